Background: an optimization exercise with open tools, aiming at small area. Do not read the settings as production practice. At most, simulation tests tie the RTL to the original design; equivalence was not proved. The runs stand in the order in which they began. Some may have run side by side, so a run need not build on the results above it, and the first need not be the original design. The series may have gaps, and a smaller design here may also do less where the tests do not look. For run 7, only the layout was checked, not whether the RTL still works. Power is estimated from default activity; no workload was simulated.

==> design/flow/design.v <==
module alu#(
  parameter WIDTH = 16
) (
  input [WIDTH-1:0] a,
  input [WIDTH-1:0] b,
  input cond,
  input [5:0] sel,
  output [WIDTH-1:0] out
);
assign out = alu(a, b, cond, sel);
function [WIDTH-1:0] alu(
  input [WIDTH-1:0] a,
  input [WIDTH-1:0] b,
  input cond,
  input [5:0] sel);
begin
  logic [WIDTH-1:0] add;
  logic [WIDTH:0] sub;
  logic of;
  logic zf;
  logic sf;  
  logic lt;  
  logic cf;  
  logic signed [WIDTH-1:0] sb;
  add = b + a;
  sub = b - a;
  of = is_overflow(a[15], b[15], sub[15]);
  zf = sub == {WIDTH{1'b0}};
  sf = sub[15];
  lt = sf ^ of;
  cf = sub[16];
  sb = b;
  casex (sel)
    6'b0000xx: alu = a + sel[1:0];
    6'b000100: alu = ~a;
    6'b0001x1: alu = a ^ 16'h8000;
    6'b000110: alu = a | (a[7] ? 16'hff00 : 16'd0);
    6'b001xxx: alu = b;
    6'b010000: alu = b & a;
    6'b010001: alu = b | a;
    6'b01001x: alu = b ^ a;
    6'b010100: alu = b >> a;
    6'b010101: alu = sb >>> a;
    6'b010110: alu = b << a;
    6'b100000: alu = add;
    6'b100001: alu = sub;
    6'b100010: alu = b * a;
    6'b101000: alu = {{WIDTH-1{1'b0}}, zf};
    6'b101001: alu = {{WIDTH-1{1'b0}}, ~zf};
    6'b101010: alu = lt;
    6'b101011: alu = lt | zf;
    6'b101100: alu = cf;
    6'b101101: alu = cf | zf;
    6'b11xxx0: alu = cond ? a : add;
    6'b11xxx1: alu = cond ? add : a;
    default:   alu = {WIDTH{1'b0}};
  endcase
end
endfunction
function is_overflow(input a, input b, input b_sub_a);
begin
  is_overflow = (b & ~a & ~b_sub_a) | (~b & a & b_sub_a);
end
endfunction
endmodule
module stack#(
  parameter WIDTH = 16,
  parameter DEPTH = 16
) (
  input rst,
  input clk,
  input pop,
  input push,
  input load,
  input [WIDTH-1:0] data_in,
  output [WIDTH-1:0] data0,
  output [WIDTH-1:0] data1
);
logic [WIDTH-1:0] data[0:DEPTH-1];
assign data0 = data[0];
assign data1 = data[1];
integer i;
always @(posedge clk, posedge rst) begin
  if (rst)
    for (i = 0; i < DEPTH; i = i+1) data[i] <= {WIDTH{1'b0}};
  else begin
    if (load)
      data[0] <= data_in;
    else if (pop)
      data[0] <= data[1];
    else if (push)
      data[0] <= {WIDTH{1'b0}};
    if (pop) begin
      for (i = 1; i < DEPTH-1; i = i+1) data[i] <= data[i + 1];
      data[DEPTH-1] <= {WIDTH{1'b0}};
    end
    else if (push) begin
      for (i = 1; i < DEPTH; i = i+1) data[i] <= data[i - 1];
    end
  end
end
endmodule
module signalizer(
  input rst,
  input clk,
  output phase_decode,
  output phase_exec,
  output phase_rdmem,
  output phase_fetch
);
logic reg1, reg2;
assign phase_decode = ~reg1 & ~reg2;
assign phase_exec   =  reg1 & ~reg2;
assign phase_rdmem  =  reg1 &  reg2;
assign phase_fetch  = ~reg1 &  reg2;
always @(posedge clk, posedge rst) begin
  if (rst) begin
    reg1 <= 1'b1;
    reg2 <= 1'b1;
  end else begin
    reg1 <= ~reg2;
    reg2 <= reg1;
  end
end
endmodule
module decoder(
  input [17:0] insn,
  output sign,
  output [15:0] imm_mask,
  output [2:0] src_a,
  output [1:0] src_b,
  output [5:0] alu_sel,
  output wr_stk1,
  output pop,
  output push,
  output load_stk,
  output load_fp,
  output load_gp,
  output load_ip,
  output load_isr,
  output cpop,
  output cpush,
  output byt,
  output dmem_ren,
  output dmem_wen,
  output set_ien, clear_ien,
  output call,
  output pmem_wenh, pmem_wenl
);
assign imm_mask = calc_imm_mask(insn[17:14]);
assign {sign, src_a, src_b, alu_sel,
  load_stk, load_fp, load_gp, load_ip, load_isr,
  push, pop, cpush, cpop,
  wr_stk1, byt, dmem_ren, dmem_wen,
  set_ien, clear_ien, call, pmem_wenh, pmem_wenl} = decode(insn);
function [29:0] decode(input [17:0] insn);
  logic sign;
  logic [2:0] src_a;
  logic [1:0] pp;
  logic [4:0] load;
  sign = insn[11];
  src_a = {1'b0, insn[13:12]};
  pp = insn[7:6];
  load = src_a === 3'h3;
  decode = 30'd0;
  casex (insn)
    18'b11_xxxx_xxxx_xxxx_xxxx:  
      decode = {1'b0, 3'h0, 2'h1,  6'h0f,     18'b10000_1000_0000_00_000};
    18'b00_00xx_xxxx_xxxx_xxxx:  
      decode = {sign, 3'h3,   2'h1,  6'h20,   18'b00010_0010_0000_00_100};
    18'b00_0100_xxxx_xxxx_xxxx:  
      decode = {sign, 3'h3,   2'h1,  6'h20,   18'b00010_0000_0000_00_000};
    18'b00_0101_xxxx_xxxx_xxxx:  
      decode = {sign, src_a, 2'h1,  6'h20,   18'b01000_0000_0000_00_000};
    18'b00_0110_xxxx_xxxx_xxxx:  
      decode = {sign, 3'h3,   2'h1,  6'h30,  18'b00010_0100_0000_00_000};
    18'b00_1000_xxxx_xxxx_xxxx:  
      decode = {1'b0, src_a, 2'h1,  6'h0f,     18'b10000_1000_0110_00_000};
    18'b00_10xx_xxxx_xxxx_xxxx:  
      decode = {1'b0, src_a, 2'h1,  6'h20,   18'b10000_1000_0110_00_000};
    18'b00_1100_xxxx_xxxx_xxxx:  
      decode = {1'b0, src_a, 2'h1,  6'h0f,     18'b00000_0100_0101_00_000};
    18'b00_11xx_xxxx_xxxx_xxxx:  
      decode = {1'b0, src_a, 2'h1,  6'h20,   18'b00000_0100_0101_00_000};
    18'b01_0000_xxxx_xxxx_xxx0:  
      decode = {1'b0, src_a, 2'h1,  6'h0f,     18'b10000_1000_0010_00_000};
    18'b01_00xx_xxxx_xxxx_xxx0:  
      decode = {1'b0, src_a, 2'h1,  6'h20,   18'b10000_1000_0010_00_000};
    18'b01_0000_xxxx_xxxx_xxx1:  
      decode = {1'b0, src_a, 2'h1,  6'h0f,     18'b00000_0100_0001_00_000};
    18'b01_00xx_xxxx_xxxx_xxx1:  
      decode = {1'b0, src_a, 2'h1,  6'h20,   18'b00000_0100_0001_00_000};
    18'b01_01xx_xxxx_xxxx_xxxx:  
      decode = {1'b0, src_a, 2'h1,  6'h20,   18'b10000_1000_0000_00_000};
    18'b01_11xx_0xxx_xxxx_xxxx:  
      decode = {1'b0, 3'h0, 2'h0, insn[5:0],  18'b10000_0000_0000_00_000 | (pp << 11)};
    18'b01_11xx_1xxx_xx00_0x00:  
      decode = {1'b0, 3'h4, 2'h1,  6'h00,     18'b00010_0001_0000_00_000};
    18'b01_11xx_1xxx_xx00_0x01:  
      decode = {1'b0, 3'h0, 2'h1,  6'h00,     18'b00010_0110_0000_00_100};
    18'b01_11xx_1xxx_xx00_0x10:  
      decode = {1'b0, 3'h4, 2'h1,  6'h00,     18'b01000_0001_0000_00_000};
    18'b01_11xx_1xxx_xx00_0x11:  
      decode = {1'b0, 3'h1,   2'h1,  6'h00,     18'b00000_0010_0000_00_000};
    18'b01_11xx_1xxx_xx00_10x0:  
      decode = {1'b0, 3'h0, 2'h1,  6'h00,     18'b10000_0000_0010_00_000};
    18'b01_11xx_1xxx_xx00_1100:  
      decode = {1'b0, 3'h0, 2'h1,  6'h00,     18'b10000_0100_1001_00_000};
    18'b01_11xx_1xxx_xx00_1110:  
      decode = {1'b0, 3'h0, 2'h1,  6'h00,     18'b00000_0100_1001_00_000};
    18'b01_11xx_1xxx_xx00_10x1:  
      decode = {1'b0, 3'h0, 2'h1,  6'h00,     18'b10000_0000_0110_00_000};
    18'b01_11xx_1xxx_xx00_1101:  
      decode = {1'b0, 3'h0, 2'h1,  6'h00,     18'b10000_0100_1101_00_000};
    18'b01_11xx_1xxx_xx00_1111:  
      decode = {1'b0, 3'h0, 2'h1,  6'h00,     18'b00000_0100_1101_00_000};
    18'b01_11xx_1xxx_xxx1_xx0x:  
      decode = {1'b0, 3'h3,   2'h2,  6'h0f,     18'b00010_0010_0000_00_000};
    18'b01_11xx_1xxx_xxx1_xx1x:  
      decode = {1'b0, 3'h4, 2'h1,  6'h00,     18'b00010_0001_0000_10_000};
    18'b01_11xx_1xxx_xx1x_x000:  
      decode = {1'b0, 3'h0, 2'h1,  6'h00,     18'b01000_0100_0000_00_000};
    18'b01_11xx_1xxx_xx1x_x001:  
      decode = {1'b0, 3'h0, 2'h1,  6'h00,     18'b00100_0100_0000_00_000};
    18'b01_11xx_1xxx_xx1x_x010:  
      decode = {1'b0, 3'h0, 2'h1,  6'h00,     18'b00001_0100_0000_00_000};
    18'b01_11xx_1xxx_xx1x_x100:  
      decode = {1'b0, 3'h0, 2'h1,  6'h00,     18'b10000_0100_1000_00_010};
    18'b01_11xx_1xxx_xx1x_x101:  
      decode = {1'b0, 3'h0, 2'h1,  6'h00,     18'b10000_0100_1000_00_001};
  endcase
endfunction
function [15:0] calc_imm_mask(input [3:0] op);
begin
  casex (op)
    4'b11xx: calc_imm_mask = 16'hffff;  
    4'b0000: calc_imm_mask = 16'h3fff;  
    4'b0100: calc_imm_mask = 16'h0ffe;  
    default: calc_imm_mask = 16'h0fff;  
  endcase
end
endfunction
endmodule
module signals(
  input rst,
  input clk,
  input irq,
  input [17:0] insn,
  output sign,
  output [15:0] imm_mask,
  output [2:0] src_a_sel,
  output [1:0] src_b_sel,
  output [5:0] alu_sel,
  output wr_stk1,
  output pop,
  output push,
  output load_stk,
  output load_fp,
  output load_gp,
  output load_ip,
  output load_insn,
  output load_isr,
  output cpop,
  output cpush,
  output byt,
  output dmem_ren,
  output dmem_wen,
  output set_ien, clear_ien,
  output [1:0] phase,
  output pmem_wenh, pmem_wenl
);
logic src_a_fp, src_a_gp, src_a_ip, src_a_cstk;
assign src_a_sel = src_a_fp ? 3'h1
                   : src_a_gp ? 3'h2
                   : src_a_ip ? 3'h3
                   : src_a_cstk ? 3'h4
                   : 3'h0;
assign src_a_fp = phase_half & (insn_src_a === 3'h1) & ~irq_pend;
assign src_a_gp = phase_half & (insn_src_a === 3'h2) & ~irq_pend;
assign src_a_ip = ~phase_half | (insn_src_a === 3'h3) | irq_pend | (insn_call & phase_decode);
assign src_a_cstk = phase_half & (insn_src_a === 3'h4) & ~irq_pend;
assign src_b_sel = irq_pend ? 2'h2 : insn_src_b;
assign alu_sel = phase_exec ? (irq_pend ? 6'h0f : insn_alu_sel) : phase_fetch ? 6'h01 : 6'h00;
assign pop = (insn_pop & ~irq_pend) & phase_exec;
assign push = (insn_push & ~irq_pend) & (insn_dmem_ren ? phase_rdmem : phase_exec);
assign load_stk = (insn_stk & ~irq_pend) & (insn_dmem_ren ? phase_rdmem : phase_exec);
assign load_fp = (insn_fp & ~irq_pend) & phase_exec;
assign load_gp = (insn_gp & ~irq_pend) & phase_exec;
assign load_ip = reload_ip | (phase_fetch & ~irq  );
assign load_insn = phase_fetch;
assign load_isr = (insn_isr & ~irq_pend) & phase_exec;
assign cpop = (insn_cpop & ~irq_pend) & phase_exec;
assign cpush = (insn_cpush | irq_pend) & phase_decode;
assign byt = (insn_byt & ~irq_pend);
assign dmem_ren = phase_rdmem & insn_dmem_ren;
assign dmem_wen = (insn_dmem_wen & ~irq_pend) & phase_exec;
assign set_ien = (insn_set_ien & ~irq_pend) & phase_exec;
assign clear_ien = (insn_clear_ien | irq_pend) & phase_exec;
assign phase = phase_decode ? 2'd0
             : phase_exec ? 2'd1
             : phase_rdmem ? 2'd2 : 2'd3;
assign pmem_wenh = (insn_pmem_wenh & ~irq_pend) & phase_exec;
assign pmem_wenl = (insn_pmem_wenl & ~irq_pend) & phase_exec;
logic phase_decode, phase_exec, phase_rdmem, phase_fetch, irq_pend;
signalizer signalizer(.*);
logic [2:0] insn_src_a;
logic [1:0] insn_src_b;
logic [5:0] insn_alu_sel;
logic insn_pop, insn_push, insn_stk, insn_fp, insn_gp, insn_ip, insn_isr,
  insn_cpop, insn_cpush, insn_byt, insn_dmem_ren, insn_dmem_wen,
  insn_set_ien, insn_clear_ien, insn_call, insn_pmem_wenh, insn_pmem_wenl;
decoder decoder(
  .insn(insn),
  .sign(sign),
  .imm_mask(imm_mask),
  .src_a(insn_src_a),
  .src_b(insn_src_b),
  .alu_sel(insn_alu_sel),
  .wr_stk1(wr_stk1),
  .pop(insn_pop),
  .push(insn_push),
  .load_stk(insn_stk),
  .load_fp(insn_fp),
  .load_gp(insn_gp),
  .load_ip(insn_ip),
  .load_isr(insn_isr),
  .cpop(insn_cpop),
  .cpush(insn_cpush),
  .byt(insn_byt),
  .dmem_ren(insn_dmem_ren),
  .dmem_wen(insn_dmem_wen),
  .set_ien(insn_set_ien),
  .clear_ien(insn_clear_ien),
  .call(insn_call),
  .pmem_wenh(insn_pmem_wenh),
  .pmem_wenl(insn_pmem_wenl)
);
logic reload_ip;
assign reload_ip = (insn_ip | irq_pend) & phase_exec;
logic phase_half;
assign phase_half = phase_decode | phase_exec;
always @(posedge rst, posedge clk) begin
  if (rst)
    irq_pend <= 1'b0;
  else if (phase_fetch)
    irq_pend <= irq;
end
endmodule
module cpu#(
  parameter CLOCK_HZ = 27_000_000
) (
  input  rst,
  input  clk,
  input  irq,
  output dmem_ren,  
  output dmem_wen,  
  output dmem_byt,  
  output [14-1:0] dmem_addr,
  input  [15:0] dmem_rdata,  
  output [15:0] dmem_wdata,  
  output pmem_wenh, pmem_wenl,
  output [14-1:0] pmem_addr,
  input  [17:0] pmem_rdata,  
  output [17:0] pmem_wdata   
);
logic sign, wr_stk1, pop, push,
  load_stk, load_fp, load_gp, load_ip, load_isr, cpop, cpush,
  irq_masked, ien, set_ien, clear_ien, load_insn;
logic [2:0] src_a_sel;
logic [1:0] src_b_sel;
logic [1:0] phase;
logic [5:0] alu_sel;
logic [15:0] stack0, stack1, stack_in, cstack0,
             alu_out, src_a, src_b, imm_mask, dmem_wdata_raw;
logic [15:0] fp, gp, ip, isr;
logic [14-1:0] dmem_addr_d;
logic [17:0] insn;
assign src_a = src_a_sel === 3'h1   ? fp
             : src_a_sel === 3'h2   ? gp
             : src_a_sel === 3'h3   ? ip
             : src_a_sel === 3'h4 ? cstack0
             : stack0;
assign src_b = src_b_sel === 2'd0 ? stack1
               : src_b_sel === 2'd1 ? mask_imm(insn[15:0], imm_mask, sign)
               : isr;
assign stack_in = dmem_ren ? byte_format(dmem_rdata, dmem_byt, dmem_addr_d[0]) : alu_out;
assign dmem_addr = alu_out[14-1:0];
assign dmem_wdata_raw = wr_stk1 ? stack1 : stack0;
assign dmem_wdata = dmem_addr[0] ? {dmem_wdata_raw[7:0], 8'd0} : dmem_wdata_raw;
assign pmem_addr = alu_out[14-1:0];
assign pmem_wdata = {dmem_wdata_raw[1:0], dmem_wdata_raw};
assign irq_masked = ien & irq;
alu alu(
  .a(src_a),
  .b(src_b),
  .cond(stack0[0]),
  .sel(alu_sel),
  .out(alu_out)
);
stack stack(
  .rst(rst),
  .clk(clk),
  .pop(pop),
  .push(push),
  .load(load_stk),
  .data_in(stack_in),
  .data0(stack0),
  .data1(stack1)
);
stack cstack(
  .rst(rst),
  .clk(clk),
  .pop(cpop),
  .push(cpush),
  .load(cpush),
  .data_in(alu_out),
  .data0(cstack0)
);
signals signals(
  .rst(rst),
  .clk(clk),
  .irq(irq_masked),
  .insn(insn),
  .sign(sign),
  .imm_mask(imm_mask),
  .src_a_sel(src_a_sel),
  .src_b_sel(src_b_sel),
  .alu_sel(alu_sel),
  .wr_stk1(wr_stk1),
  .pop(pop),
  .push(push),
  .load_stk(load_stk),
  .load_fp(load_fp),
  .load_gp(load_gp),
  .load_ip(load_ip),
  .load_insn(load_insn),
  .load_isr(load_isr),
  .cpop(cpop),
  .cpush(cpush),
  .byt(dmem_byt),
  .dmem_ren(dmem_ren),
  .dmem_wen(dmem_wen),
  .set_ien(set_ien),
  .clear_ien(clear_ien),
  .phase(phase),
  .pmem_wenh(pmem_wenh),
  .pmem_wenl(pmem_wenl)
);
always @(posedge clk, posedge rst) begin
  if (rst)
    fp <= 16'h4000;
  else if (load_fp)
    fp <= alu_out;
end
always @(posedge clk, posedge rst) begin
  if (rst)
    gp <= 16'h0100;
  else if (load_gp)
    gp <= alu_out;
end
always @(posedge clk, posedge rst) begin
  if (rst)
    ip <= 16'h0;
  else if (load_ip)
    ip <= alu_out;
end
always @(posedge clk, posedge rst) begin
  if (rst)
    isr <= 16'd0;
  else if (load_isr)
    isr <= alu_out;
end
always @(posedge clk, posedge rst) begin
  if (rst)
    insn <= 18'd0;
  else if (load_insn)
    insn <= pmem_rdata;
end
always @(posedge clk, posedge rst) begin
  if (rst)
    dmem_addr_d <= 14'd0;
  else
    dmem_addr_d <= dmem_addr;
end
always @(posedge clk, posedge rst) begin
  if (rst)
    ien <= 1'b1;
  else if (set_ien)
    ien <= 1'b1;
  else if (clear_ien)
    ien <= 1'b0;
end
function [15:0] byte_format(input [15:0] val16, input dmem_byt, input addr1);
begin
  if (~dmem_byt)
    byte_format = val16;
  else begin
    if (addr1)
      byte_format = val16 >> 8;
    else
      byte_format = val16 & 16'h00ff;
  end
end
endfunction
function [15:0] mask_imm(input [15:0] imm16, input [15:0] imm_mask, input sign);
begin
  logic [5:0] sign_bits;
  logic [15:0] masked;
  sign_bits = 6'b111111 ^ imm_mask[15:10];
  masked = imm16 & imm_mask;
  mask_imm = sign ? (masked | (sign_bits << 10)) : masked;
end
endfunction
endmodule
==> design/flow/run.sh <==
#!/bin/bash
# synth_recipe.tcl (not shown) runs the flow's synth.tcl, then flattens the netlist and writes it again
# the make line also repeats each setting of config.mk as NAME=value (left out here)
make -C /OpenROAD-flow-scripts/flow DESIGN_CONFIG=/design/flow/config.mk WORK_HOME=/design/flow/orfs CLKGATE_MAP_FILE= SYNTH_SCRIPT=/design/flow/synth_recipe.tcl finish
==> design/flow/config.mk <==
export PLATFORM = sky130hd
export DESIGN_NAME = cpu
export DESIGN_NICKNAME = cpu
export VERILOG_FILES = /design/flow/design.v
export SDC_FILE = /design/flow/constraint.sdc
export NUM_CORES = 4
export LEC_CHECK = 0
export CAP_MARGIN = 20
export CORE_MARGIN = 2
export CORE_UTILIZATION = 40
export SLEW_MARGIN = 20
==> design/flow/constraint.sdc <==
create_clock -name core_clock -period 11.5 [get_ports {clk}]
set_input_delay 2.3000 -clock core_clock [delete_from_list [all_inputs] [get_ports {clk}]]
set_output_delay 2.3000 -clock core_clock [all_outputs]
set_load 0.01 [all_outputs]
==> flow_metrics.py, run 1 <==
metrics = {
    "global_routing": {
        "grt_pass1_vias": 32300,
        "antenna_found_initial": 0,
        "grt_util_all_layers_pct": 25.1,
        "grt_first_pass_wirelength_um": 194000,
        "overflow": 0,
        "grt_max_degree": 274,
    },
    "cells_and_area": {
        "final_common_cell": "nand2_1",
        "stdcell_count": 5897,
        "area_delta_synth_final_pct": 14.8,
        "layout_common_cells": "nand2_1, dfrtp_1, nor2_1",
        "fillers": 9243,
        "drive_gt1_share_pct": 11.3,
        "fin_nets": 4780,
    },
    "sta": {
        "fin_crit_sh_pct": 96.9,
        "worstMarginPinSlew_ns": 1.12,
        "max_slew_margin_pct": 25.2,
        "hold_viol_final": 0,
        "clock_skew_ns": 0.0463,
        "finalCriticalPeriod_ns": 11.14,
        "drv_slew": 0,
        "fmax_mhz": 89.8,
        "final-setup-viol-count": 0,
    },
    "placed_design": {
        "dp_hpwl_um": 89700,
        "place_inst": 5738,
        "io_buffers": 103,
        "gp_congestion": 1.00,
    },
    "cts": {
        "clk_pin_slew_worst_paths_ns": 0.06,
        "clockBufferDepth": 3,
        "holdBufCountCts": 0,
        "root_buffer": "clkbuf_16",
        "clk_latency_ns": 0.63,
        "tritoncts": "yes",
        "cts-buffers-inserted": 71,
        "cts_htree_levels": 3,
        "cts.sinks": 599,
    },
    "setup_path": {
        "regToRegSetupSlack_ns": 2.55,
        "critPathKind": "reg -> out",
        "required_ns": 9.20,
        "arrival_ns": 8.84,
        "worst_path_dominant_cell_family": "adder cells",
        "slowest_stage": "dfrtp_4",
        "cp_common_cell": "inv_1",
        "cp_num_buf_inv": 14,
        "path_max_fanout": 8,
        "critPathMaxStageDelay_ns": 0.54,
        "cp-start-kind": "flop",
        "crit_path_end_kind": "output pin",
    },
    "die": {
        "core_um2": 95000,
        "die_area_um2": 98200,
        "die_y_um": 313,
        "ioPinCount": 104,
        "die_x_um": 313,
        "start_util_pct": 40.3,
        "rows": 113,
    },
    "synthesis": {
        "synth_area_per_cell_um2": 8.45,
        "synthCells": 4531,
        "synthXorXnorAreaFrac_pct": 1.51,
        "yosysSeqAreaShare_pct": 39.2,
        "synth_top_flop_cell": "dfrtp_1",
        "ys_ff_latch": 599,
        "yosysWarnings": 7,
        "synthArstFlopShare_pct": 100,
        "syn_area_um2": 38300,
        "synth_top_family_by_area": "simple AND/OR/NAND/NOR gates",
        "synth-simple-area-share_pct": 19.1,
        "synthMuxAreaShare_pct": 9.30,
        "yosysUniqueCellTypes": 115,
        "synth_compound_area_share_pct": 17.9,
        "synth-edff-count": 0,
        "synth-adder-area-share_pct": 7.08,
    },
    "drt": {
        "route.detailed.drc": 0,
        "routedWlPerCell_um": 21.2,
        "firstDrtPassIters": 6,
        "drt.antenna.violating_nets": 0,
        "num_vias": 33700,
        "drt_wl_total_um": 125000,
        "drt_iter0_markers": 3405,
        "via_per_inst": 5.72,
    },
    "outcome": {
        "outcome": "complete, no violations",
    },
    "min_path": {
        "hold_class": "reg -> reg",
    },
    "run": {
        "maxCapViolCount": 0,
    },
}
==> cell type report <==
type	count	area, µm²	area share (%)
inverters	191	721	1.64
flip-flops and latches	599	15000	34.1
well taps	1265	1580	3.60
clock inverters	23	344	0.783
diodes	3	7.51	0.0171
multi-input cells	3383	21300	48.4
clock buffers	103	2100	4.77
repair buffers	330	2910	6.62
==> synth_stat cells (12+ instances only) <==
cell type	count	area share, %
dfrtp_1	594	39
inv_1	175	1.7
or3_1	16	0.26
mux2i_1	282	7.4
nand4_1	21	0.34
o211ai_1	21	0.41
buf_1	36	0.35
buf_2	29	0.38
nand2_1	1001	9.8
a211oi_1	32	0.63
a21oi_1	151	2.0
nand2b_1	15	0.25
o22ai_1	18	0.29
a21o_1	26	0.51
nand3_1	60	0.78
mux2_2	51	1.5
nor4_1	16	0.26
nor2b_1	14	0.23
nor2_1	444	4.4
a221oi_1	12	0.27
nor3_1	60	0.78
a31oi_1	255	4.2
o21ai_0	356	4.7
o21ai_1	14	0.18
xnor2_1	45	1.0
and2_1	12	0.20
fa_1	83	4.3
and3_1	17	0.28
clkbuf_1	247	2.4
ha_1	84	2.7
buf_4	40	0.78
o2111ai_1	15	0.34
==> kinds of logic after synthesis <==
group	count (synthesis)
compound gates	1073
buf+inv	549
mux	342
xor+xnor	58
flops	599
fa+ha+maj	167
simple gates	1743
==> repair_timing <==
| item | CTS | global route |
|---|---|---|
| pin swaps | 3 | 11 |
| endpoints found under the setup margin | 8 | 12 |
| resized for setup | 8 | 60 |
| buffers inserted | 3 | 26 |
==> final timing paths <==
kind	start	endpoint	cells after the start
worst min register to register	signals.signalizer.reg1$_DFF_PP1_	signals.signalizer.reg2$_DFF_PP1_	0
worst min-delay path	signals.signalizer.reg1$_DFF_PP1_	signals.signalizer.reg2$_DFF_PP1_	0
max in group asynchronous	rst	cstack.data[11][0]$_DFFE_PP0P_	4
min in group asynchronous	rst	stack.data[3][9]$_DFFE_PP0P_	2
worst max register to register	insn[15]$_DFFE_PP0P_	stack.data[0][15]$_DFFE_PP0P_	30
worst max-delay path	insn[15]$_DFFE_PP0P_	pmem_addr[9]	36
==> layer usage <==
layer | GRT usage [%] | wire, µm | up-vias | part of all wire, %
met3 | 3.88 | 8230 | 263 | 6.6
met4 | 10.4 | 5140 | 0 | 4.1
li1 | - | - | 15800 | -
met1 | 35.4 | 56000 | 16600 | 45
met2 | 38.5 | 55700 | 1073 | 45
met5 | 0 | 0 | - | 0
==> registers in the layout (all words and copies together), names as in the netlist, 16 cells and up <==
name	count
cstack.data	256
stack.data	256
insn	18
fp	16
gp	16
ip	16
isr	16
==> metrics by stage <==
step / hold slack (ns) / TNS (ns) / setup WS, ns / util [%] / area (µm²)
after global routing: 0.433 / -0.0709 / -0.0355 / 46.3 / 44000
after detailed placement: 0.412 / 0 / 0.528 / 43.2 / 41000
after CTS: 0.419 / 0 / 0.0242 / 45.8 / 43500
final: 0.420 / 0 / 0.362 / 46.3 / 44000
after global placement: 0.411 / 0 / 0.566 / 43.1 / 41000
after floorplan: 0.353 / 0 / 1.03 / - / 38300
==> worst register-to-register path, delay by kind of cell, from the launching register on <==
| family | cells | cell delay, ns |
|---|---|---|
| AO/OA/AOI/OAI | 7 | 2.02 |
| XOR/XNOR | 7 | 1.55 |
| adder cells (fa/ha/maj) | 6 | 3.03 |
| buffers and inverters | 7 | 1.06 |
| flip-flops | 1 | 0.54 |
| AND/OR/NAND/NOR | 3 | 0.72 |
Power of run 1 is not shown: the default activity estimate is doubtful for this run.
==> run 2, diff against run 1 <==
==> design/flow/design.v (replaced) <==
module alu(
  input [15:0] a,
  input [15:0] b,
  input [15:0] s0,
  input [15:0] s1,
  input [5:0] sel,
  output [15:0] out
);
assign out = alu_f(a, b, s0, s1, sel);
function [15:0] alu_f(input [15:0] a, input [15:0] b, input [15:0] s0, input [15:0] s1, input [5:0] sel);
  logic is_inc, is_sub, co, of, zf, lt, cf, left, fill;
  logic [15:0] p, q, sum, sh_in, sh;
  begin
    is_inc = sel[5:2] == 4'b0000;
    is_sub = sel[5] & ~sel[4] & (sel[3] | sel[0]);
    p = is_inc ? {14'd0, sel[1:0]} : b;
    q = a ^ {16{is_sub}};
    {co, sum} = {1'b0, p} + {1'b0, q} + {16'd0, is_sub};
    cf = ~co;
    zf = sum == 16'd0;
    of = (b[15] & ~a[15] & ~sum[15]) | (~b[15] & a[15] & sum[15]);
    lt = sum[15] ^ of;
    left = sel[1];
    fill = sel[0] & s1[15];
    sh_in = left ? rev16(s1) : s1;
    sh = (s0[15:4] != 12'd0) ? {16{fill}} : shr_fill(sh_in, s0[3:0], fill);
    casex (sel)
      6'b0000xx: alu_f = sum;
      6'b000100: alu_f = ~a;
      6'b0001x1: alu_f = a ^ 16'h8000;
      6'b000110: alu_f = a | (a[7] ? 16'hff00 : 16'd0);
      6'b001xxx: alu_f = b;
      6'b010000: alu_f = b & a;
      6'b010001: alu_f = b | a;
      6'b01001x: alu_f = b ^ a;
      6'b010100: alu_f = sh;
      6'b010101: alu_f = sh;
      6'b010110: alu_f = rev16(sh);
      6'b100000: alu_f = sum;
      6'b100001: alu_f = sum;
      6'b100010: alu_f = s1 * s0;
      6'b101000: alu_f = {15'd0, zf};
      6'b101001: alu_f = {15'd0, ~zf};
      6'b101010: alu_f = {15'd0, lt};
      6'b101011: alu_f = {15'd0, lt | zf};
      6'b101100: alu_f = {15'd0, cf};
      6'b101101: alu_f = {15'd0, cf | zf};
      6'b11xxx0: alu_f = s0[0] ? a : sum;
      6'b11xxx1: alu_f = s0[0] ? sum : a;
      default:   alu_f = 16'd0;
    endcase
  end
endfunction
function [15:0] rev16(input [15:0] x);
  integer k;
  begin
    for (k = 0; k < 16; k = k + 1)
      rev16[k] = x[15-k];
  end
endfunction
function [15:0] shr_fill(input [15:0] x, input [3:0] n, input fill);
  logic [15:0] t;
  begin
    t = x;
    if (n[0]) t = {fill, t[15:1]};
    if (n[1]) t = {{2{fill}}, t[15:2]};
    if (n[2]) t = {{4{fill}}, t[15:4]};
    if (n[3]) t = {{8{fill}}, t[15:8]};
    shr_fill = t;
  end
endfunction
endmodule
module sel3#(
  parameter W = 16
) (
  input u, d, h,
  input [W-1:0] a, b, c,
  output [W-1:0] y
);
assign y = ({W{u}} & a) | ({W{d}} & b) | ({W{h}} & c);
endmodule
module decoder(
  input [17:0] insn,
  output sign,
  output [15:0] imm_mask,
  output [2:0] src_a,
  output [1:0] src_b,
  output [5:0] alu_sel,
  output wr_stk1,
  output pop,
  output push,
  output load_stk,
  output load_fp,
  output load_gp,
  output load_ip,
  output load_isr,
  output cpop,
  output cpush,
  output byt,
  output dmem_ren,
  output dmem_wen,
  output set_ien, clear_ien,
  output call,
  output pmem_wenh, pmem_wenl
);
assign imm_mask = calc_imm_mask(insn[17:14]);
assign {sign, src_a, src_b, alu_sel,
  load_stk, load_fp, load_gp, load_ip, load_isr,
  push, pop, cpush, cpop,
  wr_stk1, byt, dmem_ren, dmem_wen,
  set_ien, clear_ien, call, pmem_wenh, pmem_wenl} = decode(insn);
function [29:0] decode(input [17:0] insn);
  logic sign;
  logic [2:0] src_a;
  logic [1:0] pp;
  logic [4:0] load;
  sign = insn[11];
  src_a = {1'b0, insn[13:12]};
  pp = insn[7:6];
  load = src_a === 3'h3;
  decode = 30'd0;
  casex (insn)
    18'b11_xxxx_xxxx_xxxx_xxxx:  
      decode = {1'b0, 3'h0, 2'h1,  6'h0f,     18'b10000_1000_0000_00_000};
    18'b00_00xx_xxxx_xxxx_xxxx:  
      decode = {sign, 3'h3,   2'h1,  6'h20,   18'b00010_0010_0000_00_100};
    18'b00_0100_xxxx_xxxx_xxxx:  
      decode = {sign, 3'h3,   2'h1,  6'h20,   18'b00010_0000_0000_00_000};
    18'b00_0101_xxxx_xxxx_xxxx:  
      decode = {sign, src_a, 2'h1,  6'h20,   18'b01000_0000_0000_00_000};
    18'b00_0110_xxxx_xxxx_xxxx:  
      decode = {sign, 3'h3,   2'h1,  6'h30,  18'b00010_0100_0000_00_000};
    18'b00_1000_xxxx_xxxx_xxxx:  
      decode = {1'b0, src_a, 2'h1,  6'h0f,     18'b10000_1000_0110_00_000};
    18'b00_10xx_xxxx_xxxx_xxxx:  
      decode = {1'b0, src_a, 2'h1,  6'h20,   18'b10000_1000_0110_00_000};
    18'b00_1100_xxxx_xxxx_xxxx:  
      decode = {1'b0, src_a, 2'h1,  6'h0f,     18'b00000_0100_0101_00_000};
    18'b00_11xx_xxxx_xxxx_xxxx:  
      decode = {1'b0, src_a, 2'h1,  6'h20,   18'b00000_0100_0101_00_000};
    18'b01_0000_xxxx_xxxx_xxx0:  
      decode = {1'b0, src_a, 2'h1,  6'h0f,     18'b10000_1000_0010_00_000};
    18'b01_00xx_xxxx_xxxx_xxx0:  
      decode = {1'b0, src_a, 2'h1,  6'h20,   18'b10000_1000_0010_00_000};
    18'b01_0000_xxxx_xxxx_xxx1:  
      decode = {1'b0, src_a, 2'h1,  6'h0f,     18'b00000_0100_0001_00_000};
    18'b01_00xx_xxxx_xxxx_xxx1:  
      decode = {1'b0, src_a, 2'h1,  6'h20,   18'b00000_0100_0001_00_000};
    18'b01_01xx_xxxx_xxxx_xxxx:  
      decode = {1'b0, src_a, 2'h1,  6'h20,   18'b10000_1000_0000_00_000};
    18'b01_11xx_0xxx_xxxx_xxxx:  
      decode = {1'b0, 3'h0, 2'h0, insn[5:0],  18'b10000_0000_0000_00_000 | (pp << 11)};
    18'b01_11xx_1xxx_xx00_0x00:  
      decode = {1'b0, 3'h4, 2'h1,  6'h00,     18'b00010_0001_0000_00_000};
    18'b01_11xx_1xxx_xx00_0x01:  
      decode = {1'b0, 3'h0, 2'h1,  6'h00,     18'b00010_0110_0000_00_100};
    18'b01_11xx_1xxx_xx00_0x10:  
      decode = {1'b0, 3'h4, 2'h1,  6'h00,     18'b01000_0001_0000_00_000};
    18'b01_11xx_1xxx_xx00_0x11:  
      decode = {1'b0, 3'h1,   2'h1,  6'h00,     18'b00000_0010_0000_00_000};
    18'b01_11xx_1xxx_xx00_10x0:  
      decode = {1'b0, 3'h0, 2'h1,  6'h00,     18'b10000_0000_0010_00_000};
    18'b01_11xx_1xxx_xx00_1100:  
      decode = {1'b0, 3'h0, 2'h1,  6'h00,     18'b10000_0100_1001_00_000};
    18'b01_11xx_1xxx_xx00_1110:  
      decode = {1'b0, 3'h0, 2'h1,  6'h00,     18'b00000_0100_1001_00_000};
    18'b01_11xx_1xxx_xx00_10x1:  
      decode = {1'b0, 3'h0, 2'h1,  6'h00,     18'b10000_0000_0110_00_000};
    18'b01_11xx_1xxx_xx00_1101:  
      decode = {1'b0, 3'h0, 2'h1,  6'h00,     18'b10000_0100_1101_00_000};
    18'b01_11xx_1xxx_xx00_1111:  
      decode = {1'b0, 3'h0, 2'h1,  6'h00,     18'b00000_0100_1101_00_000};
    18'b01_11xx_1xxx_xxx1_xx0x:  
      decode = {1'b0, 3'h3,   2'h2,  6'h0f,     18'b00010_0010_0000_00_000};
    18'b01_11xx_1xxx_xxx1_xx1x:  
      decode = {1'b0, 3'h4, 2'h1,  6'h00,     18'b00010_0001_0000_10_000};
    18'b01_11xx_1xxx_xx1x_x000:  
      decode = {1'b0, 3'h0, 2'h1,  6'h00,     18'b01000_0100_0000_00_000};
    18'b01_11xx_1xxx_xx1x_x001:  
      decode = {1'b0, 3'h0, 2'h1,  6'h00,     18'b00100_0100_0000_00_000};
    18'b01_11xx_1xxx_xx1x_x010:  
      decode = {1'b0, 3'h0, 2'h1,  6'h00,     18'b00001_0100_0000_00_000};
    18'b01_11xx_1xxx_xx1x_x100:  
      decode = {1'b0, 3'h0, 2'h1,  6'h00,     18'b10000_0100_1000_00_010};
    18'b01_11xx_1xxx_xx1x_x101:  
      decode = {1'b0, 3'h0, 2'h1,  6'h00,     18'b10000_0100_1000_00_001};
  endcase
endfunction
function [15:0] calc_imm_mask(input [3:0] op);
begin
  casex (op)
    4'b11xx: calc_imm_mask = 16'hffff;  
    4'b0000: calc_imm_mask = 16'h3fff;  
    4'b0100: calc_imm_mask = 16'h0ffe;  
    default: calc_imm_mask = 16'h0fff;  
  endcase
end
endfunction
endmodule
module cpu#(
  parameter CLOCK_HZ = 27_000_000
) (
  input  rst,
  input  clk,
  input  irq,
  output dmem_ren,
  output dmem_wen,
  output dmem_byt,
  output [14-1:0] dmem_addr,
  input  [15:0] dmem_rdata,
  output [15:0] dmem_wdata,
  output pmem_wenh, pmem_wenl,
  output [14-1:0] pmem_addr,
  input  [17:0] pmem_rdata,
  output [17:0] pmem_wdata
);
logic reg1, reg2;            
logic irq_pend, ien;
logic [17:0] insn;
logic [15:0] fp, gp, ip, isr;
logic addr_d0;               
wire ph_dec   = ~reg1 & ~reg2;
wire ph_exec  =  reg1 & ~reg2;
wire ph_rdmem =  reg1 &  reg2;
wire ph_fetch = ~reg1 &  reg2;
wire ph_half  = ~reg2;       
always @(posedge clk, posedge rst) begin
  if (rst) begin
    reg1 <= 1'b1;
    reg2 <= 1'b1;
  end else begin
    reg1 <= ~reg2;
    reg2 <= reg1;
  end
end
logic sign, wr_stk1;
logic [15:0] imm_mask;
logic [2:0] d_src_a;
logic [1:0] d_src_b;
logic [5:0] d_alu;
logic d_pop, d_push, d_stk, d_fp, d_gp, d_ip, d_isr, d_cpop, d_cpush, d_byt,
  d_ren, d_wen, d_set_ien, d_clear_ien, d_call, d_wenh, d_wenl;
decoder decoder(
  .insn(insn),
  .sign(sign),
  .imm_mask(imm_mask),
  .src_a(d_src_a),
  .src_b(d_src_b),
  .alu_sel(d_alu),
  .wr_stk1(wr_stk1),
  .pop(d_pop),
  .push(d_push),
  .load_stk(d_stk),
  .load_fp(d_fp),
  .load_gp(d_gp),
  .load_ip(d_ip),
  .load_isr(d_isr),
  .cpop(d_cpop),
  .cpush(d_cpush),
  .byt(d_byt),
  .dmem_ren(d_ren),
  .dmem_wen(d_wen),
  .set_ien(d_set_ien),
  .clear_ien(d_clear_ien),
  .call(d_call),
  .pmem_wenh(d_wenh),
  .pmem_wenl(d_wenl)
);
wire irq_masked = ien & irq;
wire np = ~irq_pend;
wire xp = np & ph_exec;      
wire stk_phase = d_ren ? ph_rdmem : ph_exec;
wire pop      = d_pop & xp;
wire push     = d_push & np & stk_phase;
wire load_stk = d_stk & np & stk_phase;
wire load_fp  = d_fp & xp;
wire load_gp  = d_gp & xp;
wire load_isr = d_isr & xp;
wire load_ip  = ((d_ip | irq_pend) & ph_exec) | (ph_fetch & ~irq_masked);
wire cpop     = d_cpop & xp;
wire cpush    = (d_cpush | irq_pend) & ph_dec;
wire set_ien  = d_set_ien & xp;
wire clear_ien = (d_clear_ien | irq_pend) & ph_exec;
assign dmem_ren  = ph_rdmem & d_ren;
assign dmem_wen  = d_wen & xp;
assign dmem_byt  = d_byt & np;
assign pmem_wenh = d_wenh & xp;
assign pmem_wenl = d_wenl & xp;
logic [15:0] stack0, stack1, cstack0, alu_out, stack_in;
logic [15:0] sr [1:15];
logic [3:0] sd;              
assign stack1 = (sd != 4'd0) ? sr[1] : 16'd0;
always @(posedge clk, posedge rst) begin
  if (rst)
    stack0 <= 16'd0;
  else if (load_stk)
    stack0 <= stack_in;
  else if (pop)
    stack0 <= stack1;
  else if (push)
    stack0 <= 16'd0;
end
always @(posedge clk, posedge rst) begin
  if (rst)
    sd <= 4'd0;
  else if (pop)
    sd <= (sd == 4'd0) ? 4'd0 : sd - 4'd1;
  else if (push)
    sd <= (sd == 4'd15) ? 4'd15 : sd + 4'd1;
end
wire s_up   = pop;
wire s_down = push & ~pop;
wire s_hold = ~pop & ~push;
logic [15:0] sr_next [1:14];
sel3 #(16) sr_sel1 (.u(s_up), .d(s_down), .h(s_hold), .a(sr[2]), .b(stack0), .c(sr[1]), .y(sr_next[1]));
genvar g;
generate
  for (g = 2; g < 15; g = g + 1) begin : sr_row
    sel3 #(16) sel (.u(s_up), .d(s_down), .h(s_hold), .a(sr[g+1]), .b(sr[g-1]), .c(sr[g]), .y(sr_next[g]));
  end
endgenerate
integer i;
always @(posedge clk) begin
  for (i = 1; i < 15; i = i + 1)
    sr[i] <= sr_next[i];
  sr[15] <= s_down ? sr[14] : sr[15];
end
logic [15:0] cr [1:15];
logic [3:0] cd;
wire [15:0] cstack1 = (cd != 4'd0) ? cr[1] : 16'd0;
always @(posedge clk, posedge rst) begin
  if (rst)
    cstack0 <= 16'd0;
  else if (cpush)
    cstack0 <= alu_out;
  else if (cpop)
    cstack0 <= cstack1;
end
always @(posedge clk, posedge rst) begin
  if (rst)
    cd <= 4'd0;
  else if (cpop)
    cd <= (cd == 4'd0) ? 4'd0 : cd - 4'd1;
  else if (cpush)
    cd <= (cd == 4'd15) ? 4'd15 : cd + 4'd1;
end
wire c_up   = cpop;
wire c_down = cpush & ~cpop;
wire c_hold = ~cpop & ~cpush;
logic [15:0] cr_next [1:14];
sel3 #(16) cr_sel1 (.u(c_up), .d(c_down), .h(c_hold), .a(cr[2]), .b(cstack0), .c(cr[1]), .y(cr_next[1]));
generate
  for (g = 2; g < 15; g = g + 1) begin : cr_row
    sel3 #(16) sel (.u(c_up), .d(c_down), .h(c_hold), .a(cr[g+1]), .b(cr[g-1]), .c(cr[g]), .y(cr_next[g]));
  end
endgenerate
always @(posedge clk) begin
  for (i = 1; i < 15; i = i + 1)
    cr[i] <= cr_next[i];
  cr[15] <= c_down ? cr[14] : cr[15];
end
logic [15:0] src_a, src_b, imm;
wire a_fp   = ph_half & np & (d_src_a == 3'h1);
wire a_gp   = ph_half & np & (d_src_a == 3'h2);
wire a_ip   = ~ph_half | (d_src_a == 3'h3) | irq_pend | (d_call & ph_dec);
wire a_cstk = ph_half & np & (d_src_a == 3'h4);
assign src_a = a_fp ? fp
             : a_gp ? gp
             : a_ip ? ip
             : a_cstk ? cstack0
             : stack0;
assign imm = (insn[15:0] & imm_mask) | (sign ? {~imm_mask[15:10], 10'd0} : 16'd0);
assign src_b = irq_pend ? isr
             : d_src_b == 2'h0 ? stack1
             : d_src_b == 2'h1 ? imm
             : isr;
wire [5:0] alu_sel = ph_exec ? (irq_pend ? 6'h0f : d_alu)
                   : ph_fetch ? 6'h01 : 6'h00;
alu alu(
  .a(src_a),
  .b(src_b),
  .s0(stack0),
  .s1(stack1),
  .sel(alu_sel),
  .out(alu_out)
);
assign stack_in = dmem_ren ? (dmem_byt ? (addr_d0 ? {8'd0, dmem_rdata[15:8]}
                                                  : {8'd0, dmem_rdata[7:0]})
                                       : dmem_rdata)
                           : alu_out;
assign dmem_addr = alu_out[14-1:0];
assign pmem_addr = alu_out[14-1:0];
wire [15:0] wdata_raw = wr_stk1 ? stack1 : stack0;
assign dmem_wdata = alu_out[0] ? {wdata_raw[7:0], 8'd0} : wdata_raw;
assign pmem_wdata = {wdata_raw[1:0], wdata_raw};
always @(posedge clk, posedge rst) begin
  if (rst)
    fp <= 16'h4000;
  else if (load_fp)
    fp <= alu_out;
end
always @(posedge clk, posedge rst) begin
  if (rst)
    gp <= 16'h0100;
  else if (load_gp)
    gp <= alu_out;
end
always @(posedge clk, posedge rst) begin
  if (rst)
    ip <= 16'h0;
  else if (load_ip)
    ip <= alu_out;
end
always @(posedge clk, posedge rst) begin
  if (rst)
    isr <= 16'd0;
  else if (load_isr)
    isr <= alu_out;
end
always @(posedge clk, posedge rst) begin
  if (rst)
    insn <= 18'd0;
  else if (ph_fetch)
    insn <= pmem_rdata;
end
always @(posedge clk, posedge rst) begin
  if (rst)
    addr_d0 <= 1'b0;
  else
    addr_d0 <= alu_out[0];
end
always @(posedge clk, posedge rst) begin
  if (rst)
    ien <= 1'b1;
  else if (set_ien)
    ien <= 1'b1;
  else if (clear_ien)
    ien <= 1'b0;
end
always @(posedge clk, posedge rst) begin
  if (rst)
    irq_pend <= 1'b0;
  else if (ph_fetch)
    irq_pend <= irq_masked;
end
endmodule
--- a/design/flow/config.mk
+++ b/design/flow/config.mk
@@ -9,3 +9,4 @@
 export CORE_MARGIN = 2
 export CORE_UTILIZATION = 40
 export SLEW_MARGIN = 20
+export SYNTH_HIERARCHICAL = 1
==> run 2 against run 1 <==
Compared with the run above: critical path type unchanged; non-clock buffer count shrank 157; fmax up 2.5%; die area fell by 15%; highest routed layer unchanged; setup slack better by 0.27 ns; area after synthesis shrank 15%; critical endpoint is now dmem_wdata[12]; synthesized cell count fell by 27%; register-to-register slack gained 1.2 ns; largest cell class unchanged.
==> flow_metrics.py, run 2 <==
metrics = {
    "synthesis": {
        "yosysMostFrequentCell": "inv_1",
        "synthCells": 3326,
        "yosysUniqueCellTypes": 99,
        "yosys.area.top_type": "dfxtp_1",
        "synth-edff-count": 32,
        "yosysSeqAreaShare_pct": 40.2,
        "synth_top_flop_cell": "dfxtp_1",
        "synthArstFlopShare_pct": 20.9,
        "ys_ff_latch": 607,
        "synth_commonest_cells": "inv_1, a222oi_1, dfxtp_1",
        "syn_area_um2": 32600,
        "netlist.area_leader.share_pct": 27.5,
        "synth_area_leaders": "dfxtp_1, a222oi_1, dfrtp_1, inv_1, fa_1",
        "synth_area_per_cell_um2": 9.81,
        "yosysWarnings": 15,
    },
    "cts": {
        "root_buffer": "clkbuf_16",
        "clockBufferDepth": 3,
        "cts.sinks": 607,
        "tritoncts": "yes",
        "cts_setup_buffers": 0,
        "clk_latency_ns": 0.61,
        "clk_pin_slew_worst_paths_ns": 0.06,
        "holdBufCountCts": 0,
        "cts_htree_levels": 3,
        "ctsResizeCount": 0,
        "cts-buffers-inserted": 69,
    },
    "setup_path": {
        "required_ns": 9.20,
        "crit_path_end_kind": "output pin",
        "critPathMaxStageDelay_ns": 0.71,
        "cp-start-kind": "flop",
        "slowest_stage": "dfrtp_1",
        "path_max_fanout": 22,
        "arrival_ns": 8.57,
        "critPathKind": "reg -> out",
    },
    "drt": {
        "route.detailed.drc": 0,
        "drt_iter0_markers": 4023,
        "via_per_inst": 5.93,
        "num_vias": 26400,
        "drt_wl_total_um": 88800,
        "firstDrtPassIters": 13,
        "routedWlPerCell_um": 19.9,
        "drt.antenna.violating_nets": 0,
    },
    "sta": {
        "setup_tns_ns": 0,
        "hold_slack_ns": 0.452,
        "fin_crit_sh_pct": 94.5,
        "worstMarginPinSlew_ns": 1.36,
        "final-setup-viol-count": 0,
        "drv_slew": 0,
        "clock_skew_ns": 0.0225,
        "finalCriticalPeriod_ns": 10.87,
        "max_slew_margin_pct": 9.23,
        "fmax_mhz": 92.0,
        "rsz0062_at_grt": "false",
        "hold_viol_final": 0,
    },
    "placed_design": {
        "dp_hpwl_um": 58300,
        "io_buffers": 103,
        "gp_congestion": 0.962,
        "placed_area_um2": 34100,
    },
    "global_routing": {
        "antenna_found_initial": 1,
        "grt_pass1_vias": 24000,
        "grt_max_degree": 244,
        "grt_first_pass_wirelength_um": 138000,
        "grt_util_all_layers_pct": 20.6,
        "overflow": 0,
    },
    "die": {
        "die_y_um": 290,
        "start_util_pct": 40.5,
        "ioPinCount": 104,
        "die_x_um": 290,
        "die_area_um2": 83900,
        "rows": 104,
        "core_um2": 80700,
    },
    "cells_and_area": {
        "final_util_pct": 45.0,
        "drive_gt1_share_pct": 9.22,
        "finalInstanceArea_um2": 36300,
        "layout_common_cells": "inv_1, a222oi_1, dfxtp_1",
        "top_regs": "cr x240, sr x240, insn x18",
        "fin_nets": 3548,
        "fillers": 7746,
        "area_delta_synth_final_pct": 11.3,
        "final_common_cell": "inv_1",
    },
    "outcome": {
        "outcome": "complete, no violations",
    },
    "power": {
        "power_density_nw_per_um2": 206,
        "ir_worst_vdd_mv": 0.105,
        "p_leak_uw": 0.0178,
    },
    "run": {
        "maxCapViolCount": 0,
    },
    "min_path": {
        "hold_class": "reg -> reg",
    },
}
==> run 2: cell families after synthesis <==
family | Yosys count | synth area share (%)
simple gates | 643 | 9.81
other cells | 2 | 0.0230
compound gates | 871 | 23.1
mux | 114 | 4.67
buf+inv | 854 | 12.1
fa+ha+maj | 169 | 8.34
flops | 607 | 40.2
xor+xnor | 66 | 1.79
==> run 2: critical path, delay by kind of cell (launching register included) <==
| kind | cells | cell delay (ns) |
|---|---|---|
| DFF | 1 | 0.71 |
| and+or+nand+nor | 8 | 2.15 |
| buffers and inverters | 4 | 1.28 |
| adders and majority gates | 1 | 0.49 |
| AOI/OAI and AO/OA | 11 | 3.14 |
| muxes | 1 | 0.18 |
==> run 2: Yosys stat by module (local to each module, per instance), a selection <==
module	cells inside	cell area (µm²)	flops+latches	times used
cpu	1248	17400	607	1
decoder	140	833	0	1
alu	958	7420	0	1
==> run 2: stage by stage <==
step	cells	total power [µW]	worst slack, ns
after CTS	4454	7510	0.696
after global placement	4330	5280	1.49
after global routing	4455	7890	0.00247
after floorplan	3336	4270	3.01
final	4456	7490	0.634
after detailed placement	4330	5300	1.38
==> run 2: path summary, 6_finish.rpt <==
path / endpoint / slack, ns / from / cells past startpoint
worst min register to register: cr[15][8]$_DFFE_PP_ / 0.45 / cr[14][8]$_DFF_P_ / 0
worst min-delay path: cr[15][8]$_DFFE_PP_ / 0.45 / cr[14][8]$_DFF_P_ / 0
max in group asynchronous: cstack0[14]$_DFFE_PP0N_ / 7.88 / rst / 3
min in group asynchronous: cd[0]$_DFFE_PP0N_ / 2.18 / rst / 2
worst max-delay path: dmem_wdata[12] / 0.63 / insn[15]$_DFFE_PP0P_ / 25
worst max register to register: stack0[15]$_DFFE_PP0P_ / 3.72 / sd[0]$_DFFE_PP0N_ / 26
==> run 2: area by class of cell <==
type | count | area, µm² | share of cell area, %
clock inverter | 21 | 248 | 0.682
clock buffer | 103 | 1990 | 5.47
timing repair buffer | 173 | 1610 | 4.44
tap | 1060 | 1330 | 3.65
sequential | 607 | 13100 | 36.1
inverter | 616 | 2330 | 6.42
antenna | 1 | 2.50 | 0.00689
multi-input combinational | 1875 | 15700 | 43.2
==> run 2: report_power, final <==
group          internal, µW  leakage [µW]  switching (µW)
logic                  1050        0.0111            1630
registers              2350       0.00560             296
clock network          1290       0.00110             873
total                  4690        0.0178            2800
==> run 2: layer usage <==
layer / track usage [%] / vias up / part of all wire, %
li1: - / 12300 / -
met1: 30.4 / 13000 / 47
met2: 29.9 / 1011 / 42
met3: 4.35 / 138 / 8.4
met4: 6.72 / 0 / 2.9
met5: 0 / - / 0
==> run 3, diff against run 2 <==
--- a/design/flow/config.mk
+++ b/design/flow/config.mk
@@ -7,6 +7,6 @@
 export LEC_CHECK = 0
 export CAP_MARGIN = 20
 export CORE_MARGIN = 2
-export CORE_UTILIZATION = 40
+export CORE_UTILIZATION = 65
 export SLEW_MARGIN = 20
 export SYNTH_HIERARCHICAL = 1
==> run 3 against run 2 <==
Compared with the run above: count of clock-buffer cells in the layout is 8 lower; fmax is 1.4% lower; combinational power is 2% higher; cell count is 9.2% lower; critical path type unchanged; critical endpoint is now dmem_wdata[14]; largest cell class unchanged.
==> flow_metrics.py, run 3 <==
metrics = {
    "outcome": {
        "outcome": "complete, no violations",
    },
    "synthesis": {
        "yosysWarnings": 15,
        "synth-edff-count": 32,
        "synth_compound_area_share_pct": 23.1,
        "yosysUniqueCellTypes": 99,
        "synth-simple-area-share_pct": 9.81,
        "yosysMostFrequentCell": "inv_1",
        "synthArstFlopShare_pct": 20.9,
        "synthXorXnorAreaFrac_pct": 1.79,
        "synth_area_leaders": "dfxtp_1, a222oi_1, dfrtp_1, inv_1, fa_1",
        "synth_top_flop_cell": "dfxtp_1",
        "synth-adder-area-share_pct": 8.34,
        "ys_ff_latch": 607,
        "syn_area_um2": 32600,
        "yosysSeqAreaShare_pct": 40.2,
        "synthMuxAreaShare_pct": 4.67,
        "synthCells": 3326,
        "synth_commonest_cells": "inv_1, a222oi_1, dfxtp_1",
        "synth_top_family_by_area": "compound AO/OA/AOI/OAI gates",
        "netlist.area_leader.share_pct": 27.5,
        "synth_area_per_cell_um2": 9.81,
        "yosys.area.top_type": "dfxtp_1",
    },
    "drt": {
        "drt_wl_total_um": 94900,
        "route.detailed.drc": 0,
        "drt.antenna.violating_nets": 0,
        "firstDrtPassIters": 22,
        "drt_iter0_markers": 4535,
        "num_vias": 27400,
        "via_per_inst": 6.77,
        "routedWlPerCell_um": 23.4,
    },
    "die": {
        "rows": 82,
        "die_y_um": 228,
        "core_um2": 49900,
        "start_util_pct": 65.5,
        "die_area_um2": 52000,
        "ioPinCount": 104,
        "die_x_um": 228,
    },
    "min_path": {
        "min-delay-start": "cr[14][2]$_DFF_P_",
        "hold_class": "reg -> reg",
    },
    "cells_and_area": {
        "final_common_cell": "inv_1",
        "fin_nets": 3532,
        "insertedDiodeCount": 0,
        "drive_gt1_share_pct": 8.86,
        "stdcell_count": 4045,
        "layout_common_cells": "inv_1, a222oi_1, dfxtp_1",
        "final_util_pct": 71.2,
        "area_delta_synth_final_pct": 8.83,
        "top_regs": "cr x240, sr x240, insn x18",
    },
    "cts": {
        "ctsResizeCount": 0,
        "root_buffer": "clkbuf_16",
        "clk_latency_ns": 0.64,
        "cts-buffers-inserted": 58,
        "tritoncts": "yes",
        "clockBufferDepth": 3,
        "clk_pin_slew_worst_paths_ns": 0.07,
        "cts_htree_levels": 2,
        "holdBufCountCts": 0,
        "cts.sinks": 607,
        "cts_setup_buffers": 0,
    },
    "sta": {
        "setup_ws_ns": 0.484,
        "max_slew_margin_pct": 13.2,
        "rsz0062_at_grt": "false",
        "fin_crit_sh_pct": 95.8,
        "setup_tns_ns": 0,
        "drv_slew": 0,
        "worstMarginPinSlew_ns": 1.30,
        "fmax_mhz": 90.8,
        "clock_skew_ns": 0.0398,
        "final-setup-viol-count": 0,
        "hold_viol_final": 0,
        "finalCriticalPeriod_ns": 11.02,
    },
    "setup_path": {
        "path_max_fanout": 25,
        "required_ns": 9.20,
        "cp-start-kind": "flop",
        "regToRegSetupSlack_ns": 3.51,
        "r2r_start": "insn[15]$_DFFE_PP0P_",
        "crit_path_end_kind": "output pin",
        "arrival_ns": 8.72,
        "startpoint": "insn[15]$_DFFE_PP0P_",
        "critPathKind": "reg -> out",
    },
    "placed_design": {
        "gp_congestion": 1.06,
        "io_buffers": 103,
        "place_inst": 3937,
        "place_ws_ns": 1.48,
        "dp_hpwl_um": 62000,
    },
    "global_routing": {
        "antenna_found_initial": 0,
        "grt_first_pass_wirelength_um": 147000,
        "grt_max_degree": 244,
        "grt_util_all_layers_pct": 35.4,
        "overflow": 0,
        "grt_pass1_vias": 25700,
    },
    "power": {
        "power_density_nw_per_um2": 206,
        "p_leak_uw": 0.0177,
        "ir_worst_vdd_mv": 0.193,
        "power_uw": 7330,
    },
    "run": {
        "maxCapViolCount": 0,
    },
}
## run 3: through the flow
stage                     hold WS (ns)  cell area (µm²)
after floorplan                  0.352            32700
final                            0.458            35500
after detailed placement         0.443            33500
after CTS                        0.452            35500
after global placement           0.433            33500
after global routing             0.465            35500
## run 3: final timing paths
check	to	cells after the start
min in group asynchronous	insn[7]$_DFFE_PP0P_	2
max	dmem_wdata[14]	26
max reg2reg	cstack0[0]$_DFFE_PP0N_	26
max in group asynchronous	fp[13]$_DFFE_PP0P_	3
min	cr[15][2]$_DFFE_PP_	0
min reg2reg	cr[15][2]$_DFFE_PP_	0
## run 3: per-module statistics from Yosys, one instance, submodules excluded, excerpt
module | cells inside | flip-flops and latches | area, µm²
alu | 958 | 0 | 7420
decoder | 140 | 0 | 833
cpu | 1248 | 607 | 17400
## run 3: cells by family after synthesis
logic type | Yosys count
flip-flops | 607
AO/OA/AOI/OAI | 871
adder cells (fa/ha/maj) | 169
XOR/XNOR | 66
other | 2
multiplexers | 114
buffers and inverters | 854
AND/OR/NAND/NOR | 643
## run 3: routing by layer
layer / part of all wire, % / track usage [%]
met1: 41 / 48.5
met2: 46 / 55.5
met3: 8.2 / 5.75
met4: 4.6 / 15.8
met5: 0 / 0
## run 3: layout make-up
type | count | area, µm²
fillers | 3588 | 14300
inverters | 616 | 2330
repair buffers | 168 | 1560
multi-input cells | 1875 | 15700
clock buffers | 95 | 1820
well taps | 672 | 841
flip-flops and latches | 607 | 13100
clock inverters | 12 | 163
## run 3: report_power, final
| group | internal, µW | switching (µW) |
|---|---|---|
| clock network | 1130 | 823 |
| registers | 2350 | 296 |
| logic | 1040 | 1690 |
| total | 4530 | 2800 |
## run 3: worst max-delay path, stage by stage, from the launching register on
cell and delay [ns]:
dfrtp_1 0.72, and4b_4 0.36, nand4_1 0.14, o211ai_1 0.63, o21bai_1 0.26, a221oi_4 0.33, buf_4 0.25, nor2_1 0.06
a311oi_1 0.46, buf_4 0.24, inv_1 0.07, a211o_4 0.29, and2_1 0.18, fa_1 0.49, a21o_1 0.20, and4_1 0.21
or4_1 0.50, a211oi_1 0.29, o2111ai_1 0.19, a2111oi_2 0.24, nand4b_1 0.17, mux2i_1 0.19, nand4_1 0.37, buf_4 0.38
a211oi_1 0.22, a21oi_1 0.09, clkdlybuf4s50_1 0.51
==> run 4, diff against run 3 <==
--- a/design/flow/design.v
+++ b/design/flow/design.v
@@ -6,50 +6,74 @@
   input [5:0] sel,
   output [15:0] out
 );
-assign out = alu_f(a, b, s0, s1, sel);
-function [15:0] alu_f(input [15:0] a, input [15:0] b, input [15:0] s0, input [15:0] s1, input [5:0] sel);
-  logic is_inc, is_sub, co, of, zf, lt, cf, left, fill;
-  logic [15:0] p, q, sum, sh_in, sh;
-  begin
-    is_inc = sel[5:2] == 4'b0000;
-    is_sub = sel[5] & ~sel[4] & (sel[3] | sel[0]);
-    p = is_inc ? {14'd0, sel[1:0]} : b;
-    q = a ^ {16{is_sub}};
-    {co, sum} = {1'b0, p} + {1'b0, q} + {16'd0, is_sub};
-    cf = ~co;
-    zf = sum == 16'd0;
-    of = (b[15] & ~a[15] & ~sum[15]) | (~b[15] & a[15] & sum[15]);
-    lt = sum[15] ^ of;
-    left = sel[1];
-    fill = sel[0] & s1[15];
-    sh_in = left ? rev16(s1) : s1;
-    sh = (s0[15:4] != 12'd0) ? {16{fill}} : shr_fill(sh_in, s0[3:0], fill);
-    casex (sel)
-      6'b0000xx: alu_f = sum;
-      6'b000100: alu_f = ~a;
-      6'b0001x1: alu_f = a ^ 16'h8000;
-      6'b000110: alu_f = a | (a[7] ? 16'hff00 : 16'd0);
-      6'b001xxx: alu_f = b;
-      6'b010000: alu_f = b & a;
-      6'b010001: alu_f = b | a;
-      6'b01001x: alu_f = b ^ a;
-      6'b010100: alu_f = sh;
-      6'b010101: alu_f = sh;
-      6'b010110: alu_f = rev16(sh);
-      6'b100000: alu_f = sum;
-      6'b100001: alu_f = sum;
-      6'b100010: alu_f = s1 * s0;
-      6'b101000: alu_f = {15'd0, zf};
-      6'b101001: alu_f = {15'd0, ~zf};
-      6'b101010: alu_f = {15'd0, lt};
-      6'b101011: alu_f = {15'd0, lt | zf};
-      6'b101100: alu_f = {15'd0, cf};
-      6'b101101: alu_f = {15'd0, cf | zf};
-      6'b11xxx0: alu_f = s0[0] ? a : sum;
-      6'b11xxx1: alu_f = s0[0] ? sum : a;
-      default:   alu_f = 16'd0;
-    endcase
-  end
+wire is_inc = sel[5:2] == 4'b0000;
+wire is_sub = sel[5] & ~sel[4] & (sel[3] | sel[0]);
+wire [15:0] p = is_inc ? {14'd0, sel[1:0]} : b;
+wire [15:0] q = a ^ {16{is_sub}};
+wire [15:0] sum;
+wire co;
+add16 add(.x(p), .y(q), .ci(is_sub), .s(sum), .co(co));
+wire cf = ~co;
+wire zf = a == b;           
+wire of = (b[15] & ~a[15] & ~sum[15]) | (~b[15] & a[15] & sum[15]);
+wire lt = sum[15] ^ of;
+wire left = sel[1];
+wire fill = sel[0] & s1[15];
+wire [15:0] sh_in = left ? rev16(s1) : s1;
+wire [15:0] sh = (s0[15:4] != 12'd0) ? {16{fill}} : shr_fill(sh_in, s0[3:0], fill);
+wire [15:0] prod;
+mul16 mul(.a(s1), .b(s0), .y(prod));
+wire f_inc   = sel[5:2] == 4'b0000;
+wire f_not   = sel == 6'b000100;
+wire f_sign  = {sel[5:2], sel[0]} == 5'b00011;
+wire f_exts  = sel == 6'b000110;
+wire f_b     = sel[5:3] == 3'b001;
+wire f_and   = sel == 6'b010000;
+wire f_or    = sel == 6'b010001;
+wire f_xor   = sel[5:1] == 5'b01001;
+wire f_shr   = sel[5:1] == 5'b01010;
+wire f_shl   = sel == 6'b010110;
+wire f_add   = sel[5:1] == 5'b10000;
+wire f_mul   = sel == 6'b100010;
+wire f_cmp   = sel[5:3] == 3'b101;
+wire f_addz  = sel[5:4] == 2'b11;
+wire addz_a  = f_addz & (s0[0] ^ sel[0]);      
+wire en_sum  = f_inc | f_add | (f_addz & ~addz_a);
+wire [3:0] t = ({4{f_not}}  & 4'b0011)
+             | ({4{f_sign | f_exts | addz_a}} & 4'b1100)
+             | ({4{f_b}}    & 4'b1010)
+             | ({4{f_and}}  & 4'b1000)
+             | ({4{f_or}}   & 4'b1110)
+             | ({4{f_xor}}  & 4'b0110);
+wire [3:0] t15 = f_sign ? 4'b0011 : t;
+wire [15:0] ax = {a[15:8] | {8{f_exts & a[7]}}, a[7:0]};
+logic flag;
+always @* begin
+  case (sel[2:0])
+    3'd0: flag = zf;
+    3'd1: flag = ~zf;
+    3'd2: flag = lt;
+    3'd3: flag = lt | zf;
+    3'd4: flag = cf;
+    3'd5: flag = cf | zf;
+    default: flag = 1'b0;
+  endcase
+end
+wire [15:0] shl = rev16(sh);
+logic [15:0] r;
+integer k;
+always @* begin
+  for (k = 0; k < 16; k = k + 1)
+    r[k] = (en_sum & sum[k])
+         | lut2(k == 15 ? t15 : t, ax[k], b[k])
+         | (f_shr & sh[k])
+         | (f_shl & shl[k])
+         | (f_mul & prod[k]);
+  r[0] = r[0] | (f_cmp & flag);
+end
+assign out = r;
+function lut2(input [3:0] tt, input x, input y);
+  lut2 = (tt[3] & x & y) | (tt[2] & x & ~y) | (tt[1] & ~x & y) | (tt[0] & ~x & ~y);
 endfunction
 function [15:0] rev16(input [15:0] x);
   integer k;
@@ -70,6 +94,41 @@
   end
 endfunction
 endmodule
+module add16(
+  input [15:0] x,
+  input [15:0] y,
+  input ci,
+  output [15:0] s,
+  output co
+);
+wire [8:0] c;
+assign c[0] = ci;
+genvar i;
+generate
+  for (i = 0; i < 8; i = i + 1) begin : lo
+    fa fa(.a(x[i]), .b(y[i]), .c(c[i]), .s(s[i]), .co(c[i+1]));
+  end
+endgenerate
+wire [8:0] c0;
+wire [7:0] s0;
+ha ha0(.a(x[8]), .b(y[8]), .s(s0[0]), .co(c0[1]));
+wire [8:0] c1;
+wire [7:0] s1;
+xnor_g xs1(.a(x[8]), .b(y[8]), .y(s1[0]));
+or_g oc1(.a(x[8]), .b(y[8]), .y(c1[1]));
+generate
+  for (i = 1; i < 8; i = i + 1) begin : hi
+    fa fa0(.a(x[8+i]), .b(y[8+i]), .c(c0[i]), .s(s0[i]), .co(c0[i+1]));
+    fa fa1(.a(x[8+i]), .b(y[8+i]), .c(c1[i]), .s(s1[i]), .co(c1[i+1]));
+  end
+endgenerate
+assign s[15:8] = c[8] ? s1 : s0;
+assign co = c[8] ? c1[8] : c0[8];
+endmodule
+module ha(input a, input b, output s, output co);
+assign s = a ^ b;
+assign co = a & b;
+endmodule
 module sel3#(
   parameter W = 16
 ) (
@@ -197,6 +256,399 @@
 end
 endfunction
 endmodule
+module mul16(input [15:0] a, input [15:0] b, output [15:0] y);
+wire p0_0 = ~(a[0] & b[0]);
+wire p1_0 = ~(a[1] & b[0]);
+wire p2_0 = ~(a[2] & b[0]);
+wire p3_0 = ~(a[3] & b[0]);
+wire p4_0 = ~(a[4] & b[0]);
+wire p5_0 = ~(a[5] & b[0]);
+wire p6_0 = ~(a[6] & b[0]);
+wire p7_0 = ~(a[7] & b[0]);
+wire p8_0 = ~(a[8] & b[0]);
+wire p9_0 = ~(a[9] & b[0]);
+wire p10_0 = ~(a[10] & b[0]);
+wire p11_0 = ~(a[11] & b[0]);
+wire p12_0 = ~(a[12] & b[0]);
+wire p13_0 = ~(a[13] & b[0]);
+wire p14_0 = ~(a[14] & b[0]);
+wire p15_0 = ~(a[15] & b[0]);
+wire p0_1 = ~(a[0] & b[1]);
+wire p1_1 = ~(a[1] & b[1]);
+wire p2_1 = ~(a[2] & b[1]);
+wire p3_1 = ~(a[3] & b[1]);
+wire p4_1 = ~(a[4] & b[1]);
+wire p5_1 = ~(a[5] & b[1]);
+wire p6_1 = ~(a[6] & b[1]);
+wire p7_1 = ~(a[7] & b[1]);
+wire p8_1 = ~(a[8] & b[1]);
+wire p9_1 = ~(a[9] & b[1]);
+wire p10_1 = ~(a[10] & b[1]);
+wire p11_1 = ~(a[11] & b[1]);
+wire p12_1 = ~(a[12] & b[1]);
+wire p13_1 = ~(a[13] & b[1]);
+wire p14_1 = ~(a[14] & b[1]);
+wire p0_2 = ~(a[0] & b[2]);
+wire p1_2 = ~(a[1] & b[2]);
+wire p2_2 = ~(a[2] & b[2]);
+wire p3_2 = ~(a[3] & b[2]);
+wire p4_2 = ~(a[4] & b[2]);
+wire p5_2 = ~(a[5] & b[2]);
+wire p6_2 = ~(a[6] & b[2]);
+wire p7_2 = ~(a[7] & b[2]);
+wire p8_2 = ~(a[8] & b[2]);
+wire p9_2 = ~(a[9] & b[2]);
+wire p10_2 = ~(a[10] & b[2]);
+wire p11_2 = ~(a[11] & b[2]);
+wire p12_2 = ~(a[12] & b[2]);
+wire p13_2 = ~(a[13] & b[2]);
+wire p0_3 = ~(a[0] & b[3]);
+wire p1_3 = ~(a[1] & b[3]);
+wire p2_3 = ~(a[2] & b[3]);
+wire p3_3 = ~(a[3] & b[3]);
+wire p4_3 = ~(a[4] & b[3]);
+wire p5_3 = ~(a[5] & b[3]);
+wire p6_3 = ~(a[6] & b[3]);
+wire p7_3 = ~(a[7] & b[3]);
+wire p8_3 = ~(a[8] & b[3]);
+wire p9_3 = ~(a[9] & b[3]);
+wire p10_3 = ~(a[10] & b[3]);
+wire p11_3 = ~(a[11] & b[3]);
+wire p12_3 = ~(a[12] & b[3]);
+wire p0_4 = ~(a[0] & b[4]);
+wire p1_4 = ~(a[1] & b[4]);
+wire p2_4 = ~(a[2] & b[4]);
+wire p3_4 = ~(a[3] & b[4]);
+wire p4_4 = ~(a[4] & b[4]);
+wire p5_4 = ~(a[5] & b[4]);
+wire p6_4 = ~(a[6] & b[4]);
+wire p7_4 = ~(a[7] & b[4]);
+wire p8_4 = ~(a[8] & b[4]);
+wire p9_4 = ~(a[9] & b[4]);
+wire p10_4 = ~(a[10] & b[4]);
+wire p11_4 = ~(a[11] & b[4]);
+wire p0_5 = ~(a[0] & b[5]);
+wire p1_5 = ~(a[1] & b[5]);
+wire p2_5 = ~(a[2] & b[5]);
+wire p3_5 = ~(a[3] & b[5]);
+wire p4_5 = ~(a[4] & b[5]);
+wire p5_5 = ~(a[5] & b[5]);
+wire p6_5 = ~(a[6] & b[5]);
+wire p7_5 = ~(a[7] & b[5]);
+wire p8_5 = ~(a[8] & b[5]);
+wire p9_5 = ~(a[9] & b[5]);
+wire p10_5 = ~(a[10] & b[5]);
+wire p0_6 = ~(a[0] & b[6]);
+wire p1_6 = ~(a[1] & b[6]);
+wire p2_6 = ~(a[2] & b[6]);
+wire p3_6 = ~(a[3] & b[6]);
+wire p4_6 = ~(a[4] & b[6]);
+wire p5_6 = ~(a[5] & b[6]);
+wire p6_6 = ~(a[6] & b[6]);
+wire p7_6 = ~(a[7] & b[6]);
+wire p8_6 = ~(a[8] & b[6]);
+wire p9_6 = ~(a[9] & b[6]);
+wire p0_7 = ~(a[0] & b[7]);
+wire p1_7 = ~(a[1] & b[7]);
+wire p2_7 = ~(a[2] & b[7]);
+wire p3_7 = ~(a[3] & b[7]);
+wire p4_7 = ~(a[4] & b[7]);
+wire p5_7 = ~(a[5] & b[7]);
+wire p6_7 = ~(a[6] & b[7]);
+wire p7_7 = ~(a[7] & b[7]);
+wire p8_7 = ~(a[8] & b[7]);
+wire p0_8 = ~(a[0] & b[8]);
+wire p1_8 = ~(a[1] & b[8]);
+wire p2_8 = ~(a[2] & b[8]);
+wire p3_8 = ~(a[3] & b[8]);
+wire p4_8 = ~(a[4] & b[8]);
+wire p5_8 = ~(a[5] & b[8]);
+wire p6_8 = ~(a[6] & b[8]);
+wire p7_8 = ~(a[7] & b[8]);
+wire p0_9 = ~(a[0] & b[9]);
+wire p1_9 = ~(a[1] & b[9]);
+wire p2_9 = ~(a[2] & b[9]);
+wire p3_9 = ~(a[3] & b[9]);
+wire p4_9 = ~(a[4] & b[9]);
+wire p5_9 = ~(a[5] & b[9]);
+wire p6_9 = ~(a[6] & b[9]);
+wire p0_10 = ~(a[0] & b[10]);
+wire p1_10 = ~(a[1] & b[10]);
+wire p2_10 = ~(a[2] & b[10]);
+wire p3_10 = ~(a[3] & b[10]);
+wire p4_10 = ~(a[4] & b[10]);
+wire p5_10 = ~(a[5] & b[10]);
+wire p0_11 = ~(a[0] & b[11]);
+wire p1_11 = ~(a[1] & b[11]);
+wire p2_11 = ~(a[2] & b[11]);
+wire p3_11 = ~(a[3] & b[11]);
+wire p4_11 = ~(a[4] & b[11]);
+wire p0_12 = ~(a[0] & b[12]);
+wire p1_12 = ~(a[1] & b[12]);
+wire p2_12 = ~(a[2] & b[12]);
+wire p3_12 = ~(a[3] & b[12]);
+wire p0_13 = ~(a[0] & b[13]);
+wire p1_13 = ~(a[1] & b[13]);
+wire p2_13 = ~(a[2] & b[13]);
+wire p0_14 = ~(a[0] & b[14]);
+wire p1_14 = ~(a[1] & b[14]);
+wire p0_15 = ~(a[0] & b[15]);
+wire s0, c0;
+han ha0 (.a(p0_1), .b(p1_0), .s(s0), .co(c0));
+wire s1, c1;
+fa fa1 (.a(p0_2), .b(p1_1), .c(p2_0), .s(s1), .co(c1));
+wire s2, c2;
+han ha2 (.a(c0), .b(s1), .s(s2), .co(c2));
+wire s3, c3;
+fa fa3 (.a(p0_3), .b(p1_2), .c(p2_1), .s(s3), .co(c3));
+wire s4, c4;
+fa fa4 (.a(p3_0), .b(c1), .c(s3), .s(s4), .co(c4));
+wire s5, c5;
+han ha5 (.a(c2), .b(s4), .s(s5), .co(c5));
+wire s6, c6;
+fa fa6 (.a(p0_4), .b(p1_3), .c(p2_2), .s(s6), .co(c6));
+wire s7, c7;
+fa fa7 (.a(p3_1), .b(p4_0), .c(c3), .s(s7), .co(c7));
+wire s8, c8;
+fa fa8 (.a(s6), .b(s7), .c(c4), .s(s8), .co(c8));
+wire s9, c9;
+han ha9 (.a(c5), .b(s8), .s(s9), .co(c9));
+wire s10, c10;
+fa fa10 (.a(p0_5), .b(p1_4), .c(p2_3), .s(s10), .co(c10));
+wire s11, c11;
+fa fa11 (.a(p3_2), .b(p4_1), .c(p5_0), .s(s11), .co(c11));
+wire s12, c12;
+fa fa12 (.a(c6), .b(s10), .c(s11), .s(s12), .co(c12));
+wire s13, c13;
+fa fa13 (.a(c7), .b(s12), .c(c8), .s(s13), .co(c13));
+wire s14, c14;
+han ha14 (.a(c9), .b(s13), .s(s14), .co(c14));
+wire s15, c15;
+fa fa15 (.a(p0_6), .b(p1_5), .c(p2_4), .s(s15), .co(c15));
+wire s16, c16;
+fa fa16 (.a(p3_3), .b(p4_2), .c(p5_1), .s(s16), .co(c16));
+wire s17, c17;
+fa fa17 (.a(p6_0), .b(c10), .c(c11), .s(s17), .co(c17));
+wire s18, c18;
+fa fa18 (.a(s15), .b(s16), .c(s17), .s(s18), .co(c18));
+wire s19, c19;
+fa fa19 (.a(c12), .b(s18), .c(c13), .s(s19), .co(c19));
+wire s20, c20;
+han ha20 (.a(c14), .b(s19), .s(s20), .co(c20));
+wire s21, c21;
+fa fa21 (.a(p0_7), .b(p1_6), .c(p2_5), .s(s21), .co(c21));
+wire s22, c22;
+fa fa22 (.a(p3_4), .b(p4_3), .c(p5_2), .s(s22), .co(c22));
+wire s23, c23;
+fa fa23 (.a(p6_1), .b(p7_0), .c(c15), .s(s23), .co(c23));
+wire s24, c24;
+fa fa24 (.a(c16), .b(s21), .c(s22), .s(s24), .co(c24));
+wire s25, c25;
+fa fa25 (.a(c17), .b(s23), .c(s24), .s(s25), .co(c25));
+wire s26, c26;
+fa fa26 (.a(c18), .b(s25), .c(c19), .s(s26), .co(c26));
+wire s27, c27;
+han ha27 (.a(c20), .b(s26), .s(s27), .co(c27));
+wire s28, c28;
+fa fa28 (.a(p0_8), .b(p1_7), .c(p2_6), .s(s28), .co(c28));
+wire s29, c29;
+fa fa29 (.a(p3_5), .b(p4_4), .c(p5_3), .s(s29), .co(c29));
+wire s30, c30;
+fa fa30 (.a(p6_2), .b(p7_1), .c(p8_0), .s(s30), .co(c30));
+wire s31, c31;
+fa fa31 (.a(c21), .b(c22), .c(s28), .s(s31), .co(c31));
+wire s32, c32;
+fa fa32 (.a(s29), .b(s30), .c(c23), .s(s32), .co(c32));
+wire s33, c33;
+fa fa33 (.a(c24), .b(s31), .c(s32), .s(s33), .co(c33));
+wire s34, c34;
+fa fa34 (.a(c25), .b(s33), .c(c26), .s(s34), .co(c34));
+wire s35, c35;
+han ha35 (.a(c27), .b(s34), .s(s35), .co(c35));
+wire s36, c36;
+fa fa36 (.a(p0_9), .b(p1_8), .c(p2_7), .s(s36), .co(c36));
+wire s37, c37;
+fa fa37 (.a(p3_6), .b(p4_5), .c(p5_4), .s(s37), .co(c37));
+wire s38, c38;
+fa fa38 (.a(p6_3), .b(p7_2), .c(p8_1), .s(s38), .co(c38));
+wire s39, c39;
+fa fa39 (.a(p9_0), .b(c28), .c(c29), .s(s39), .co(c39));
+wire s40, c40;
+fa fa40 (.a(c30), .b(s36), .c(s37), .s(s40), .co(c40));
+wire s41, c41;
+fa fa41 (.a(s38), .b(s39), .c(c31), .s(s41), .co(c41));
+wire s42, c42;
+fa fa42 (.a(s40), .b(c32), .c(s41), .s(s42), .co(c42));
+wire s43, c43;
+fa fa43 (.a(c33), .b(s42), .c(c34), .s(s43), .co(c43));
+wire s44, c44;
+han ha44 (.a(c35), .b(s43), .s(s44), .co(c44));
+wire s45, c45;
+fa fa45 (.a(p0_10), .b(p10_0), .c(p1_9), .s(s45), .co(c45));
+wire s46, c46;
+fa fa46 (.a(p2_8), .b(p3_7), .c(p4_6), .s(s46), .co(c46));
+wire s47, c47;
+fa fa47 (.a(p5_5), .b(p6_4), .c(p7_3), .s(s47), .co(c47));
+wire s48, c48;
+fa fa48 (.a(p8_2), .b(p9_1), .c(c36), .s(s48), .co(c48));
+wire s49, c49;
+fa fa49 (.a(c37), .b(c38), .c(s45), .s(s49), .co(c49));
+wire s50, c50;
+fa fa50 (.a(s46), .b(s47), .c(c39), .s(s50), .co(c50));
+wire s51, c51;
+fa fa51 (.a(s48), .b(c40), .c(s49), .s(s51), .co(c51));
+wire s52, c52;
+fa fa52 (.a(c41), .b(s50), .c(s51), .s(s52), .co(c52));
+wire s53, c53;
+fa fa53 (.a(c42), .b(s52), .c(c43), .s(s53), .co(c53));
+wire s54, c54;
+han ha54 (.a(c44), .b(s53), .s(s54), .co(c54));
+wire s55, c55;
+fa fa55 (.a(p0_11), .b(p10_1), .c(p11_0), .s(s55), .co(c55));
+wire s56, c56;
+fa fa56 (.a(p1_10), .b(p2_9), .c(p3_8), .s(s56), .co(c56));
+wire s57, c57;
+fa fa57 (.a(p4_7), .b(p5_6), .c(p6_5), .s(s57), .co(c57));
+wire s58, c58;
+fa fa58 (.a(p7_4), .b(p8_3), .c(p9_2), .s(s58), .co(c58));
+wire s59, c59;
+fa fa59 (.a(c45), .b(c46), .c(c47), .s(s59), .co(c59));
+wire s60, c60;
+fa fa60 (.a(s55), .b(s56), .c(s57), .s(s60), .co(c60));
+wire s61, c61;
+fa fa61 (.a(s58), .b(c48), .c(s59), .s(s61), .co(c61));
+wire s62, c62;
+fa fa62 (.a(c49), .b(s60), .c(c50), .s(s62), .co(c62));
+wire s63, c63;
+fa fa63 (.a(s61), .b(c51), .c(s62), .s(s63), .co(c63));
+wire s64, c64;
+fa fa64 (.a(c52), .b(s63), .c(c53), .s(s64), .co(c64));
+wire s65, c65;
+han ha65 (.a(c54), .b(s64), .s(s65), .co(c65));
+wire s66, c66;
+fa fa66 (.a(p0_12), .b(p10_2), .c(p11_1), .s(s66), .co(c66));
+wire s67, c67;
+fa fa67 (.a(p12_0), .b(p1_11), .c(p2_10), .s(s67), .co(c67));
+wire s68, c68;
+fa fa68 (.a(p3_9), .b(p4_8), .c(p5_7), .s(s68), .co(c68));
+wire s69, c69;
+fa fa69 (.a(p6_6), .b(p7_5), .c(p8_4), .s(s69), .co(c69));
+wire s70, c70;
+fa fa70 (.a(p9_3), .b(c55), .c(c56), .s(s70), .co(c70));
+wire s71, c71;
+fa fa71 (.a(c57), .b(c58), .c(s66), .s(s71), .co(c71));
+wire s72, c72;
+fa fa72 (.a(s67), .b(s68), .c(s69), .s(s72), .co(c72));
+wire s73, c73;
+fa fa73 (.a(c59), .b(s70), .c(c60), .s(s73), .co(c73));
+wire s74, c74;
+fa fa74 (.a(s71), .b(s72), .c(c61), .s(s74), .co(c74));
+wire s75, c75;
+fa fa75 (.a(s73), .b(c62), .c(s74), .s(s75), .co(c75));
+wire s76, c76;
+fa fa76 (.a(c63), .b(s75), .c(c64), .s(s76), .co(c76));
+wire s77, c77;
+han ha77 (.a(c65), .b(s76), .s(s77), .co(c77));
+wire s78, c78;
+fa fa78 (.a(p0_13), .b(p10_3), .c(p11_2), .s(s78), .co(c78));
+wire s79, c79;
+fa fa79 (.a(p12_1), .b(p13_0), .c(p1_12), .s(s79), .co(c79));
+wire s80, c80;
+fa fa80 (.a(p2_11), .b(p3_10), .c(p4_9), .s(s80), .co(c80));
+wire s81, c81;
+fa fa81 (.a(p5_8), .b(p6_7), .c(p7_6), .s(s81), .co(c81));
+wire s82, c82;
+fa fa82 (.a(p8_5), .b(p9_4), .c(c66), .s(s82), .co(c82));
+wire s83, c83;
+fa fa83 (.a(c67), .b(c68), .c(c69), .s(s83), .co(c83));
+wire s84, c84;
+fa fa84 (.a(s78), .b(s79), .c(s80), .s(s84), .co(c84));
+wire s85, c85;
+fa fa85 (.a(s81), .b(c70), .c(s82), .s(s85), .co(c85));
+wire s86, c86;
+fa fa86 (.a(s83), .b(c71), .c(c72), .s(s86), .co(c86));
+wire s87, c87;
+fa fa87 (.a(s84), .b(c73), .c(s85), .s(s87), .co(c87));
+wire s88, c88;
+fa fa88 (.a(s86), .b(c74), .c(s87), .s(s88), .co(c88));
+wire s89, c89;
+fa fa89 (.a(c75), .b(s88), .c(c76), .s(s89), .co(c89));
+wire s90, c90;
+han ha90 (.a(c77), .b(s89), .s(s90), .co(c90));
+wire s91, c91;
+fa fa91 (.a(p0_14), .b(p10_4), .c(p11_3), .s(s91), .co(c91));
+wire s92, c92;
+fa fa92 (.a(p12_2), .b(p13_1), .c(p14_0), .s(s92), .co(c92));
+wire s93, c93;
+fa fa93 (.a(p1_13), .b(p2_12), .c(p3_11), .s(s93), .co(c93));
+wire s94, c94;
+fa fa94 (.a(p4_10), .b(p5_9), .c(p6_8), .s(s94), .co(c94));
+wire s95, c95;
+fa fa95 (.a(p7_7), .b(p8_6), .c(p9_5), .s(s95), .co(c95));
+wire s96, c96;
+fa fa96 (.a(c78), .b(c79), .c(c80), .s(s96), .co(c96));
+wire s97, c97;
+fa fa97 (.a(c81), .b(s91), .c(s92), .s(s97), .co(c97));
+wire s98, c98;
+fa fa98 (.a(s93), .b(s94), .c(s95), .s(s98), .co(c98));
+wire s99, c99;
+fa fa99 (.a(c82), .b(c83), .c(s96), .s(s99), .co(c99));
+wire s100, c100;
+fa fa100 (.a(c84), .b(s97), .c(s98), .s(s100), .co(c100));
+wire s101, c101;
+fa fa101 (.a(c85), .b(c86), .c(s99), .s(s101), .co(c101));
+wire s102, c102;
+fa fa102 (.a(s100), .b(c87), .c(s101), .s(s102), .co(c102));
+wire s103, c103;
+fa fa103 (.a(c88), .b(s102), .c(c89), .s(s103), .co(c103));
+wire s104, c104;
+han ha104 (.a(c90), .b(s103), .s(s104), .co(c104));
+wire x105 = p0_15 ^ p10_5 ^ p11_4;
+wire x106 = p12_3 ^ p13_2 ^ p14_1;
+wire x107 = p15_0 ^ p1_14 ^ p2_13;
+wire x108 = p3_12 ^ p4_11 ^ p5_10;
+wire x109 = p6_9 ^ p7_8 ^ p8_7;
+wire x110 = p9_6 ^ c91 ^ c92;
+wire x111 = c93 ^ c94 ^ c95;
+wire x112 = x105 ^ x106 ^ x107;
+wire x113 = x108 ^ x109 ^ c96;
+wire x114 = x110 ^ x111 ^ c97;
+wire x115 = c98 ^ x112 ^ x113;
+wire x116 = c99 ^ x114 ^ c100;
+wire x117 = x115 ^ c101 ^ x116;
+wire x118 = c102 ^ x117 ^ c103;
+wire x119 = ~(c104 ^ x118);
+assign y[0] = ~p0_0;
+assign y[1] = ~s0;
+assign y[2] = ~s2;
+assign y[3] = ~s5;
+assign y[4] = ~s9;
+assign y[5] = ~s14;
+assign y[6] = ~s20;
+assign y[7] = ~s27;
+assign y[8] = ~s35;
+assign y[9] = ~s44;
+assign y[10] = ~s54;
+assign y[11] = ~s65;
+assign y[12] = ~s77;
+assign y[13] = ~s90;
+assign y[14] = ~s104;
+assign y[15] = ~x119;
+endmodule
+module fa(input a, input b, input c, output s, output co);
+assign s = a ^ b ^ c;
+assign co = (a & b) | (a & c) | (b & c);
+endmodule
+module han(input a, input b, output s, output co);
+xnor_g xs(.a(a), .b(b), .y(s));
+or_g oc(.a(a), .b(b), .y(co));
+endmodule
+module xnor_g(input a, input b, output y);
+assign y = ~(a ^ b);
+endmodule
+module or_g(input a, input b, output y);
+assign y = a | b;
+endmodule
 module cpu#(
   parameter CLOCK_HZ = 27_000_000
 ) (
--- a/design/flow/config.mk
+++ b/design/flow/config.mk
@@ -7,6 +7,9 @@
 export LEC_CHECK = 0
 export CAP_MARGIN = 20
 export CORE_MARGIN = 2
-export CORE_UTILIZATION = 65
+export CORE_UTILIZATION = 60
+export CTS_BUF_LIST = sky130_fd_sc_hd__clkbuf_8
+export CTS_CLUSTER_DIAMETER = 60
+export CTS_CLUSTER_SIZE = 20
 export SLEW_MARGIN = 20
 export SYNTH_HIERARCHICAL = 1
==> run 4 against run 3 <==
Compared with the run above: non-clock buffer count increased by 36; clock power is 44% lower; count of clock-buffer cells in the layout down 54; largest cell class unchanged; setup slack worse by 0.19 ns; sequential share of layout area is 1.8 points higher; global-route usage shrank 3.1 points; combinational power rose by 7%; first-iteration DRC count down 8.2%; clock skew is 0.0033 ns higher; fmax is 1.7% lower; area after synthesis down 2.4%; still clean; largest power group unchanged; flip-flop and latch count is the same.
==> flow_metrics.py, run 4 <==
metrics = {
    "power": {
        "ir_worst_vdd_mv": 0.158,
        "power_density_nw_per_um2": 196,
        "p_leak_uw": 0.0158,
    },
    "drt": {
        "firstDrtPassIters": 17,
        "num_vias": 26000,
        "route.detailed.drc": 0,
        "drt.antenna.violating_nets": 0,
        "drt_wl_total_um": 91800,
        "via_per_inst": 6.69,
        "routedWlPerCell_um": 23.6,
        "drt_iter0_markers": 4162,
    },
    "synthesis": {
        "netlist.area_leader.share_pct": 28.1,
        "yosysWarnings": 15,
        "synth_top_family_by_area": "compound AO/OA/AOI/OAI gates",
        "yosysSeqAreaShare_pct": 41.1,
        "ys_ff_latch": 607,
        "synth-edff-count": 32,
        "yosys.area.top_type": "dfxtp_1",
        "synth-adder-area-share_pct": 7.45,
        "yosysUniqueCellTypes": 98,
        "synth_compound_area_share_pct": 21.7,
        "synthCells": 3138,
        "synthMuxAreaShare_pct": 6.17,
        "synthArstFlopShare_pct": 20.9,
        "synth_area_leaders": "dfxtp_1, a222oi_1, dfrtp_1, fa_1, inv_1",
        "yosysMostFrequentCell": "inv_1",
        "synthXorXnorAreaFrac_pct": 2.18,
        "syn_area_um2": 31900,
        "synth_area_per_cell_um2": 10.2,
        "synth-simple-area-share_pct": 10.2,
        "synth_top_flop_cell": "dfxtp_1",
        "synth_commonest_cells": "inv_1, a222oi_1, dfxtp_1",
    },
    "die": {
        "die_area_um2": 55000,
        "die_x_um": 234,
        "rows": 84,
        "core_um2": 52600,
        "ioPinCount": 104,
        "start_util_pct": 60.6,
        "die_y_um": 234,
    },
    "cells_and_area": {
        "stdcell_count": 3886,
        "regArea_um2": 13100,
        "fillers": 4214,
        "top_regs": "cr x240, sr x240, insn x18",
        "layout_common_cells": "inv_1, a222oi_1, dfxtp_1",
        "drive_gt1_share_pct": 10.7,
        "final_common_cell": "inv_1",
        "multi_input_area_um2": 15400,
        "area_delta_synth_final_pct": 6.39,
        "fin_nets": 3323,
    },
    "setup_path": {
        "crit_path_end_kind": "output pin",
        "cp-start-kind": "flop",
        "worst_path_dominant_cell_family": "adder cells",
        "slowest_stage": "clkdlybuf4s50_1",
        "path_max_fanout": 15,
        "critPathKind": "reg -> out",
        "cp_num_buf_inv": 5,
        "critPathMaxStageDelay_ns": 0.55,
        "arrival_ns": 8.91,
        "cp_common_cell": "fa_1",
        "required_ns": 9.20,
    },
    "cts": {
        "cts_htree_levels": 2,
        "root_buffer": "clkbuf_8",
        "clockBufferDepth": 3,
        "clk_pin_slew_worst_paths_ns": 0.11,
        "holdBufCountCts": 0,
        "tritoncts": "yes",
        "cts-buffers-inserted": 41,
        "cts.sinks": 607,
        "clk_latency_ns": 0.68,
    },
    "global_routing": {
        "overflow": 0,
        "grt_first_pass_wirelength_um": 138000,
        "grt_util_all_layers_pct": 32.3,
        "grt_max_degree": 142,
        "antenna_found_initial": 3,
        "grt_pass1_vias": 23700,
    },
    "outcome": {
        "outcome": "complete, no violations",
    },
    "min_path": {
        "hold_class": "reg -> reg",
    },
    "sta": {
        "setup_ws_ns": 0.295,
        "drv_slew": 0,
        "fmax_mhz": 89.2,
        "finalCriticalPeriod_ns": 11.21,
        "fin_crit_sh_pct": 97.4,
        "rsz0062_at_grt": "false",
        "worstMarginPinSlew_ns": 1.19,
        "final-setup-viol-count": 0,
        "clock_skew_ns": 0.0431,
        "setup_tns_ns": 0,
        "hold_viol_final": 0,
        "max_slew_margin_pct": 20.0,
    },
    "placed_design": {
        "dp_hpwl_um": 62000,
        "place_ws_ns": 0.475,
        "place_inst": 3791,
        "gp_congestion": 0.996,
        "io_buffers": 103,
    },
    "run": {
        "maxCapViolCount": 0,
    },
}
==> run 4: cell count changes in the layout (fill, tap and decap cells not counted), sizes merged, moves of 35 or more <==
| cell | delta |
|---|---|
| and2 | -64 |
| buf | +35 |
| clkbuf | -53 |
| ha | -79 |
| inv | -78 |
| nand2 | +72 |
==> run 4: report_power, final <==
part | switching (µW) | internal [µW] | total (µW)
registers | 303 | 2350 | 2650
logic | 1750 | 1170 | 2920
clock network | 721 | 367 | 1090
total | 2780 | 3880 | 6660
==> run 4: logic make-up after synthesis <==
family,Yosys count
AO/OA/AOI/OAI,772
XOR/XNOR,76
adder cells (fa/ha/maj),122
buffers and inverters,740
flip-flops,607
multiplexers,153
other,2
AND/OR/NAND/NOR,666
==> run 4: per-module statistics from Yosys (local to each module, per instance), a selection <==
module / cells inside / flip-flops and latches / cell area [µm²]
add16: 10 / 0 / 146
or_g: 1 / 0 / 6.26
mul16: 196 / 0 / 918
alu: 420 / 0 / 3090
fa: 1 / 0 / 20.0
cpu: 1248 / 607 / 17400
ha: 1 / 0 / 12.5
==> run 4: cell type report <==
type	count	share of cell area, %
antenna	1	0.00738
clock buffer	41	1.66
clock inverter	35	0.709
inverter	509	5.69
multi-input combinational	1801	45.3
sequential	607	38.7
tap	688	2.54
timing repair buffer	204	5.37
==> run 4: routing by layer <==
| layer | part of all wire [%] | GRT usage [%] | vias to the layer above |
|---|---|---|---|
| li1 | - | - | 11700 |
| met1 | 43 | 45.3 | 13000 |
| met2 | 45 | 50.4 | 1155 |
| met3 | 7.9 | 5.91 | 219 |
| met4 | 4.0 | 11.3 | 2 |
| met5 | 0.014 | 0 | - |
==> run 4: stage by stage <==
stage	total power, µW	utilization (%)	hold slack, ns	cell area, µm²
after floorplan	4350	-	0.352	31900
after global placement	5450	62.5	0.438	32800
after detailed placement	5500	62.5	0.445	32900
after CTS	6590	64.1	0.455	33700
after global routing	6980	64.5	0.475	33900
final	6660	64.5	0.467	33900
==> run 4: worst paths after layout <==
path | startpoint | end | slack (ns) | depth (start not counted)
max | insn[17]$_DFFE_PP0P_ | dmem_addr[0] | 0.29 | 27
min | cr[14][2]$_DFF_P_ | cr[15][2]$_DFFE_PP_ | 0.47 | 0
max reg2reg | sd[0]$_DFFE_PP0N_ | stack0[15]$_DFFE_PP0P_ | 1.59 | 32
min reg2reg | cr[14][2]$_DFF_P_ | cr[15][2]$_DFFE_PP_ | 0.47 | 0
max in group asynchronous | rst | ip[3]$_DFFE_PP0P_ | 8.18 | 3
min in group asynchronous | rst | isr[9]$_DFFE_PP0P_ | 2.14 | 2
==> run 4: worst reg2reg max path, delay by kind of cell (launching register included) <==
kind	cells	cell delay (ns)
AOI/OAI and AO/OA	4	1.00
xor gates and xnor gates	5	1.17
adders and majority gates	14	5.45
buffers and inverters	3	0.66
DFF	1	0.44
and+or+nand+nor	6	1.12
==> run 4: timing repair <==
action,in CTS,in global routing
setup endpoints to repair,22,22
resized for setup,3,20
pin swaps,1,2
cloned,0,1
buffers inserted,2,14
==> run 5, diff against run 4 <==
--- a/design/flow/config.mk
+++ b/design/flow/config.mk
@@ -7,9 +7,9 @@
 export LEC_CHECK = 0
 export CAP_MARGIN = 20
 export CORE_MARGIN = 2
-export CORE_UTILIZATION = 60
+export CORE_UTILIZATION = 45
 export CTS_BUF_LIST = sky130_fd_sc_hd__clkbuf_8
-export CTS_CLUSTER_DIAMETER = 60
-export CTS_CLUSTER_SIZE = 20
+export CTS_CLUSTER_DIAMETER = 50
+export CTS_CLUSTER_SIZE = 16
 export SLEW_MARGIN = 20
 export SYNTH_HIERARCHICAL = 1
==> run 5 against run 4 <==
Compared with the run above: still clean on timing, DRC and antenna; power rose by 9.6%; area after synthesis stayed put; critical endpoint is now dmem_addr[13]; sequential power hardly changed; final area grew 3.2%; highest routed layer is now met4.
==> flow_metrics.py, run 5 <==
metrics = {
    "outcome": {
        "outcome": "complete, no violations",
    },
    "drt": {
        "firstDrtPassIters": 14,
        "drt.antenna.violating_nets": 0,
        "routedWlPerCell_um": 22.4,
        "via_per_inst": 6.23,
        "drt_iter0_markers": 4288,
        "drt_wl_total_um": 93700,
        "route.detailed.drc": 0,
        "num_vias": 26000,
    },
    "synthesis": {
        "netlist.area_leader.share_pct": 28.1,
        "synth_area_leaders": "dfxtp_1, a222oi_1, dfrtp_1, fa_1, inv_1",
        "syn_area_um2": 31900,
        "yosysWarnings": 15,
        "synthCells": 3138,
        "yosysUniqueCellTypes": 98,
        "synth_top_flop_cell": "dfxtp_1",
        "synth_commonest_cells": "inv_1, a222oi_1, dfxtp_1",
        "yosysSeqAreaShare_pct": 41.1,
        "synth-edff-count": 32,
        "yosysMostFrequentCell": "inv_1",
        "synthArstFlopShare_pct": 20.9,
        "synth_area_per_cell_um2": 10.2,
        "ys_ff_latch": 607,
        "yosys.area.top_type": "dfxtp_1",
    },
    "sta": {
        "max_slew_margin_pct": 16.1,
        "drv_slew": 0,
        "finalCriticalPeriod_ns": 11.31,
        "fin_crit_sh_pct": 98.3,
        "fmax_mhz": 88.4,
        "hold_viol_final": 0,
        "hold_slack_ns": 0.457,
        "setup_ws_ns": 0.193,
        "worstMarginPinSlew_ns": 1.25,
        "clock_skew_ns": 0.0500,
        "setup_tns_ns": 0,
        "final-setup-viol-count": 0,
    },
    "setup_path": {
        "startpoint": "sd[0]$_DFFE_PP0N_",
        "r2r_start": "sd[0]$_DFFE_PP0N_",
        "arrival_ns": 9.01,
        "required_ns": 9.20,
        "cp-start-kind": "flop",
        "r2r-end": "stack0[15]$_DFFE_PP0P_",
        "worst_path_dominant_cell_family": "adder cells",
        "critPathMaxStageDelay_ns": 0.60,
        "critPathKind": "reg -> out",
        "cp_num_cells": 23,
        "slowest_stage": "clkdlybuf4s50_1",
        "crit_path_end_kind": "output pin",
        "rr_worst_depth": 30,
        "cp_common_cell": "fa_1",
        "cp_num_buf_inv": 3,
        "worstPathCellList": "inv_1, ha_1, nor3b_4, nor2b_2, nand2_1, fa_1, fa_1, fa_1, fa_1, fa_1, fa_1, fa_1, fa_1, fa_1, fa_1, fa_1, fa_1, xnor2_1, inv_1, a22oi_1, o311a_1, o21ai_1, clkdlybuf4s50_1",
        "path_max_fanout": 10,
        "regToRegSetupSlack_ns": 1.69,
        "endpoint": "dmem_addr[13]",
    },
    "cts": {
        "tritoncts": "yes",
        "cts-buffers-inserted": 69,
        "root_buffer": "clkbuf_8",
        "clockBufferDepth": 3,
        "clk_latency_ns": 0.70,
        "holdBufCountCts": 0,
        "cts.sinks": 607,
        "clk_pin_slew_worst_paths_ns": 0.09,
        "cts_htree_levels": 3,
    },
    "global_routing": {
        "grt_use_met1_pct": 34.3,
        "antenna_found_initial": 3,
        "grt_util_all_layers_pct": 24.8,
        "grt_use_met3_pct": 4.65,
        "overflow": 0,
        "grt-busiest-layer": "met2",
        "grt_pass1_vias": 24300,
        "grt_first_pass_wirelength_um": 143000,
        "grt_max_degree": 243,
        "grtUsageMet2_pct": 37.3,
    },
    "cells_and_area": {
        "regArea_um2": 13100,
        "fin_nets": 3342,
        "final_common_cell": "inv_1",
        "fillers": 6464,
        "multi_input_area_um2": 15300,
        "final_util_pct": 50.0,
        "drive_gt1_share_pct": 12.2,
        "top_regs": "cr x240, sr x240, insn x18",
        "area_delta_synth_final_pct": 9.77,
        "layout_common_cells": "inv_1, a222oi_1, dfxtp_1",
    },
    "power": {
        "ir_worst_vdd_mv": 0.161,
        "power_density_nw_per_um2": 209,
        "p_leak_uw": 0.0161,
    },
    "die": {
        "core_um2": 70000,
        "die_x_um": 270,
        "start_util_pct": 45.5,
        "rows": 97,
        "die_y_um": 270,
        "ioPinCount": 104,
        "die_area_um2": 73000,
    },
    "placed_design": {
        "place_ws_ns": 0.677,
        "io_buffers": 103,
        "gp_congestion": 0.973,
        "dp_hpwl_um": 61800,
    },
    "min_path": {
        "hold_class": "reg -> reg",
    },
    "run": {
        "maxCapViolCount": 0,
    },
}
==> run 5: cell counts after synthesis <==
No cell type changed its count.
==> run 5: logic make-up after synthesis <==
family / Yosys count / synth area share (%)
buf+inv: 740 / 11.1
other cells: 2 / 0.0236
compound gates: 772 / 21.7
fa+ha+maj: 122 / 7.45
mux: 153 / 6.17
xor+xnor: 76 / 2.18
simple gates: 666 / 10.2
flops: 607 / 41.1
==> run 5: per-layer routing <==
metal	wire [µm]	part of all wire, %
met5	0	0
met1	40800	43
met4	4700	5.0
met3	7150	7.6
met2	41100	44
==> run 5: through the flow <==
step,cells,instance area (µm²),power (µW)
floorplan,3148,31900,4350
global placement,4042,33200,5490
detailed placement,4042,33200,5540
CTS,4171,34900,7290
global route,4181,35000,7640
finish,4183,35000,7300
==> run 5: worst min path at each step <==
| stage | startpoint | cells past startpoint | slack, ns | to |
|---|---|---|---|---|
| after global routing | sr[14][4]$_DFF_P_ | 0 | 0.47 | sr[15][4]$_DFFE_PP_ |
| final | cr[14][7]$_DFF_P_ | 0 | 0.46 | cr[15][7]$_DFFE_PP_ |
| after global placement | sr[14][2]$_DFF_P_ | 0 | 0.44 | sr[15][2]$_DFFE_PP_ |
| after floorplan | reg1$_DFF_PP1_ | 0 | 0.35 | reg2$_DFF_PP1_ |
| after CTS | cr[14][7]$_DFF_P_ | 0 | 0.45 | cr[15][7]$_DFFE_PP_ |
| after detailed placement | sr[14][4]$_DFF_P_ | 0 | 0.44 | sr[15][4]$_DFFE_PP_ |
==> run 5: modules after synthesis, one instance, submodules excluded, excerpt <==
module / cells inside / flops+latches
mul16: 196 / 0
add16: 10 / 0
decoder: 140 / 0
fa: 1 / 0
ha: 1 / 0
xnor_g: 1 / 0
alu: 420 / 0
cpu: 1248 / 607
or_g: 1 / 0
==> run 5: repair_timing <==
item                                    in CTS  in global routing
pin swaps                                    1                  3
endpoints found under the setup margin      10                 24
gates resized for setup                      2                 13
gates cloned                                 0                  1
setup buffers                                1                  7
==> run 5: where the power goes <==
part | leakage [µW] | internal (µW) | switching, µW | total, µW
sequential | 0.00558 | 2350 | 278 | 2630
clock | 0.000858 | 837 | 887 | 1720
combinational | 0.00970 | 1160 | 1780 | 2940
==> run 5: cell type report <==
| cell class | count | share of cell area (%) |
|---|---|---|
| multi-input combinational | 1801 | 43.8 |
| clock buffer | 71 | 2.79 |
| tap | 940 | 3.36 |
| clock inverter | 57 | 1.95 |
| inverter | 509 | 5.52 |
| sequential | 607 | 37.5 |
| antenna | 3 | 0.0215 |
| timing repair buffer | 195 | 5.03 |
==> run 6, diff against run 5 <==
--- a/design/flow/design.v
+++ b/design/flow/design.v
@@ -19,8 +19,8 @@
 wire lt = sum[15] ^ of;
 wire left = sel[1];
 wire fill = sel[0] & s1[15];
-wire [15:0] sh_in = left ? rev16(s1) : s1;
-wire [15:0] sh = (s0[15:4] != 12'd0) ? {16{fill}} : shr_fill(sh_in, s0[3:0], fill);
+wire [15:0] sh;
+shr16 shr(.x(s1), .left(left), .fill(fill), .n(s0), .y(sh));
 wire [15:0] prod;
 mul16 mul(.a(s1), .b(s0), .y(prod));
 wire f_inc   = sel[5:2] == 4'b0000;
@@ -82,17 +82,6 @@
       rev16[k] = x[15-k];
   end
 endfunction
-function [15:0] shr_fill(input [15:0] x, input [3:0] n, input fill);
-  logic [15:0] t;
-  begin
-    t = x;
-    if (n[0]) t = {fill, t[15:1]};
-    if (n[1]) t = {{2{fill}}, t[15:2]};
-    if (n[2]) t = {{4{fill}}, t[15:4]};
-    if (n[3]) t = {{8{fill}}, t[15:8]};
-    shr_fill = t;
-  end
-endfunction
 endmodule
 module add16(
   input [15:0] x,
@@ -129,14 +118,28 @@
 assign s = a ^ b;
 assign co = a & b;
 endmodule
-module sel3#(
-  parameter W = 16
-) (
-  input u, d, h,
-  input [W-1:0] a, b, c,
-  output [W-1:0] y
+module shr16(
+  input [15:0] x,
+  input left,
+  input fill,
+  input [15:0] n,
+  output [15:0] y
 );
-assign y = ({W{u}} & a) | ({W{d}} & b) | ({W{h}} & c);
+wire [15:0] l0, l1, l2, l3, l4;    
+genvar i;
+generate
+  for (i = 0; i < 16; i = i + 1) begin : st
+    mux2i_g m0(.a(x[i]), .b(x[15-i]), .s(left), .y(l0[i]));
+    mux2i_g m1(.a(l0[i]), .b(i + 1 < 16 ? l0[i+1] : ~fill), .s(n[0]), .y(l1[i]));
+    mux2i_g m2(.a(l1[i]), .b(i + 2 < 16 ? l1[i+2] : fill), .s(n[1]), .y(l2[i]));
+    mux2i_g m3(.a(l2[i]), .b(i + 4 < 16 ? l2[i+4] : ~fill), .s(n[2]), .y(l3[i]));
+    mux2i_g m4(.a(l3[i]), .b(i + 8 < 16 ? l3[i+8] : fill), .s(n[3]), .y(l4[i]));
+  end
+endgenerate
+assign y = (n[15:4] != 12'd0) ? {16{fill}} : ~l4;
+endmodule
+module mux2i_g(input a, input b, input s, output y);
+assign y = ~(s ? b : a);
 endmodule
 module decoder(
   input [17:0] insn,
@@ -739,9 +742,12 @@
 assign pmem_wenh = d_wenh & xp;
 assign pmem_wenl = d_wenl & xp;
 logic [15:0] stack0, stack1, cstack0, alu_out, stack_in;
-logic [15:0] sr [1:15];
-logic [3:0] sd;              
-assign stack1 = (sd != 4'd0) ? sr[1] : 16'd0;
+logic [15:0] sp [0:15];
+logic sa;
+logic [3:0] sd;
+wire [15:0] se1 = sa ? sp[1] : ~sp[0];
+assign stack1 = (sd != 4'd0) ? se1 : 16'd0;
+wire s_down = ~pop & (push | ~sa);
 always @(posedge clk, posedge rst) begin
   if (rst)
     stack0 <= 16'd0;
@@ -760,26 +766,33 @@
   else if (push)
     sd <= (sd == 4'd15) ? 4'd15 : sd + 4'd1;
 end
-wire s_up   = pop;
-wire s_down = push & ~pop;
-wire s_hold = ~pop & ~push;
-logic [15:0] sr_next [1:14];
-sel3 #(16) sr_sel1 (.u(s_up), .d(s_down), .h(s_hold), .a(sr[2]), .b(stack0), .c(sr[1]), .y(sr_next[1]));
-genvar g;
+always @(posedge clk, posedge rst) begin
+  if (rst)
+    sa <= 1'b0;
+  else if (~push & ~pop)
+    sa <= ~sa;
+end
+wire [15:0] sp_next [0:14];
+genvar g, b;
 generate
-  for (g = 2; g < 15; g = g + 1) begin : sr_row
-    sel3 #(16) sel (.u(s_up), .d(s_down), .h(s_hold), .a(sr[g+1]), .b(sr[g-1]), .c(sr[g]), .y(sr_next[g]));
+  for (g = 0; g < 15; g = g + 1) begin : sp_pos
+    for (b = 0; b < 16; b = b + 1) begin : sp_bit
+      mux2i_g m(.a(sp[g+1][b]), .b(g == 0 ? stack0[b] : sp[g-1][b]), .s(s_down), .y(sp_next[g][b]));
+    end
   end
 endgenerate
 integer i;
 always @(posedge clk) begin
-  for (i = 1; i < 15; i = i + 1)
-    sr[i] <= sr_next[i];
-  sr[15] <= s_down ? sr[14] : sr[15];
+  for (i = 0; i < 15; i = i + 1)
+    sp[i] <= sp_next[i];
+  sp[15] <= ~sp[14];
 end
-logic [15:0] cr [1:15];
+logic [15:0] cp [0:15];
+logic ca;
 logic [3:0] cd;
-wire [15:0] cstack1 = (cd != 4'd0) ? cr[1] : 16'd0;
+wire [15:0] ce1 = ca ? cp[1] : ~cp[0];
+wire [15:0] cstack1 = (cd != 4'd0) ? ce1 : 16'd0;
+wire c_down = ~cpop & (cpush | ~ca);
 always @(posedge clk, posedge rst) begin
   if (rst)
     cstack0 <= 16'd0;
@@ -796,20 +809,24 @@
   else if (cpush)
     cd <= (cd == 4'd15) ? 4'd15 : cd + 4'd1;
 end
-wire c_up   = cpop;
-wire c_down = cpush & ~cpop;
-wire c_hold = ~cpop & ~cpush;
-logic [15:0] cr_next [1:14];
-sel3 #(16) cr_sel1 (.u(c_up), .d(c_down), .h(c_hold), .a(cr[2]), .b(cstack0), .c(cr[1]), .y(cr_next[1]));
+always @(posedge clk, posedge rst) begin
+  if (rst)
+    ca <= 1'b0;
+  else if (~cpush & ~cpop)
+    ca <= ~ca;
+end
+wire [15:0] cp_next [0:14];
 generate
-  for (g = 2; g < 15; g = g + 1) begin : cr_row
-    sel3 #(16) sel (.u(c_up), .d(c_down), .h(c_hold), .a(cr[g+1]), .b(cr[g-1]), .c(cr[g]), .y(cr_next[g]));
+  for (g = 0; g < 15; g = g + 1) begin : cp_pos
+    for (b = 0; b < 16; b = b + 1) begin : cp_bit
+      mux2i_g m(.a(cp[g+1][b]), .b(g == 0 ? cstack0[b] : cp[g-1][b]), .s(c_down), .y(cp_next[g][b]));
+    end
   end
 endgenerate
 always @(posedge clk) begin
-  for (i = 1; i < 15; i = i + 1)
-    cr[i] <= cr_next[i];
-  cr[15] <= c_down ? cr[14] : cr[15];
+  for (i = 0; i < 15; i = i + 1)
+    cp[i] <= cp_next[i];
+  cp[15] <= ~cp[14];
 end
 logic [15:0] src_a, src_b, imm;
 wire a_fp   = ph_half & np & (d_src_a == 3'h1);
==> run 6 against run 5 <==
Compared with the run above: still clean; final area decreased by 2.4%; combinational power increased by 85%; via count decreased by 19%; fmax increased by 0.75%; first-iteration DRC count decreased by 64%; global-route usage decreased by 0.56 points; area after synthesis decreased by 5.1%; setup slack improved by 0.084 ns; die area decreased by 5.1%; largest cell class unchanged; highest routed layer unchanged.
==> flow_metrics.py, run 6 <==
metrics = {
    "die": {
        "die_y_um": 263,
        "start_util_pct": 45.3,
        "rows": 95,
        "die_area_um2": 69300,
        "ioPinCount": 104,
        "core_um2": 66800,
        "die_x_um": 263,
    },
    "synthesis": {
        "synth_area_per_cell_um2": 11.0,
        "synth_commonest_cells": "mux2i_1, dfxtp_1, nand2_1",
        "ys_ff_latch": 641,
        "synthArstFlopShare_pct": 20.1,
        "yosysMostFrequentCell": "mux2i_1",
        "yosysWarnings": 13,
        "yosysUniqueCellTypes": 91,
        "yosysSeqAreaShare_pct": 44.6,
        "synth_area_leaders": "dfxtp_1, mux2i_1, dfrtp_1, fa_1, nand2_1",
        "syn_area_um2": 30200,
        "synth_top_flop_cell": "dfxtp_1",
        "yosys.area.top_type": "dfxtp_1",
        "netlist.area_leader.share_pct": 33.9,
        "synthCells": 2750,
        "synth-edff-count": 0,
    },
    "setup_path": {
        "arrival_ns": 8.92,
        "regToRegSetupSlack_ns": 1.57,
        "required_ns": 9.20,
        "path_max_fanout": 16,
        "r2r_start": "sd[0]$_DFFE_PP0N_",
        "critPathKind": "reg -> out",
        "crit_path_end_kind": "output pin",
        "cp-start-kind": "flop",
        "cp_common_cell": "fa_1",
        "worstPathCellList": "inv_1, ha_1, nor3b_2, buf_12, a21oi_1, nand2_1, fa_1, fa_1, fa_1, fa_1, fa_1, fa_1, fa_1, fa_1, fa_1, fa_1, fa_1, xnor2_1, inv_1, a222oi_1, nand3_2, clkdlybuf4s50_1",
        "slowest_stage": "clkdlybuf4s50_1",
        "critPathMaxStageDelay_ns": 0.61,
        "r2r-end": "cstack0[15]$_DFFE_PP0N_",
        "rr_worst_depth": 29,
    },
    "cells_and_area": {
        "final_util_pct": 51.1,
        "final_common_cell": "mux2i_1",
        "stdcell_count": 3815,
        "fin_nets": 3054,
        "drive_gt1_share_pct": 13.8,
        "top_regs": "cp x256, sp x256, insn x18",
        "area_delta_synth_final_pct": 13.0,
        "layout_common_cells": "mux2i_1, dfxtp_1, nand2_1",
    },
    "cts": {
        "clockBufferDepth": 3,
        "cts.sinks": 641,
        "holdBufCountCts": 0,
        "tritoncts": "yes",
        "clk_latency_ns": 0.72,
        "cts-buffers-inserted": 68,
        "cts_htree_levels": 3,
        "clk_pin_slew_worst_paths_ns": 0.09,
        "root_buffer": "clkbuf_8",
    },
    "min_path": {
        "holdPathEnd": "sp[15][6]$_DFF_P_",
        "min_path_cells": 1,
        "min-delay-start": "sp[14][6]$_DFF_P_",
        "hold_class": "reg -> reg",
    },
    "sta": {
        "drv_slew": 0,
        "finalCriticalPeriod_ns": 11.22,
        "setup_tns_ns": 0,
        "hold_slack_ns": 0.365,
        "setup_ws_ns": 0.277,
        "fin_crit_sh_pct": 97.6,
        "clock_skew_ns": 0.0455,
        "hold_viol_final": 0,
        "final-setup-viol-count": 0,
        "max_slew_margin_pct": 12.2,
        "worstMarginPinSlew_ns": 1.30,
        "fmax_mhz": 89.1,
    },
    "drt": {
        "firstDrtPassIters": 10,
        "route.detailed.drc": 0,
        "via_per_inst": 5.55,
        "drt_iter0_markers": 1534,
        "routedWlPerCell_um": 22.1,
        "num_vias": 21200,
        "drt_wl_total_um": 84300,
        "drt.antenna.violating_nets": 0,
    },
    "run": {
        "maxCapViolCount": 0,
    },
    "power": {
        "power_density_nw_per_um2": 313,
        "p_leak_uw": 0.0154,
        "ir_worst_vdd_mv": 0.233,
    },
    "outcome": {
        "outcome": "complete, no violations",
    },
    "global_routing": {
        "grt_pass1_vias": 21500,
        "grt_max_degree": 166,
        "grt_util_all_layers_pct": 24.2,
        "overflow": 0,
        "antenna_found_initial": 4,
        "grt_first_pass_wirelength_um": 130000,
    },
    "placed_design": {
        "place_ws_ns": 0.450,
        "dp_hpwl_um": 60900,
        "place_inst": 3689,
        "io_buffers": 103,
        "gp_congestion": 0.976,
    },
}
-- run 6: cell count changes after synthesis, sizes merged, moves of 30 or more --
cell,delta
a222oi,-459
inv,-434
a21oi,+89
dfxtp,+64
nor2b,-30
edfxtp,-32
mux2i,+541
buf,-103
-- run 6: worst max path at each step --
stage,cells past startpoint,endpoint,from,slack (ns)
after global placement,27,dmem_wdata[14],insn[14]$_DFFE_PP0P_,0.53
after CTS,27,dmem_wdata[13],insn[13]$_DFFE_PP0P_,0.04
after floorplan,4,cp[0][0]$_DFF_P_,ca$_DFFE_PP0P_,0.22
after global routing,29,dmem_wdata[13],insn[15]$_DFFE_PP0P_,-0.02
after detailed placement,26,dmem_wdata[13],insn[14]$_DFFE_PP0P_,0.45
final,22,pmem_addr[13],sd[0]$_DFFE_PP0N_,0.28
-- run 6: modules after synthesis (local to each module, per instance), excerpt --
module   times used  flops+latches  cells  area, µm²
add16             1              0     10        146
alu               1              0    217       1720
cpu               1            641   1452      18300
decoder           1              0    146        873
fa              113              0      1       20.0
ha                1              0      1       12.5
mul16             1              0    196        918
mux2i_g         560              0      1       10.0
or_g             15              0      1       6.26
shr16             1              0     25        219
xnor_g           15              0      1       8.76
-- run 6: kinds of logic after synthesis --
group,count (synthesis),synth area share [%]
DFF,641,44.6
other,2,0.0248
and+or+nand+nor,631,9.90
AOI/OAI and AO/OA,362,8.02
adders and majority gates,122,7.85
muxes,688,23.6
buffers and inverters,226,3.63
xor gates and xnor gates,78,2.35
-- run 6: per-stage QoR --
step / area, µm² / power (µW)
6_report: 34200 / 10700
5_1_grt: 34200 / 11400
4_1_cts: 34000 / 10700
3_5_place_dp: 32500 / 9050
3_3_place_gp: 32500 / 8940
2_1_floorplan: 30300 / 7750
-- run 6: per-layer routing --
| metal | wire, µm | part of all wire (%) | track usage [%] |
|---|---|---|---|
| met5 | 0 | 0 | 0 |
| met4 | 2980 | 3.5 | 8.86 |
| met3 | 5000 | 5.9 | 4.46 |
| met2 | 37200 | 44 | 37.5 |
| met1 | 39100 | 46 | 33.9 |
-- run 6: area by class of cell --
type                    instances  area (µm²)
clock buffers                  70         963
flip-flops and latches        641       13500
clock inverters                46         559
fillers                      6037       32600
diodes                          1        2.50
multi-input cells            1895       15900
repair buffers                213        1910
well taps                     873        1090
inverters                      76         288
-- run 6: power by group --
part           internal (µW)  switching (µW)  total [µW]
Combinational           2440            2990        5430
Clock                    707             922        1630
Sequential              3070             560        3630
Total                   6220            4470       10700
-- run 6: worst max-delay path, delay by kind of cell, from the launching register on --
| kind | cells | cell delay (ns) |
|---|---|---|
| DFF | 1 | 0.43 |
| buffers and inverters | 4 | 0.95 |
| xor gates and xnor gates | 1 | 0.23 |
| AOI/OAI and AO/OA | 2 | 0.98 |
| adders and majority gates | 12 | 4.84 |
| and+or+nand+nor | 3 | 0.74 |
-- run 6: timing repair --
| item | CTS | global route |
|---|---|---|
| buffers inserted | 0 | 7 |
| pin swaps | 0 | 7 |
| endpoints found under the setup margin | 20 | 20 |
| gates cloned | 0 | 2 |
| gates resized for setup | 6 | 28 |
==> run 7, diff against run 6 <==
--- a/design/flow/design.v
+++ b/design/flow/design.v
@@ -413,7 +413,7 @@
 wire s7, c7;
 fa fa7 (.a(p3_1), .b(p4_0), .c(c3), .s(s7), .co(c7));
 wire s8, c8;
-fa fa8 (.a(s6), .b(s7), .c(c4), .s(s8), .co(c8));
+fa fa8 (.a(s6), .b(c4), .c(s7), .s(s8), .co(c8));
 wire s9, c9;
 han ha9 (.a(c5), .b(s8), .s(s9), .co(c9));
 wire s10, c10;
@@ -433,9 +433,9 @@
 wire s17, c17;
 fa fa17 (.a(p6_0), .b(c10), .c(c11), .s(s17), .co(c17));
 wire s18, c18;
-fa fa18 (.a(s15), .b(s16), .c(s17), .s(s18), .co(c18));
+fa fa18 (.a(s15), .b(s16), .c(c12), .s(s18), .co(c18));
 wire s19, c19;
-fa fa19 (.a(c12), .b(s18), .c(c13), .s(s19), .co(c19));
+fa fa19 (.a(s17), .b(s18), .c(c13), .s(s19), .co(c19));
 wire s20, c20;
 han ha20 (.a(c14), .b(s19), .s(s20), .co(c20));
 wire s21, c21;
@@ -479,7 +479,7 @@
 wire s40, c40;
 fa fa40 (.a(c30), .b(s36), .c(s37), .s(s40), .co(c40));
 wire s41, c41;
-fa fa41 (.a(s38), .b(s39), .c(c31), .s(s41), .co(c41));
+fa fa41 (.a(s38), .b(c31), .c(s39), .s(s41), .co(c41));
 wire s42, c42;
 fa fa42 (.a(s40), .b(c32), .c(s41), .s(s42), .co(c42));
 wire s43, c43;
@@ -499,7 +499,7 @@
 wire s50, c50;
 fa fa50 (.a(s46), .b(s47), .c(c39), .s(s50), .co(c50));
 wire s51, c51;
-fa fa51 (.a(s48), .b(c40), .c(s49), .s(s51), .co(c51));
+fa fa51 (.a(c40), .b(s48), .c(s49), .s(s51), .co(c51));
 wire s52, c52;
 fa fa52 (.a(c41), .b(s50), .c(s51), .s(s52), .co(c52));
 wire s53, c53;
@@ -519,11 +519,11 @@
 wire s60, c60;
 fa fa60 (.a(s55), .b(s56), .c(s57), .s(s60), .co(c60));
 wire s61, c61;
-fa fa61 (.a(s58), .b(c48), .c(s59), .s(s61), .co(c61));
+fa fa61 (.a(s58), .b(c48), .c(c49), .s(s61), .co(c61));
 wire s62, c62;
-fa fa62 (.a(c49), .b(s60), .c(c50), .s(s62), .co(c62));
+fa fa62 (.a(s59), .b(s60), .c(c50), .s(s62), .co(c62));
 wire s63, c63;
-fa fa63 (.a(s61), .b(c51), .c(s62), .s(s63), .co(c63));
+fa fa63 (.a(c51), .b(s61), .c(s62), .s(s63), .co(c63));
 wire s64, c64;
 fa fa64 (.a(c52), .b(s63), .c(c53), .s(s64), .co(c64));
 wire s65, c65;
@@ -543,7 +543,7 @@
 wire s72, c72;
 fa fa72 (.a(s67), .b(s68), .c(s69), .s(s72), .co(c72));
 wire s73, c73;
-fa fa73 (.a(c59), .b(s70), .c(c60), .s(s73), .co(c73));
+fa fa73 (.a(c59), .b(c60), .c(s70), .s(s73), .co(c73));
 wire s74, c74;
 fa fa74 (.a(s71), .b(s72), .c(c61), .s(s74), .co(c74));
 wire s75, c75;
@@ -567,9 +567,9 @@
 wire s84, c84;
 fa fa84 (.a(s78), .b(s79), .c(s80), .s(s84), .co(c84));
 wire s85, c85;
-fa fa85 (.a(s81), .b(c70), .c(s82), .s(s85), .co(c85));
+fa fa85 (.a(s81), .b(c70), .c(c71), .s(s85), .co(c85));
 wire s86, c86;
-fa fa86 (.a(s83), .b(c71), .c(c72), .s(s86), .co(c86));
+fa fa86 (.a(c72), .b(s82), .c(s83), .s(s86), .co(c86));
 wire s87, c87;
 fa fa87 (.a(s84), .b(c73), .c(s85), .s(s87), .co(c87));
 wire s88, c88;
@@ -595,9 +595,9 @@
 wire s98, c98;
 fa fa98 (.a(s93), .b(s94), .c(s95), .s(s98), .co(c98));
 wire s99, c99;
-fa fa99 (.a(c82), .b(c83), .c(s96), .s(s99), .co(c99));
+fa fa99 (.a(c82), .b(c83), .c(c84), .s(s99), .co(c99));
 wire s100, c100;
-fa fa100 (.a(c84), .b(s97), .c(s98), .s(s100), .co(c100));
+fa fa100 (.a(s96), .b(s97), .c(s98), .s(s100), .co(c100));
 wire s101, c101;
 fa fa101 (.a(c85), .b(c86), .c(s99), .s(s101), .co(c101));
 wire s102, c102;
@@ -611,15 +611,15 @@
 wire x107 = p15_0 ^ p1_14 ^ p2_13;
 wire x108 = p3_12 ^ p4_11 ^ p5_10;
 wire x109 = p6_9 ^ p7_8 ^ p8_7;
-wire x110 = p9_6 ^ c91 ^ c92;
-wire x111 = c93 ^ c94 ^ c95;
-wire x112 = x105 ^ x106 ^ x107;
-wire x113 = x108 ^ x109 ^ c96;
-wire x114 = x110 ^ x111 ^ c97;
-wire x115 = c98 ^ x112 ^ x113;
-wire x116 = c99 ^ x114 ^ c100;
-wire x117 = x115 ^ c101 ^ x116;
-wire x118 = c102 ^ x117 ^ c103;
+wire x110 = p9_6 ^ x105 ^ x106;
+wire x111 = x107 ^ x108 ^ x109;
+wire x112 = c91 ^ c92 ^ c93;
+wire x113 = c94 ^ c95 ^ x110;
+wire x114 = x111 ^ x112 ^ c96;
+wire x115 = c97 ^ c98 ^ x113;
+wire x116 = x114 ^ c99 ^ c100;
+wire x117 = x115 ^ x116 ^ c101;
+wire x118 = x117 ^ c102 ^ c103;
 wire x119 = ~(c104 ^ x118);
 assign y[0] = ~p0_0;
 assign y[1] = ~s0;
@@ -745,8 +745,9 @@
 logic [15:0] sp [0:15];
 logic sa;
 logic [3:0] sd;
+logic snz;                   
 wire [15:0] se1 = sa ? sp[1] : ~sp[0];
-assign stack1 = (sd != 4'd0) ? se1 : 16'd0;
+assign stack1 = snz ? se1 : 16'd0;
 wire s_down = ~pop & (push | ~sa);
 always @(posedge clk, posedge rst) begin
   if (rst)
@@ -768,6 +769,14 @@
 end
 always @(posedge clk, posedge rst) begin
   if (rst)
+    snz <= 1'b0;
+  else if (pop)
+    snz <= sd[3:1] != 3'd0;
+  else if (push)
+    snz <= 1'b1;
+end
+always @(posedge clk, posedge rst) begin
+  if (rst)
     sa <= 1'b0;
   else if (~push & ~pop)
     sa <= ~sa;
@@ -790,8 +799,9 @@
 logic [15:0] cp [0:15];
 logic ca;
 logic [3:0] cd;
+logic cnz;                   
 wire [15:0] ce1 = ca ? cp[1] : ~cp[0];
-wire [15:0] cstack1 = (cd != 4'd0) ? ce1 : 16'd0;
+wire [15:0] cstack1 = cnz ? ce1 : 16'd0;
 wire c_down = ~cpop & (cpush | ~ca);
 always @(posedge clk, posedge rst) begin
   if (rst)
@@ -811,6 +821,14 @@
 end
 always @(posedge clk, posedge rst) begin
   if (rst)
+    cnz <= 1'b0;
+  else if (cpop)
+    cnz <= cd[3:1] != 3'd0;
+  else if (cpush)
+    cnz <= 1'b1;
+end
+always @(posedge clk, posedge rst) begin
+  if (rst)
     ca <= 1'b0;
   else if (~cpush & ~cpop)
     ca <= ~ca;
==> design/flow/flow/run.sh (new file) <==
#!/bin/bash
set -euo pipefail
bash standard.sh \
  "BUFFER_PORTS_ARGS=-buffer_cell sky130_fd_sc_hd__buf_2" \
  "CTS_ARGS=-sink_clustering_enable -repair_clock_nets -sink_clustering_size 16 -sink_clustering_max_diameter 50 -buf_list sky130_fd_sc_hd__clkbuf_8 -dont_use_dummy_load" \
  finish > flow.log 2>&1
==> design/flow/standard.sh (new file) <==
#!/bin/bash
# synth_recipe.tcl (not shown) runs the flow's synth.tcl, then flattens the netlist and writes it again
# the make line also repeats each setting of config.mk as NAME=value (left out here)
make -C /OpenROAD-flow-scripts/flow DESIGN_CONFIG=/design/flow/config.mk WORK_HOME=/design/flow/orfs CLKGATE_MAP_FILE= SYNTH_SCRIPT=/design/flow/synth_recipe.tcl "${@:-finish}"
removed: design/flow/run.sh
==> run 7 against run 6 <==
Compared with the run above: setup slack improved by 0.093 ns; sequential share of layout area increased by 1.7 points; hold slack worse by 0.018 ns; register-to-register slack lost 0.06 ns; core utilization fell by 2.1 points; area after synthesis is 0.72% higher; critical path depth rose by 3; die area grew 0.70%; critical endpoint is now dmem_wdata[14]; largest cell class unchanged.
==> flow_metrics.py, run 7 <==
metrics = {
    "outcome": {
        "outcome": "complete, no violations",
    },
    "sta": {
        "fin_crit_sh_pct": 96.8,
        "hold_slack_ns": 0.346,
        "max_slew_margin_pct": 21.2,
        "final-setup-viol-count": 0,
        "finalCriticalPeriod_ns": 11.13,
        "drv_slew": 0,
        "hold_viol_final": 0,
        "clock_skew_ns": 0.105,
        "worstMarginPinSlew_ns": 1.18,
        "setup_tns_ns": 0,
        "rsz0062_at_grt": "false",
        "fmax_mhz": 89.8,
    },
    "synthesis": {
        "synth-simple-area-share_pct": 10.6,
        "synth_commonest_cells": "mux2i_1, dfxtp_1, nand2_1",
        "yosysUniqueCellTypes": 89,
        "synthArstFlopShare_pct": 20.4,
        "yosysSeqAreaShare_pct": 44.4,
        "yosysMostFrequentCell": "mux2i_1",
        "synth_top_flop_cell": "dfxtp_1",
        "netlist.area_leader.share_pct": 33.7,
        "synth-edff-count": 0,
        "syn_area_um2": 30400,
        "synthMuxAreaShare_pct": 23.5,
        "yosys.area.top_type": "dfxtp_1",
        "yosysWarnings": 13,
        "synthCells": 2804,
        "synth_area_per_cell_um2": 10.9,
        "synth_compound_area_share_pct": 7.56,
        "ys_ff_latch": 643,
        "synth_top_family_by_area": "multiplexers",
        "synth_area_leaders": "dfxtp_1, mux2i_1, dfrtp_1, fa_1, nand2_1",
        "synthXorXnorAreaFrac_pct": 2.29,
        "synth-adder-area-share_pct": 7.80,
    },
    "cells_and_area": {
        "area_delta_synth_final_pct": 7.89,
        "multi_input_area_um2": 15900,
        "final_common_cell": "mux2i_1",
        "regArea_um2": 13500,
        "drive_gt1_share_pct": 14.2,
        "finalInstanceArea_um2": 32900,
        "top_regs": "cp x256, sp x256, insn x18",
        "fillers": 6161,
        "layout_common_cells": "mux2i_1, dfxtp_1, nand2_1",
        "fin_nets": 3059,
    },
    "setup_path": {
        "critPathKind": "reg -> out",
        "worst_path_dominant_cell_family": "adder cells",
        "cp_num_buf_inv": 1,
        "cp_common_cell": "fa_1",
        "required_ns": 9.20,
        "cp-start-kind": "flop",
        "arrival_ns": 8.83,
        "critPathMaxStageDelay_ns": 0.55,
        "crit_path_end_kind": "output pin",
        "path_max_fanout": 19,
        "slowest_stage": "dfrtp_2",
    },
    "placed_design": {
        "placed_area_um2": 31900,
        "dp_hpwl_um": 56500,
        "gp_congestion": 0.929,
        "io_buffers": 103,
    },
    "drt": {
        "routedWlPerCell_um": 20.9,
        "drt.antenna.violating_nets": 0,
        "drt_wl_total_um": 79000,
        "num_vias": 21000,
        "via_per_inst": 5.56,
        "route.detailed.drc": 0,
        "firstDrtPassIters": 9,
        "top_layer": "met4",
        "routed-wl-met3_um": 4340,
        "met1_length_um": 36700,
        "met2_length_um": 34400,
        "drt_iter0_markers": 1708,
    },
    "die": {
        "start_util_pct": 45.4,
        "ioPinCount": 104,
        "die_y_um": 264,
        "core_um2": 67000,
        "die_area_um2": 69800,
        "die_x_um": 264,
        "rows": 95,
    },
    "cts": {
        "clockBufferDepth": 3,
        "holdBufCountCts": 0,
        "clk_pin_slew_worst_paths_ns": 0.07,
        "cts_setup_buffers": 0,
        "tritoncts": "yes",
        "cts-buffers-inserted": 61,
        "cts_htree_levels": 2,
        "cts.sinks": 643,
        "clk_latency_ns": 0.71,
        "ctsResizeCount": 4,
        "root_buffer": "clkbuf_8",
    },
    "global_routing": {
        "grt_max_degree": 179,
        "overflow": 0,
        "grt_first_pass_wirelength_um": 124000,
        "grt_util_all_layers_pct": 22.6,
        "grt_pass1_vias": 21100,
        "antenna_found_initial": 2,
    },
    "min_path": {
        "hold_class": "reg -> reg",
    },
    "run": {
        "maxCapViolCount": 0,
    },
}
==> run 7: final cells by class <==
| class | count | share of cell area, % |
|---|---|---|
| diodes | 3 | 0.0229 |
| clock buffers | 61 | 2.56 |
| inverters | 78 | 0.899 |
| multi-input cells | 1932 | 48.4 |
| flip-flops and latches | 643 | 41.2 |
| well taps | 873 | 3.33 |
| repair buffers | 184 | 3.60 |
==> run 7: routing by layer <==
layer,vias to the layer above,GRT usage (%)
met2,622,34.5
met3,178,3.45
met4,0,9.46
met5,-,0
met1,10300,31.9
li1,9914,-
==> run 7: worst paths after layout <==
path                                            from                  end  slack (ns)  depth (start not counted)
worst min register to register    sp[14][13]$_DFF_P_   sp[15][13]$_DFF_P_        0.35                          1
worst max-delay path            insn[16]$_DFFE_PP0P_       dmem_wdata[14]        0.37                         25
max in group asynchronous                        rst    gp[8]$_DFFE_PP1P_        8.55                          4
worst max register to register        sa$_DFFE_PP0P_  isr[15]$_DFFE_PP0P_        1.51                         27
worst min-delay path              sp[14][13]$_DFF_P_   sp[15][13]$_DFF_P_        0.35                          1
min in group asynchronous                        rst    addr_d0$_DFF_PP0_        1.75                          2
==> run 7: per-module statistics from Yosys, one instance, submodules excluded, a selection <==
| module | cell area (µm²) | flip-flops and latches | copies in the design | cells inside |
|---|---|---|---|---|
| cpu | 18500 | 643 | 1 | 1506 |
| alu | 1720 | 0 | 1 | 217 |
| ha | 12.5 | 0 | 1 | 1 |
| add16 | 146 | 0 | 1 | 10 |
| shr16 | 219 | 0 | 1 | 25 |
| or_g | 6.26 | 0 | 15 | 1 |
| xnor_g | 8.76 | 0 | 15 | 1 |
| mul16 | 906 | 0 | 1 | 196 |
| mux2i_g | 10.0 | 0 | 560 | 1 |
| decoder | 873 | 0 | 1 | 146 |
| fa | 20.0 | 0 | 113 | 1 |
==> run 7: logic make-up (layout without fill, tap and decap cells) <==
logic type               Yosys count  in the layout
buffers and inverters            239            323
other                              2             15
multiplexers                     689            689
flip-flops                       643            643
adder cells (fa/ha/maj)          122            122
AND/OR/NAND/NOR                  683            683
AO/OA/AOI/OAI                    348            348
XOR/XNOR                          78             78
==> run 7: per-stage QoR <==
step	std cells	setup WS, ns	utilization, %
finish	3774	0.370	49.0
global route	3774	0.0238	49.0
CTS	3769	0.118	48.8
detailed placement	3708	0.266	47.6
global placement	3708	0.381	47.6
floorplan	2814	1.37	-
Power of run 7 is not shown: default switching activity piles up to over one toggle a cycle in this logic, so the estimate is an artifact.
==> run 8, diff against run 7 <==
--- a/design/flow/design.v
+++ b/design/flow/design.v
@@ -141,6 +141,12 @@
 module mux2i_g(input a, input b, input s, output y);
 assign y = ~(s ? b : a);
 endmodule
+module sel3(input u, input d, input h, input a, input b, input c, output y);
+assign y = (u & a) | (d & b) | (h & c);
+endmodule
+module rd1(input p0_n, input p0, input p1_sel, input p1, output y);
+assign y = (~p0_n & ~p0) | (p1_sel & p1);
+endmodule
 module decoder(
   input [17:0] insn,
   output sign,
@@ -746,18 +752,20 @@
 logic sa;
 logic [3:0] sd;
 logic snz;                   
-wire [15:0] se1 = sa ? sp[1] : ~sp[0];
-assign stack1 = snz ? se1 : 16'd0;
+wire s_rd0_n = ~(snz & ~sa);
+wire s_rd1 = snz & sa;
+rd1 s_rd[15:0] (.p0_n(s_rd0_n), .p0(sp[0]), .p1_sel(s_rd1), .p1(sp[1]), .y(stack1));
 wire s_down = ~pop & (push | ~sa);
+wire s0_ld = load_stk;
+wire s0_po = ~load_stk & pop;
+wire s0_h  = ~load_stk & ~pop & ~push;
+wire [15:0] stack0_next;
+sel3 s0_sel[15:0] (.u(s0_ld), .d(s0_po), .h(s0_h), .a(stack_in), .b(stack1), .c(stack0), .y(stack0_next));
 always @(posedge clk, posedge rst) begin
   if (rst)
     stack0 <= 16'd0;
-  else if (load_stk)
-    stack0 <= stack_in;
-  else if (pop)
-    stack0 <= stack1;
-  else if (push)
-    stack0 <= 16'd0;
+  else
+    stack0 <= stack0_next;
 end
 always @(posedge clk, posedge rst) begin
   if (rst)
@@ -800,16 +808,20 @@
 logic ca;
 logic [3:0] cd;
 logic cnz;                   
-wire [15:0] ce1 = ca ? cp[1] : ~cp[0];
-wire [15:0] cstack1 = cnz ? ce1 : 16'd0;
+wire [15:0] cstack1;
+wire c_rd0_n = ~(cnz & ~ca);
+wire c_rd1 = cnz & ca;
+rd1 c_rd[15:0] (.p0_n(c_rd0_n), .p0(cp[0]), .p1_sel(c_rd1), .p1(cp[1]), .y(cstack1));
 wire c_down = ~cpop & (cpush | ~ca);
+wire c0_po = ~cpush & cpop;
+wire c0_h  = ~cpush & ~cpop;
+wire [15:0] cstack0_next;
+sel3 c0_sel[15:0] (.u(cpush), .d(c0_po), .h(c0_h), .a(alu_out), .b(cstack1), .c(cstack0), .y(cstack0_next));
 always @(posedge clk, posedge rst) begin
   if (rst)
     cstack0 <= 16'd0;
-  else if (cpush)
-    cstack0 <= alu_out;
-  else if (cpop)
-    cstack0 <= cstack1;
+  else
+    cstack0 <= cstack0_next;
 end
 always @(posedge clk, posedge rst) begin
   if (rst)
==> run 8 against run 7 <==
Compared with the run above: count of clock-buffer cells in the layout is 10 higher; hold slack got worse by 0.018 ns; critical path depth increased by 2; flip-flop and latch count is the same; clock skew grew 0.010 ns; non-clock buffer count fell by 4; register-to-register slack worse by 0.02 ns; core utilization increased by 0.54 points; first-iteration DRC count decreased by 5.2%; sequential share of layout area increased by 0.26 points; area after synthesis down 1.4%; routed wire length fell by 0.53%; largest cell class unchanged.
==> flow_metrics.py, run 8 <==
metrics = {
    "global_routing": {
        "grt_max_degree": 167,
        "antenna_found_initial": 2,
        "overflow": 0,
        "grt_pass1_vias": 20500,
        "grt_util_all_layers_pct": 22.5,
        "grt_first_pass_wirelength_um": 122000,
    },
    "setup_path": {
        "cp-start-kind": "flop",
        "path_max_fanout": 20,
        "worst_path_dominant_cell_family": "adder cells",
        "critPathMaxStageDelay_ns": 0.54,
        "required_ns": 9.20,
        "rr_worst_depth": 30,
        "cp_common_cell": "fa_1",
        "arrival_ns": 8.67,
        "critPathKind": "reg -> out",
        "r2r-end": "stack0[15]$_DFF_PP0_",
        "cp_num_cells": 27,
        "slowest_stage": "nor4_1",
        "crit_path_end_kind": "output pin",
        "cp_num_buf_inv": 4,
        "regToRegSetupSlack_ns": 1.49,
        "r2r_start": "sa$_DFFE_PP0P_",
    },
    "sta": {
        "setup_tns_ns": 0,
        "hold_viol_final": 0,
        "final-setup-viol-count": 0,
        "setup_ws_ns": 0.530,
        "finalCriticalPeriod_ns": 10.97,
        "fmax_mhz": 91.2,
        "fin_crit_sh_pct": 95.4,
        "max_slew_margin_pct": 18.3,
        "drv_slew": 0,
        "worstMarginPinSlew_ns": 1.19,
        "clock_skew_ns": 0.115,
        "hold_slack_ns": 0.328,
        "rsz0062_at_grt": "false",
    },
    "min_path": {
        "holdPathEnd": "cp[15][11]$_DFF_P_",
        "hold_class": "reg -> reg",
        "min-delay-start": "cp[14][11]$_DFF_P_",
        "min_path_cells": 1,
    },
    "cts": {
        "holdBufCountCts": 0,
        "clockBufferDepth": 3,
        "cts.sinks": 643,
        "clk_pin_slew_worst_paths_ns": 0.08,
        "clk_latency_ns": 0.69,
        "tritoncts": "yes",
        "root_buffer": "clkbuf_8",
        "cts-buffers-inserted": 71,
        "cts_htree_levels": 3,
    },
    "synthesis": {
        "synth_area_per_cell_um2": 11.4,
        "ys_ff_latch": 643,
        "yosysWarnings": 13,
        "syn_area_um2": 30000,
        "yosysSeqAreaShare_pct": 45.1,
        "yosysUniqueCellTypes": 93,
        "synth_top_flop_cell": "dfxtp_1",
        "synth_commonest_cells": "mux2i_1, dfxtp_1, nand2_1",
        "synthCells": 2629,
        "netlist.area_leader.share_pct": 34.1,
        "yosys.area.top_type": "dfxtp_1",
        "synth-edff-count": 0,
        "synthArstFlopShare_pct": 20.4,
        "synth_area_leaders": "dfxtp_1, mux2i_1, dfrtp_1, fa_1, nand2_1",
        "yosysMostFrequentCell": "mux2i_1",
    },
    "die": {
        "core_um2": 65900,
        "die_x_um": 262,
        "ioPinCount": 104,
        "rows": 94,
        "die_area_um2": 68800,
        "start_util_pct": 45.6,
        "die_y_um": 262,
    },
    "cells_and_area": {
        "drive_gt1_share_pct": 15.7,
        "fin_nets": 2927,
        "top_regs": "cp x256, sp x256, insn x18",
        "final_util_pct": 49.5,
        "area_delta_synth_final_pct": 8.70,
        "layout_common_cells": "mux2i_1, dfxtp_1, nand2_1",
        "final_common_cell": "mux2i_1",
    },
    "placed_design": {
        "io_buffers": 103,
        "gp_congestion": 0.937,
        "dp_hpwl_um": 56300,
        "place_ws_ns": 0.785,
    },
    "drt": {
        "num_vias": 20300,
        "via_per_inst": 5.60,
        "drt_wl_total_um": 78600,
        "drt.antenna.violating_nets": 0,
        "drt_iter0_markers": 1619,
        "firstDrtPassIters": 6,
        "route.detailed.drc": 0,
        "routedWlPerCell_um": 21.6,
    },
    "outcome": {
        "outcome": "complete, no violations",
    },
    "power": {
        "power_uw": 8960,
        "ir_worst_vdd_mv": 0.421,
        "power_density_nw_per_um2": 275,
        "p_leak_uw": 0.0148,
    },
    "run": {
        "maxCapViolCount": 0,
    },
}
-- run 8: cell types whose count changed after synthesis, moves of 30 or more --
cell / previous run / this run
a31oi_1: 49 / 15
o2bb2ai_2: 0 / 32
nand3_1: 52 / 19
a21oi_1: 89 / 39
nand2_1: 351 / 306
clkbuf_1: 79 / 43
a222oi_1: 8 / 40
inv_1: 77 / 107
-- run 8: worst register-to-register path: cells and delay by family, from the launching register on --
family	cells	cell delay [ns]
buffers and inverters	2	0.29
adders and majority gates	13	5.29
xor gates and xnor gates	5	1.07
AOI/OAI and AO/OA	6	2.09
and+or+nand+nor	4	0.68
DFF	1	0.43
-- run 8: area by class of cell --
cell class | instances | area [µm²]
Tap cell | 864 | 1080
Timing Repair Buffer | 180 | 1150
Inverter | 107 | 404
Multi-Input combinational cell | 1765 | 15500
Sequential cell | 643 | 13500
Antenna cell | 3 | 7.51
Clock buffer | 71 | 977
Fill cell | 5964 | 33200
-- run 8: through the flow --
step,cells,cell area (µm²)
floorplan,2639,30100
global placement,3556,31600
detailed placement,3556,31600
CTS,3627,32500
global route,3632,32600
finish,3633,32600
-- run 8: worst max path at each step --
stage	start	to	slack, ns
final	insn[15]$_DFFE_PP0P_	dmem_wdata[10]	0.53
after global routing	insn[15]$_DFFE_PP0P_	dmem_wdata[15]	0.11
after CTS	insn[16]$_DFFE_PP0P_	dmem_wdata[10]	0.08
after detailed placement	insn[16]$_DFFE_PP0P_	dmem_wdata[10]	0.79
after global placement	insn[16]$_DFFE_PP0P_	dmem_wdata[10]	0.90
after floorplan	insn[16]$_DFFE_PP0P_	sp[0][0]$_DFF_P_	0.14
-- run 8: per-module statistics from Yosys (local to each module, per instance), a selection --
module / cells / cell area, µm² / flops+latches / copies in the design
cpu: 1235 / 17100 / 643 / 1
add16: 10 / 146 / 0 / 1
ha: 1 / 12.5 / 0 / 1
fa: 1 / 20.0 / 0 / 113
decoder: 146 / 873 / 0 / 1
mul16: 196 / 906 / 0 / 1
mux2i_g: 1 / 10.0 / 0 / 560
rd1: 1 / 15.0 / 0 / 32
shr16: 25 / 219 / 0 / 1
-- run 8: power breakdown --
group | leakage [µW] | total, µW | switching, µW | internal [µW]
Clock | 0.000511 | 1260 | 712 | 547
Combinational | 0.00836 | 4120 | 2350 | 1770
Sequential | 0.00595 | 3580 | 551 | 3030
Total | 0.0148 | 8960 | 3610 | 5340
-- run 8: what timing repair did --
item | CTS | global route
setup buffers | 0 | 2
endpoints found under the setup margin | 0 | 17
endpoints found under the hold margin | 0 | 0
resized for setup | 0 | 10
-- run 8: metal layers --
metal | routed length [µm] | part of all wire (%) | up-vias | global-route usage (%)
met5 | 13 | 0.017 | - | 0
met4 | 2870 | 3.6 | 2 | 8.78
met3 | 4430 | 5.6 | 151 | 4.36
met2 | 35800 | 46 | 596 | 35.6
met1 | 35400 | 45 | 10100 | 30.3
li1 | - | - | 9454 | -
-- run 8: cells by family (layout without fill, tap and decap cells) --
kind of cell / count (synthesis) / in the layout / synth area share (%)
adder cells (fa/ha/maj): 122 / 122 / 7.91
XOR/XNOR: 78 / 78 / 2.32
multiplexers: 683 / 683 / 23.6
buffers and inverters: 231 / 358 / 3.81
flip-flops: 643 / 643 / 45.1
AO/OA/AOI/OAI: 313 / 313 / 8.35
other: 2 / 15 / 0.0250
AND/OR/NAND/NOR: 557 / 557 / 8.91
==> run 9, diff against run 8 <==
--- a/design/flow/design.v
+++ b/design/flow/design.v
@@ -145,7 +145,28 @@
 assign y = (u & a) | (d & b) | (h & c);
 endmodule
 module rd1(input p0_n, input p0, input p1_sel, input p1, output y);
-assign y = (~p0_n & ~p0) | (p1_sel & p1);
+wire n1;
+nand2_g g1(.a(p1_sel), .b(p1), .y(n1));
+o21ai_g g2(.a1(p0_n), .a2(p0), .b1(n1), .y(y));
+endmodule
+module ao5(input e1, input d1, input e2, input d2, input e3, input d3,
+           input e4, input d4, input e5, input d5, output y);
+wire n1, n2;
+a222oi_g g1(.a1(e1), .a2(d1), .b1(e2), .b2(d2), .c1(e3), .c2(d3), .y(n1));
+a22oi_g g2(.a1(e4), .a2(d4), .b1(e5), .b2(d5), .y(n2));
+nand2_g g3(.a(n1), .b(n2), .y(y));
+endmodule
+module nand2_g(input a, input b, output y);
+assign y = ~(a & b);
+endmodule
+module o21ai_g(input a1, input a2, input b1, output y);
+assign y = ~((a1 | a2) & b1);
+endmodule
+module a222oi_g(input a1, input a2, input b1, input b2, input c1, input c2, output y);
+assign y = ~((a1 & a2) | (b1 & b2) | (c1 & c2));
+endmodule
+module a22oi_g(input a1, input a2, input b1, input b2, output y);
+assign y = ~((a1 & a2) | (b1 & b2));
 endmodule
 module decoder(
   input [17:0] insn,
@@ -747,7 +768,7 @@
 assign dmem_byt  = d_byt & np;
 assign pmem_wenh = d_wenh & xp;
 assign pmem_wenl = d_wenl & xp;
-logic [15:0] stack0, stack1, cstack0, alu_out, stack_in;
+logic [15:0] stack0, stack1, cstack0, alu_out;
 logic [15:0] sp [0:15];
 logic sa;
 logic [3:0] sd;
@@ -756,11 +777,20 @@
 wire s_rd1 = snz & sa;
 rd1 s_rd[15:0] (.p0_n(s_rd0_n), .p0(sp[0]), .p1_sel(s_rd1), .p1(sp[1]), .y(stack1));
 wire s_down = ~pop & (push | ~sa);
-wire s0_ld = load_stk;
-wire s0_po = ~load_stk & pop;
-wire s0_h  = ~load_stk & ~pop & ~push;
+wire s0_mem  = load_stk & dmem_ren;
+wire s0_hi   = s0_mem & dmem_byt & addr_d0;        
+wire s0_lo   = s0_mem & ~(dmem_byt & addr_d0);     
+wire s0_up   = s0_mem & ~dmem_byt;                 
+wire s0_alu  = load_stk & ~dmem_ren;
+wire s0_po   = ~load_stk & pop;
+wire s0_h    = ~load_stk & ~pop & ~push;
 wire [15:0] stack0_next;
-sel3 s0_sel[15:0] (.u(s0_ld), .d(s0_po), .h(s0_h), .a(stack_in), .b(stack1), .c(stack0), .y(stack0_next));
+ao5 s0_lo_sel[7:0] (.e1(s0_alu), .d1(alu_out[7:0]), .e2(s0_lo), .d2(dmem_rdata[7:0]),
+  .e3(s0_hi), .d3(dmem_rdata[15:8]), .e4(s0_po), .d4(stack1[7:0]), .e5(s0_h), .d5(stack0[7:0]),
+  .y(stack0_next[7:0]));
+ao5 s0_hi_sel[15:8] (.e1(s0_alu), .d1(alu_out[15:8]), .e2(s0_up), .d2(dmem_rdata[15:8]),
+  .e3(1'b0), .d3(1'b0), .e4(s0_po), .d4(stack1[15:8]), .e5(s0_h), .d5(stack0[15:8]),
+  .y(stack0_next[15:8]));
 always @(posedge clk, posedge rst) begin
   if (rst)
     stack0 <= 16'd0;
@@ -883,10 +913,6 @@
   .sel(alu_sel),
   .out(alu_out)
 );
-assign stack_in = dmem_ren ? (dmem_byt ? (addr_d0 ? {8'd0, dmem_rdata[15:8]}
-                                                  : {8'd0, dmem_rdata[7:0]})
-                                       : dmem_rdata)
-                           : alu_out;
 assign dmem_addr = alu_out[14-1:0];
 assign pmem_addr = alu_out[14-1:0];
 wire [15:0] wdata_raw = wr_stk1 ? stack1 : stack0;
==> design/flow/flow/run.sh (replaced) <==
#!/bin/bash
set -euo pipefail
bash standard.sh \
  "BUFFER_PORTS_ARGS=-buffer_cell sky130_fd_sc_hd__buf_1" \
  "CTS_ARGS=-sink_clustering_enable -repair_clock_nets -sink_clustering_size 16 -sink_clustering_max_diameter 50 -buf_list sky130_fd_sc_hd__clkbuf_8 -dont_use_dummy_load" \
  finish > flow.log 2>&1
==> run 9 against run 8 <==
Compared with the run above: register-to-register slack worse by 0.08 ns; via count down 0.39%; flip-flop and latch count unchanged; still clean on timing, DRC and antenna; first-iteration DRC count down 6.5%.
==> flow_metrics.py, run 9 <==
metrics = {
    "die": {
        "die_area_um2": 68300,
        "start_util_pct": 45.4,
        "die_x_um": 261,
        "rows": 94,
        "ioPinCount": 104,
        "core_um2": 65600,
        "die_y_um": 261,
    },
    "cells_and_area": {
        "top_regs": "cp x256, sp x256, insn x18",
        "final_util_pct": 49.3,
        "fin_nets": 2945,
        "drive_gt1_share_pct": 11.4,
        "final_common_cell": "mux2i_1",
        "layout_common_cells": "mux2i_1, dfxtp_1, nand2_1",
        "area_delta_synth_final_pct": 8.56,
    },
    "setup_path": {
        "critPathKind": "reg -> out",
        "arrival_ns": 8.81,
        "required_ns": 9.20,
        "cp_common_cell": "fa_1",
        "cp-start-kind": "flop",
        "cp_num_buf_inv": 4,
        "rr_worst_depth": 28,
        "regToRegSetupSlack_ns": 1.41,
        "path_max_fanout": 27,
        "slowest_stage": "dfrtp_1",
        "critPathMaxStageDelay_ns": 0.65,
        "cp_num_cells": 26,
        "crit_path_end_kind": "output pin",
        "worst_path_dominant_cell_family": "adder cells",
    },
    "synthesis": {
        "yosysSeqAreaShare_pct": 45.4,
        "yosysWarnings": 13,
        "ys_ff_latch": 643,
        "yosysMostFrequentCell": "mux2i_1",
        "synth_top_flop_cell": "dfxtp_1",
        "synth_area_leaders": "dfxtp_1, mux2i_1, dfrtp_1, fa_1, nand2_1",
        "yosys.area.top_type": "dfxtp_1",
        "synthCells": 2628,
        "syn_area_um2": 29800,
        "netlist.area_leader.share_pct": 34.4,
        "synth_area_per_cell_um2": 11.3,
        "synth-edff-count": 0,
        "synthArstFlopShare_pct": 20.4,
        "synth_commonest_cells": "mux2i_1, dfxtp_1, nand2_1",
        "yosysUniqueCellTypes": 93,
    },
    "sta": {
        "rsz0062_at_grt": "false",
        "fin_crit_sh_pct": 96.6,
        "drv_slew": 0,
        "worstMarginPinSlew_ns": 1.22,
        "hold_viol_final": 0,
        "setup_tns_ns": 0,
        "clock_skew_ns": 0.108,
        "finalCriticalPeriod_ns": 11.11,
        "fmax_mhz": 90.0,
        "final-setup-viol-count": 0,
        "max_slew_margin_pct": 17.8,
    },
    "drt": {
        "route.detailed.drc": 0,
        "via_per_inst": 5.55,
        "routedWlPerCell_um": 20.9,
        "drt.antenna.violating_nets": 0,
        "drt_wl_total_um": 76200,
        "firstDrtPassIters": 6,
        "drt_iter0_markers": 1513,
        "num_vias": 20300,
    },
    "placed_design": {
        "dp_hpwl_um": 54100,
        "gp_congestion": 0.966,
        "io_buffers": 103,
    },
    "cts": {
        "clockBufferDepth": 3,
        "tritoncts": "yes",
        "root_buffer": "clkbuf_8",
        "cts_htree_levels": 3,
        "clk_latency_ns": 0.69,
        "cts.sinks": 643,
        "clk_pin_slew_worst_paths_ns": 0.09,
        "holdBufCountCts": 0,
        "cts-buffers-inserted": 70,
    },
    "global_routing": {
        "grt_first_pass_wirelength_um": 118000,
        "grt_max_degree": 167,
        "grt_pass1_vias": 20400,
        "overflow": 0,
        "antenna_found_initial": 2,
        "grt_util_all_layers_pct": 22.4,
    },
    "min_path": {
        "hold_class": "reg -> reg",
        "min_path_cells": 1,
    },
    "run": {
        "maxCapViolCount": 0,
    },
    "outcome": {
        "outcome": "complete, no violations",
    },
}
-- run 9: cell count changes after synthesis, moves of 9 or more --
cell / delta
inv_1: -18
nand2_1: +25
o2bb2ai_2: -32
o22ai_2: +9
a22oi_2: +16
o21ai_1: +32
o21ai_0: -19
-- run 9: metal layers --
metal	vias up	routed length (µm)	global-route usage [%]
met1	9996	34600	30.7
met5	-	0	0
li1	9507	-	-
met4	0	3200	10.1
met2	581	33700	34.2
met3	167	4780	4.37
-- run 9: final timing paths --
| path | endpoint | start |
|---|---|---|
| min in group asynchronous | cstack0[1]$_DFF_PP0_ | rst |
| max in group asynchronous | isr[5]$_DFFE_PP0P_ | rst |
| hold reg to reg | sp[15][15]$_DFF_P_ | sp[14][15]$_DFF_P_ |
| setup reg to reg | stack0[15]$_DFF_PP0_ | sa$_DFFE_PP0P_ |
| setup / recovery | pmem_addr[0] | insn[4]$_DFFE_PP0P_ |
| hold / removal | sp[15][15]$_DFF_P_ | sp[14][15]$_DFF_P_ |
-- run 9: worst reg2reg max path, delay by kind of cell (launching register included) --
| kind | cells | cell delay (ns) |
|---|---|---|
| fa+ha+maj | 13 | 5.27 |
| simple gates | 4 | 0.87 |
| compound gates | 5 | 1.85 |
| flops | 1 | 0.44 |
| xor+xnor | 5 | 1.28 |
| buf+inv | 1 | 0.25 |
-- run 9: cell families (layout without fill, tap and decap cells) --
kind of cell	count (synthesis)	in the layout	synth area share, %
other	3	31	0.0378
muxes	675	675	23.5
xor gates and xnor gates	78	78	2.34
buffers and inverters	209	340	3.56
and+or+nand+nor	582	582	9.27
DFF	643	643	45.4
AOI/OAI and AO/OA	316	316	7.94
adders and majority gates	122	122	7.97
-- run 9: per-module statistics from Yosys (local to each module, per instance), a selection --
module	cells inside	cell area (µm²)
or_g	1	6.26
cpu	1186	16900
nand2_g	1	3.75
mux2i_g	1	10.0
shr16	25	219
alu	217	1720
o21ai_g	1	5.00
a22oi_g	1	12.5
sel3	2	13.8
add16	10	146
ha	1	12.5
decoder	146	873
xnor_g	1	8.76
a222oi_g	1	10.0
fa	1	20.0
mul16	196	906
-- run 9: per-stage QoR --
step / hold slack, ns / cells / cell area [µm²] / worst slack [ns]
finish: 0.353 / 3651 / 32400 / 0.392
global route: 0.372 / 3649 / 32400 / 0.0161
global placement: 0.358 / 3576 / 31300 / 0.800
CTS: 0.359 / 3647 / 32300 / 0.00673
floorplan: 0.352 / 2653 / 29900 / 0.0798
detailed placement: 0.360 / 3577 / 31300 / 0.527
-- run 9: timing repair --
| item | CTS | global route |
|---|---|---|
| gates resized for setup | 5 | 4 |
| setup buffers | 0 | 1 |
| setup endpoints to repair | 18 | 18 |
-- run 9: area by class of cell --
cell class | count | area [µm²]
fill | 5939 | 33300
antenna | 3 | 7.51
tap | 864 | 1080
timing repair buffer | 181 | 1020
sequential | 643 | 13500
inverter | 89 | 337
clock buffer | 70 | 963
multi-input combinational | 1801 | 15400
Power of run 9 is not shown: the default activity estimate is doubtful for this run.
==> run 10, diff against run 9 <==
==> design/flow/flow/run.sh (replaced) <==
#!/bin/bash
set -euo pipefail
bash standard.sh \
  "BUFFER_PORTS_ARGS=-buffer_cell sky130_fd_sc_hd__buf_1" \
  "CTS_ARGS=-sink_clustering_enable -repair_clock_nets -sink_clustering_size 30 -sink_clustering_max_diameter 60 -buf_list sky130_fd_sc_hd__clkbuf_16 -dont_use_dummy_load" \
  finish > flow.log 2>&1
==> run 10 against run 9 <==
Compared with the run above: critical path depth is the same; synthesized cell count is the same; via count shrank 0.63%; setup slack gained 0.012 ns; clock skew shrank 0.012 ns; first-iteration DRC count grew 1.8%; hold slack is essentially flat; flip-flop and latch count is the same; critical endpoint unchanged.
==> flow_metrics.py, run 10 <==
metrics = {
    "outcome": {
        "outcome": "complete, no violations",
    },
    "global_routing": {
        "overflow": 0,
        "grt_first_pass_wirelength_um": 118000,
        "grt_max_degree": 167,
        "grt_pass1_vias": 20200,
        "grt_util_all_layers_pct": 22.1,
        "antenna_found_initial": 0,
    },
    "placed_design": {
        "io_buffers": 103,
        "dp_hpwl_um": 54100,
        "place_inst": 3577,
        "gp_congestion": 0.966,
    },
    "setup_path": {
        "critPathKind": "reg -> out",
        "rr_worst_depth": 28,
        "r2r-end": "stack0[15]$_DFF_PP0_",
        "cp_common_cell": "fa_1",
        "required_ns": 9.20,
        "path_max_fanout": 27,
        "crit_path_end_kind": "output pin",
        "critPathMaxStageDelay_ns": 0.65,
        "cp-start-kind": "flop",
        "slowest_stage": "dfrtp_1",
        "regToRegSetupSlack_ns": 1.42,
        "arrival_ns": 8.80,
        "startpoint": "insn[4]$_DFFE_PP0P_",
        "r2r_start": "sa$_DFFE_PP0P_",
    },
    "sta": {
        "max_slew_margin_pct": 16.9,
        "finalCriticalPeriod_ns": 11.10,
        "drv_slew": 0,
        "rsz0062_at_grt": "false",
        "hold_viol_final": 0,
        "final-setup-viol-count": 0,
        "fmax_mhz": 90.1,
        "fin_crit_sh_pct": 96.5,
        "worstMarginPinSlew_ns": 1.25,
        "clock_skew_ns": 0.0966,
        "setup_tns_ns": 0,
    },
    "cells_and_area": {
        "final_common_cell": "mux2i_1",
        "fillers": 5891,
        "fin_nets": 2919,
        "layout_common_cells": "mux2i_1, dfxtp_1, nand2_1",
        "top_regs": "cp x256, sp x256, insn x18",
        "drive_gt1_share_pct": 10.4,
        "stdcell_count": 3623,
        "area_delta_synth_final_pct": 8.98,
    },
    "drt": {
        "drt_wl_total_um": 75700,
        "firstDrtPassIters": 5,
        "routedWlPerCell_um": 20.9,
        "drt.antenna.violating_nets": 0,
        "route.detailed.drc": 0,
        "num_vias": 20100,
        "via_per_inst": 5.55,
        "drt_iter0_markers": 1540,
    },
    "cts": {
        "clk_pin_slew_worst_paths_ns": 0.07,
        "holdBufCountCts": 0,
        "cts-buffers-inserted": 44,
        "tritoncts": "yes",
        "cts_htree_levels": 2,
        "cts.sinks": 643,
        "clk_latency_ns": 0.61,
        "root_buffer": "clkbuf_16",
        "clockBufferDepth": 3,
    },
    "die": {
        "die_x_um": 261,
        "die_y_um": 261,
        "start_util_pct": 45.4,
        "rows": 94,
        "ioPinCount": 104,
        "core_um2": 65600,
        "die_area_um2": 68300,
    },
    "min_path": {
        "hold_class": "reg -> reg",
        "min-delay-start": "sp[15][8]$_DFF_P_",
        "holdPathEnd": "sp[14][8]$_DFF_P_",
        "min_path_cells": 1,
    },
    "synthesis": {
        "yosysUniqueCellTypes": 93,
        "netlist.area_leader.share_pct": 34.4,
        "yosysMostFrequentCell": "mux2i_1",
        "synth_area_leaders": "dfxtp_1, mux2i_1, dfrtp_1, fa_1, nand2_1",
        "synth_top_flop_cell": "dfxtp_1",
        "synthCells": 2628,
        "yosysWarnings": 13,
        "synthArstFlopShare_pct": 20.4,
        "synth_area_per_cell_um2": 11.3,
        "yosysSeqAreaShare_pct": 45.4,
        "ys_ff_latch": 643,
        "synth-edff-count": 0,
        "syn_area_um2": 29800,
        "yosys.area.top_type": "dfxtp_1",
        "synth_commonest_cells": "mux2i_1, dfxtp_1, nand2_1",
    },
    "run": {
        "maxCapViolCount": 0,
    },
}
==> run 10: layout make-up <==
cell class	instances	area, µm²	share of cell area, %
multi-input cells	1801	15400	47.4
flip-flops and latches	643	13500	41.7
clock buffers	44	1100	3.39
well taps	864	1080	3.33
repair buffers	181	1020	3.15
inverters	89	337	1.04
diodes	1	2.50	0.00770
==> run 10: stage by stage <==
| step | setup WS [ns] | hold WS (ns) | instance area [µm²] | util [%] |
|---|---|---|---|---|
| detailed placement | 0.527 | 0.360 | 31300 | 47.8 |
| finish | 0.404 | 0.354 | 32500 | 49.5 |
| global placement | 0.800 | 0.358 | 31300 | 47.7 |
| CTS | 0.0444 | 0.357 | 32500 | 49.5 |
| global route | 0.0247 | 0.369 | 32500 | 49.5 |
| floorplan | 0.0798 | 0.352 | 29900 | - |
==> run 10: routing by layer <==
metal	track usage, %	vias to the layer above	routed length, µm
li1	-	9435	-
met1	30.9	9975	34800
met2	34.0	565	33500
met3	3.69	149	4280
met4	9.31	0	3150
met5	0	-	0
==> run 10: worst max-delay path: cells and delay by family, from the launching register on <==
kind,cells,cell delay [ns]
adder cells (fa/ha/maj),8,3.13
AO/OA/AOI/OAI,7,1.83
flip-flops,1,0.65
AND/OR/NAND/NOR,5,1.39
XOR/XNOR,1,0.09
buffers and inverters,4,0.80
multiplexers,1,0.32
==> run 10: worst max-delay path by stage <==
stage | to | slack [ns] | cells past startpoint
after floorplan | sp[0][0]$_DFF_P_ | 0.08 | 8
after detailed placement | pmem_addr[0] | 0.53 | 24
final | pmem_addr[0] | 0.40 | 26
after CTS | pmem_addr[0] | 0.04 | 27
after global routing | dmem_wdata[14] | 0.02 | 26
after global placement | pmem_addr[0] | 0.80 | 25
==> run 10: modules after synthesis (local to each module, per instance), excerpt <==
module / cell area [µm²] / times used / cells
decoder: 873 / 1 / 146
ha: 12.5 / 1 / 1
nand2_g: 3.75 / 48 / 1
a22oi_g: 12.5 / 16 / 1
sel3: 13.8 / 16 / 2
or_g: 6.26 / 15 / 1
o21ai_g: 5.00 / 32 / 1
alu: 1720 / 1 / 217
cpu: 16900 / 1 / 1186
mul16: 906 / 1 / 196
fa: 20.0 / 113 / 1
mux2i_g: 10.0 / 560 / 1
a222oi_g: 10.0 / 16 / 1
shr16: 219 / 1 / 25
add16: 146 / 1 / 10
xnor_g: 8.76 / 15 / 1
==> run 10: cell families (layout without fill, tap and decap cells) <==
kind of cell / after synthesis / in the layout / share of synthesized area, %
muxes: 675 / 675 / 23.5
DFF: 643 / 643 / 45.4
and+or+nand+nor: 582 / 582 / 9.27
AOI/OAI and AO/OA: 316 / 316 / 7.94
buffers and inverters: 209 / 314 / 3.56
adders and majority gates: 122 / 122 / 7.97
xor gates and xnor gates: 78 / 78 / 2.34
other: 3 / 29 / 0.0378
==> run 10: repair_timing <==
item,in CTS,in global routing
endpoints found under the setup margin,14,18
setup buffers,0,1
resized for setup,4,2
Power of run 10 is not shown: the default activity estimate is doubtful for this run.
==> run 11, diff against run 10 <==
--- a/design/flow/design.v
+++ b/design/flow/design.v
@@ -60,21 +60,18 @@
   endcase
 end
 wire [15:0] shl = rev16(sh);
-logic [15:0] r;
-integer k;
-always @* begin
-  for (k = 0; k < 16; k = k + 1)
-    r[k] = (en_sum & sum[k])
-         | lut2(k == 15 ? t15 : t, ax[k], b[k])
-         | (f_shr & sh[k])
-         | (f_shl & shl[k])
-         | (f_mul & prod[k]);
-  r[0] = r[0] | (f_cmp & flag);
-end
-assign out = r;
-function lut2(input [3:0] tt, input x, input y);
-  lut2 = (tt[3] & x & y) | (tt[2] & x & ~y) | (tt[1] & ~x & y) | (tt[0] & ~x & ~y);
-endfunction
+wire [15:0] lut;
+wire [15:0] lx;
+genvar k;
+generate
+  for (k = 0; k < 16; k = k + 1) begin : outbit
+    wire [3:0] tk = (k == 15) ? t15 : t;
+    mux4_g lm(.d0(tk[0]), .d1(tk[1]), .d2(tk[2]), .d3(tk[3]), .s0(b[k]), .s1(ax[k]), .y(lut[k]));
+    ao4_g om(.e1(en_sum), .d1(sum[k]), .e2(f_shr), .d2(sh[k]), .e3(f_shl), .d3(shl[k]),
+             .e4(f_mul), .d4(prod[k]), .x(lx[k]), .y(out[k]));
+  end
+endgenerate
+assign lx = {lut[15:1], lut[0] | (f_cmp & flag)};
 function [15:0] rev16(input [15:0] x);
   integer k;
   begin
@@ -138,6 +135,13 @@
 endgenerate
 assign y = (n[15:4] != 12'd0) ? {16{fill}} : ~l4;
 endmodule
+module mux4_g(input d0, input d1, input d2, input d3, input s0, input s1, output y);
+assign y = s1 ? (s0 ? d3 : d2) : (s0 ? d1 : d0);
+endmodule
+module ao4_g(input e1, input d1, input e2, input d2, input e3, input d3,
+             input e4, input d4, input x, output y);
+assign y = (e1 & d1) | (e2 & d2) | (e3 & d3) | (e4 & d4) | x;
+endmodule
 module mux2i_g(input a, input b, input s, output y);
 assign y = ~(s ? b : a);
 endmodule
==> design/flow/flow/run.sh (replaced) <==
#!/bin/bash
set -euo pipefail
bash standard.sh \
  "BUFFER_PORTS_ARGS=-buffer_cell sky130_fd_sc_hd__buf_1" \
  "CTS_ARGS=-sink_clustering_enable -repair_clock_nets -sink_clustering_size 16 -sink_clustering_max_diameter 50 -buf_list sky130_fd_sc_hd__clkbuf_8 -dont_use_dummy_load" \
  finish > flow.log 2>&1
==> run 11 against run 10 <==
Compared with the run above: flip-flop and latch count unchanged; die area decreased by 0.52%; largest cell class unchanged; highest routed layer is now met5; critical path depth decreased by 6; clock skew increased by 0.017 ns.
==> flow_metrics.py, run 11 <==
metrics = {
    "synthesis": {
        "yosysUniqueCellTypes": 88,
        "yosys.area.top_type": "dfxtp_1",
        "syn_area_um2": 29700,
        "synthCells": 2599,
        "synth_area_leaders": "dfxtp_1, mux2i_1, dfrtp_1, fa_1, nand2_1",
        "yosysMostFrequentCell": "mux2i_1",
        "synth_area_per_cell_um2": 11.4,
        "ys_ff_latch": 643,
        "netlist.area_leader.share_pct": 34.6,
        "yosysWarnings": 13,
        "synth_commonest_cells": "mux2i_1, dfxtp_1, nand2_1",
        "synth_top_flop_cell": "dfxtp_1",
        "synthArstFlopShare_pct": 20.4,
        "yosysSeqAreaShare_pct": 45.6,
        "synth-edff-count": 0,
    },
    "cts": {
        "clockBufferDepth": 3,
        "clk_pin_slew_worst_paths_ns": 0.09,
        "cts_htree_levels": 3,
        "cts-buffers-inserted": 71,
        "clk_latency_ns": 0.70,
        "cts.sinks": 643,
        "tritoncts": "yes",
        "root_buffer": "clkbuf_8",
    },
    "placed_design": {
        "place_ws_ns": 0.557,
        "placed_area_um2": 31100,
        "dp_hpwl_um": 52400,
        "io_buffers": 103,
        "gp_congestion": 0.878,
    },
    "cells_and_area": {
        "layout_common_cells": "mux2i_1, dfxtp_1, nand2_1",
        "finalInstanceArea_um2": 32200,
        "drive_gt1_share_pct": 11.7,
        "multi_input_area_um2": 15300,
        "regArea_um2": 13500,
        "top_regs": "cp x256, sp x256, insn x18",
        "area_delta_synth_final_pct": 8.53,
        "final_common_cell": "mux2i_1",
        "fillers": 5975,
        "fin_nets": 2912,
    },
    "sta": {
        "worstMarginPinSlew_ns": 1.19,
        "max_slew_margin_pct": 20.6,
        "fmax_mhz": 90.1,
        "finalCriticalPeriod_ns": 11.10,
        "setup_tns_ns": 0,
        "final-setup-viol-count": 0,
        "rsz0062_at_grt": "false",
        "setup_ws_ns": 0.402,
        "clock_skew_ns": 0.113,
        "drv_slew": 0,
        "hold_viol_final": 0,
        "fin_crit_sh_pct": 96.5,
    },
    "die": {
        "core_um2": 65500,
        "die_x_um": 261,
        "die_y_um": 261,
        "rows": 94,
        "ioPinCount": 104,
        "die_area_um2": 68000,
        "start_util_pct": 45.3,
    },
    "min_path": {
        "min-delay-start": "sp[14][4]$_DFF_P_",
        "hold_class": "reg -> reg",
    },
    "setup_path": {
        "cp-start-kind": "flop",
        "required_ns": 9.20,
        "worst_path_dominant_cell_family": "adder cells",
        "crit_path_end_kind": "output pin",
        "worstPathCellList": "nand2b_1, o21ai_1, nand2_1, fa_1, fa_1, fa_1, fa_1, fa_1, fa_1, fa_1, fa_1, fa_1, fa_1, fa_1, fa_1, xnor2_1, inv_1, a222oi_1, nand2_1, buf_1",
        "critPathKind": "reg -> out",
        "critPathMaxStageDelay_ns": 0.80,
        "path_max_fanout": 12,
        "cp_common_cell": "fa_1",
        "r2r_start": "sa$_DFFE_PP0P_",
        "cp_num_buf_inv": 2,
        "slowest_stage": "o21ai_1",
        "arrival_ns": 8.80,
        "startpoint": "sa$_DFFE_PP0P_",
    },
    "drt": {
        "route.detailed.drc": 0,
        "via_per_inst": 5.51,
        "num_vias": 19900,
        "drt_iter0_markers": 1404,
        "routedWlPerCell_um": 20.5,
        "drt_wl_total_um": 74000,
        "drt.antenna.violating_nets": 0,
        "firstDrtPassIters": 6,
    },
    "global_routing": {
        "grt_util_all_layers_pct": 22.0,
        "grt_pass1_vias": 20200,
        "antenna_found_initial": 5,
        "grt_first_pass_wirelength_um": 116000,
        "overflow": 0,
        "grt_max_degree": 167,
    },
    "outcome": {
        "outcome": "complete, no violations",
    },
    "run": {
        "maxCapViolCount": 0,
    },
}
[run 11: cell type report]
class,count,area share [%]
tap,864,3.36
antenna,3,0.0233
multi-input combinational,1779,47.6
clock buffer,71,3.04
sequential,643,42.1
inverter,90,1.07
timing repair buffer,168,2.87
[run 11: stage by stage]
| stage | std cells | utilization (%) | hold slack [ns] |
|---|---|---|---|
| 2_1_floorplan | 2624 | - | 0.352 |
| 3_3_place_gp | 3540 | 47.5 | 0.358 |
| 3_5_place_dp | 3540 | 47.5 | 0.359 |
| 4_1_cts | 3611 | 49.0 | 0.339 |
| 5_1_grt | 3618 | 49.1 | 0.345 |
| 6_report | 3618 | 49.1 | 0.341 |
[run 11: kinds of logic after synthesis]
group / count (synthesis) / share of synthesized area (%)
buffers and inverters: 202 / 3.38
muxes: 677 / 24.0
adders and majority gates: 122 / 8.01
other: 3 / 0.0380
DFF: 643 / 45.6
and+or+nand+nor: 570 / 9.00
AOI/OAI and AO/OA: 304 / 7.59
xor gates and xnor gates: 78 / 2.35
[run 11: per-layer routing]
metal	vias to the layer above	share of wire, %	global-route usage, %
met5	-	0.054	0
met4	6	2.8	6.90
met3	136	6.1	4.11
met2	558	45	34.4
met1	9854	46	30.8
li1	9371	-	-
[run 11: path summary, 6_finish.rpt]
kind	to	slack [ns]	cells after the start
max in group asynchronous	insn[15]$_DFFE_PP0P_	8.32	3
max	pmem_addr[13]	0.40	20
min in group asynchronous	cstack0[7]$_DFF_PP0_	1.76	2
min	sp[15][4]$_DFF_P_	0.34	1
max reg2reg	stack0[15]$_DFF_PP0_	1.39	26
min reg2reg	sp[15][4]$_DFF_P_	0.34	1
[run 11: timing repair]
item,CTS,global route
endpoints found under the setup margin,18,18
hold buffers,0,0
gates resized for setup,1,6
cloned,0,0
pin swaps,0,1
buffers inserted,0,3
[run 11: worst reg2reg max path: cells and delay by family (launching register included)]
kind            cells  cell delay (ns)
fa+ha+maj          13             5.30
compound gates      3             1.64
simple gates        5             1.46
xor+xnor            5             1.14
flops               1             0.44
[run 11: per-module statistics from Yosys, one instance, submodules excluded, a selection]
module	flops+latches	area, µm²	copies in the design	cells
ao4_g	0	18.8	16	3
cpu	643	16900	1	1186
a222oi_g	0	10.0	16	1
fa	0	20.0	113	1
or_g	0	6.26	15	1
decoder	0	873	1	146
shr16	0	219	1	25
nand2_g	0	3.75	48	1
xnor_g	0	8.76	15	1
Power of run 11 is not shown: the default activity estimate is doubtful for this run.
==> run 12, diff against run 11 <==
--- a/design/flow/design.v
+++ b/design/flow/design.v
@@ -14,7 +14,7 @@
 wire co;
 add16 add(.x(p), .y(q), .ci(is_sub), .s(sum), .co(co));
 wire cf = ~co;
-wire zf = a == b;           
+wire zf = sum == 16'd0;     
 wire of = (b[15] & ~a[15] & ~sum[15]) | (~b[15] & a[15] & sum[15]);
 wire lt = sum[15] ^ of;
 wire left = sel[1];
@@ -952,12 +952,8 @@
   else if (ph_fetch)
     insn <= pmem_rdata;
 end
-always @(posedge clk, posedge rst) begin
-  if (rst)
-    addr_d0 <= 1'b0;
-  else
-    addr_d0 <= alu_out[0];
-end
+always @(posedge clk)
+  addr_d0 <= alu_out[0];
 always @(posedge clk, posedge rst) begin
   if (rst)
     ien <= 1'b1;
==> design/flow/flow/run.sh (replaced) <==
#!/bin/bash
set -euo pipefail
bash standard.sh \
  "BUFFER_PORTS_ARGS=-buffer_cell sky130_fd_sc_hd__buf_1" \
  "CTS_ARGS=-sink_clustering_enable -repair_clock_nets -sink_clustering_size 18 -sink_clustering_max_diameter 60 -buf_list sky130_fd_sc_hd__clkbuf_8 -dont_use_dummy_load" \
  finish > flow.log 2>&1
==> run 12 against run 11 <==
Compared with the run above: fmax fell by 0.29%; flip-flop and latch count unchanged; critical path depth is 1 lower; final area fell by 1.2%; clock skew increased by 0.0042 ns; register-to-register slack better by 0.31 ns; setup slack got worse by 0.032 ns; highest routed layer unchanged; hold slack worse by 0.034 ns; core utilization barely moved.
==> flow_metrics.py, run 12 <==
metrics = {
    "synthesis": {
        "synthCells": 2582,
        "yosysUniqueCellTypes": 90,
        "synth_area_leaders": "dfxtp_1, mux2i_1, dfrtp_1, fa_1, nand2_1",
        "ys_ff_latch": 643,
        "synth_area_per_cell_um2": 11.4,
        "yosysSeqAreaShare_pct": 45.8,
        "synthArstFlopShare_pct": 20.2,
        "yosysMostFrequentCell": "mux2i_1",
        "netlist.area_leader.share_pct": 34.8,
        "syn_area_um2": 29500,
        "synth_top_flop_cell": "dfxtp_1",
        "yosysWarnings": 13,
        "synth_commonest_cells": "mux2i_1, dfxtp_1, nand2_1",
        "yosys.area.top_type": "dfxtp_1",
        "synth-edff-count": 0,
    },
    "cells_and_area": {
        "regArea_um2": 13500,
        "drive_gt1_share_pct": 11.4,
        "area_delta_synth_final_pct": 7.75,
        "fillers": 6008,
        "final_common_cell": "mux2i_1",
        "layout_common_cells": "mux2i_1, dfxtp_1, nand2_1",
        "fin_nets": 2879,
        "multi_input_area_um2": 15200,
        "top_regs": "cp x256, sp x256, insn x18",
    },
    "die": {
        "die_y_um": 260,
        "rows": 93,
        "core_um2": 64700,
        "die_x_um": 260,
        "start_util_pct": 45.6,
        "ioPinCount": 104,
        "die_area_um2": 67700,
    },
    "run": {
        "maxCapViolCount": 0,
    },
    "sta": {
        "fin_crit_sh_pct": 96.8,
        "setup_ws_ns": 0.370,
        "final-setup-viol-count": 0,
        "clock_skew_ns": 0.117,
        "drv_slew": 0,
        "worstMarginPinSlew_ns": 1.13,
        "finalCriticalPeriod_ns": 11.13,
        "setup_tns_ns": 0,
        "rsz0062_at_grt": "false",
        "hold_viol_final": 0,
        "max_slew_margin_pct": 24.5,
        "fmax_mhz": 89.8,
    },
    "drt": {
        "drt_wl_total_um": 73600,
        "drt_iter0_markers": 1430,
        "route.detailed.drc": 0,
        "routedWlPerCell_um": 20.6,
        "firstDrtPassIters": 8,
        "via_per_inst": 5.51,
        "num_vias": 19700,
        "drt.antenna.violating_nets": 0,
    },
    "min_path": {
        "min_path_cells": 1,
        "min-delay-start": "cp[14][1]$_DFF_P_",
        "hold_class": "reg -> reg",
        "holdPathEnd": "cp[15][1]$_DFF_P_",
    },
    "global_routing": {
        "antenna_found_initial": 5,
        "grt_first_pass_wirelength_um": 116000,
        "grt_max_degree": 167,
        "overflow": 0,
        "grt_util_all_layers_pct": 21.9,
        "grt_pass1_vias": 20100,
    },
    "setup_path": {
        "path_max_fanout": 8,
        "r2r-end": "stack0[15]$_DFF_PP0_",
        "required_ns": 9.20,
        "r2r_start": "sa$_DFFE_PP0P_",
        "regToRegSetupSlack_ns": 1.70,
        "crit_path_end_kind": "output pin",
        "critPathKind": "reg -> out",
        "cp-start-kind": "flop",
        "arrival_ns": 8.83,
        "rr_worst_depth": 25,
    },
    "placed_design": {
        "gp_congestion": 0.896,
        "io_buffers": 103,
        "dp_hpwl_um": 52500,
        "place_ws_ns": 0.514,
    },
    "cts": {
        "cts_htree_levels": 2,
        "tritoncts": "yes",
        "root_buffer": "clkbuf_8",
        "clk_latency_ns": 0.70,
        "cts-buffers-inserted": 50,
        "clk_pin_slew_worst_paths_ns": 0.11,
        "clockBufferDepth": 3,
        "cts.sinks": 643,
    },
    "outcome": {
        "outcome": "complete, no violations",
    },
}
[run 12: how the worst max path moves through the flow]
| stage | start | depth (start not counted) | end |
|---|---|---|---|
| after floorplan | insn[16]$_DFFE_PP0P_ | 8 | sp[0][0]$_DFF_P_ |
| after global placement | insn[15]$_DFFE_PP0P_ | 27 | dmem_wdata[12] |
| after detailed placement | insn[15]$_DFFE_PP0P_ | 27 | dmem_wdata[10] |
| after CTS | insn[14]$_DFFE_PP0P_ | 27 | dmem_wdata[10] |
| after global routing | insn[12]$_DFFE_PP0P_ | 27 | dmem_wdata[9] |
| final | sa$_DFFE_PP0P_ | 19 | dmem_addr[13] |
[run 12: cell families (layout without fill, tap and decap cells)]
| kind of cell | count (synthesis) | count (layout) | share of synthesized area [%] |
|---|---|---|---|
| other | 3 | 29 | 0.0381 |
| buffers and inverters | 201 | 314 | 3.44 |
| muxes | 676 | 676 | 24.1 |
| AOI/OAI and AO/OA | 302 | 302 | 7.59 |
| xor gates and xnor gates | 63 | 63 | 1.92 |
| and+or+nand+nor | 574 | 574 | 9.14 |
| adders and majority gates | 120 | 120 | 7.96 |
| DFF | 643 | 643 | 45.8 |
[run 12: timing repair]
item | 4_1_cts | 5_1_grt
endpoints found under the setup margin | 16 | 18
hold endpoints to repair | 0 | 0
gates resized for setup | 4 | 13
setup buffers | 0 | 2
hold buffers | 0 | 0
pin swaps | 0 | 1
[run 12: critical path, cell delays in order, from the launching register on]
cell	delay [ns]
dfrtp_1	0.43
nand2b_1	0.45
o21ai_1	0.95
nand2_1	0.20
fa_1	0.58
fa_1	0.44
fa_1	0.43
fa_1	0.40
fa_1	0.39
fa_1	0.38
fa_1	0.39
fa_1	0.39
fa_1	0.39
fa_1	0.38
fa_1	0.48
xnor2_1	0.23
inv_1	0.07
a222oi_1	0.45
nand2_1	0.52
buf_1	0.26
[run 12: per-module statistics from Yosys, one instance, submodules excluded, excerpt]
module,area (µm²),flops+latches,cells inside
ha,12.5,0,1
mul16,906,0,196
add16,146,0,10
mux4_g,22.5,0,1
or_g,6.26,0,1
decoder,873,0,146
alu,768,0,107
cpu,16900,643,1186
[run 12: cell type report]
| class | count | area share [%] |
|---|---|---|
| inverter | 90 | 1.08 |
| antenna | 1 | 0.00787 |
| clock buffer | 50 | 2.16 |
| tap | 855 | 3.36 |
| timing repair buffer | 174 | 3.07 |
| multi-input combinational | 1763 | 47.8 |
| sequential | 643 | 42.6 |
[run 12: per-stage QoR]
stage	std cells	hold slack, ns	util (%)	instance area (µm²)
final	3576	0.307	49.2	31800
after global routing	3576	0.314	49.2	31800
after CTS	3572	0.308	49.0	31700
after detailed placement	3522	0.362	47.9	31000
after global placement	3522	0.358	47.9	31000
after floorplan	2607	0.352	-	29600
[run 12: per-layer routing]
layer  vias to the layer above  track usage, %  wire, µm
met5                         -               0        34
met4                         6            6.32      1930
met3                       142            4.00      4310
met2                       495            34.8     33300
met1                      9777            30.5     34000
li1                       9295               -         -
Power of run 12 is not shown: the default activity estimate is doubtful for this run.
==> run 13, diff against run 12 <==
==> design/flow/flow/run.sh (replaced) <==
#!/bin/bash
set -euo pipefail
bash standard.sh \
  "BUFFER_PORTS_ARGS=-buffer_cell sky130_fd_sc_hd__buf_1" \
  "CTS_ARGS=-sink_clustering_enable -repair_clock_nets -sink_clustering_size 20 -sink_clustering_max_diameter 60 -buf_list sky130_fd_sc_hd__clkbuf_8 -dont_use_dummy_load" \
  finish > flow.log 2>&1
==> run 13 against run 12 <==
Compared with the run above: still clean on timing, DRC and antenna; clock skew grew 0.050 ns; via count unchanged; sequential share of layout area rose by 0.067 points; synthesized cell count did not move; area after synthesis is the same; non-clock buffer count fell by 2; hold slack better by 0.016 ns; setup slack got worse by 0.0048 ns; largest cell class unchanged.
==> flow_metrics.py, run 13 <==
metrics = {
    "setup_path": {
        "path_max_fanout": 8,
        "crit_path_end_kind": "output pin",
        "r2r_start": "sa$_DFFE_PP0P_",
        "required_ns": 9.20,
        "cp-start-kind": "flop",
        "arrival_ns": 8.84,
        "critPathMaxStageDelay_ns": 0.95,
        "startpoint": "sa$_DFFE_PP0P_",
        "worstPathCellList": "nand2b_1, o21ai_1, nand2_1, fa_1, fa_1, fa_1, fa_1, fa_1, fa_1, fa_1, fa_1, fa_1, fa_1, fa_1, xnor2_1, inv_1, a222oi_1, nand2_1, buf_1",
        "critPathKind": "reg -> out",
        "cp_common_cell": "fa_1",
        "slowest_stage": "o21ai_1",
    },
    "cells_and_area": {
        "top_regs": "cp x256, sp x256, insn x18",
        "layout_common_cells": "mux2i_1, dfxtp_1, nand2_1",
        "area_delta_synth_final_pct": 7.57,
        "final_common_cell": "mux2i_1",
        "final_util_pct": 49.1,
        "drive_gt1_share_pct": 11.2,
        "fin_nets": 2875,
    },
    "global_routing": {
        "grt_pass1_vias": 20100,
        "overflow": 0,
        "grt_first_pass_wirelength_um": 116000,
        "grt_util_all_layers_pct": 21.8,
        "grt_max_degree": 167,
        "antenna_found_initial": 6,
    },
    "drt": {
        "drt.antenna.violating_nets": 0,
        "drt_wl_total_um": 73600,
        "via_per_inst": 5.52,
        "routedWlPerCell_um": 20.6,
        "num_vias": 19700,
        "route.detailed.drc": 0,
        "firstDrtPassIters": 6,
        "drt_iter0_markers": 1461,
    },
    "die": {
        "core_um2": 64700,
        "die_area_um2": 67700,
        "ioPinCount": 104,
        "die_x_um": 260,
        "rows": 93,
        "start_util_pct": 45.6,
        "die_y_um": 260,
    },
    "placed_design": {
        "io_buffers": 103,
        "dp_hpwl_um": 52500,
        "gp_congestion": 0.896,
    },
    "sta": {
        "hold_viol_final": 0,
        "max_slew_margin_pct": 25.4,
        "clock_skew_ns": 0.167,
        "finalCriticalPeriod_ns": 11.14,
        "fmax_mhz": 89.8,
        "worstMarginPinSlew_ns": 1.12,
        "final-setup-viol-count": 0,
        "fin_crit_sh_pct": 96.8,
        "drv_slew": 0,
    },
    "cts": {
        "cts-buffers-inserted": 48,
        "clockBufferDepth": 3,
        "cts.sinks": 643,
        "clk_latency_ns": 0.72,
        "cts_htree_levels": 2,
        "root_buffer": "clkbuf_8",
        "clk_pin_slew_worst_paths_ns": 0.11,
        "tritoncts": "yes",
    },
    "synthesis": {
        "synth_area_leaders": "dfxtp_1, mux2i_1, dfrtp_1, fa_1, nand2_1",
        "yosysWarnings": 13,
        "syn_area_um2": 29500,
        "yosysMostFrequentCell": "mux2i_1",
        "yosysUniqueCellTypes": 90,
        "synthArstFlopShare_pct": 20.2,
        "synthCells": 2582,
        "synth_area_per_cell_um2": 11.4,
        "synth-edff-count": 0,
        "synth_commonest_cells": "mux2i_1, dfxtp_1, nand2_1",
        "yosysSeqAreaShare_pct": 45.8,
        "synth_top_flop_cell": "dfxtp_1",
        "ys_ff_latch": 643,
        "netlist.area_leader.share_pct": 34.8,
        "yosys.area.top_type": "dfxtp_1",
    },
    "outcome": {
        "outcome": "complete, no violations",
    },
    "run": {
        "maxCapViolCount": 0,
    },
    "min_path": {
        "min-delay-start": "cp[14][11]$_DFF_P_",
        "hold_class": "reg -> reg",
    },
}
run 13: changes by cell type in the layout (fill, tap and decap cells not counted), sizes merged:
cell	before	now
buf	174	172
clkbuf	50	48
run 13: cell type report:
cell class	instances	area, µm²
timing repair buffer	172	957
multi-input combinational	1763	15200
sequential	643	13500
tap	855	1070
antenna	1	2.50
fill	5988	32900
inverter	90	343
clock buffer	48	661
run 13: path summary, 6_finish.rpt:
| kind | endpoint | slack [ns] | cells after the start |
|---|---|---|---|
| worst min-delay path | cp[15][11]$_DFF_P_ | 0.32 | 1 |
| worst min register to register | cp[15][11]$_DFF_P_ | 0.32 | 1 |
| worst max register to register | stack0[15]$_DFF_PP0_ | 1.73 | 25 |
| min in group asynchronous | cstack0[8]$_DFF_PP0_ | 1.69 | 2 |
| worst max-delay path | dmem_addr[13] | 0.36 | 19 |
| max in group asynchronous | insn[14]$_DFFE_PP0P_ | 8.34 | 3 |
run 13: modules after synthesis (local to each module, per instance), a selection:
module | cell area (µm²) | flip-flops and latches | cells | copies in the design
fa | 20.0 | 0 | 1 | 113
alu | 768 | 0 | 107 | 1
mux4_g | 22.5 | 0 | 1 | 16
add16 | 146 | 0 | 10 | 1
decoder | 873 | 0 | 146 | 1
ha | 12.5 | 0 | 1 | 1
or_g | 6.26 | 0 | 1 | 15
shr16 | 219 | 0 | 25 | 1
mux2i_g | 10.0 | 0 | 1 | 560
a222oi_g | 10.0 | 0 | 1 | 16
nand2_g | 3.75 | 0 | 1 | 48
o21ai_g | 5.00 | 0 | 1 | 32
sel3 | 13.8 | 0 | 2 | 16
ao4_g | 18.8 | 0 | 3 | 16
run 13: critical path, delay by kind of cell, from the launching register on:
family / cells / cell delay, ns
xor gates and xnor gates: 1 / 0.22
adders and majority gates: 11 / 4.65
and+or+nand+nor: 3 / 1.18
buffers and inverters: 2 / 0.33
DFF: 1 / 0.43
AOI/OAI and AO/OA: 2 / 1.40
run 13: per-stage QoR:
step | instance area (µm²) | setup TNS [ns] | hold slack [ns] | worst slack (ns) | cells
6_report | 31800 | 0 | 0.322 | 0.365 | 3572
5_1_grt | 31800 | -0.0430 | 0.341 | -0.0130 | 3572
4_1_cts | 31700 | 0 | 0.331 | 0.141 | 3570
3_5_place_dp | 31000 | 0 | 0.362 | 0.514 | 3522
3_3_place_gp | 31000 | 0 | 0.358 | 0.666 | 3522
2_1_floorplan | 29600 | 0 | 0.352 | 0.0798 | 2607
run 13: cell families after synthesis:
| group | share of synthesized area (%) |
|---|---|
| simple gates | 9.14 |
| fa+ha+maj | 7.96 |
| other cells | 0.0381 |
| flops | 45.8 |
| xor+xnor | 1.92 |
| mux | 24.1 |
| compound gates | 7.59 |
| buf+inv | 3.44 |
run 13: routing by layer:
| layer | vias up | GRT usage, % | share of wire [%] |
|---|---|---|---|
| met4 | 8 | 6.21 | 2.5 |
| met5 | - | 0 | 0.063 |
| met2 | 494 | 35.0 | 46 |
| met1 | 9806 | 30.3 | 46 |
| met3 | 127 | 3.91 | 5.9 |
| li1 | 9280 | - | - |
run 13: what timing repair did:
action,CTS,global route
cloned,0,0
setup buffers,0,0
pin swaps,0,0
endpoints found under the setup margin,16,18
endpoints found under the hold margin,0,0
resized for setup,4,10
hold buffers,0,0
Power of run 13 is not shown: the default activity estimate is doubtful for this run.
==> run 14, diff against run 13 <==
==> design/flow/flow/run.sh (replaced) <==
#!/bin/bash
set -euo pipefail
bash standard.sh \
  "BUFFER_PORTS_ARGS=-buffer_cell sky130_fd_sc_hd__buf_1" \
  "CTS_ARGS=-sink_clustering_enable -repair_clock_nets -sink_clustering_size 20 -sink_clustering_max_diameter 60 -buf_list sky130_fd_sc_hd__clkbuf_8 -dont_use_dummy_load" \
  "RECOVER_POWER=100" \
  finish > flow.log 2>&1
==> design/flow/config.mk (replaced) <==
export PLATFORM = sky130hd
export DESIGN_NAME = cpu
export DESIGN_NICKNAME = cpu
export VERILOG_FILES = /design/flow/design.v
export SDC_FILE = /design/flow/constraint.sdc
export NUM_CORES = 4
export LEC_CHECK = 0
export CAP_MARGIN = 10
export CORE_MARGIN = 2
export CORE_UTILIZATION = 45
export CTS_BUF_LIST = sky130_fd_sc_hd__clkbuf_8
export CTS_CLUSTER_DIAMETER = 50
export CTS_CLUSTER_SIZE = 16
export SLEW_MARGIN = 10
export SYNTH_HIERARCHICAL = 1
==> run 14 against run 13 <==
Compared with the run above: now fails the layout checks on max-capacitance violations, max-slew violations; via count increased by 0.13%; final area shrank 0.39%; flip-flop and latch count stayed put; fmax increased by 0.66%; core utilization shrank 0.19 points; sequential share of layout area grew 0.17 points; count of clock-buffer cells in the layout unchanged; global-route usage is the same; area after synthesis unchanged; non-clock buffer count fell by 1; clock skew barely moved; first-iteration DRC count increased by 3.4%.
==> flow_metrics.py, run 14 <==
metrics = {
    "drt": {
        "num_vias": 19700,
        "drt.antenna.violating_nets": 0,
        "via_per_inst": 5.53,
        "routedWlPerCell_um": 20.6,
        "firstDrtPassIters": 7,
        "drt_wl_total_um": 73500,
        "route.detailed.drc": 0,
        "drt_iter0_markers": 1511,
    },
    "run": {
        "maxCapViolCount": 7,
    },
    "global_routing": {
        "overflow": 0,
        "grt_util_all_layers_pct": 21.8,
        "grt_max_degree": 167,
        "grt_first_pass_wirelength_um": 116000,
        "grt_pass1_vias": 20100,
        "antenna_found_initial": 6,
    },
    "die": {
        "die_y_um": 260,
        "rows": 93,
        "core_um2": 64700,
        "start_util_pct": 45.6,
        "die_area_um2": 67700,
        "ioPinCount": 104,
        "die_x_um": 260,
    },
    "min_path": {
        "hold_class": "reg -> reg",
    },
    "cells_and_area": {
        "final_common_cell": "mux2i_1",
        "layout_common_cells": "mux2i_1, dfxtp_1, nand2_1",
        "fin_nets": 2874,
        "drive_gt1_share_pct": 10.5,
        "stdcell_count": 3571,
        "top_regs": "cp x256, sp x256, insn x18",
        "fillers": 6002,
        "area_delta_synth_final_pct": 7.15,
    },
    "synthesis": {
        "yosys.area.top_type": "dfxtp_1",
        "synthCells": 2582,
        "syn_area_um2": 29500,
        "yosysUniqueCellTypes": 90,
        "yosysSeqAreaShare_pct": 45.8,
        "yosysMostFrequentCell": "mux2i_1",
        "synth-edff-count": 0,
        "synth_area_leaders": "dfxtp_1, mux2i_1, dfrtp_1, fa_1, nand2_1",
        "netlist.area_leader.share_pct": 34.8,
        "synth_top_flop_cell": "dfxtp_1",
        "ys_ff_latch": 643,
        "synth_area_per_cell_um2": 11.4,
        "yosysWarnings": 13,
        "synth_commonest_cells": "mux2i_1, dfxtp_1, nand2_1",
        "synthArstFlopShare_pct": 20.2,
    },
    "cts": {
        "clockBufferDepth": 3,
        "cts_setup_buffers": 0,
        "root_buffer": "clkbuf_8",
        "tritoncts": "yes",
        "clk_pin_slew_worst_paths_ns": 0.11,
        "cts_htree_levels": 2,
        "cts.sinks": 643,
        "cts-buffers-inserted": 48,
        "clk_latency_ns": 0.72,
    },
    "sta": {
        "worstMarginPinSlew_ns": 5.07,
        "fin_crit_sh_pct": 96.2,
        "drv_slew": 621,
        "fmax_mhz": 90.4,
        "hold_viol_final": 0,
        "final-setup-viol-count": 0,
        "hold_slack_ns": 0.330,
        "clock_skew_ns": 0.167,
        "max_slew_margin_pct": -238,
        "finalCriticalPeriod_ns": 11.06,
    },
    "placed_design": {
        "gp_congestion": 0.896,
        "io_buffers": 103,
        "place_inst": 3522,
        "dp_hpwl_um": 52500,
    },
    "setup_path": {
        "critPathKind": "reg -> out",
        "required_ns": 9.20,
        "arrival_ns": 8.76,
        "path_max_fanout": 25,
        "crit_path_end_kind": "output pin",
        "cp-start-kind": "flop",
    },
    "outcome": {
        "failed_checks": "max-capacitance violations, max-slew violations",
        "outcome": "complete, but fails checks",
    },
}
[run 14: cell counts after synthesis]
Identical to the previous run, type by type.
[run 14: layout make-up]
type                    instances  area, µm²  share of cell area, %
diodes                          1       2.50                0.00791
clock buffers                  48        661                   2.09
inverters                      90        339                   1.07
multi-input cells            1763      15100                   47.9
flip-flops and latches        643      13500                   42.8
well taps                     855       1070                   3.38
repair buffers                171        878                   2.78
[run 14: path summary, 6_finish.rpt]
path,from,end,slack (ns),cells past startpoint
setup / recovery,insn[17]$_DFFE_PP0P_,dmem_wdata[10],0.44,27
setup reg to reg,insn[17]$_DFFE_PP0P_,cp[0][11]$_DFF_P_,1.06,9
hold / removal,cp[14][11]$_DFF_P_,cp[15][11]$_DFF_P_,0.33,1
min in group asynchronous,rst,cstack0[8]$_DFF_PP0_,2.55,2
hold reg to reg,cp[14][11]$_DFF_P_,cp[15][11]$_DFF_P_,0.33,1
max in group asynchronous,rst,insn[14]$_DFFE_PP0P_,4.41,3
[run 14: cell families (layout without fill, tap and decap cells)]
kind of cell    after synthesis  after routing  synth area share (%)
flops                       643            643                  45.8
xor+xnor                     63             63                  1.92
mux                         676            676                  24.1
fa+ha+maj                   120            120                  7.96
other cells                   3             29                0.0381
buf+inv                     201            309                  3.44
simple gates                574            574                  9.14
compound gates              302            302                  7.59
[run 14: critical path, stage by stage, from the launching register on]
cell and delay [ns]:
dfrtp_1 0.64, nand4b_2 0.30, nor2_4 0.10, o2bb2ai_1 0.15
a31o_2 0.28, and2_1 0.29, or3_4 0.46, nor2_4 0.10
mux2_1 0.35, fa_1 0.45, fa_1 0.39, fa_1 0.38
fa_1 0.39, fa_1 0.39, fa_1 0.39, fa_1 0.41
fa_2 0.50, mux2_4 0.36, nor4_1 0.34, nand4_1 0.16
and3_1 0.21, a2111oi_2 0.27, a21oi_1 0.07, nand2_1 0.10
buf_4 0.28, nor2_1 0.08, a21oi_1 0.13, buf_1 0.17
[run 14: metal layers]
metal,GRT usage (%),wire length [µm],vias to the layer above
met2,35.0,33500,554
met3,3.91,4790,129
li1,-,-,9277
met5,0,46,-
met4,6.21,1820,8
met1,30.3,33300,9772
[run 14: modules after synthesis (local to each module, per instance), excerpt]
module,flip-flops and latches,area [µm²]
fa,0,20.0
xnor_g,0,8.76
mux4_g,0,22.5
or_g,0,6.26
decoder,0,873
mux2i_g,0,10.0
sel3,0,13.8
shr16,0,219
cpu,643,16900
ha,0,12.5
nand2_g,0,3.75
mul16,0,906
[run 14: through the flow]
step | cell area [µm²] | util, % | setup TNS (ns) | setup slack [ns]
global placement | 31000 | 47.9 | 0 | 0.666
detailed placement | 31000 | 47.9 | 0 | 0.514
CTS | 31700 | 48.9 | 0 | 0.141
global route | 31600 | 48.9 | -0.0378 | -0.0119
finish | 31600 | 48.9 | 0 | 0.438
floorplan | 29600 | - | 0 | 0.0798
[run 14: timing repair]
action,CTS,global route
gates resized for setup,4,10
hold buffers,0,0
setup endpoints to repair,16,18
Power of run 14 is not shown: the default activity estimate is doubtful for this run.
==> run 15, diff against run 14 <==
==> design/flow/flow/run.sh (replaced) <==
#!/bin/bash
set -euo pipefail
bash standard.sh \
  "BUFFER_PORTS_ARGS=-buffer_cell sky130_fd_sc_hd__buf_1" \
  "CTS_ARGS=-sink_clustering_enable -repair_clock_nets -sink_clustering_size 20 -sink_clustering_max_diameter 60 -buf_list sky130_fd_sc_hd__clkbuf_8 -dont_use_dummy_load" \
  finish > flow.log 2>&1
==> run 15 against run 14 <==
Compared with the run above: now clean on timing, DRC and antenna; fmax is 0.28% lower; die area stayed put; critical path depth is 8 lower; flip-flop and latch count stayed put; non-clock buffer count stayed put; register-to-register slack better by 0.68 ns; final area is 0.27% higher; critical endpoint is now dmem_addr[13]; highest routed layer unchanged.
==> flow_metrics.py, run 15 <==
metrics = {
    "synthesis": {
        "ys_ff_latch": 643,
        "synthArstFlopShare_pct": 20.2,
        "synthCells": 2582,
        "yosys.area.top_type": "dfxtp_1",
        "netlist.area_leader.share_pct": 34.8,
        "synth_top_flop_cell": "dfxtp_1",
        "synth_area_leaders": "dfxtp_1, mux2i_1, dfrtp_1, fa_1, nand2_1",
        "yosysUniqueCellTypes": 90,
        "synth_area_per_cell_um2": 11.4,
        "yosysWarnings": 13,
        "synth-edff-count": 0,
        "syn_area_um2": 29500,
        "synth_commonest_cells": "mux2i_1, dfxtp_1, nand2_1",
        "yosysSeqAreaShare_pct": 45.8,
        "yosysMostFrequentCell": "mux2i_1",
    },
    "global_routing": {
        "overflow": 0,
        "grt_util_all_layers_pct": 21.8,
        "antenna_found_initial": 6,
        "grtUsageMet2_pct": 35.0,
        "grt_max_degree": 167,
        "grt-busiest-layer": "met2",
        "grt_use_met1_pct": 30.3,
        "grt_first_pass_wirelength_um": 116000,
        "grt_use_met3_pct": 3.91,
        "grt_pass1_vias": 20100,
    },
    "sta": {
        "setup_ws_ns": 0.407,
        "drv_slew": 0,
        "final-setup-viol-count": 0,
        "fin_crit_sh_pct": 96.5,
        "finalCriticalPeriod_ns": 11.09,
        "max_slew_margin_pct": 18.5,
        "fmax_mhz": 90.1,
        "worstMarginPinSlew_ns": 1.22,
        "hold_viol_final": 0,
        "clock_skew_ns": 0.166,
    },
    "drt": {
        "routedWlPerCell_um": 20.6,
        "num_vias": 19700,
        "drt.antenna.violating_nets": 0,
        "drt_wl_total_um": 73500,
        "firstDrtPassIters": 7,
        "route.detailed.drc": 0,
        "via_per_inst": 5.50,
        "drt_iter0_markers": 1394,
    },
    "placed_design": {
        "io_buffers": 103,
        "place_inst": 3522,
        "dp_hpwl_um": 52500,
        "placed_area_um2": 31000,
        "place_ws_ns": 0.514,
        "gp_congestion": 0.896,
    },
    "setup_path": {
        "endpoint": "dmem_addr[13]",
        "slowest_stage": "o21ai_1",
        "critPathMaxStageDelay_ns": 0.95,
        "worstPathCellList": "nand2b_1, o21ai_1, nand2_1, fa_1, fa_1, fa_1, fa_1, fa_1, fa_1, fa_1, fa_1, fa_1, fa_1, fa_1, xnor2_1, inv_1, a222oi_1, nand2_1, buf_1",
        "path_max_fanout": 8,
        "regToRegSetupSlack_ns": 1.74,
        "startpoint": "sa$_DFFE_PP0P_",
        "r2r_start": "sa$_DFFE_PP0P_",
        "cp_common_cell": "fa_1",
        "rr_worst_depth": 25,
        "crit_path_end_kind": "output pin",
        "cp-start-kind": "flop",
        "r2r-end": "stack0[15]$_DFF_PP0_",
        "required_ns": 9.20,
        "arrival_ns": 8.79,
        "critPathKind": "reg -> out",
    },
    "cells_and_area": {
        "stdcell_count": 3571,
        "finalInstanceArea_um2": 31700,
        "final_common_cell": "mux2i_1",
        "final_util_pct": 49.0,
        "drive_gt1_share_pct": 11.1,
        "fillers": 5993,
        "fin_nets": 2874,
        "area_delta_synth_final_pct": 7.44,
        "top_regs": "cp x256, sp x256, insn x18",
        "layout_common_cells": "mux2i_1, dfxtp_1, nand2_1",
    },
    "die": {
        "die_area_um2": 67700,
        "start_util_pct": 45.6,
        "core_um2": 64700,
        "die_y_um": 260,
        "rows": 93,
        "ioPinCount": 104,
        "die_x_um": 260,
    },
    "cts": {
        "clk_latency_ns": 0.72,
        "cts-buffers-inserted": 48,
        "holdBufCountCts": 0,
        "cts_htree_levels": 2,
        "clk_pin_slew_worst_paths_ns": 0.11,
        "clockBufferDepth": 3,
        "root_buffer": "clkbuf_8",
        "cts.sinks": 643,
        "tritoncts": "yes",
    },
    "outcome": {
        "outcome": "complete, no violations",
    },
    "run": {
        "maxCapViolCount": 0,
    },
    "min_path": {
        "hold_class": "reg -> reg",
    },
}
## run 15: changes by cell type in the layout (fill, tap and decap cells not counted), sizes merged
| cell | change |
|---|---|
| inv | +1 |
| clkinvlp | -1 |
| clkbuf | -6 |
| buf | +6 |
## run 15: per-module statistics from Yosys, one instance, submodules excluded, excerpt
module	cells inside	area, µm²	flops+latches	copies in the design
shr16	25	219	0	1
mul16	196	906	0	1
sel3	2	13.8	0	16
o21ai_g	1	5.00	0	32
nand2_g	1	3.75	0	48
a22oi_g	1	12.5	0	16
alu	107	768	0	1
## run 15: metrics by stage
step	TNS, ns	hold WS, ns
after global placement	0	0.358
after global routing	-0.0430	0.341
after floorplan	0	0.352
after CTS	0	0.331
final	0	0.326
after detailed placement	0	0.362
## run 15: final cells by class
class / instances / area (µm²) / area share (%)
flip-flops and latches: 643 / 13500 / 42.7
diodes: 1 / 2.50 / 0.00789
well taps: 855 / 1070 / 3.37
multi-input cells: 1763 / 15200 / 47.9
repair buffers: 171 / 922 / 2.91
clock buffers: 48 / 661 / 2.08
inverters: 90 / 343 / 1.08
## run 15: cells by family after synthesis
group	synth area share, %
AOI/OAI and AO/OA	7.59
xor gates and xnor gates	1.92
adders and majority gates	7.96
buffers and inverters	3.44
DFF	45.8
muxes	24.1
other	0.0381
and+or+nand+nor	9.14
## run 15: what timing repair did
item	CTS	global route
buffers inserted	0	0
endpoints found under the hold margin	0	0
setup endpoints to repair	16	18
gates resized for setup	4	10
## run 15: per-layer routing
layer | routed length [µm] | vias to the layer above | part of all wire, %
met1 | 33500 | 9725 | 46
met3 | 4640 | 128 | 6.3
met4 | 1820 | 8 | 2.5
li1 | - | 9276 | -
met5 | 46 | - | 0.063
met2 | 33500 | 516 | 46
## run 15: critical path: cells and delay by family (launching register included)
kind            cells  cell delay, ns
fa+ha+maj          11            4.64
xor+xnor            1            0.22
simple gates        3            1.16
flops               1            0.43
buf+inv             2            0.33
compound gates      2            1.37
## run 15: how the worst min path moves through the flow
stage                  startpoint            endpoint  cells past startpoint
2_1_floorplan   cp[14][0]$_DFF_P_   cp[15][0]$_DFF_P_                      1
3_3_place_gp   cp[14][12]$_DFF_P_  cp[15][12]$_DFF_P_                      1
3_5_place_dp    cp[14][4]$_DFF_P_   cp[15][4]$_DFF_P_                      1
4_1_cts        cp[14][11]$_DFF_P_  cp[15][11]$_DFF_P_                      1
5_1_grt         sp[0][14]$_DFF_P_   sp[1][14]$_DFF_P_                      1
6_report       cp[14][11]$_DFF_P_  cp[15][11]$_DFF_P_                      1
Power of run 15 is not shown: the default activity estimate is doubtful for this run.
==> run 16, diff against run 15 <==
--- a/design/flow/design.v
+++ b/design/flow/design.v
@@ -160,6 +160,10 @@
 a22oi_g g2(.a1(e4), .a2(d4), .b1(e5), .b2(d5), .y(n2));
 nand2_g g3(.a(n1), .b(n2), .y(y));
 endmodule
+module ao4(input e1, input d1, input e2, input d2, input e3, input d3,
+           input e4, input d4, output y);
+assign y = (e1 & d1) | (e2 & d2) | (e3 & d3) | (e4 & d4);
+endmodule
 module nand2_g(input a, input b, output y);
 assign y = ~(a & b);
 endmodule
@@ -174,8 +178,7 @@
 endmodule
 module decoder(
   input [17:0] insn,
-  output sign,
-  output [15:0] imm_mask,
+  output [15:0] imm,
   output [2:0] src_a,
   output [1:0] src_b,
   output [5:0] alu_sel,
@@ -192,11 +195,14 @@
   output byt,
   output dmem_ren,
   output dmem_wen,
-  output set_ien, clear_ien,
+  output set_ien,
   output call,
   output pmem_wenh, pmem_wenl
 );
+logic sign, clear_ien;
+logic [15:0] imm_mask;
 assign imm_mask = calc_imm_mask(insn[17:14]);
+assign imm = (insn[15:0] & imm_mask) | (sign ? {~imm_mask[15:10], 10'd0} : 16'd0);
 assign {sign, src_a, src_b, alu_sel,
   load_stk, load_fp, load_gp, load_ip, load_isr,
   push, pop, cpush, cpop,
@@ -719,17 +725,16 @@
     reg2 <= reg1;
   end
 end
-logic sign, wr_stk1;
-logic [15:0] imm_mask;
+logic wr_stk1;
+logic [15:0] imm;
 logic [2:0] d_src_a;
 logic [1:0] d_src_b;
 logic [5:0] d_alu;
 logic d_pop, d_push, d_stk, d_fp, d_gp, d_ip, d_isr, d_cpop, d_cpush, d_byt,
-  d_ren, d_wen, d_set_ien, d_clear_ien, d_call, d_wenh, d_wenl;
+  d_ren, d_wen, d_set_ien, d_call, d_wenh, d_wenl;
 decoder decoder(
   .insn(insn),
-  .sign(sign),
-  .imm_mask(imm_mask),
+  .imm(imm),
   .src_a(d_src_a),
   .src_b(d_src_b),
   .alu_sel(d_alu),
@@ -747,7 +752,6 @@
   .dmem_ren(d_ren),
   .dmem_wen(d_wen),
   .set_ien(d_set_ien),
-  .clear_ien(d_clear_ien),
   .call(d_call),
   .pmem_wenh(d_wenh),
   .pmem_wenl(d_wenl)
@@ -766,7 +770,7 @@
 wire cpop     = d_cpop & xp;
 wire cpush    = (d_cpush | irq_pend) & ph_dec;
 wire set_ien  = d_set_ien & xp;
-wire clear_ien = (d_clear_ien | irq_pend) & ph_exec;
+wire clear_ien = irq_pend & ph_exec;    
 assign dmem_ren  = ph_rdmem & d_ren;
 assign dmem_wen  = d_wen & xp;
 assign dmem_byt  = d_byt & np;
@@ -792,9 +796,8 @@
 ao5 s0_lo_sel[7:0] (.e1(s0_alu), .d1(alu_out[7:0]), .e2(s0_lo), .d2(dmem_rdata[7:0]),
   .e3(s0_hi), .d3(dmem_rdata[15:8]), .e4(s0_po), .d4(stack1[7:0]), .e5(s0_h), .d5(stack0[7:0]),
   .y(stack0_next[7:0]));
-ao5 s0_hi_sel[15:8] (.e1(s0_alu), .d1(alu_out[15:8]), .e2(s0_up), .d2(dmem_rdata[15:8]),
-  .e3(1'b0), .d3(1'b0), .e4(s0_po), .d4(stack1[15:8]), .e5(s0_h), .d5(stack0[15:8]),
-  .y(stack0_next[15:8]));
+ao4 s0_hi_sel[15:8] (.e1(s0_alu), .d1(alu_out[15:8]), .e2(s0_up), .d2(dmem_rdata[15:8]),
+  .e3(s0_po), .d3(stack1[15:8]), .e4(s0_h), .d4(stack0[15:8]), .y(stack0_next[15:8]));
 always @(posedge clk, posedge rst) begin
   if (rst)
     stack0 <= 16'd0;
@@ -892,7 +895,7 @@
     cp[i] <= cp_next[i];
   cp[15] <= ~cp[14];
 end
-logic [15:0] src_a, src_b, imm;
+logic [15:0] src_a, src_b;
 wire a_fp   = ph_half & np & (d_src_a == 3'h1);
 wire a_gp   = ph_half & np & (d_src_a == 3'h2);
 wire a_ip   = ~ph_half | (d_src_a == 3'h3) | irq_pend | (d_call & ph_dec);
@@ -902,7 +905,6 @@
              : a_ip ? ip
              : a_cstk ? cstack0
              : stack0;
-assign imm = (insn[15:0] & imm_mask) | (sign ? {~imm_mask[15:10], 10'd0} : 16'd0);
 assign src_b = irq_pend ? isr
              : d_src_b == 2'h0 ? stack1
              : d_src_b == 2'h1 ? imm
==> run 16 against run 15 <==
Compared with the run above: register-to-register slack got worse by 0.03 ns; first-iteration DRC count grew 15%; largest cell class unchanged; die area is 0.12% lower; routed wire length increased by 2.5%; critical path depth up 10; hold slack better by 0.028 ns; still clean on timing, DRC and antenna; critical path type unchanged.
==> flow_metrics.py, run 16 <==
metrics = {
    "cells_and_area": {
        "drive_gt1_share_pct": 11.7,
        "area_delta_synth_final_pct": 7.37,
        "fin_nets": 2837,
        "finalInstanceArea_um2": 31700,
        "final_common_cell": "mux2i_1",
        "layout_common_cells": "mux2i_1, dfxtp_1, nand2_1",
        "stdcell_count": 3536,
        "top_regs": "cp x256, sp x256, insn x18",
    },
    "synthesis": {
        "ys_ff_latch": 643,
        "synth_commonest_cells": "mux2i_1, dfxtp_1, nand2_1",
        "yosysMostFrequentCell": "mux2i_1",
        "synthArstFlopShare_pct": 20.2,
        "yosys.area.top_type": "dfxtp_1",
        "synth-edff-count": 0,
        "netlist.area_leader.share_pct": 34.8,
        "yosysSeqAreaShare_pct": 45.9,
        "synth_area_per_cell_um2": 11.5,
        "synth_top_flop_cell": "dfxtp_1",
        "yosysWarnings": 13,
        "synth_area_leaders": "dfxtp_1, mux2i_1, dfrtp_1, fa_1, nand2_1",
        "yosysUniqueCellTypes": 93,
        "synthCells": 2561,
        "syn_area_um2": 29500,
    },
    "die": {
        "die_area_um2": 67600,
        "rows": 93,
        "die_x_um": 260,
        "ioPinCount": 104,
        "die_y_um": 260,
        "start_util_pct": 45.6,
        "core_um2": 64600,
    },
    "drt": {
        "drt.antenna.violating_nets": 0,
        "routedWlPerCell_um": 21.3,
        "via_per_inst": 5.56,
        "drt_iter0_markers": 1610,
        "num_vias": 19700,
        "firstDrtPassIters": 6,
        "drt_wl_total_um": 75300,
        "route.detailed.drc": 0,
    },
    "setup_path": {
        "critPathMaxStageDelay_ns": 0.45,
        "arrival_ns": 8.78,
        "crit_path_end_kind": "output pin",
        "regToRegSetupSlack_ns": 1.71,
        "path_max_fanout": 26,
        "slowest_stage": "fa_1",
        "critPathKind": "reg -> out",
        "cp-start-kind": "flop",
        "required_ns": 9.20,
        "cp_common_cell": "fa_1",
    },
    "power": {
        "ir_worst_vdd_mv": 0.193,
        "pwr-share-comb_pct": 48.6,
        "p_leak_uw": 0.0141,
        "power_uw": 9080,
        "power_frac_clock_pct": 11.8,
        "power_density_nw_per_um2": 287,
        "intPower_uw": 5340,
        "switchingPower_uw": 3750,
        "seqPwrFrac_pct": 39.6,
        "swShare_pct": 41.2,
    },
    "sta": {
        "clock_skew_ns": 0.0934,
        "fin_crit_sh_pct": 96.4,
        "hold_viol_final": 0,
        "hold_slack_ns": 0.354,
        "drv_slew": 0,
        "worstMarginPinSlew_ns": 1.23,
        "max_slew_margin_pct": 18.0,
        "final-setup-viol-count": 0,
        "fmax_mhz": 90.2,
        "finalCriticalPeriod_ns": 11.08,
        "setup_ws_ns": 0.419,
    },
    "cts": {
        "holdBufCountCts": 0,
        "cts_htree_levels": 2,
        "tritoncts": "yes",
        "clk_latency_ns": 0.69,
        "cts-buffers-inserted": 50,
        "clk_pin_slew_worst_paths_ns": 0.11,
        "clockBufferDepth": 3,
        "root_buffer": "clkbuf_8",
        "cts.sinks": 643,
    },
    "placed_design": {
        "dp_hpwl_um": 53300,
        "placed_area_um2": 30800,
        "gp_congestion": 0.951,
        "place_inst": 3479,
        "place_ws_ns": 0.617,
        "io_buffers": 103,
    },
    "global_routing": {
        "grt_pass1_vias": 20200,
        "grt_first_pass_wirelength_um": 118000,
        "overflow": 0,
        "grt_util_all_layers_pct": 22.5,
        "antenna_found_initial": 3,
        "grt_max_degree": 166,
    },
    "outcome": {
        "outcome": "complete, no violations",
    },
    "min_path": {
        "hold_class": "reg -> reg",
    },
    "run": {
        "maxCapViolCount": 0,
    },
}
-- run 16: final cells by class --
type                            count  area (µm²)
Fill cell                        5906       32900
Multi-Input combinational cell   1717       15000
Sequential cell                   643       13500
Tap cell                          855        1070
Timing Repair Buffer              178         996
Clock buffer                       50         688
Inverter                           90         340
Antenna cell                        3        7.51
-- run 16: logic make-up (layout without fill, tap and decap cells) --
kind of cell | Yosys count | after routing | share of synthesized area, %
DFF | 643 | 643 | 45.9
adders and majority gates | 120 | 120 | 7.97
AOI/OAI and AO/OA | 287 | 287 | 7.20
buffers and inverters | 201 | 318 | 3.64
xor gates and xnor gates | 63 | 63 | 1.92
muxes | 688 | 688 | 24.5
other | 0 | 3 | 0
and+or+nand+nor | 559 | 559 | 8.87
-- run 16: Yosys stat by module (local to each module, per instance), a selection --
module / cells / flip-flops and latches / copies in the design
ao4: 3 / 0 / 8
ao4_g: 3 / 0 / 16
a222oi_g: 1 / 0 / 8
alu: 107 / 0 / 1
or_g: 1 / 0 / 15
decoder: 150 / 0 / 1
o21ai_g: 1 / 0 / 32
shr16: 25 / 0 / 1
xnor_g: 1 / 0 / 15
cpu: 1161 / 643 / 1
nand2_g: 1 / 0 / 40
-- run 16: final timing paths --
check	from	endpoint	cells after the start
hold / removal	sp[2][8]$_DFF_P_	sp[1][8]$_DFF_P_	1
setup / recovery	insn[17]$_DFFE_PP0P_	dmem_wdata[10]	29
setup reg to reg	sa$_DFFE_PP0P_	cstack0[15]$_DFF_PP0_	25
min in group asynchronous	rst	isr[10]$_DFFE_PP0P_	2
hold reg to reg	sp[2][8]$_DFF_P_	sp[1][8]$_DFF_P_	1
max in group asynchronous	rst	stack0[13]$_DFF_PP0_	3
-- run 16: timing repair --
item	CTS	global route
endpoints found under the setup margin	8	20
setup buffers	0	4
pin swaps	0	2
gates resized for setup	2	17
-- run 16: worst max-delay path: cells and delay by family, from the launching register on --
family | cells | cell delay (ns)
adder cells (fa/ha/maj) | 8 | 3.27
AND/OR/NAND/NOR | 10 | 2.11
AO/OA/AOI/OAI | 6 | 1.42
buffers and inverters | 3 | 0.55
flip-flops | 1 | 0.36
multiplexers | 1 | 0.30
XOR/XNOR | 1 | 0.16
-- run 16: per-layer routing --
layer	vias to the layer above	share of wire, %	GRT usage (%)
met5	-	0.0093	0
met4	2	3.3	7.90
met3	139	5.9	3.72
met2	523	46	36.4
met1	9797	45	30.4
li1	9203	-	-
-- run 16: metrics by stage --
stage | setup TNS (ns) | util [%]
global placement | 0 | 47.8
detailed placement | 0 | 47.8
finish | 0 | 49.0
CTS | 0 | 48.8
global route | -0.00952 | 49.0
floorplan | 0 | -
-- run 16: power by group through the flow --
stage | registers, µW | clock network (µW) | logic (µW)
finish | 3600 | 1070 | 4420
global route | 3710 | 1210 | 4810
CTS | 3610 | 1130 | 4400
detailed placement | 3660 | 0 | 4380
global placement | 3620 | 0 | 4300
floorplan | 3530 | 0 | 3660
==> run 17, diff against run 16 <==
--- a/design/flow/design.v
+++ b/design/flow/design.v
@@ -108,8 +108,20 @@
     fa fa1(.a(x[8+i]), .b(y[8+i]), .c(c1[i]), .s(s1[i]), .co(c1[i+1]));
   end
 endgenerate
-assign s[15:8] = c[8] ? s1 : s0;
-assign co = c[8] ? c1[8] : c0[8];
+wire c8_n = ~c[8];
+wire [8:0] hs0 = {c0[8], s0};
+wire [8:0] hs1 = {c1[8], s1};
+wire [8:0] n1, n0, hs;
+genvar j;
+generate
+  for (j = 0; j < 9; j = j + 1) begin : pick
+    nand2_g g1(.a(c[8]), .b(hs1[j]), .y(n1[j]));
+    nand2_g g0(.a(c8_n), .b(hs0[j]), .y(n0[j]));
+    nand2_g g2(.a(n1[j]), .b(n0[j]), .y(hs[j]));
+  end
+endgenerate
+assign s[15:8] = hs[7:0];
+assign co = hs[8];
 endmodule
 module ha(input a, input b, output s, output co);
 assign s = a ^ b;
@@ -133,7 +145,9 @@
     mux2i_g m4(.a(l3[i]), .b(i + 8 < 16 ? l3[i+8] : fill), .s(n[3]), .y(l4[i]));
   end
 endgenerate
-assign y = (n[15:4] != 12'd0) ? {16{fill}} : ~l4;
+wire big = n[15:4] != 12'd0;
+wire nbf = ~(big & fill);
+o21ai_g ov[15:0] (.a1(big), .a2(l4), .b1(nbf), .y(y));
 endmodule
 module mux4_g(input d0, input d1, input d2, input d3, input s0, input s1, output y);
 assign y = s1 ? (s0 ? d3 : d2) : (s0 ? d1 : d0);
==> run 17 against run 16 <==
Compared with the run above: still clean; fmax decreased by 0.19%; count of clock-buffer cells in the layout decreased by 1; global-route usage increased by 0.13 points; final area decreased by 0.23%; die area decreased by 0.42%; power decreased by 1.3%; cell count increased by 0.40%.
==> flow_metrics.py, run 17 <==
metrics = {
    "drt": {
        "routedWlPerCell_um": 21.6,
        "firstDrtPassIters": 7,
        "drt_wl_total_um": 76600,
        "drt_iter0_markers": 1454,
        "route.detailed.drc": 0,
        "num_vias": 19700,
        "drt.antenna.violating_nets": 0,
        "via_per_inst": 5.56,
    },
    "global_routing": {
        "grt_first_pass_wirelength_um": 118000,
        "antenna_found_initial": 4,
        "grt_max_degree": 167,
        "grt_util_all_layers_pct": 22.6,
        "grt_pass1_vias": 20100,
        "overflow": 0,
    },
    "synthesis": {
        "synth_area_per_cell_um2": 11.4,
        "yosysSeqAreaShare_pct": 46.1,
        "synth_top_flop_cell": "dfxtp_1",
        "syn_area_um2": 29400,
        "yosysUniqueCellTypes": 92,
        "synthCells": 2576,
        "synth-edff-count": 0,
        "netlist.area_leader.share_pct": 35.0,
        "synth_commonest_cells": "mux2i_1, dfxtp_1, nand2_1",
        "yosysWarnings": 13,
        "synthArstFlopShare_pct": 20.2,
        "ys_ff_latch": 643,
        "yosysMostFrequentCell": "mux2i_1",
        "synth_area_leaders": "dfxtp_1, mux2i_1, dfrtp_1, fa_1, nand2_1",
        "yosys.area.top_type": "dfxtp_1",
    },
    "cts": {
        "clk_pin_slew_worst_paths_ns": 0.11,
        "cts.sinks": 643,
        "cts-buffers-inserted": 49,
        "tritoncts": "yes",
        "cts_htree_levels": 2,
        "holdBufCountCts": 0,
        "root_buffer": "clkbuf_8",
        "clk_latency_ns": 0.72,
        "clockBufferDepth": 3,
    },
    "setup_path": {
        "path_max_fanout": 15,
        "required_ns": 9.20,
        "critPathKind": "reg -> out",
        "arrival_ns": 8.80,
        "regToRegSetupSlack_ns": 1.37,
        "cp_common_cell": "fa_1",
        "cp-start-kind": "flop",
        "critPathMaxStageDelay_ns": 0.52,
        "slowest_stage": "dfrtp_2",
        "crit_path_end_kind": "output pin",
    },
    "placed_design": {
        "dp_hpwl_um": 54500,
        "gp_congestion": 0.909,
        "io_buffers": 103,
        "place_ws_ns": 0.387,
        "place_inst": 3493,
    },
    "die": {
        "die_x_um": 259,
        "ioPinCount": 104,
        "start_util_pct": 45.5,
        "rows": 93,
        "die_y_um": 259,
        "core_um2": 64500,
        "die_area_um2": 67300,
    },
    "cells_and_area": {
        "fillers": 5891,
        "drive_gt1_share_pct": 11.0,
        "area_delta_synth_final_pct": 7.57,
        "stdcell_count": 3550,
        "final_common_cell": "mux2i_1",
        "layout_common_cells": "mux2i_1, dfxtp_1, nand2_1",
        "top_regs": "cp x256, sp x256, insn x18",
        "fin_nets": 2852,
    },
    "power": {
        "p_leak_uw": 0.0140,
        "ir_worst_vdd_mv": 0.229,
        "power_density_nw_per_um2": 284,
        "power_uw": 8960,
    },
    "sta": {
        "setup_ws_ns": 0.398,
        "worstMarginPinSlew_ns": 1.30,
        "hold_viol_final": 0,
        "clock_skew_ns": 0.126,
        "max_slew_margin_pct": 13.0,
        "final-setup-viol-count": 0,
        "fmax_mhz": 90.1,
        "drv_slew": 0,
        "finalCriticalPeriod_ns": 11.10,
        "fin_crit_sh_pct": 96.5,
    },
    "min_path": {
        "hold_class": "reg -> reg",
    },
    "run": {
        "maxCapViolCount": 0,
    },
    "outcome": {
        "outcome": "complete, no violations",
    },
}
-- run 17: Yosys stat by module (local to each module, per instance), excerpt --
module / times used / cells / cell area [µm²]
a22oi_g: 8 / 1 / 12.5
ao4_g: 16 / 3 / 18.8
cpu: 1 / 1161 / 16900
ha: 1 / 1 / 12.5
mux2i_g: 560 / 1 / 10.0
nand2_g: 67 / 1 / 3.75
o21ai_g: 48 / 1 / 5.00
or_g: 15 / 1 / 6.26
sel3: 16 / 2 / 13.8
shr16: 1 / 6 / 55.1
xnor_g: 15 / 1 / 8.76
-- run 17: area by class of cell --
class	instances	area [µm²]	area share [%]
antenna	2	5.00	0.0158
clock buffer	49	674	2.14
inverter	91	350	1.11
multi-input combinational	1735	15000	47.4
sequential	643	13500	42.9
tap	855	1070	3.39
timing repair buffer	175	990	3.13
-- run 17: worst paths after layout --
kind,end,startpoint,depth (start not counted)
worst max-delay path,dmem_wdata[12],insn[16]$_DFFE_PP0P_,30
worst min-delay path,sp[15][10]$_DFF_P_,sp[14][10]$_DFF_P_,1
max in group asynchronous,stack0[4]$_DFF_PP0_,rst,3
worst min register to register,sp[15][10]$_DFF_P_,sp[14][10]$_DFF_P_,1
min in group asynchronous,cstack0[0]$_DFF_PP0_,rst,2
worst max register to register,isr[15]$_DFFE_PP0P_,sa$_DFFE_PP0P_,27
-- run 17: logic make-up (layout without fill, tap and decap cells) --
| kind of cell | after synthesis | count (layout) | synth area share [%] |
|---|---|---|---|
| fa+ha+maj | 120 | 120 | 8.00 |
| xor+xnor | 63 | 63 | 1.93 |
| buf+inv | 198 | 315 | 3.48 |
| other cells | 0 | 2 | 0 |
| flops | 643 | 643 | 46.1 |
| simple gates | 586 | 586 | 9.25 |
| mux | 678 | 678 | 24.1 |
| compound gates | 288 | 288 | 7.13 |
-- run 17: repair_timing --
item	4_1_cts	5_1_grt
resized for setup	3	19
setup buffers	0	5
endpoints found under the setup margin	18	18
pin swaps	0	5
cloned	0	1
-- run 17: power breakdown --
group	leakage [µW]	switching [µW]	internal, µW	total, µW
combinational	0.00774	2510	1790	4310
clock	0.000352	688	380	1070
sequential	0.00595	515	3070	3590
-- run 17: per-layer routing --
layer  global-route usage, %  routed length (µm)  up-vias
li1                        -                   -     9230
met1                    30.7               34600     9807
met2                    36.8               35300      537
met3                    4.07                4180      156
met4                    6.91                2470        6
met5                       0                  42        -
-- run 17: metrics by stage --
step | utilization [%] | hold WS (ns) | TNS (ns) | cell area (µm²)
floorplan | - | 0.352 | 0 | 29400
global placement | 47.7 | 0.358 | 0 | 30800
detailed placement | 47.7 | 0.362 | 0 | 30800
CTS | 48.8 | 0.329 | 0 | 31400
global route | 49.0 | 0.331 | -0.0576 | 31600
finish | 49.0 | 0.323 | 0 | 31600
-- run 17: critical path, delay by kind of cell (launching register included) --
| family | cells | cell delay (ns) |
|---|---|---|
| buf+inv | 5 | 1.04 |
| simple gates | 10 | 1.68 |
| fa+ha+maj | 7 | 2.93 |
| compound gates | 7 | 1.83 |
| xor+xnor | 1 | 0.17 |
| flops | 1 | 0.52 |
==> run 18, diff against run 17 <==
==> design/flow/flow/run.sh (replaced) <==
#!/bin/bash
set -euo pipefail
bash standard.sh \
  "BUFFER_PORTS_ARGS=-buffer_cell sky130_fd_sc_hd__buf_1" \
  "CTS_ARGS=-sink_clustering_enable -repair_clock_nets -sink_clustering_size 18 -sink_clustering_max_diameter 55 -buf_list sky130_fd_sc_hd__clkbuf_8 -dont_use_dummy_load" \
  finish > flow.log 2>&1
--- a/design/flow/config.mk
+++ b/design/flow/config.mk
@@ -7,7 +7,7 @@
 export LEC_CHECK = 0
 export CAP_MARGIN = 10
 export CORE_MARGIN = 2
-export CORE_UTILIZATION = 45
+export CORE_UTILIZATION = 50
 export CTS_BUF_LIST = sky130_fd_sc_hd__clkbuf_8
 export CTS_CLUSTER_DIAMETER = 50
 export CTS_CLUSTER_SIZE = 16
==> run 18 against run 17 <==
Compared with the run above: still clean; register-to-register slack improved by 0.29 ns; clock power barely moved; setup slack improved by 0.093 ns; non-clock buffer count fell by 1; fmax rose by 0.85%; global-route usage rose by 1.8 points; hold slack improved by 0.059 ns; clock skew fell by 0.019 ns; flip-flop and latch count did not move; sequential share of layout area rose by 0.17 points; sequential power barely moved; synthesized cell count did not move.
==> flow_metrics.py, run 18 <==
metrics = {
    "synthesis": {
        "synth-edff-count": 0,
        "syn_area_um2": 29400,
        "synthCells": 2576,
        "synth_top_family_by_area": "multiplexers",
        "synth_commonest_cells": "mux2i_1, dfxtp_1, nand2_1",
        "synthXorXnorAreaFrac_pct": 1.93,
        "synth_area_leaders": "dfxtp_1, mux2i_1, dfrtp_1, fa_1, nand2_1",
        "synthArstFlopShare_pct": 20.2,
        "yosysUniqueCellTypes": 92,
        "ys_ff_latch": 643,
        "synthMuxAreaShare_pct": 24.1,
        "netlist.area_leader.share_pct": 35.0,
        "yosysMostFrequentCell": "mux2i_1",
        "yosysWarnings": 13,
        "synth-simple-area-share_pct": 9.25,
        "yosysSeqAreaShare_pct": 46.1,
        "synth_top_flop_cell": "dfxtp_1",
        "synth_compound_area_share_pct": 7.13,
        "synth-adder-area-share_pct": 8.00,
        "yosys.area.top_type": "dfxtp_1",
        "synth_area_per_cell_um2": 11.4,
    },
    "drt": {
        "top_layer": "met5",
        "routedWlPerCell_um": 21.2,
        "num_vias": 19700,
        "route.detailed.drc": 0,
        "firstDrtPassIters": 6,
        "drt_wl_total_um": 73300,
        "drt.antenna.violating_nets": 0,
        "via_per_inst": 5.68,
        "drt_iter0_markers": 1295,
        "routed-wl-met3_um": 4450,
        "met2_length_um": 33900,
        "met1_length_um": 32200,
    },
    "power": {
        "ir_worst_vdd_mv": 0.247,
        "pwr-share-comb_pct": 47.6,
        "seqPwrFrac_pct": 40.3,
        "intPower_uw": 5240,
        "switchingPower_uw": 3650,
        "power_density_nw_per_um2": 283,
        "power_frac_clock_pct": 12.0,
        "swShare_pct": 41.0,
        "p_leak_uw": 0.0141,
    },
    "cells_and_area": {
        "stdcell_count": 3462,
        "fillers": 5146,
        "final_common_cell": "mux2i_1",
        "layout_common_cells": "mux2i_1, dfxtp_1, nand2_1",
        "regArea_um2": 13500,
        "drive_gt1_share_pct": 10.6,
        "multi_input_area_um2": 14900,
        "final_util_pct": 54.3,
        "top_regs": "cp x256, sp x256, insn x18",
        "area_delta_synth_final_pct": 7.10,
        "fin_nets": 2854,
    },
    "cts": {
        "cts_htree_levels": 2,
        "holdBufCountCts": 0,
        "tritoncts": "yes",
        "clockBufferDepth": 3,
        "clk_pin_slew_worst_paths_ns": 0.09,
        "root_buffer": "clkbuf_8",
        "clk_latency_ns": 0.70,
        "cts.sinks": 643,
        "cts-buffers-inserted": 52,
    },
    "sta": {
        "fmax_mhz": 90.8,
        "worstMarginPinSlew_ns": 1.22,
        "drv_slew": 0,
        "clock_skew_ns": 0.107,
        "setup_tns_ns": 0,
        "fin_crit_sh_pct": 95.7,
        "final-setup-viol-count": 0,
        "max_slew_margin_pct": 18.5,
        "rsz0062_at_grt": "false",
        "hold_slack_ns": 0.382,
        "hold_viol_final": 0,
        "finalCriticalPeriod_ns": 11.01,
    },
    "placed_design": {
        "place_inst": 3406,
        "gp_congestion": 0.912,
        "dp_hpwl_um": 51900,
        "io_buffers": 103,
    },
    "die": {
        "die_x_um": 246,
        "start_util_pct": 50.7,
        "die_area_um2": 60700,
        "rows": 88,
        "core_um2": 57900,
        "die_y_um": 246,
        "ioPinCount": 104,
    },
    "setup_path": {
        "slowest_stage": "fa_1",
        "critPathKind": "reg -> out",
        "arrival_ns": 8.71,
        "cp_common_cell": "fa_1",
        "rr_worst_depth": 28,
        "crit_path_end_kind": "output pin",
        "critPathMaxStageDelay_ns": 0.45,
        "cp-start-kind": "flop",
        "path_max_fanout": 33,
        "required_ns": 9.20,
    },
    "global_routing": {
        "grt_util_all_layers_pct": 24.4,
        "antenna_found_initial": 2,
        "grt_pass1_vias": 19900,
        "grt_max_degree": 168,
        "overflow": 0,
        "grt_first_pass_wirelength_um": 114000,
    },
    "min_path": {
        "hold_class": "reg -> reg",
        "min_path_cells": 1,
    },
    "outcome": {
        "outcome": "complete, no violations",
    },
    "run": {
        "maxCapViolCount": 0,
    },
}
run 18: logic make-up (layout without fill, tap and decap cells):
logic type | after synthesis | after routing
flops | 643 | 643
other cells | 0 | 2
xor+xnor | 63 | 63
simple gates | 586 | 586
fa+ha+maj | 120 | 120
buf+inv | 198 | 317
compound gates | 288 | 288
mux | 678 | 678
run 18: per-layer routing:
| metal | track usage, % | vias up |
|---|---|---|
| li1 | - | 9248 |
| met1 | 32.6 | 9728 |
| met2 | 39.1 | 538 |
| met3 | 4.44 | 149 |
| met4 | 9.94 | 2 |
| met5 | 0 | - |
run 18: through the flow:
stage               area [µm²]  total power [µW]  worst slack [ns]
floorplan                29400              7040             0.498
global placement         30700              7750             0.664
detailed placement       30700              7860             0.442
CTS                      31400              8960             0.101
global route             31400              9540           0.00782
finish                   31400              8890             0.491
run 18: worst paths after layout:
check                                           from               endpoint  slack, ns
worst max-delay path            insn[15]$_DFFE_PP0P_          dmem_wdata[8]       0.49
worst min-delay path               cp[14][5]$_DFF_P_      cp[15][5]$_DFF_P_       0.38
worst max register to register        sa$_DFFE_PP0P_  cstack0[15]$_DFF_PP0_       1.66
worst min register to register     cp[14][5]$_DFF_P_      cp[15][5]$_DFF_P_       0.38
max in group asynchronous                        rst    stack0[3]$_DFF_PP0_       8.19
min in group asynchronous                        rst  cstack0[13]$_DFF_PP0_       1.73
run 18: cell type report:
type                    instances  area share, %
multi-input cells            1735           47.5
well taps                     765           3.04
flip-flops and latches        643           43.0
diodes                          2         0.0159
clock buffers                  52           2.28
repair buffers                174           3.06
inverters                      91           1.09
run 18: timing repair:
action                                 4_1_cts  5_1_grt
resized for setup                            3        6
endpoints found under the hold margin        0        0
pin swaps                                    0        1
setup buffers                                0        2
setup endpoints to repair                   18       18
run 18: Yosys stat by module, one instance, submodules excluded, excerpt:
module,copies in the design,cell area (µm²)
decoder,1,903
shr16,1,55.1
mux4_g,16,22.5
ao4_g,16,18.8
ao4,8,18.8
a22oi_g,8,12.5
a222oi_g,8,10.0
xnor_g,15,8.76
or_g,15,6.26
o21ai_g,48,5.00
nand2_g,67,3.75
run 18: power by group through the flow:
stage	Combinational, µW	Clock (µW)	Sequential (µW)
after detailed placement	4210	0	3640
after CTS	4230	1130	3590
after floorplan	3530	0	3510
final	4230	1070	3580
after global routing	4630	1210	3700
after global placement	4140	0	3610
run 18: worst max-delay path, delay by kind of cell (launching register included):
family	cells	cell delay, ns
AOI/OAI and AO/OA	6	1.46
xor gates and xnor gates	1	0.16
adders and majority gates	7	2.90
buffers and inverters	4	0.85
DFF	1	0.33
and+or+nand+nor	13	2.34

## static timing again, ports no longer ideal
Ports are ideal in the flow. The routed layouts listed here were re-timed in OpenROAD.
Step 1: set_driving_cell puts a clkbuf_16 on clk and a buf_2 on each other input, an assumption about the parent block.
Step 2 times the ports against the registers' clock, not the clock port: input delays grow and output delays shrink by t, the midpoint of the rising clock arrivals with the driver on.
Slacks: ideal / step 1 / step 2; pairs: ideal / step 1.
run | t (ns) | setup slack, ns | worst setup path after step 2
run 1 | 0.677 | 0.362 / 0.295 / 0.972 | register to output
run 2 | 0.657 | 0.634 / 0.572 / 1.229 | register to output
run 3 | 0.685 | 0.484 / 0.418 / 1.103 | register to output
run 4 | 0.718 | 0.295 / 0.233 / 0.950 | register to output
run 5 | 0.738 | 0.193 / 0.129 / 0.867 | register to output
run 6 | 0.756 | 0.277 / 0.214 / 0.970 | register to output
run 7 | 0.713 | 0.370 / 0.314 / 1.027 | register to output
run 8 | 0.690 | 0.530 / 0.473 / 1.163 | register to output
run 9 | 0.691 | 0.392 / 0.338 / 1.028 | register to output
run 10 | 0.627 | 0.404 / 0.340 / 0.966 | register to output
run 11 | 0.705 | 0.402 / 0.341 / 1.045 | register to output
run 12 | 0.712 | 0.370 / 0.305 / 1.017 | register to output
run 13 | 0.703 | 0.365 / 0.299 / 1.002 | register to output
run 14 | 0.702 | 0.438 / 0.373 / 1.057 | register to register
run 15 | 0.702 | 0.407 / 0.342 / 1.044 | register to output
run 16 | 0.708 | 0.419 / 0.354 / 1.061 | register to output
run 17 | 0.724 | 0.398 / 0.332 / 1.055 | register to output
run 18 | 0.700 | 0.491 / 0.433 / 1.133 | register to output
